Source: an optimization exercise on an open RTL-to-GDS flow (aim: small area, a short achievable clock period and few clock cycles). Production flows keep margins and buffers that such runs may drop. RTL that was checked went through simulation tests only; none was proved equivalent to the original. Order is by start time. A run may have started before the one above it ended, and the first run may already hold edits. Not every run is shown, and edits may drop behaviour that the tests do not exercise. No functional check of the RTL was part of runs 3, 4, 7, 12 and 14.

[design.v]
module ALU(Ain,Bin,ALUop,out,Z,N,V);
  input [15:0] Ain, Bin;
  input [1:0] ALUop;
  output reg [15:0] out;
  output reg Z,N,V;
  always @(*) begin
    Z = 1'b0;
    N = 1'b0;
    V = 1'b0;
    case(ALUop)
      2'b00: begin  
        out = Ain + Bin;
        V = (~Ain[15] & ~Bin[15] & out[15]) | (Ain[15] & Bin[15] & ~out[15]);
      end
      2'b01: begin  
        out = Ain - Bin;
        V = (~Ain[15] & Bin[15] & out[15]) | (Ain[15] & ~Bin[15] & ~out[15]);
      end
      2'b10: out = Bin & Ain;
      2'b11: out = ~Bin;
      default: out = out;
    endcase
    if (out == 16'b0) Z = 1'b1;
    else Z = 1'b0;
    if (out[15] == 1'b1) N = 1'b1;
    else N = 1'b0;
  end
endmodule
module shifter(in,shift,sout);
    input [15:0] in;
    input [1:0] shift;
    output reg [15:0] sout;
    always @(*) begin
        case (shift) 
            2'b00: sout <= in;  
            2'b01: sout <= in << 1'b1;  
            2'b10: sout <= in >> 1'b1;  
            2'b11: sout <= $signed(in) >>> 1'b1;  
        endcase
    end
endmodule
module regfile(data_in,writenum,write,readnum,clk,data_out);
    input [15:0] data_in;
    input [2:0] writenum, readnum;
    input write, clk;
    output reg [15:0] data_out;
    reg [15:0] R0, R1, R2, R3, R4, R5, R6, R7;
    wire [7:0] tmpWrite;
    assign tmpWrite = (write) ? (1 << writenum) : 8'b0;  
    always @(posedge clk) begin
        if (tmpWrite[0]) R0 <= data_in;
        else R0 <= R0;
        if (tmpWrite[1]) R1 <= data_in;
        else R1 <= R1;
        if (tmpWrite[2]) R2 <= data_in;
        else R2 <= R2;
        if (tmpWrite[3]) R3 <= data_in;
        else R3 <= R3;
        if (tmpWrite[4]) R4 <= data_in;
        else R4 <= R4;
        if (tmpWrite[5]) R5 <= data_in;
        else R5 <= R5;
        if (tmpWrite[6]) R6 <= data_in;
        else R6 <= R6;
        if (tmpWrite[7]) R7 <= data_in;
        else R7 <= R7;
    end
    always @(*) begin
        case(readnum)
            3'b000: data_out = R0;
            3'b001: data_out = R1;
            3'b010: data_out = R2;
            3'b011: data_out = R3;
            3'b100: data_out = R4;
            3'b101: data_out = R5;
            3'b110: data_out = R6;
            3'b111: data_out = R7;
            default: data_out = 16'b0;
        endcase
    end
endmodule
module inDecoder(in, nsel, opcode, ALUop, sximm5, sximm8, shift, writenum, readnum);
    input [15:0] in;
    input [2:0] nsel;
    output reg [1:0] ALUop, shift;
    output reg [15:0] sximm5, sximm8;
    output reg [2:0] opcode, readnum, writenum;
    wire [2:0] Rn, Rd, Rm;
    wire [4:0] imm5;
    wire [7:0] imm8;
    assign imm5 = in[4:0];
    assign imm8 = in[7:0];
    assign ALUop = in[12:11];
    assign shift = (opcode == 3'b110 | opcode == 3'b101) ? in[4:3] : 2'b00;  
    assign Rn = in[10:8];
    assign Rd = in[7:5];
    assign Rm = in[2:0];
    assign op = in[12:11];
    assign opcode = in[15:13];
    assign sximm5 = {{11{imm5[4]}},imm5};
    assign sximm8 = {{8{imm8[7]}},imm8};
    always @(*) begin
        case(nsel) 
            3'b001 : begin 
                writenum <= Rm; 
                readnum <= Rm; 
            end
            3'b010 : begin 
                writenum <= Rd; 
                readnum <= Rd; 
            end
            3'b100 : begin 
                writenum <= Rn; 
                readnum <= Rn; 
            end
            default: begin
                writenum = 3'b000;
                readnum = 3'b000;
            end 
        endcase
    end
endmodule
module stateMachine(clk, s, reset, opcode, ALUop, shift, nsel, vsel, write, loada, loadb, loadc, loads, asel, bsel, load_addr, load_ir, load_pc, addr_sel, mem_cmd, reset_pc);
    input clk, s, reset;
    input [1:0] ALUop, shift;
    input [2:0] opcode;
    output wire load_addr, load_ir, addr_sel, reset_pc, load_pc;
    output wire [1:0] mem_cmd;
    output wire [1:0] vsel;
    output wire [2:0] nsel;
    output wire loada, loadb, loadc, loads, write, asel, bsel;
    enum reg [5:0] {mov_1, mov1, mov2, mov3, 
                    mvn1, mvn2, mvn3, 
                    add1, add2, add3, add4, 
                    cmp1, cmp2, cmp3, 
                    and1, and2, and3, and4,
                    ldr1, ldr2, ldr3, ldr4, ldr5, ldr6,
                    str1, str2, str3, str4, str5,
                    RST, IF1, IF2, UpdatePC, HALT, Decode} state;
    always @(posedge clk) begin
        if (reset) 
            state <= RST;
        else begin
            case (state)
                RST: state <= IF1;
                IF1: state <= IF2;
                IF2: state <= UpdatePC;
                UpdatePC: state <= Decode;
                HALT: state <= HALT;
                Decode: begin
                    if (opcode == 3'b111) state <= HALT;
                    else if (opcode == 3'b110) begin
                        if (ALUop == 2'b10) state <= mov_1;
                        else if (ALUop == 2'b00) state <= mov1;
                    end
                    else if (opcode == 3'b101) begin
                        if (ALUop == 2'b00) state <= add1;
                        else if (ALUop == 2'b01) state <= cmp1;
                        else if (ALUop == 2'b10) state <= and1;
                        else if (ALUop == 2'b11) state <= mvn1;
                    end
                    else if (opcode == 3'b011 && ALUop == 2'b00) state <= ldr1;
                    else if (opcode == 3'b100 && ALUop == 2'b00) state <= str1;
                end
                mov_1: state <= IF1;
                mov1: state <= mov2;
                mov2: state <= mov3;
                mov3: state <= IF1;
                add1: state <= add2;
                add2: state <= add3;
                add3: state <= add4;
                add4: state <= IF1;
                and1: state <= and2;
                and2: state <= and3;
                and3: state <= and4;
                and4: state <= IF1;
                cmp1: state <= cmp2;
                cmp2: state <= cmp3;
                cmp3: state <= IF1;
                mvn1: state <= mvn2;
                mvn2: state <= mvn3;
                mvn3: state <= IF1;
                ldr1: state <= ldr2;
                ldr2: state <= ldr3;
                ldr3: state <= ldr4;
                ldr4: state <= ldr5;
                ldr5: state <= IF1;
                str1: state <= str2;
                str2: state <= str3;
                str3: state <= str4;
                str4: state <= str5;
                str5: state <= IF1;
            endcase
        end
    end
    assign W = (state == IF1) ? 1'b1 : 1'b0 ;
    assign loada = (state == add1) ? 1'b1 :
                    (state == cmp1) ? 1'b1 :
                    (state == and1) ? 1'b1 : 
                    (state == ldr1) ? 1'b1 :   
                    (state == str1) ? 1'b1 : 
                    1'b0 ;
    assign loadb = (state == add2) ? 1'b1 :
                    (state == cmp2) ? 1'b1 :
                    (state == and2) ? 1'b1 :
                    (state == mvn1) ? 1'b1 :
                    (state == mov1) ? 1'b1 : 
                    (state == str3) ? 1'b1 : 1'b0 ;
    assign loadc = (state == add3) ? 1'b1 :
                    (state == and3) ? 1'b1 :
                    (state == mvn2) ? 1'b1 :
                    (state == mov2) ? 1'b1 : 
                    (state == cmp3) ? 1'b1 : 
                    (state == ldr2) ? 1'b1 : 
                    (state == str2) ? 1'b1 : 
                    (state == str4) ? 1'b1 : 
                    1'b0;
    assign loads = (state == cmp3) ? 1'b1 : 1'b0 ;
    assign vsel = (state == mov_1) ? 2'b01 : 
                  (state == ldr5) ? 2'b00 : 
                  2'b11 ;
    assign asel = (state == mvn2) ? 1'b1 :
                    (state == mov2) ? 1'b1 : 
                    (state == str2) ? 1'b0 : 
                    (state == str4) ? 1'b1 :
                    1'b0 ;
    assign bsel = (state == ldr2) ? 1'b1 :
                  (state == str2) ? 1'b1 : 
                   1'b0;
    assign nsel = (state == add1) ? 3'b100 :
                    (state == cmp1) ? 3'b100 :
                    (state == and1) ? 3'b100 :
                    (state == mov_1) ? 3'b100 :
                    (state == add4) ? 3'b010 :
                    (state == and4) ? 3'b010 :
                    (state == mvn3) ? 3'b010 :
                    (state == mov3) ? 3'b010 : 
                    (state == ldr1) ? 3'b100 :    
                    (state == ldr5) ? 3'b010 : 
                    (state == ldr6) ? 3'b010 : 
                    (state == str1) ? 3'b100 : 
                    (state == str3) ? 3'b010 : 
                    3'b001 ;
    assign write = (state == add4) ? 1'b1 :
                    (state == mvn3) ? 1'b1 :
                    (state == and4) ? 1'b1 :
                    (state == mov_1) ? 1'b1 :
                    (state == mov3) ? 1'b1 : 
                    (state == ldr5) ? 1'b1 :
                    (state == ldr6) ? 1'b1 :
                    1'b0 ;
    assign load_pc = (state == RST) ? 1'b1 :
                     (state == UpdatePC) ? 1'b1 : 1'b0;
    assign reset_pc = (state == RST) ? 1'b1 : 1'b0;
    assign load_ir = (state == IF2) ? 1'b1 : 1'b0;
    assign addr_sel = (state == IF1) ? 1'b1 :
                      (state == IF2) ? 1'b1 : 
                      (state == str4) ? 1'b0 :
                      (state == str5) ? 1'b0 : 
                      1'b0;
    assign mem_cmd = (state == IF1) ? 2'b10 :
                      (state == IF2) ? 2'b10 : 
                      (state == ldr4) ? 2'b10 : 
                      (state == ldr5) ? 2'b10 : 
                      (state == str5) ? 2'b01 :
                      2'b00;
    assign load_addr = (state == ldr3) ? 1'b1 : 
                        (state == str3) ? 1'b1 : 1'b0;
endmodule
module datapath(
    input [2:0] writenum, readnum,
    input [1:0] shift, ALUop,
    input write, loada, loadb, loadc, loads, asel, bsel, clk,
    input [1:0] vsel,
    input [15:0] mdata, sximm8, sximm5,
    input [7:0] PC,
    output reg [15:0] datapath_out, 
    output reg Z_out, V_out, N_out
  );
    reg [15:0] data_in;
    wire [15:0] data_out;
    regfile REGFILE (.data_in(data_in), .writenum(writenum), .write(write), .readnum(readnum), .clk(clk), .data_out(data_out));
    reg [15:0] Ain, Bin;
    wire [15:0] out;
    wire Z,N,V;
    ALU ALU (.Ain(Ain), .Bin(Bin), .out(out), .Z(Z), .N(N), .V(V), .ALUop(ALUop));
    reg [15:0] in;
    wire [15:0] sout;
    shifter SHIFT (.in(in), .sout(sout), .shift(shift));
    reg [15:0] A, C;
    assign Ain = asel ? 16'b0 : A;
    assign Bin = bsel ? sximm5 : sout;
    always @(*) begin
        case(vsel) 
            2'b00 : data_in <= mdata;
            2'b01 : data_in <= sximm8;
            2'b10 : data_in <= {8'b0,PC};
            2'b11 : data_in <= C;
        endcase
    end
    always_ff @(posedge clk) begin
        if (loada) A <= data_out;   
        if (loadb) in <= data_out;
        if (loadc) begin
            C <= out;
            datapath_out <= out;
        end
        if (loads) begin
            Z_out <= Z;
            N_out <= N;
            V_out <= V;
        end
    end
endmodule
module cpu(clk,reset,N,V,Z, mem_cmd, mem_addr, read_data, write_data);
    input clk, reset;
    input [15:0] read_data;
    output [15:0] write_data;
    output Z, V, N;
    output [8:0] mem_addr;
    output [1:0] mem_cmd;
    reg [15:0] instruction; 
    wire [2:0] nsel;
    wire [1:0] ALUop, shift;
    wire [2:0] opcode, readnum, writenum;
    wire [15:0] sximm5, sximm8;
    wire write;
    wire [1:0] vsel;
    wire loada, loadb, loadc, loads, asel, bsel; 
    reg [7:0] PC;
    wire [15:0] mdata;
    assign mdata = read_data;  
    wire load_pc, reset_pc, load_addr, addr_sel, load_ir;
    inDecoder dec(.in(instruction), .nsel(nsel), .opcode(opcode), 
              .ALUop(ALUop), .sximm5(sximm5), .sximm8(sximm8), 
              .shift(shift), .readnum(readnum), .writenum(writenum));
    stateMachine sm(.clk(clk), .s(s), .reset(reset), .opcode(opcode), .ALUop(ALUop), .shift(shift),
                    .nsel(nsel), .vsel(vsel), .write(write), 
                    .loada(loada), .loadb(loadb), .loadc(loadc), .loads(loads), .asel(asel), .bsel(bsel), 
                    .load_addr(load_addr), .load_ir(load_ir), .load_pc(load_pc),.addr_sel(addr_sel), .mem_cmd(mem_cmd), .reset_pc(reset_pc));
    datapath DP(.ALUop(ALUop), .sximm5(sximm5), .sximm8(sximm8),  
                .shift(shift), .readnum(readnum), .writenum(writenum), 
                .mdata(mdata), .clk(clk), .PC(PC), 
                .write(write), .loada(loada), .loadb(loadb), .loadc(loadc), .loads(loads), .asel(asel), .bsel(bsel), .vsel(vsel),
                .datapath_out(write_data), .Z_out(Z), .V_out(V), .N_out(N));
    reg [8:0] next_pc;
    assign next_pc = (reset_pc) ? 9'b0 : (PC + 1'b1);
    reg [8:0] address;
    assign mem_addr = (addr_sel) ? PC : address;
    always_ff @(posedge clk) begin
        if (load_pc) PC <= next_pc;
        if (load_addr) address <= write_data[8:0];
        if (load_ir) instruction <= read_data; 
    end
endmodule
[constraint.sdc]
create_clock -name core_clock -period 7.0 [get_ports {clk}]
set_input_delay 1.4000 -clock core_clock [delete_from_list [all_inputs] [get_ports {clk}]]
set_output_delay 1.4000 -clock core_clock [all_outputs]
set_load 0.01 [all_outputs]
[config.mk]
export PLATFORM = sky130hd
export DESIGN_NAME = cpu
export DESIGN_NICKNAME = cpu
export VERILOG_FILES = /design/flow/design.v
export SDC_FILE = /design/flow/constraint.sdc
export NUM_CORES = 4
export LEC_CHECK = 0
export CAP_MARGIN = 20
export CORE_MARGIN = 2
export CORE_UTILIZATION = 40
export SLEW_MARGIN = 20
[run.sh]
#!/bin/bash
# synth_recipe.tcl (not shown) runs the flow's synth.tcl, then flattens the netlist and writes it again
# the make line also repeats each setting of config.mk as NAME=value (left out here)
make -C /OpenROAD-flow-scripts/flow DESIGN_CONFIG=/design/flow/config.mk WORK_HOME=/design/flow/orfs CLKGATE_MAP_FILE= SYNTH_SCRIPT=/design/flow/synth_recipe.tcl finish
==> impl_metrics.json, run 1 <==
{
  "antenna_found_initial": 0,
  "tns_ns": 0,
  "diodes": 0,
  "max_freq_ghz": 0.188,
  "path_max_fanout": 30,
  "yosysTopAreaCell": "edfxtp_1",
  "grt_pass1_wl_um": 52600,
  "r2r_end": "DP.Z_out",
  "syn_area_um2": 12500,
  "yosysTopAreaCellShare_pct": 50.9,
  "path_clk_slew_ns": 0.07,
  "cp.required_ns": 7.37,
  "vias_per_cell": 5.82,
  "cts_tree": "yes",
  "yosysWarnings": 18,
  "syn_nets": 1261,
  "ios": 48,
  "async_flop_share_pct": 0,
  "vias": 9497,
  "top_layer_used": "met4",
  "postCtsResizedCells": 0,
  "netlist_instances": 1199,
  "multi_input_area_um2": 5510,
  "synth_edf_count": 212,
  "avgSynthCellArea_um2": 10.4,
  "cp-start-kind": "flop",
  "num_rows": 64,
  "hp-class": "flop to flop",
  "dr_wl_met3_um": 2000,
  "cts_root_buffer": "clkbuf_16",
  "start_util_pct": 40.8,
  "wl_um": 33900,
  "final.min_clock_period_ns": 5.31,
  "slew_violations": 0,
  "yosysUniqueCellTypes": 92,
  "cap_violations": 0,
  "cts-buffers-inserted": 24,
  "grt_pass1_vias": 8868,
  "ctsLongestPathBuffers": 3,
  "wl_met2_um": 16000,
  "nNetsFinal": 1281,
  "syn_to_final_growth_pct": 12.9,
  "max_slew_margin_pct": 35.8,
  "cp.arrival_ns": 5.68,
  "seq_area_um2": 6490,
  "dr.first_iter.drc_count": 1017,
  "rsz0062_at_grt": "false",
  "status": "finished clean",
  "wl_per_cell_um": 20.8,
  "ys_ff_latch": 218,
  "critPathCapture": "DP.Z_out",
  "io_buffers": 47,
  "grt_use_total_pct": 20.5,
  "layout_common_cells": "edfxtp_1, nand2_1, nor2_1",
  "worstHoldStart": "DP.C[6]",
  "clkLatencyLatePin_ns": 0.54,
  "fillers": 2874,
  "mostFrequentLayoutCell": "edfxtp_1",
  "antenna_left": 0,
  "place_congestion": 0.908,
  "drcViolationCount": 0,
  "reg2reg_depth": 21,
  "dp_hpwl_um": 24200,
  "path_class": "flop to flop",
  "cts_setup_buffers": 0,
  "dieArea_um2": 32700,
  "setup_viol_count_final": 0,
  "overflow": 0,
  "ys.flop_type": "edfxtp_1",
  "skew_ns": 0.0125,
  "core_um2": 30700,
  "cts.sinks": 218,
  "synth-seq-area-share_pct": 51.9,
  "drt-met1-wl_um": 15200,
  "cts_max_level": 1,
  "fp.dieW_um": 181,
  "cp-end-kind": "flop",
  "tightest_slew_ns": 0.963,
  "layout-drive-gt1-share_pct": 9.88,
  "reg2reg_slack_ns": 1.69,
  "fin_crit_sh_pct": 75.9,
  "hold_viol": 0,
  "startpoint": "sm.state[1]",
  "reg2reg_from": "sm.state[1]",
  "hold_buffers": 0,
  "first_pass_iters": 5,
  "grt_max_degree": 46,
  "synth_area_leaders": "edfxtp_1, ha_1, nand2_1",
  "dieHeight_um": 181
}
-- state kept, by name (all words and copies together), names as in the netlist, 6 cells and up --
| name | count |
|---|---|
| DP.A | 16 |
| DP.C | 16 |
| DP.REGFILE.R0 | 16 |
| DP.REGFILE.R1 | 16 |
| DP.REGFILE.R2 | 16 |
| DP.REGFILE.R3 | 16 |
| DP.REGFILE.R4 | 16 |
| DP.REGFILE.R5 | 16 |
| DP.REGFILE.R6 | 16 |
| DP.REGFILE.R7 | 16 |
| DP.in | 16 |
| PC | 8 |
| address | 9 |
| instruction | 16 |
| sm.state | 6 |
-- metrics by stage --
step / area, um2 / instances / setup slack (ns) / hold slack [ns] / util, %
after floorplan: 12500 / 1199 / 2.27 / 0.520 / -
after global placement: 13300 / 1589 / 1.86 / 0.591 / 43.4
after detailed placement: 13300 / 1589 / 1.72 / 0.596 / 43.4
after CTS: 14100 / 1631 / 1.68 / 0.612 / 46.0
after global routing: 14100 / 1631 / 1.29 / 0.633 / 46.0
final: 14100 / 1631 / 1.69 / 0.614 / 46.0
-- cell usage after synthesis (10+ instances only) --
master and n:
a21oi_1 90, nand2_1 134, clkbuf_1 38, mux2_2 11
o22ai_1 19, nor2_1 97, nand2b_1 14, a31oi_1 22
a21o_1 10, and3_1 16, inv_1 45, edfxtp_1 212
or2_2 15, o21ai_0 55, o21ai_1 11, mux2i_1 16
ha_1 42, and2_1 10, buf_2 23, xor2_1 10
nor2b_1 28, o21a_1 10, nor3_1 46, nand3_1 37
-- routing by layer --
metal	track usage (%)	vias to the layer above
met4	4.55	0
met1	29.0	4633
met5	0	-
li1	-	4507
met2	33.1	310
met3	3.33	47
-- worst min path at each step --
| stage | to | slack (ns) | depth (start not counted) |
|---|---|---|---|
| 5_1_grt | address[4] | 0.63 | 0 |
| 3_3_place_gp | DP.A[13] | 0.59 | 1 |
| 6_report | address[6] | 0.61 | 0 |
| 4_1_cts | address[4] | 0.61 | 0 |
| 3_5_place_dp | DP.A[11] | 0.60 | 1 |
| 2_1_floorplan | address[0] | 0.52 | 0 |
-- final cells by class --
type | count | share of cell area, %
Sequential cell | 218 | 45.9
Multi-Input combinational cell | 857 | 39.0
Timing Repair Buffer | 72 | 4.66
Clock buffer | 26 | 4.31
Tap cell | 396 | 3.51
Clock inverter | 16 | 1.36
Inverter | 46 | 1.22
-- worst max-delay path: stages (launching register included) --
cell and delay [ns]:
dfxtp_1 0.31, buf_4 0.32, clkinv_1 0.31, nor2_1 0.32, a22oi_1 0.12, nor3_1 0.15, a41oi_1 0.06, nor2_1 0.12
buf_4 0.22, nand2b_1 0.18, inv_1 0.05, ha_1 0.22, fa_1 0.47, a21o_1 0.23, a2111oi_4 0.41, o21ai_2 0.09
mux2_4 0.31, nand4_2 0.10, o31ai_1 0.07, or4_1 0.52, or4_1 0.42, nor4_2 0.14
-- cells by family (layout without fill, tap and decap cells) --
kind of cell / after synthesis / after routing / synth area share, %
xor+xnor: 22 / 22 / 1.87
fa+ha+maj: 44 / 44 / 4.52
mux: 28 / 28 / 2.39
flops: 218 / 218 / 51.9
buf+inv: 124 / 160 / 4.61
simple gates: 445 / 445 / 17.7
compound gates: 318 / 318 / 17.1
Testbench counts, summed over its fixed seeds: cycles 94,424.
Power of run 1 is not shown: the default activity estimate is doubtful for this run.
==> run 2, diff against run 1 <==
==> design.v (replaced) <==
module cpu(clk,reset,N,V,Z, mem_cmd, mem_addr, read_data, write_data);
    input clk, reset;
    input [15:0] read_data;
    output [15:0] write_data;
    output Z, V, N;
    output [8:0] mem_addr;
    output [1:0] mem_cmd;
    localparam [1:0] C_NONE = 2'b00, C_WRITE = 2'b01, C_READ = 2'b10;
    reg [127:0] R;               
    reg [15:0] IR;               
    reg        irv;              
    reg        halted;
    reg [1:0]  cmd;              
    reg [8:0]  maddr;            
    reg [15:0] wdata;            
    reg [7:0]  fpc;              
    reg        isf;              
    reg        fv;               
    reg        ldm_v, ldw_v;     
    reg [2:0]  ldm_rd, ldw_rd;
    reg        ldw_kill;         
    reg        fN, fV, fZ;
    assign mem_cmd = cmd;
    assign mem_addr = maddr;
    assign write_data = wdata;
    assign N = fN;
    assign V = fV;
    assign Z = fZ;
    wire [2:0] op = IR[15:13];
    wire [1:0] alu = IR[12:11];
    wire [2:0] rn = IR[10:8];
    wire [2:0] rd = IR[7:5];
    wire [1:0] sh = IR[4:3];
    wire [2:0] rm = IR[2:0];
    wire i_ldr  = ~op[2];
    wire i_str  = op[2] & ~op[1] & ~op[0];
    wire i_alu  = op[2] & ~op[1] & op[0];
    wire i_mov  = op[2] & op[1] & ~op[0];
    wire i_halt = op[2] & op[1] & op[0];
    wire i_movi = i_mov & alu[1];
    wire i_cmp  = i_alu & (alu == 2'b01);
    wire i_wr   = i_mov | (i_alu & (alu != 2'b01));
    wire [2:0] dst = i_movi ? rn : rd;
    wire use_rn = i_ldr | i_str | (i_alu & (alu != 2'b11));
    wire use_rm = i_alu | (i_mov & ~alu[1]);
    wire use_rd = i_str;
    wire hazard = ldm_v & ((use_rn & (rn == ldm_rd)) | (use_rm & (rm == ldm_rd)) |
                           (use_rd & (rd == ldm_rd)));
    wire ex = irv & ~halted & ~ldw_v & ~hazard;
    wire [2:0] bidx = i_str ? rd : rm;
    reg [15:0] a, bq;
    integer i;
    always @(*) begin
        a = 16'b0;
        bq = 16'b0;
        for (i = 0; i < 8; i = i + 1) begin
            a  = a  | ({16{rn == i}} & R[16*i +: 16]);
            bq = bq | ({16{bidx == i}} & R[16*i +: 16]);
        end
    end
    reg [15:0] b;
    always @(*) begin
        case (sh)
            2'b00: b = bq;
            2'b01: b = {bq[14:0], 1'b0};
            2'b10: b = {1'b0, bq[15:1]};
            default: b = {bq[15], bq[15:1]};
        endcase
    end
    wire [15:0] sum = a + b;
    wire [16:0] dif = {1'b0, a} + {1'b0, ~b} + 17'd1;
    wire cN = dif[15];
    wire cV = (~a[15] & b[15] & dif[15]) | (a[15] & ~b[15] & ~dif[15]);
    wire cZ = (a == b);
    reg [15:0] res;
    always @(*) begin
        if (i_movi) res = {{8{IR[7]}}, IR[7:0]};
        else if (i_mov) res = b;
        else case (alu)
            2'b00: res = sum;
            2'b10: res = a & b;
            default: res = ~b;
        endcase
    end
    wire [8:0] daddr = a[8:0] + {{4{IR[4]}}, IR[4:0]};
    integer j;
    wire        we = (ldw_v & ~ldw_kill) | (ex & i_wr);
    wire [2:0]  widx = ldw_v ? ldw_rd : dst;
    wire [15:0] wd = ldw_v ? read_data : res;
    always_ff @(posedge clk) begin
        for (j = 0; j < 8; j = j + 1)
            if (we && widx == j) R[16*j +: 16] <= wd;
    end
    wire accept = fv & (~irv | ex);
    wire reject = fv & irv & ~ex;
    always_ff @(posedge clk) begin
        if (accept) IR <= read_data;
        wdata <= bq;
        if (ex & i_cmp) begin
            fN <= cN;
            fV <= cV;
            fZ <= cZ;
        end
    end
    wire mem_ex = ex & (i_ldr | i_str);
    wire stop = halted | (ex & i_halt);
    always_ff @(posedge clk) begin
        if (reset) begin
            irv <= 1'b0;
            halted <= 1'b0;
            cmd <= C_READ;
            maddr <= 9'd0;
            fpc <= 8'd1;
            isf <= 1'b1;
            fv <= 1'b0;
            ldm_v <= 1'b0;
            ldw_v <= 1'b0;
        end else begin
            irv <= accept | (irv & ~ex);
            halted <= stop;
            ldm_v <= ex & i_ldr;
            ldw_v <= ldm_v;
            fv <= isf;
            isf <= 1'b0;
            if (mem_ex) begin
                cmd <= i_ldr ? C_READ : C_WRITE;
                maddr <= daddr;
            end else if (stop) begin
                cmd <= C_NONE;
            end else begin
                cmd <= C_READ;
                isf <= 1'b1;
                if (reject) maddr <= {1'b0, fpc - 8'd1};
                else begin
                    maddr <= {1'b0, fpc};
                    fpc <= fpc + 8'd1;
                end
            end
        end
        ldm_rd <= rd;
        ldw_rd <= ldm_rd;
        ldw_kill <= ex & i_wr & (dst == ldm_rd);
    end
endmodule
==> impl_metrics.json, run 2 <==
{
  "start_util_pct": 40.5,
  "avgSynthCellArea_um2": 10.6,
  "rsz0062_at_grt": "false",
  "cts_max_level": 4,
  "diodes": 0,
  "fillers": 2588,
  "ctsLongestPathBuffers": 2,
  "hold_buffers": 0,
  "antenna_left": 0,
  "grt_max_degree": 47,
  "syn_area_um2": 11600,
  "cp-end-kind": "flop",
  "nNetsFinal": 1193,
  "cts_root_buffer": "clkbuf_16",
  "max_freq_ghz": 0.166,
  "dieHeight_um": 174,
  "tightest_slew_ns": 0.939,
  "clkLatencyLatePin_ns": 0.46,
  "path_clk_slew_ns": 0.08,
  "hold_viol": 0,
  "path_max_fanout": 16,
  "async_flop_share_pct": 0,
  "final.min_clock_period_ns": 6.01,
  "synth-seq-area-share_pct": 46.4,
  "top_regs": "R x128, IR x16, wdata x16",
  "dieArea_um2": 30300,
  "vias_per_cell": 6.14,
  "ys.flop_type": "edfxtp_1",
  "grt_pass1_wl_um": 55900,
  "cap_violations": 0,
  "path_class": "flop to flop",
  "synth_area_leaders": "edfxtp_1, dfxtp_1, ha_1",
  "vias": 9382,
  "grt_use_total_pct": 24.6,
  "synth_edf_count": 147,
  "setup_viol_count_final": 0,
  "ys_ff_latch": 195,
  "cts-buffers-inserted": 17,
  "overflow": 0,
  "mostFrequentLayoutCell": "edfxtp_1",
  "tns_ns": 0,
  "cts_tree": "yes",
  "cts.sinks": 195,
  "io_buffers": 47,
  "cts_setup_buffers": 0,
  "yosysTopAreaCellShare_pct": 38.1,
  "fp.dieW_um": 174,
  "first_pass_iters": 6,
  "largest_register_ffs": 128,
  "max_slew_margin_pct": 35.6,
  "slew_violations": 0,
  "cp-start-kind": "flop",
  "cp.arrival_ns": 6.26,
  "postCtsResizedCells": 0,
  "wl_per_cell_um": 24.4,
  "num_rows": 62,
  "synth_top_cells_by_count": "edfxtp_1, nor2_1, nand2_1, a21oi_1, a22oi_1",
  "antenna_found_initial": 1,
  "ios": 48,
  "layout-drive-gt1-share_pct": 11.8,
  "drcViolationCount": 0,
  "skew_ns": 0.0136,
  "netlist_instances": 1097,
  "post-synth-top-count-cell": "edfxtp_1",
  "syn_nets": 1160,
  "hp-class": "flop to flop",
  "dr.first_iter.drc_count": 1092,
  "dp_hpwl_um": 26700,
  "layout_common_cells": "edfxtp_1, nor2_1, nand2_1",
  "largest-register": "R",
  "yosysTopAreaCell": "edfxtp_1",
  "syn_to_final_growth_pct": 13.4,
  "core_um2": 28600,
  "yosysUniqueCellTypes": 83,
  "status": "finished clean",
  "wl_um": 37300,
  "place_congestion": 0.924,
  "fin_crit_sh_pct": 85.9,
  "grt_pass1_vias": 8747,
  "cp.required_ns": 7.25,
  "yosysWarnings": 1
}
==> run 2: cell types whose count changed in the layout (fill, tap and decap cells not counted), moves of 22 or more <==
cell	before	now
mux2_2	11	33
o21ai_0	55	23
a21oi_1	90	60
edfxtp_1	212	147
mux2i_1	16	46
dfxtp_1	6	48
nand2_1	134	69
xnor2_1	8	30
a22oi_1	9	55
==> run 2: critical path: stages (launching register included) <==
cell and delay [ns]:
edfxtp_1 0.52, nor3b_4 0.37, buf_4 0.32, mux2i_1 0.64
mux2_2 0.40, a21oi_1 0.37, a21o_1 0.23, nor2_1 0.06
or2_2 0.31, ha_1 0.39, o21ai_0 0.18, o21a_1 0.22
o21ai_0 0.29, nand4_1 0.14, a31oi_1 0.39, a211oi_1 0.14
or4_1 0.52, nand3_1 0.29
==> run 2: final cells by class <==
class	instances	area, um2	area share (%)
clock buffers	17	425	3.24
clock inverters	15	204	1.55
inverters	52	195	1.49
multi-input cells	780	5710	43.4
flip-flops and latches	195	5380	40.9
well taps	384	480	3.66
repair buffers	84	748	5.70
==> run 2: cell families after synthesis <==
group                      Yosys count  synth area share [%]
adders and majority gates           45                  4.99
and+or+nand+nor                    314                  13.7
AOI/OAI and AO/OA                  285                  18.1
DFF                                195                  46.4
xor gates and xnor gates            46                  3.48
muxes                               90                  8.93
buffers and inverters              122                  4.44
==> run 2: path summary, 6_finish.rpt <==
| path | from | endpoint | slack, ns | depth (start not counted) |
|---|---|---|---|---|
| max reg2reg | IR[15] | R[15] | 0.99 | 17 |
| min | isf | fv | 0.45 | 1 |
| max | IR[15] | R[15] | 0.99 | 17 |
| min reg2reg | isf | fv | 0.45 | 1 |
==> run 2: metal layers <==
layer / up-vias / wire, um / GRT usage [%]
met3: 79 / 3070 / 4.55
met4: 0 / 1400 / 9.94
met1: 4566 / 15600 / 33.1
met2: 504 / 17200 / 39.2
li1: 4233 / - / -
met5: - / 0 / 0
==> run 2: metrics by stage <==
stage | worst slack, ns | cell area [um2] | hold WS (ns) | instances | utilization [%]
detailed placement | 1.23 | 12500 | 0.436 | 1495 | 43.7
global route | 0.641 | 13100 | 0.462 | 1527 | 45.9
floorplan | 2.36 | 11600 | 0.329 | 1097 | -
CTS | 1.17 | 13100 | 0.456 | 1527 | 45.9
global placement | 1.26 | 12500 | 0.430 | 1495 | 43.6
finish | 0.989 | 13100 | 0.454 | 1527 | 45.9
Testbench counts for the RTL of run 2, summed over its fixed seeds: cycles 17,575.
Power of run 2 is not shown: the default activity estimate is doubtful for this run.
==> run 3, diff against run 2 <==
--- a/design.v
+++ b/design.v
@@ -69,7 +69,9 @@
     end
-    wire [15:0] sum = a + b;
-    wire [16:0] dif = {1'b0, a} + {1'b0, ~b} + 17'd1;
-    wire cN = dif[15];
-    wire cV = (~a[15] & b[15] & dif[15]) | (a[15] & ~b[15] & ~dif[15]);
-    wire cZ = (a == b);
+    wire i_ldst = i_ldr | i_str;
+    wire [15:0] bb = i_ldst ? {{11{IR[4]}}, IR[4:0]} : b;
+    wire sub = ~i_ldst & alu[0];
+    wire [15:0] sum = a + (bb ^ {16{sub}}) + {15'b0, sub};
+    wire cN = sum[15];
+    wire cV = (a[15] ^ sum[15]) & (a[15] ^ b[15]);
+    wire cZ = (sum == 16'b0);
     reg [15:0] res;
@@ -84,3 +86,3 @@
     end
-    wire [8:0] daddr = a[8:0] + {{4{IR[4]}}, IR[4:0]};
+    wire [8:0] daddr = sum[8:0];
     integer j;
--- a/config.mk
+++ b/config.mk
@@ -10,2 +10,3 @@
 export CORE_UTILIZATION = 40
+export SETUP_SLACK_MARGIN = 3.5
 export SLEW_MARGIN = 20
==> impl_metrics.json, run 3 <==
{
  "crit_chain": "or3b_4, mux2_8, buf_12, buf_6, mux2i_1, o211ai_1, a21oi_2, inv_1, o21ai_2, xnor2_1, a21oi_1, ha_2, a21o_4, nor3_4, a221oi_2, buf_4, nand4_1, a41oi_2, nand3_1, nand2_2, xnor2_2, o21ai_2, o22a_2",
  "path_clk_slew_ns": 0.09,
  "synth_top_cells_by_count": "edfxtp_1, nand2_1, nor2_1, a21oi_1, mux2i_1",
  "dieHeight_um": 171,
  "fin_crit_sh_pct": 73.6,
  "largest_register_ffs": 128,
  "dr.first_iter.drc_count": 986,
  "reg2reg_from": "IR[14]",
  "cts_max_level": 4,
  "synth-seq-area-share_pct": 48.3,
  "core_um2": 27600,
  "netlist_instances": 1023,
  "ios": 48,
  "io_buffers": 47,
  "first_pass_iters": 8,
  "dp_hpwl_um": 23800,
  "ctsLongestPathBuffers": 2,
  "vias_per_cell": 6.09,
  "reg2reg_slack_ns": 1.85,
  "cap_violations": 0,
  "drcViolationCount": 0,
  "largest-register": "R",
  "skew_ns": 0.0219,
  "status": "finished clean",
  "dieArea_um2": 29200,
  "syn_area_um2": 11100,
  "tightest_slew_ns": 1.39,
  "cts_tree": "yes",
  "layout-drive-gt1-share_pct": 29.4,
  "grt_use_total_pct": 25.4,
  "ys.flop_type": "edfxtp_1",
  "wl_per_cell_um": 23.8,
  "wl_um": 36800,
  "cp.required_ns": 7.18,
  "setup_viol_count_final": 0,
  "yosysTopAreaCell": "edfxtp_1",
  "path_class": "flop to flop",
  "cp-start-kind": "flop",
  "yosysTopAreaCellShare_pct": 39.6,
  "whs_path_depth": 0,
  "grt_pass1_vias": 9040,
  "syn_nets": 1059,
  "grt_max_degree": 40,
  "diodes": 0,
  "overflow": 0,
  "top_regs": "R x128, IR x16, wdata x16",
  "avgSynthCellArea_um2": 10.9,
  "num_rows": 61,
  "antenna_found_initial": 0,
  "start_util_pct": 40.3,
  "cp.arrival_ns": 5.33,
  "fin_hold_ws_ns": 0.464,
  "yosysWarnings": 1,
  "max_slew_margin_pct": 6.05,
  "final_util_pct": 52.5,
  "fp.dieW_um": 171,
  "r2r_end": "R[126]",
  "vias": 9399,
  "synth_area_leaders": "edfxtp_1, dfxtp_1, mux4_2",
  "cpPeakStageDelay_ns": 0.49,
  "cpMostUsedCell": "o21ai_2",
  "ys_ff_latch": 195,
  "yosysUniqueCellTypes": 88,
  "fillers": 2395,
  "hold_end": "ldw_rd[2]",
  "async_flop_share_pct": 0,
  "antenna_left": 0,
  "hold_buffers": 0,
  "tns_ns": 0,
  "grt_pass1_wl_um": 54900,
  "final.min_clock_period_ns": 5.15,
  "path_max_fanout": 8,
  "cts-buffers-inserted": 17,
  "hold_viol": 0,
  "worstHoldStart": "ldm_rd[2]",
  "cts.sinks": 195,
  "rsz0062_at_grt": "true",
  "clkLatencyLatePin_ns": 0.46,
  "post-synth-top-count-cell": "edfxtp_1",
  "nNetsFinal": 1189,
  "mostFrequentLayoutCell": "edfxtp_1",
  "slew_violations": 0,
  "cts_root_buffer": "clkbuf_16",
  "hp-class": "flop to flop",
  "synth_edf_count": 147,
  "reg2reg_depth": 23,
  "cp-end-kind": "flop",
  "layout_common_cells": "edfxtp_1, buf_4, nand2_1",
  "max_freq_ghz": 0.194,
  "place_congestion": 0.909,
  "syn_to_final_growth_pct": 30.2,
  "slowest_stage": "or3b_4"
}
==> run 3: cell types whose count changed after synthesis, sizes merged, moves of 18 or more <==
cell,delta
a22oi,-49
ha,-26
nand2,+24
mux2,-18
mux4,+23
o21ai,+32
==> run 3: repair_timing <==
action	CTS	global route
buffers inserted	71	29
cloned	3	0
setup endpoints to repair	191	267
pin swaps	52	55
gates resized for setup	102	56
==> run 3: area by class of cell <==
class                           instances  area, um2  area share [%]
Timing Repair Buffer                  170       1520            10.5
Clock inverter                         15        239            1.65
Sequential cell                       195       5380            37.1
Tap cell                              378        473            3.26
Inverter                               36        135           0.932
Multi-Input combinational cell        733       6330            43.7
Clock buffer                           17        425            2.93
==> run 3: cells by family (layout without fill, tap and decap cells) <==
| group | Yosys count | count (layout) | synth area share, % |
|---|---|---|---|
| and+or+nand+nor | 301 | 301 | 12.9 |
| AOI/OAI and AO/OA | 260 | 260 | 16.5 |
| DFF | 195 | 195 | 48.3 |
| buffers and inverters | 98 | 238 | 3.78 |
| muxes | 95 | 98 | 12.1 |
| xor gates and xnor gates | 56 | 56 | 4.40 |
| adders and majority gates | 18 | 18 | 2.09 |
==> run 3: worst max-delay path: cells and delay by family (launching register included) <==
kind	cells	cell delay [ns]
multiplexers	2	0.52
XOR/XNOR	2	0.28
adder cells (fa/ha/maj)	1	0.39
AO/OA/AOI/OAI	9	1.79
buffers and inverters	4	0.61
AND/OR/NAND/NOR	5	0.86
flip-flops	1	0.40
==> run 3: metrics by stage <==
stage / cell area, um2 / cells / setup WS (ns)
after CTS: 13900 / 1515 / 2.04
final: 14500 / 1544 / 1.85
after global placement: 12100 / 1409 / 1.05
after floorplan: 11300 / 1023 / 2.24
after detailed placement: 12100 / 1409 / 0.957
after global routing: 14500 / 1544 / 1.70
==> run 3: worst max-delay path by stage <==
stage | startpoint | to | slack (ns) | depth (start not counted)
global placement | IR[14] | R[26] | 1.05 | 18
CTS | IR[13] | fZ | 2.04 | 22
detailed placement | IR[14] | R[106] | 0.96 | 18
floorplan | IR[14] | R[110] | 2.24 | 23
global route | IR[14] | R[126] | 1.70 | 22
finish | IR[14] | R[126] | 1.85 | 23
==> run 3: layer usage <==
layer	global-route usage [%]	routed length [um]	vias up	part of all wire, %
li1	-	-	4152	-
met1	33.5	14300	4604	39
met2	40.9	17400	528	47
met3	4.21	3240	115	8.8
met4	12.6	1870	0	5.1
met5	0	0	-	0
Power of run 3 is not shown: the default activity estimate is doubtful for this run.
==> run 4, diff against run 3 <==
--- a/config.mk
+++ b/config.mk
@@ -10,3 +10,3 @@
 export CORE_UTILIZATION = 40
-export SETUP_SLACK_MARGIN = 3.5
+export SETUP_SLACK_MARGIN = 2.5
 export SLEW_MARGIN = 20
==> impl_metrics.json, run 4 <==
{
  "status": "finished clean",
  "fp.dieW_um": 171,
  "fin_hold_ws_ns": 0.440,
  "cts-buffers-inserted": 17,
  "vias": 9397,
  "grt_max_degree": 40,
  "first_pass_iters": 6,
  "grt_pass1_wl_um": 54800,
  "r2r_end": "R[94]",
  "cpPeakStageDelay_ns": 0.47,
  "path_class": "flop to flop",
  "yosysTopAreaCellShare_pct": 39.6,
  "slew_violations": 0,
  "reg2reg_depth": 21,
  "dp_hpwl_um": 23600,
  "crit_chain": "or3b_4, mux2_8, mux2_4, a221oi_4, a2bb2oi_4, a21oi_2, xnor2_1, o21ai_1, inv_1, fa_2, nor2b_4, o31ai_4, a221oi_2, buf_4, nand4_1, a41oi_2, nand3_1, nand2_2, xnor2_2, o21ai_1, o22a_2",
  "setup_slack_ns": 1.83,
  "hold_viol": 0,
  "yosysTopAreaCell": "edfxtp_1",
  "max_freq_ghz": 0.194,
  "skew_ns": 0.0134,
  "wl_per_cell_um": 23.9,
  "post-place-ws_ns": 1.06,
  "wl_um": 37200,
  "synth-seq-area-share_pct": 48.3,
  "path_clk_slew_ns": 0.09,
  "synthXorXnorAreaFrac_pct": 4.40,
  "slowest_stage": "or3b_4",
  "fin_crit_sh_pct": 73.8,
  "synth_fa_ha_area_share_pct": 2.09,
  "post-synth-top-count-cell": "edfxtp_1",
  "largest-register": "R",
  "reg2reg_from": "IR[14]",
  "core_um2": 27600,
  "dieHeight_um": 171,
  "cts_tree": "yes",
  "ys.flop_type": "edfxtp_1",
  "largest_register_ffs": 128,
  "antenna_left": 0,
  "antenna_found_initial": 0,
  "synth_edf_count": 147,
  "syn_to_final_growth_pct": 29.7,
  "diodes": 0,
  "cts_root_buffer": "clkbuf_16",
  "final.min_clock_period_ns": 5.17,
  "async_flop_share_pct": 0,
  "rsz0062_at_grt": "true",
  "overflow": 0,
  "tns_ns": 0,
  "cp-end-kind": "flop",
  "yosys.area_share.simple_pct": 12.9,
  "mostFrequentLayoutCell": "edfxtp_1",
  "hold_end": "fv",
  "start_util_pct": 40.3,
  "clkLatencyLatePin_ns": 0.45,
  "reg2reg_slack_ns": 1.83,
  "synth.area.mux_share_pct": 12.1,
  "syn_area_um2": 11100,
  "cp-start-kind": "flop",
  "worstHoldStart": "isf",
  "synth_area_leaders": "edfxtp_1, dfxtp_1, mux4_2",
  "grt_use_total_pct": 25.3,
  "layout_common_cells": "edfxtp_1, buf_4, nand2_1",
  "syn_nets": 1059,
  "grt_pass1_vias": 8929,
  "avgSynthCellArea_um2": 10.9,
  "startpoint": "IR[14]",
  "vias_per_cell": 6.04,
  "place_congestion": 0.878,
  "ys_ff_latch": 195,
  "dieArea_um2": 29200,
  "max_slew_margin_pct": 20.6,
  "path_max_fanout": 8,
  "whs_path_depth": 1,
  "top_regs": "R x128, IR x16, wdata x16",
  "synth_compound_area_share_pct": 16.5,
  "nNetsFinal": 1200,
  "ctsLongestPathBuffers": 2,
  "netlist_instances": 1023,
  "cts_max_level": 4,
  "cts.sinks": 195,
  "cp.arrival_ns": 5.33,
  "cpMostUsedCell": "o21ai_1",
  "synth_top_family_by_area": "compound AO/OA/AOI/OAI gates",
  "hp-class": "flop to flop",
  "num_rows": 61,
  "layout-drive-gt1-share_pct": 29.8,
  "io_buffers": 47,
  "dr.first_iter.drc_count": 1101,
  "tightest_slew_ns": 1.18,
  "yosysWarnings": 1,
  "setup_viol_count_final": 0,
  "drcViolationCount": 0,
  "cap_violations": 0,
  "cp.required_ns": 7.16,
  "synth_top_cells_by_count": "edfxtp_1, nand2_1, nor2_1, a21oi_1, mux2i_1",
  "ios": 48,
  "yosysUniqueCellTypes": 88
}
-- run 4: stage by stage --
| step | std cells | utilization, % | instance area (um2) |
|---|---|---|---|
| 2_1_floorplan | 1023 | - | 11300 |
| 3_3_place_gp | 1412 | 43.8 | 12100 |
| 3_5_place_dp | 1412 | 43.8 | 12100 |
| 4_1_cts | 1509 | 49.9 | 13800 |
| 5_1_grt | 1555 | 52.3 | 14400 |
| 6_report | 1555 | 52.3 | 14400 |
-- run 4: worst max-delay path, delay by kind of cell, from the launching register on --
family | cells | cell delay (ns)
AOI/OAI and AO/OA | 9 | 1.87
xor gates and xnor gates | 2 | 0.29
adders and majority gates | 1 | 0.38
buffers and inverters | 2 | 0.26
DFF | 1 | 0.42
muxes | 2 | 0.72
and+or+nand+nor | 5 | 0.95
-- run 4: kinds of logic (layout without fill, tap and decap cells) --
kind of cell	Yosys count	in the layout
compound gates	260	260
xor+xnor	56	56
buf+inv	98	247
flops	195	195
simple gates	301	302
fa+ha+maj	18	18
mux	95	99
-- run 4: per-layer routing --
layer  share of wire, %  wire length, um  GRT usage (%)
met1                 40            15000           33.6
met2                 47            17600           41.2
met3                7.8             2900           3.28
met4                4.6             1720           11.7
met5                  0                0              0
-- run 4: layout make-up --
type | count | area (um2)
clock buffer | 17 | 425
clock inverter | 15 | 189
tap | 378 | 473
timing repair buffer | 179 | 1560
sequential | 195 | 5380
inverter | 36 | 135
fill | 2388 | 13200
multi-input combinational | 735 | 6280
-- run 4: how the worst max path moves through the flow --
stage,endpoint,slack (ns),depth (start not counted)
after floorplan,R[110],2.24,23
after global placement,R[37],1.16,18
after detailed placement,R[125],1.06,18
final,R[94],1.83,21
after CTS,fZ,1.99,19
after global routing,R[14],1.69,23
-- run 4: timing repair --
| item | 4_1_cts | 5_1_grt |
|---|---|---|
| resized for setup | 98 | 62 |
| pin swaps | 65 | 53 |
| endpoints found under the setup margin | 129 | 128 |
| gates cloned | 5 | 1 |
| buffers inserted | 60 | 45 |
| hold buffers | 0 | 0 |
Power of run 4 is not shown: the default activity estimate is doubtful for this run.
==> run 5, diff against run 4 <==
==> design.v (replaced) <==
module cpu(clk,reset,N,V,Z, mem_cmd, mem_addr, read_data, write_data);
    input clk, reset;
    input [15:0] read_data;
    output [15:0] write_data;
    output Z, V, N;
    output [8:0] mem_addr;
    output [1:0] mem_cmd;
    localparam [1:0] C_NONE = 2'b00, C_WRITE = 2'b01, C_READ = 2'b10;
    reg [127:0] R;               
    reg        halted;
    reg [1:0]  cmd;              
    reg [8:0]  maddr;            
    reg [15:0] wdata;            
    reg        isf;              
    reg [7:0]  fpc;              
    reg [7:0]  apc;              
    reg        fv;               
    reg        ldm_v, ldw_v;     
    reg [2:0]  ldm_rd, ldw_rd;
    reg        ldw_kill;         
    reg        fN, fV, fZ;
    assign mem_cmd = cmd;
    assign mem_addr = maddr;
    assign write_data = wdata;
    assign N = fN;
    assign V = fV;
    assign Z = fZ;
    reg [15:0] IR;
    reg        irv;
    reg [2:0]  bidx;             
    wire [2:0] op = IR[15:13];
    wire [1:0] alu = IR[12:11];
    wire [2:0] rn = IR[10:8];
    wire [2:0] rd = IR[7:5];
    wire [1:0] sh = IR[4:3];
    wire [2:0] rm = IR[2:0];
    wire i_ldr  = ~op[2];
    wire i_str  = op[2] & ~op[1] & ~op[0];
    wire i_alu  = op[2] & ~op[1] & op[0];
    wire i_mov  = op[2] & op[1] & ~op[0];
    wire i_halt = op[2] & op[1] & op[0];
    wire i_movi = i_mov & alu[1];
    wire i_cmp  = i_alu & (alu == 2'b01);
    wire i_add  = i_alu & (alu == 2'b00);
    wire i_and  = i_alu & (alu == 2'b10);
    wire i_mvn  = i_alu & (alu == 2'b11);
    wire i_wr   = i_mov | (i_alu & (alu != 2'b01));
    wire [2:0] dst = i_movi ? rn : rd;
    wire use_rn = i_ldr | i_str | (i_alu & (alu != 2'b11));
    wire use_rm = i_alu | (i_mov & ~alu[1]);
    wire use_rd = i_str;
    reg [15:0] A, B;
    reg        xv, x_wr, x_add, x_and, x_mvn, x_cmp, x_ldr, x_str, x_halt;
    reg [2:0]  x_dst;
    reg [4:0]  x_imm5;
    wire [15:0] xres;
    wire rd_x = (use_rn & (rn == x_dst)) | (use_rm & (rm == x_dst)) | (use_rd & (rd == x_dst));
    wire rd_m = (use_rn & (rn == ldm_rd)) | (use_rm & (rm == ldm_rd)) | (use_rd & (rd == ldm_rd));
    wire r_hazard = (xv & x_ldr & rd_x) | (ldm_v & rd_m);
    wire x_fire = xv & ~halted & ~(ldw_v & x_wr);
    wire r_go = irv & ~halted & (~xv | x_fire) & ~r_hazard;
    reg [15:0] rfa, rfb;
    integer i;
    always @(*) begin
        rfa = 16'b0;
        rfb = 16'b0;
        for (i = 0; i < 8; i = i + 1) begin
            rfa = rfa | ({16{rn == i}} & R[16*i +: 16]);
            rfb = rfb | ({16{bidx == i}} & R[16*i +: 16]);
        end
    end
    wire ldw_ok = ldw_v & ~ldw_kill;
    wire fa_x = xv & x_wr & (x_dst == rn);
    wire fa_l = ldw_ok & (ldw_rd == rn);
    wire fb_x = xv & x_wr & (x_dst == bidx);
    wire fb_l = ldw_ok & (ldw_rd == bidx);
    wire [15:0] ra = fa_x ? xres : (fa_l ? read_data : rfa);
    wire [15:0] rb = fb_x ? xres : (fb_l ? read_data : rfb);
    reg [15:0] B_n;
    always @(*) begin
        if (i_movi) B_n = {{8{IR[7]}}, IR[7:0]};
        else if (i_str) B_n = rb;
        else case (sh)
            2'b00: B_n = rb;
            2'b01: B_n = {rb[14:0], 1'b0};
            2'b10: B_n = {1'b0, rb[15:1]};
            default: B_n = {rb[15], rb[15:1]};
        endcase
    end
    wire [15:0] A_n = ra ^ {16{i_cmp}};    
    wire [15:0] sum = A + B;
    assign xres = x_add ? sum : (x_and ? (A & B) : (x_mvn ? ~B : B));
    wire cN = ~sum[15];
    wire cZ = &sum;
    wire cV = (A[15] == B[15]) & (sum[15] != A[15]);
    wire [8:0] xaddr = A[8:0] + {{4{x_imm5[4]}}, x_imm5};
    integer j;
    wire        we = ldw_ok | (x_fire & x_wr);
    wire [2:0]  widx = ldw_v ? ldw_rd : x_dst;
    wire [15:0] wd = ldw_v ? read_data : xres;
    always @(posedge clk) begin
        for (j = 0; j < 8; j = j + 1)
            if (we && widx == j) R[16*j +: 16] <= wd;
    end
    wire accept = fv & (~irv | r_go);
    wire reject = fv & irv & ~r_go;
    wire [7:0] nf = reject ? apc : fpc;
    wire mem_go = x_fire & (x_ldr | x_str);
    wire stop = halted | (x_fire & x_halt);
    always @(posedge clk) begin
        if (accept) begin
            IR <= read_data;
            bidx <= (read_data[15:13] == 3'b100) ? read_data[7:5] : read_data[2:0];
        end
        if (r_go) begin
            A <= A_n;
            B <= B_n;
            x_wr <= i_wr;
            x_add <= i_add;
            x_and <= i_and;
            x_mvn <= i_mvn;
            x_cmp <= i_cmp;
            x_ldr <= i_ldr;
            x_str <= i_str;
            x_halt <= i_halt;
            x_dst <= dst;
            x_imm5 <= IR[4:0];
        end
        wdata <= B;
        apc <= maddr[7:0];
        if (x_fire & x_cmp) begin
            fN <= cN;
            fV <= cV;
            fZ <= cZ;
        end
        ldm_rd <= x_dst;
        ldw_rd <= ldm_rd;
        ldw_kill <= x_fire & x_wr & ldm_v & (x_dst == ldm_rd);
    end
    always @(posedge clk) begin
        if (reset) begin
            irv <= 1'b0;
            xv <= 1'b0;
            halted <= 1'b0;
            cmd <= C_READ;
            maddr <= 9'd0;
            isf <= 1'b1;
            fpc <= 8'd1;
            fv <= 1'b0;
            ldm_v <= 1'b0;
            ldw_v <= 1'b0;
        end else begin
            irv <= accept | (irv & ~r_go);
            xv <= r_go | (xv & ~x_fire);
            halted <= stop;
            ldm_v <= x_fire & x_ldr;
            ldw_v <= ldm_v;
            fv <= isf & ~reject;
            if (mem_go) begin
                cmd <= x_ldr ? C_READ : C_WRITE;
                maddr <= xaddr;
                isf <= 1'b0;
                fpc <= nf;
            end else if (stop) begin
                cmd <= C_NONE;
                isf <= 1'b0;
            end else begin
                cmd <= C_READ;
                maddr <= {1'b0, nf};
                isf <= 1'b1;
                fpc <= nf + 8'd1;
            end
        end
    end
endmodule
--- a/config.mk
+++ b/config.mk
@@ -10,3 +10,3 @@
 export CORE_UTILIZATION = 40
-export SETUP_SLACK_MARGIN = 2.5
+export SETUP_SLACK_MARGIN = 3.5
 export SLEW_MARGIN = 20
==> impl_metrics.json, run 5 <==
{
  "yosys.area_share.simple_pct": 11.0,
  "critical-path-top-delay-family": "compound AO/OA/AOI/OAI gates",
  "synth_top_cells_by_count": "edfxtp_1, nor2_1, a21oi_1, nand2_1, xnor2_1",
  "grt_pass1_vias": 9997,
  "post-synth-top-count-cell": "edfxtp_1",
  "synth_fa_ha_area_share_pct": 2.57,
  "tightest_slew_ns": 1.10,
  "synth_compound_area_share_pct": 17.2,
  "reg2reg_depth": 9,
  "synthXorXnorAreaFrac_pct": 5.61,
  "ys.flop_type": "edfxtp_1",
  "cts_root_buffer": "clkbuf_16",
  "reg2reg_slack_ns": 3.67,
  "synth_top_family_by_area": "compound AO/OA/AOI/OAI gates",
  "startpoint": "B[0]",
  "core_um2": 33700,
  "avgSynthCellArea_um2": 11.1,
  "nNetsFinal": 1307,
  "antenna_left": 0,
  "skew_ns": 0.0340,
  "path_clk_slew_ns": 0.06,
  "hold_viol": 0,
  "status": "finished clean",
  "yosysWarnings": 1,
  "syn_area_um2": 13700,
  "r2r_end": "R[94]",
  "slew_violations": 0,
  "dr.first_iter.drc_count": 1132,
  "ys_ff_latch": 255,
  "place_congestion": 0.921,
  "grt_max_degree": 49,
  "cts_max_level": 1,
  "layout-drive-gt1-share_pct": 11.0,
  "cp.required_ns": 7.29,
  "drcViolationCount": 0,
  "fin_crit_sh_pct": 47.5,
  "largest_register_ffs": 128,
  "hold_end": "apc[7]",
  "cts.sinks": 255,
  "netlist_instances": 1235,
  "num_rows": 67,
  "synth_edf_count": 198,
  "synth-seq-area-share_pct": 51.6,
  "synth.area.mux_share_pct": 8.49,
  "cts_tree": "yes",
  "clkLatencyLatePin_ns": 0.57,
  "yosysTopAreaCellShare_pct": 43.3,
  "slowest_stage": "mux2i_2",
  "syn_to_final_growth_pct": 13.6,
  "path_max_fanout": 8,
  "vias_per_cell": 6.03,
  "fp.dieW_um": 189,
  "worstHoldStart": "maddr[7]",
  "hp-class": "flop to flop",
  "layout_common_cells": "edfxtp_1, nor2_1, a21oi_1",
  "ios": 48,
  "max_slew_margin_pct": 25.9,
  "cap_violations": 0,
  "mostFrequentLayoutCell": "edfxtp_1",
  "grt_pass1_wl_um": 60800,
  "dp_hpwl_um": 27800,
  "largest-register": "R",
  "syn_nets": 1280,
  "antenna_found_initial": 0,
  "critPathBufInv": 0,
  "yosysTopAreaCell": "edfxtp_1",
  "cpPeakStageDelay_ns": 0.52,
  "diodes": 0,
  "yosysUniqueCellTypes": 82,
  "fin_area_um2": 15600,
  "cts-buffers-inserted": 29,
  "first_pass_iters": 7,
  "crit_chain": "ha_1, fa_1, a21o_1, a221o_1, a22o_1, a21oi_1, xnor2_1, a21oi_1, mux2i_2",
  "rsz0062_at_grt": "false",
  "final.min_clock_period_ns": 3.33,
  "grt_use_total_pct": 22.0,
  "dieHeight_um": 189,
  "overflow": 0,
  "cpMostUsedCell": "a21oi_1",
  "dpl_cell_area_um2": 14600,
  "cp-end-kind": "flop",
  "cp-start-kind": "flop",
  "whs_path_depth": 0,
  "setup_viol_count_final": 0,
  "async_flop_share_pct": 0,
  "wl_per_cell_um": 23.1,
  "ctsLongestPathBuffers": 3,
  "tns_ns": 0,
  "start_util_pct": 40.8,
  "path_class": "flop to flop",
  "cp.arrival_ns": 3.62,
  "reg2reg_from": "B[0]",
  "wl_um": 40100,
  "dieArea_um2": 35800,
  "max_freq_ghz": 0.301,
  "vias": 10400,
  "io_buffers": 47,
  "synth_area_leaders": "edfxtp_1, dfxtp_1, xnor2_1"
}
[run 5: cell types whose count changed after synthesis, moves of 12 or more]
cell      previous run  this run
buf_2                9        26
o21ai_0             47        67
o22ai_1              2        15
mux4_2              29        17
a22oi_1              6        24
xnor2_1             30        71
mux2_2              15        37
edfxtp_1           147       198
nor2_1              84       109
mux2i_1             49        34
a21oi_1             61        85
nand2_1             93        81
[run 5: repair_timing]
action,CTS,global route
setup endpoints to repair,0,22
hold buffers,0,0
setup buffers,0,1
resized for setup,0,4
[run 5: final cells by class]
type / instances / area [um2]
repair buffers: 73 / 673
multi-input cells: 874 / 6190
flip-flops and latches: 255 / 7090
well taps: 448 / 561
clock buffers: 35 / 768
fillers: 3131 / 18100
inverters: 29 / 109
clock inverters: 18 / 220
[run 5: metal layers]
metal  GRT usage (%)  vias to the layer above  share of wire [%]
met4            6.23                        0                2.8
met5               0                        -                  0
li1                -                     4793                  -
met1            29.8                     5117                 42
met3            3.97                       81                7.5
met2            36.1                      451                 47
[run 5: worst max path at each step]
stage / to / slack (ns) / cells after the start
2_1_floorplan: IR[0] / 3.71 / 6
3_3_place_gp: bidx[1] / 3.48 / 3
3_5_place_dp: bidx[1] / 3.50 / 3
4_1_cts: R[14] / 3.55 / 9
5_1_grt: fpc[6] / 3.51 / 13
6_report: R[94] / 3.67 / 9
[run 5: cells by family after synthesis]
group,after synthesis
adder cells (fa/ha/maj),27
XOR/XNOR,88
multiplexers,89
AO/OA/AOI/OAI,349
buffers and inverters,106
AND/OR/NAND/NOR,321
flip-flops,255
[run 5: per-stage QoR]
stage	std cells	hold slack, ns	setup WS, ns	util [%]
2_1_floorplan	1235	0.326	3.71	-
3_3_place_gp	1678	0.356	3.48	43.3
3_5_place_dp	1678	0.363	3.50	43.3
4_1_cts	1731	0.372	3.55	46.3
5_1_grt	1732	0.375	3.51	46.3
6_report	1732	0.366	3.67	46.3
Testbench counts for the RTL of run 5, summed over its fixed seeds: cycles 17,817.
Power of run 5 is not shown: the default activity estimate is doubtful for this run.
==> run 6, diff against run 5 <==
--- a/config.mk
+++ b/config.mk
@@ -10,3 +10,3 @@
 export CORE_UTILIZATION = 40
-export SETUP_SLACK_MARGIN = 3.5
+export SETUP_SLACK_MARGIN = 4.5
 export SLEW_MARGIN = 20
==> impl_metrics.json, run 6 <==
{
  "status": "finished clean",
  "grt_max_degree": 39,
  "clkLatencyLatePin_ns": 0.57,
  "final.min_clock_period_ns": 2.97,
  "reg2reg_from": "B[0]",
  "yosys.area_share.simple_pct": 11.0,
  "fin_cells": 1829,
  "hp-class": "flop to flop",
  "final_util_pct": 51.2,
  "yosysUniqueCellTypes": 82,
  "synth_compound_area_share_pct": 17.2,
  "vias_per_cell": 6.04,
  "cp.required_ns": 7.30,
  "num_rows": 67,
  "largest_register_ffs": 128,
  "cp.arrival_ns": 3.26,
  "async_flop_share_pct": 0,
  "critPathBufInv": 4,
  "setup_viol_count_final": 0,
  "post-synth-top-count-cell": "edfxtp_1",
  "avgSynthCellArea_um2": 11.1,
  "antenna_found_initial": 0,
  "cts_max_level": 1,
  "yosysTopAreaCellShare_pct": 43.3,
  "cts-buffers-inserted": 28,
  "fin_crit_sh_pct": 42.4,
  "path_clk_slew_ns": 0.06,
  "nNetsFinal": 1405,
  "ios": 48,
  "synth_top_family_by_area": "compound AO/OA/AOI/OAI gates",
  "dieArea_um2": 35800,
  "cts_root_buffer": "clkbuf_16",
  "wl_um": 43600,
  "antenna_left": 0,
  "tns_ns": 0,
  "vias": 11000,
  "first_pass_iters": 6,
  "fin_hold_ws_ns": 0.360,
  "ys.flop_type": "edfxtp_1",
  "syn_to_final_growth_pct": 25.6,
  "dp_hpwl_um": 27600,
  "synth_edf_count": 198,
  "synth.area.mux_share_pct": 8.49,
  "max_slew_margin_pct": 47.8,
  "path_max_fanout": 8,
  "io_buffers": 47,
  "fp.dieW_um": 189,
  "diodes": 0,
  "slowest_stage": "edfxtp_1",
  "wl_per_cell_um": 23.8,
  "cpMostUsedCell": "buf_6",
  "yosysWarnings": 1,
  "synth_top_cells_by_count": "edfxtp_1, nor2_1, a21oi_1, nand2_1, xnor2_1",
  "synth_area_leaders": "edfxtp_1, dfxtp_1, xnor2_1",
  "skew_ns": 0.0236,
  "place_congestion": 0.917,
  "startpoint": "B[0]",
  "ys_ff_latch": 255,
  "start_util_pct": 40.8,
  "synth_fa_ha_area_share_pct": 2.57,
  "grt_use_total_pct": 23.6,
  "grt_pass1_wl_um": 65200,
  "cts.sinks": 255,
  "ctsLongestPathBuffers": 3,
  "dp.cells": 1680,
  "syn_nets": 1280,
  "hold_viol": 0,
  "rsz0062_at_grt": "true",
  "layout-drive-gt1-share_pct": 28.4,
  "overflow": 0,
  "layout_common_cells": "edfxtp_1, nor2_1, buf_4",
  "drcViolationCount": 0,
  "hold_buffers": 0,
  "worstHoldStart": "maddr[1]",
  "critical-path-top-delay-family": "compound AO/OA/AOI/OAI gates",
  "dieHeight_um": 189,
  "largest-register": "R",
  "grt_pass1_vias": 10600,
  "dr.first_iter.drc_count": 1273,
  "mostFrequentLayoutCell": "edfxtp_1",
  "netlist_instances": 1235,
  "max_freq_ghz": 0.337,
  "core_um2": 33700,
  "cts_tree": "yes",
  "yosysTopAreaCell": "edfxtp_1",
  "cp-end-kind": "flop",
  "crit_chain": "ha_4, fa_2, a21o_1, a221o_2, buf_4, buf_6, xnor2_4, mux2i_4, buf_6, buf_6, mux2_4",
  "cap_violations": 0,
  "tightest_slew_ns": 0.775,
  "path_class": "flop to flop",
  "synth-seq-area-share_pct": 51.6,
  "slew_violations": 0,
  "synthXorXnorAreaFrac_pct": 5.61,
  "cpPeakStageDelay_ns": 0.45,
  "syn_area_um2": 13700,
  "cp-start-kind": "flop"
}
run 6: cell count changes in the layout (fill, tap and decap cells not counted), sizes merged, moves of 4 or more:
cell	change
clkbuf	+12
clkinv	-6
buf	+116
bufinv	-4
clkdlybuf4s50	-32
clkinvlp	+5
run 6: path summary, 6_finish.rpt:
| check | to | slack [ns] | depth (start not counted) |
|---|---|---|---|
| max | R[118] | 4.03 | 11 |
| min | apc[1] | 0.36 | 0 |
| max reg2reg | R[118] | 4.03 | 11 |
| min reg2reg | apc[1] | 0.36 | 0 |
run 6: layout make-up:
cell class	count	area, um2
flip-flops and latches	255	7100
inverters	29	124
multi-input cells	875	7030
repair inverters	3	22.5
repair buffers	168	1530
clock inverters	9	82.6
fillers	2936	16400
well taps	448	561
clock buffers	42	806
run 6: metal layers:
layer	track usage [%]	wire, um	up-vias
li1	-	-	4991
met1	32.2	17500	5337
met2	38.9	20300	622
met3	3.47	4110	95
met4	7.51	1650	0
met5	0	0	-
run 6: cells by family after synthesis:
kind of cell	count (synthesis)
mux	89
compound gates	349
buf+inv	106
xor+xnor	88
simple gates	321
flops	255
fa+ha+maj	27
run 6: what timing repair did:
| item | 4_1_cts | 5_1_grt |
|---|---|---|
| pin swaps | 31 | 20 |
| setup endpoints to repair | 244 | 242 |
| cloned | 6 | 2 |
| gates resized for setup | 252 | 87 |
| buffers inserted | 61 | 29 |
run 6: metrics by stage:
step / area, um2 / setup slack (ns)
floorplan: 13800 / 4.18
global placement: 14700 / 3.41
detailed placement: 14700 / 3.43
CTS: 16700 / 4.07
global route: 17300 / 3.93
finish: 17300 / 4.03
Power of run 6 is not shown: the default activity estimate is doubtful for this run.
==> run 7, diff against run 6 <==
--- a/design.v
+++ b/design.v
@@ -15,3 +15,2 @@
     reg [7:0]  fpc;              
-    reg [7:0]  apc;              
     reg        fv;               
@@ -29,3 +28,2 @@
     reg        irv;
-    reg [2:0]  bidx;             
     wire [2:0] op = IR[15:13];
@@ -48,2 +46,3 @@
     wire [2:0] dst = i_movi ? rn : rd;
+    wire [2:0] bidx = i_str ? rd : rm;       
     wire use_rn = i_ldr | i_str | (i_alu & (alu != 2'b11));
@@ -78,13 +77,11 @@
     wire [15:0] rb = fb_x ? xres : (fb_l ? read_data : rfb);
-    reg [15:0] B_n;
-    always @(*) begin
-        if (i_movi) B_n = {{8{IR[7]}}, IR[7:0]};
-        else if (i_str) B_n = rb;
-        else case (sh)
-            2'b00: B_n = rb;
-            2'b01: B_n = {rb[14:0], 1'b0};
-            2'b10: B_n = {1'b0, rb[15:1]};
-            default: B_n = {rb[15], rb[15:1]};
-        endcase
-    end
+    wire s_imm = i_movi;
+    wire s_pas = ~i_movi & (i_str | (sh == 2'b00));
+    wire s_shl = ~i_movi & ~i_str & (sh == 2'b01);
+    wire s_shr = ~i_movi & ~i_str & sh[1];
+    wire s_msb = ~i_movi & ~i_str & (sh == 2'b11);
+    wire [15:0] imm8 = {{8{IR[7]}}, IR[7:0]};
+    wire [15:0] B_n = ({16{s_imm}} & imm8) | ({16{s_pas}} & rb) |
+                      ({16{s_shl}} & {rb[14:0], 1'b0}) |
+                      ({16{s_shr}} & {s_msb & rb[15], rb[15:1]});
     wire [15:0] A_n = ra ^ {16{i_cmp}};    
@@ -106,3 +103,3 @@
     wire reject = fv & irv & ~r_go;
-    wire [7:0] nf = reject ? apc : fpc;
+    wire [7:0] nf = reject ? fpc - {6'b0, isf, ~isf} : fpc;
     wire mem_go = x_fire & (x_ldr | x_str);
@@ -110,6 +107,3 @@
     always @(posedge clk) begin
-        if (accept) begin
-            IR <= read_data;
-            bidx <= (read_data[15:13] == 3'b100) ? read_data[7:5] : read_data[2:0];
-        end
+        if (accept) IR <= read_data;
         if (r_go) begin
@@ -129,3 +123,2 @@
         wdata <= B;
-        apc <= maddr[7:0];
         if (x_fire & x_cmp) begin
--- a/config.mk
+++ b/config.mk
@@ -10,3 +10,5 @@
 export CORE_UTILIZATION = 40
-export SETUP_SLACK_MARGIN = 4.5
+export CTS_BUF_LIST = sky130_fd_sc_hd__clkbuf_8
+export CTS_CLUSTER_SIZE = 30
+export SETUP_SLACK_MARGIN = 4.0
 export SLEW_MARGIN = 20
==> impl_metrics.json, run 7 <==
{
  "fin_crit_sh_pct": 47.0,
  "reg2reg_depth": 9,
  "whs_path_depth": 0,
  "path_clk_slew_ns": 0.06,
  "ys.flop_type": "edfxtp_1",
  "cap_violations": 0,
  "clkLatencyLatePin_ns": 0.61,
  "vias_per_cell": 6.08,
  "cts_root_buffer": "clkbuf_8",
  "post-synth-top-count-cell": "edfxtp_1",
  "synth_compound_area_share_pct": 17.8,
  "grt_pass1_wl_um": 67000,
  "final.min_clock_period_ns": 3.29,
  "grt_pass1_vias": 10900,
  "num_rows": 67,
  "grt_use_total_pct": 24.9,
  "syn_nets": 1310,
  "cts-buffers-inserted": 44,
  "synth.area.mux_share_pct": 7.59,
  "yosysWarnings": 1,
  "path_max_fanout": 17,
  "ys_ff_latch": 244,
  "nNetsFinal": 1432,
  "place_congestion": 0.887,
  "syn_area_um2": 13500,
  "tightest_slew_ns": 1.22,
  "core_um2": 33400,
  "yosys.area_share.simple_pct": 11.5,
  "synth_top_cells_by_count": "edfxtp_1, nor2_1, nand2_1, a21oi_1, xnor2_1",
  "cts_max_level": 2,
  "cp-end-kind": "flop",
  "first_pass_iters": 6,
  "wl_per_cell_um": 24.2,
  "ios": 48,
  "grt_max_degree": 49,
  "async_flop_share_pct": 0,
  "synth_fa_ha_area_share_pct": 2.94,
  "synth_top_family_by_area": "compound AO/OA/AOI/OAI gates",
  "slew_violations": 0,
  "dp_hpwl_um": 28000,
  "status": "finished clean",
  "yosysTopAreaCellShare_pct": 43.3,
  "layout-drive-gt1-share_pct": 23.9,
  "wl_um": 45100,
  "syn_to_final_growth_pct": 25.3,
  "synth_edf_count": 195,
  "vias": 11300,
  "avgSynthCellArea_um2": 10.7,
  "largest_register_ffs": 128,
  "io_buffers": 47,
  "dieHeight_um": 188,
  "rsz0062_at_grt": "true",
  "max_freq_ghz": 0.304,
  "mostFrequentLayoutCell": "edfxtp_1",
  "hold_viol": 0,
  "cp.required_ns": 7.31,
  "synth_area_leaders": "edfxtp_1, dfxtp_1, xnor2_1",
  "tns_ns": 0,
  "max_slew_margin_pct": 17.6,
  "netlist_instances": 1262,
  "layout_common_cells": "edfxtp_1, nor2_1, nand2_1",
  "cts_tree": "yes",
  "yosysTopAreaCell": "edfxtp_1",
  "setup_viol_count_final": 0,
  "skew_ns": 0.0597,
  "largest-register": "R",
  "drcViolationCount": 0,
  "ctsLongestPathBuffers": 3,
  "dr.first_iter.drc_count": 1204,
  "start_util_pct": 40.5,
  "yosysUniqueCellTypes": 76,
  "cp.arrival_ns": 3.60,
  "overflow": 0,
  "cp-start-kind": "flop",
  "antenna_found_initial": 0,
  "path_class": "flop to flop",
  "antenna_left": 0,
  "synth-seq-area-share_pct": 50.6,
  "cts.sinks": 244,
  "fp.dieW_um": 188,
  "dieArea_um2": 35300,
  "hp-class": "flop to flop",
  "synthXorXnorAreaFrac_pct": 6.22
}
run 7: cell count changes in the layout (fill, tap and decap cells not counted), moves of 11 or more:
cell	change
nand2_1	+19
mux2_2	+14
clkbuf_16	-30
clkdlybuf4s50_1	+32
buf_6	-12
o211ai_1	+11
clkbuf_8	+44
a21oi_1	+15
inv_1	+19
xnor2_1	+12
buf_2	-24
mux4_2	-14
run 7: critical path: stages (launching register included):
cell and delay [ns]:
edfxtp_1 0.41, or3b_4 0.44, buf_4 0.19, mux2_4 0.43, a222oi_1 0.70, o221a_2 0.31, o21ai_0 0.09, mux2i_1 0.20
buf_4 0.15, o221ai_1 0.11
run 7: path summary, 6_finish.rpt:
path                                  end  slack [ns]    from
worst min-delay path            wdata[12]        0.45   B[12]
worst min register to register  wdata[12]        0.45   B[12]
worst max-delay path                 B[7]        3.71  IR[13]
worst max register to register       B[7]        3.71  IR[13]
run 7: kinds of logic (layout without fill, tap and decap cells):
family          Yosys count  in the layout
mux                      90             91
other cells               0              1
simple gates            333            335
buf+inv                 113            265
xor+xnor                 96             96
flops                   244            244
compound gates          356            356
fa+ha+maj                30             30
run 7: routing by layer:
layer / share of wire, % / global-route usage, %
met2: 46 / 40.2
met3: 9.6 / 5.84
met1: 40 / 31.8
met5: 0 / 0
met4: 4.7 / 11.1
run 7: final cells by class:
cell class,count,area [um2]
clock buffer,49,674
clock inverter,30,169
sequential,244,6840
inverter,29,121
fill,2942,16400
multi-input combinational,908,7010
timing repair buffer,157,1560
tap,448,561
antenna,1,2.50
run 7: timing repair:
item | in CTS | in global routing
setup endpoints to repair | 123 | 58
setup buffers | 62 | 16
pin swaps | 28 | 51
hold buffers | 0 | 0
resized for setup | 90 | 85
gates cloned | 9 | 0
run 7: through the flow:
step | cell area (um2) | instances | hold slack (ns) | worst slack, ns | util [%]
floorplan | 13600 | 1262 | 0.329 | 3.73 | -
finish | 16900 | 1866 | 0.449 | 3.71 | 50.7
CTS | 16400 | 1849 | 0.452 | 3.77 | 49.1
detailed placement | 14500 | 1699 | 0.439 | 2.90 | 43.4
global placement | 14500 | 1699 | 0.441 | 2.97 | 43.4
global route | 16900 | 1865 | 0.462 | 3.67 | 50.7
Power of run 7 is not shown: the default activity estimate is doubtful for this run.
==> run 8, diff against run 7 <==
--- a/design.v
+++ b/design.v
@@ -51,3 +51,9 @@
     reg [15:0] A, B;
-    reg        xv, x_wr, x_add, x_and, x_mvn, x_cmp, x_ldr, x_str, x_halt;
+    reg        xv;
+    reg [2:0]  xop;
+    wire x_wr   = ~xop[2];
+    wire x_cmp  = xop == 3'b100;
+    wire x_ldr  = xop == 3'b101;
+    wire x_str  = xop == 3'b110;
+    wire x_halt = xop == 3'b111;
     reg [2:0]  x_dst;
@@ -57,3 +63,4 @@
     wire rd_m = (use_rn & (rn == ldm_rd)) | (use_rm & (rm == ldm_rd)) | (use_rd & (rd == ldm_rd));
-    wire r_hazard = (xv & x_ldr & rd_x) | (ldm_v & rd_m);
+    wire rd_w = (use_rn & (rn == ldw_rd)) | (use_rm & (rm == ldw_rd)) | (use_rd & (rd == ldw_rd));
+    wire r_hazard = (xv & x_ldr & rd_x) | (ldm_v & rd_m) | (ldw_v & rd_w);
     wire x_fire = xv & ~halted & ~(ldw_v & x_wr);
@@ -72,7 +79,5 @@
     wire fa_x = xv & x_wr & (x_dst == rn);
-    wire fa_l = ldw_ok & (ldw_rd == rn);
     wire fb_x = xv & x_wr & (x_dst == bidx);
-    wire fb_l = ldw_ok & (ldw_rd == bidx);
-    wire [15:0] ra = fa_x ? xres : (fa_l ? read_data : rfa);
-    wire [15:0] rb = fb_x ? xres : (fb_l ? read_data : rfb);
+    wire [15:0] ra = fa_x ? xres : rfa;
+    wire [15:0] rb = fb_x ? xres : rfb;
     wire s_imm = i_movi;
@@ -88,3 +93,12 @@
     wire [15:0] sum = A + B;
-    assign xres = x_add ? sum : (x_and ? (A & B) : (x_mvn ? ~B : B));
+    reg [15:0] xres_r;
+    always @(*) begin
+        case (xop[1:0])
+            2'b00: xres_r = sum;
+            2'b01: xres_r = B;
+            2'b10: xres_r = A & B;
+            default: xres_r = ~B;
+        endcase
+    end
+    assign xres = xres_r;
     wire cN = ~sum[15];
@@ -111,10 +125,4 @@
             B <= B_n;
-            x_wr <= i_wr;
-            x_add <= i_add;
-            x_and <= i_and;
-            x_mvn <= i_mvn;
-            x_cmp <= i_cmp;
-            x_ldr <= i_ldr;
-            x_str <= i_str;
-            x_halt <= i_halt;
+            xop <= i_add ? 3'b000 : i_mov ? 3'b001 : i_and ? 3'b010 : i_mvn ? 3'b011 :
+                   i_cmp ? 3'b100 : i_ldr ? 3'b101 : i_str ? 3'b110 : 3'b111;
             x_dst <= dst;
--- a/config.mk
+++ b/config.mk
@@ -7,2 +7,3 @@
 export LEC_CHECK = 0
+export ABC_AREA = 1
 export CAP_MARGIN = 20
==> impl_metrics.json, run 8 <==
{
  "worstHoldStart": "B[12]",
  "hp-class": "flop to flop",
  "mostFrequentLayoutCell": "nand2_1",
  "vias": 11200,
  "path_clk_slew_ns": 0.06,
  "whs_path_depth": 0,
  "max_slew_margin_pct": 34.0,
  "yosysTopAreaCellShare_pct": 44.6,
  "ys.flop_type": "edfxtp_1",
  "overflow": 0,
  "path_max_fanout": 8,
  "grt_pass1_vias": 10200,
  "ctsLongestPathBuffers": 3,
  "largest_register_ffs": 128,
  "skew_ns": 0.0339,
  "hold_buffers": 0,
  "rsz0062_at_grt": "true",
  "diodes": 0,
  "cp.arrival_ns": 3.22,
  "gr-usage-met2_pct": 39.0,
  "synth-seq-area-share_pct": 52.2,
  "place_congestion": 0.971,
  "reg2reg_from": "B[3]",
  "cts-buffers-inserted": 43,
  "slew_violations": 0,
  "cts_root_buffer": "clkbuf_8",
  "nNetsFinal": 1589,
  "drcViolationCount": 0,
  "cpMostUsedCell": "nand2_1",
  "status": "finished clean",
  "first_pass_iters": 6,
  "tightest_slew_ns": 0.986,
  "cp-end-kind": "flop",
  "syn_nets": 1475,
  "fin_crit_sh_pct": 42.2,
  "met1_usage_pct": 30.8,
  "reg2reg_depth": 11,
  "setup_viol_count_final": 0,
  "cap_violations": 0,
  "fillers": 3005,
  "syn_to_final_growth_pct": 18.4,
  "final.min_clock_period_ns": 2.95,
  "synth_area_leaders": "edfxtp_1, nand2_1, dfxtp_1",
  "wl_per_cell_um": 20.4,
  "core_um2": 31600,
  "io_buffers": 47,
  "grt_use_total_pct": 23.6,
  "yosysTopAreaCell": "edfxtp_1",
  "path_class": "flop to flop",
  "tns_ns": 0,
  "cts.sinks": 239,
  "syn_area_um2": 12800,
  "dieArea_um2": 33400,
  "synth_top_cells_by_count": "nand2_1, edfxtp_1, inv_1, nor2_1, nand3_1",
  "synth_edf_count": 190,
  "dieHeight_um": 183,
  "max_freq_ghz": 0.339,
  "yosysUniqueCellTypes": 56,
  "antenna_left": 0,
  "netlist_instances": 1427,
  "wl_um": 40300,
  "yosysWarnings": 1,
  "cp.required_ns": 7.27,
  "slowest_stage": "o21ai_1",
  "start_util_pct": 40.6,
  "async_flop_share_pct": 0,
  "num_rows": 65,
  "grt.busiest_layer": "met2",
  "fp.dieW_um": 183,
  "post-synth-top-count-cell": "nand2_1",
  "dp_hpwl_um": 27700,
  "layout-drive-gt1-share_pct": 13.1,
  "startpoint": "B[3]",
  "cpPeakStageDelay_ns": 0.55,
  "dr.first_iter.drc_count": 1379,
  "avgSynthCellArea_um2": 8.97,
  "vias_per_cell": 5.66,
  "crit_chain": "ha_1, nand2_1, nor3_1, nor2_1, o21ai_1, nand3_1, nand3b_1, nand3_1, nand2_1, nand2_1, o21ai_1",
  "grt_max_degree": 47,
  "ios": 48,
  "cts_max_level": 2,
  "layout_common_cells": "nand2_1, edfxtp_1, inv_1",
  "cts_tree": "yes",
  "antenna_found_initial": 0,
  "grt_util_met3_pct": 4.27,
  "largest-register": "R",
  "grt_pass1_wl_um": 60300,
  "clkLatencyLatePin_ns": 0.57,
  "ys_ff_latch": 239,
  "hold_viol": 0,
  "cp-start-kind": "flop"
}
## run 8: changes by cell type in the layout (fill, tap and decap cells not counted), moves of 13 or more
cell,change
a21oi_1,-14
a21oi_2,-13
buf_4,-27
inv_1,+121
inv_2,+13
mux2_2,-40
mux2i_1,-34
nand2_1,+247
nand3_1,+73
nand4_1,+13
o21ai_0,+26
o22ai_1,+21
xnor2_1,-67
xor2_1,+20
## run 8: per-stage QoR
step	std cells	area [um2]	hold slack (ns)	utilization, %	setup slack (ns)
after floorplan	1427	12800	0.343	-	4.20
after global placement	1856	13800	0.379	43.6	3.70
after detailed placement	1856	13800	0.406	43.6	3.70
after CTS	1945	14800	0.422	46.8	4.01
after global routing	1978	15200	0.436	48.0	3.89
final	1978	15200	0.429	48.0	4.05
## run 8: worst paths after layout
| path | to | slack [ns] |
|---|---|---|
| worst max-delay path | R[15] | 4.05 |
| worst min-delay path | wdata[12] | 0.43 |
| worst min register to register | wdata[12] | 0.43 |
| worst max register to register | R[15] | 4.05 |
## run 8: timing repair
item                       4_1_cts  5_1_grt
setup buffers                    9       31
resized for setup               15       40
setup endpoints to repair      134      132
pin swaps                        0        9
gates cloned                     0        2
## run 8: final cells by class
type                    count  area (um2)  share of cell area, %
clock inverters            33         288                   1.90
inverters                 173         667                   4.40
well taps                 402         503                   3.32
repair buffers            109         973                   6.42
multi-input cells         975        5390                   35.6
clock buffers              47         647                   4.27
flip-flops and latches    239        6690                   44.1
## run 8: cell families (layout without fill, tap and decap cells)
| logic type | after synthesis | in the layout | synth area share (%) |
|---|---|---|---|
| DFF | 239 | 239 | 52.2 |
| xor gates and xnor gates | 42 | 42 | 2.87 |
| AOI/OAI and AO/OA | 278 | 278 | 13.8 |
| buffers and inverters | 214 | 362 | 6.59 |
| adders and majority gates | 30 | 30 | 3.11 |
| and+or+nand+nor | 624 | 625 | 21.4 |
## run 8: layer usage
layer / routed length [um] / vias to the layer above
met5: 0 / -
met4: 1500 / 0
met3: 3610 / 111
met2: 19000 / 625
met1: 16100 / 5254
li1: - / 5203
## run 8: worst max-delay path, delay by kind of cell, from the launching register on
kind / cells / cell delay, ns
simple gates: 8 / 1.04
compound gates: 2 / 0.76
flops: 1 / 0.46
fa+ha+maj: 1 / 0.41
Testbench counts for the RTL of run 8, summed over its fixed seeds: cycles 17,825.
Power of run 8 is not shown: the default activity estimate is doubtful for this run.
==> run 9, diff against run 8 <==
--- a/config.mk
+++ b/config.mk
@@ -11,5 +11,3 @@
 export CORE_UTILIZATION = 40
-export CTS_BUF_LIST = sky130_fd_sc_hd__clkbuf_8
-export CTS_CLUSTER_SIZE = 30
-export SETUP_SLACK_MARGIN = 4.0
+export SETUP_SLACK_MARGIN = 3.5
 export SLEW_MARGIN = 20
==> impl_metrics.json, run 9 <==
{
  "status": "finished clean",
  "grt_pass1_wl_um": 60900,
  "max_slew_margin_pct": 18.9,
  "mostFrequentLayoutCell": "nand2_1",
  "ios": 48,
  "path_clk_slew_ns": 0.06,
  "seq_area_um2": 6690,
  "layout-drive-gt1-share_pct": 8.38,
  "synth_area_leaders": "edfxtp_1, nand2_1, dfxtp_1",
  "fin_crit_sh_pct": 46.4,
  "cp-end-kind": "flop",
  "core_um2": 31600,
  "cts_setup_buffers": 0,
  "largest_register_ffs": 128,
  "wl_per_cell_um": 20.6,
  "ctsLongestPathBuffers": 3,
  "ys_ff_latch": 239,
  "largest-register": "R",
  "cts_tree": "yes",
  "synth_edf_count": 190,
  "skew_ns": 0.0128,
  "io_buffers": 47,
  "tightest_slew_ns": 1.20,
  "met1_usage_pct": 30.9,
  "dieArea_um2": 33400,
  "grt_max_degree": 46,
  "async_flop_share_pct": 0,
  "vias": 10900,
  "vias_per_cell": 5.71,
  "hold_end": "ldw_rd[0]",
  "cts.sinks": 239,
  "yosysUniqueCellTypes": 56,
  "post-synth-top-count-cell": "nand2_1",
  "num_rows": 65,
  "cp.arrival_ns": 3.46,
  "dp_hpwl_um": 27500,
  "grt_util_met3_pct": 4.23,
  "path_class": "flop to flop",
  "gr-usage-met2_pct": 38.8,
  "cp.required_ns": 7.21,
  "dr.first_iter.drc_count": 1357,
  "syn_nets": 1475,
  "setup_slack_ns": 3.75,
  "cp-start-kind": "flop",
  "drcViolationCount": 0,
  "overflow": 0,
  "antenna_left": 0,
  "cts-buffers-inserted": 28,
  "cap_violations": 0,
  "post-place-ws_ns": 3.72,
  "multi_input_area_um2": 5300,
  "grt.busiest_layer": "met2",
  "fin_hold_ws_ns": 0.417,
  "syn_to_final_growth_pct": 15.2,
  "rsz0062_at_grt": "false",
  "yosysTopAreaCell": "edfxtp_1",
  "synth_top_cells_by_count": "nand2_1, edfxtp_1, inv_1, nor2_1, nand3_1",
  "setup_viol_count_final": 0,
  "hp-class": "flop to flop",
  "fin_area_um2": 14700,
  "ys.flop_type": "edfxtp_1",
  "start_util_pct": 40.6,
  "nNetsFinal": 1531,
  "yosysTopAreaCellShare_pct": 44.6,
  "place_congestion": 0.957,
  "clkLatencyLatePin_ns": 0.54,
  "whs_path_depth": 0,
  "hold_viol": 0,
  "max_freq_ghz": 0.308,
  "dpl_cell_area_um2": 13800,
  "reg2reg_slack_ns": 3.75,
  "cts_max_level": 1,
  "fillers": 2979,
  "layout_common_cells": "nand2_1, edfxtp_1, inv_1",
  "syn_area_um2": 12800,
  "diodes": 0,
  "first_pass_iters": 5,
  "r2r_end": "R[88]",
  "netlist_instances": 1427,
  "fp.dieW_um": 183,
  "wl_um": 39300,
  "reg2reg_from": "B[0]",
  "final.min_clock_period_ns": 3.25,
  "antenna_found_initial": 0,
  "reg2reg_depth": 9,
  "synth-seq-area-share_pct": 52.2,
  "dieHeight_um": 183,
  "path_max_fanout": 8,
  "cts_root_buffer": "clkbuf_16",
  "grt_use_total_pct": 23.7,
  "yosysWarnings": 1,
  "avgSynthCellArea_um2": 8.97,
  "worstHoldStart": "ldm_rd[0]",
  "slew_violations": 0,
  "tns_ns": 0,
  "grt_pass1_vias": 10500
}
run 9: worst max path at each step:
stage	slack (ns)	end	from	depth (start not counted)
floorplan	3.97	IR[0]	IR[15]	11
global placement	3.79	R[7]	B[2]	10
detailed placement	3.72	R[55]	B[3]	10
CTS	3.70	R[119]	B[3]	10
global route	3.51	R[8]	B[0]	9
finish	3.75	R[88]	B[0]	9
run 9: cell families after synthesis:
logic type      Yosys count  synth area share (%)
flops                   239                  52.2
xor+xnor                 42                  2.87
compound gates          278                  13.8
fa+ha+maj                30                  3.11
buf+inv                 214                  6.59
simple gates            624                  21.4
run 9: metal layers:
metal  up-vias  wire length [um]
met3       126              3450
met4         0              1810
li1       5073                 -
met1      5120             16100
met5         -                 0
met2       568             18000
run 9: cell type report:
type,instances,area share (%)
flip-flops and latches,239,45.3
multi-input cells,974,35.9
clock buffers,31,4.97
inverters,173,4.40
repair buffers,67,4.21
well taps,402,3.41
clock inverters,20,1.75
run 9: what timing repair did:
action / 4_1_cts / 5_1_grt
hold buffers: 0 / 0
endpoints found under the setup margin: 0 / 48
resized for setup: 0 / 6
run 9: worst max-delay path, cell delays in order, from the launching register on:
cell	delay (ns)
edfxtp_1	0.42
ha_1	0.26
fa_1	0.44
a21oi_1	0.29
o21ai_0	0.21
xor2_1	0.23
nand2_1	0.07
o21ai_0	0.08
nand2_1	0.14
o21ai_0	0.77
run 9: per-stage QoR:
stage | utilization (%) | instances
5_1_grt | 46.7 | 1906
3_5_place_dp | 43.6 | 1855
3_3_place_gp | 43.6 | 1855
2_1_floorplan | - | 1427
6_report | 46.7 | 1906
4_1_cts | 46.7 | 1906
Power of run 9 is not shown: the default activity estimate is doubtful for this run.
==> run 10, diff against run 9 <==
--- a/config.mk
+++ b/config.mk
@@ -11,3 +11,3 @@
 export CORE_UTILIZATION = 40
-export SETUP_SLACK_MARGIN = 3.5
+export SETUP_SLACK_MARGIN = 4.5
 export SLEW_MARGIN = 20
==> impl_metrics.json, run 10 <==
{
  "largest-register": "R",
  "drcViolationCount": 0,
  "antenna_found_initial": 1,
  "cts.sinks": 239,
  "avgSynthCellArea_um2": 8.97,
  "fin_crit_sh_pct": 37.0,
  "wl_per_cell_um": 21.4,
  "io_buffers": 47,
  "cts-buffers-inserted": 27,
  "synth_top_cells_by_count": "nand2_1, edfxtp_1, inv_1, nor2_1, nand3_1",
  "wl_um": 43700,
  "core_um2": 31600,
  "yosysWarnings": 1,
  "netlist_instances": 1427,
  "path_clk_slew_ns": 0.06,
  "layout_common_cells": "nand2_1, edfxtp_1, inv_1",
  "path_max_fanout": 8,
  "yosysTopAreaCell": "edfxtp_1",
  "setup_viol_count_final": 0,
  "vias_per_cell": 5.76,
  "hold_viol": 0,
  "ctsLongestPathBuffers": 3,
  "start_util_pct": 40.6,
  "cp.required_ns": 7.28,
  "yosysTopAreaCellShare_pct": 44.6,
  "synth_edf_count": 190,
  "async_flop_share_pct": 0,
  "ios": 48,
  "slew_violations": 0,
  "syn_to_final_growth_pct": 33.1,
  "grt_pass1_vias": 10900,
  "dieArea_um2": 33400,
  "ys_ff_latch": 239,
  "cp.arrival_ns": 2.87,
  "tns_ns": 0,
  "seq_area_um2": 6690,
  "max_freq_ghz": 0.386,
  "grt_use_total_pct": 25.2,
  "fillers": 2760,
  "syn_area_um2": 12800,
  "hold_buffers": 0,
  "cts_max_level": 1,
  "max_slew_margin_pct": 43.2,
  "first_pass_iters": 6,
  "dp_hpwl_um": 27800,
  "tightest_slew_ns": 0.853,
  "syn_nets": 1475,
  "largest_register_ffs": 128,
  "dieHeight_um": 183,
  "post-synth-top-count-cell": "nand2_1",
  "synth-seq-area-share_pct": 52.2,
  "vias": 11800,
  "cap_violations": 0,
  "grt_pass1_wl_um": 64100,
  "dr.first_iter.drc_count": 1262,
  "layout-drive-gt1-share_pct": 29.6,
  "num_rows": 65,
  "place_congestion": 0.907,
  "nNetsFinal": 1671,
  "fp.dieW_um": 183,
  "path_class": "flop to flop",
  "synth_area_leaders": "edfxtp_1, nand2_1, dfxtp_1",
  "cts_tree": "yes",
  "diodes": 0,
  "yosysUniqueCellTypes": 56,
  "antenna_left": 0,
  "status": "finished clean",
  "cp-start-kind": "flop",
  "ys.flop_type": "edfxtp_1",
  "cp-end-kind": "flop",
  "clkLatencyLatePin_ns": 0.55,
  "grt_max_degree": 41,
  "hp-class": "flop to flop",
  "final.min_clock_period_ns": 2.59,
  "skew_ns": 0.0283,
  "rsz0062_at_grt": "true",
  "multi_input_area_um2": 6440,
  "overflow": 0,
  "mostFrequentLayoutCell": "nand2_1",
  "cts_root_buffer": "clkbuf_16"
}
run 10: area by class of cell:
| cell class | instances | area share, % |
|---|---|---|
| clock buffer | 39 | 4.35 |
| multi-input combinational | 975 | 37.8 |
| sequential | 239 | 39.3 |
| clock inverter | 9 | 0.852 |
| timing repair inverter | 1 | 0.0514 |
| timing repair buffer | 206 | 10.5 |
| tap | 402 | 2.95 |
| inverter | 173 | 4.22 |
run 10: worst max-delay path: stages, from the launching register on:
cell and delay [ns]:
edfxtp_1 0.46, inv_2 0.12, nand3_4 0.14, buf_12 0.18, o21ai_4 0.30, nor3_2 0.08
buf_6 0.18, nand2_2 0.07, nand2_1 0.05, nor2_1 0.08, nand4_1 0.26, nand3_1 0.18
nand2_1 0.06, nand2_1 0.09, o221ai_2 0.08
run 10: cell families (layout without fill, tap and decap cells):
| kind of cell | after synthesis | count (layout) | synth area share (%) |
|---|---|---|---|
| fa+ha+maj | 30 | 30 | 3.11 |
| simple gates | 624 | 625 | 21.4 |
| xor+xnor | 42 | 42 | 2.87 |
| compound gates | 278 | 278 | 13.8 |
| flops | 239 | 239 | 52.2 |
| buf+inv | 214 | 428 | 6.59 |
run 10: through the flow:
stage / util (%) / hold WS [ns] / worst slack, ns / area, um2 / cells
after CTS: 50.7 / 0.422 / 4.42 / 16000 / 1993
after global routing: 54.0 / 0.429 / 4.22 / 17000 / 2044
after global placement: 43.6 / 0.411 / 3.64 / 13800 / 1854
after detailed placement: 43.6 / 0.414 / 3.57 / 13800 / 1854
after floorplan: - / 0.343 / 4.27 / 12800 / 1427
final: 54.0 / 0.425 / 4.41 / 17000 / 2044
run 10: path summary, 6_finish.rpt:
check	slack, ns	start	cells past startpoint	to
max	4.41	IR[13]	14	B[4]
min	0.42	ldm_rd[0]	0	ldw_rd[0]
max reg2reg	4.41	IR[13]	14	B[4]
min reg2reg	0.42	ldm_rd[0]	0	ldw_rd[0]
run 10: layer usage:
layer / global-route usage [%] / up-vias / share of wire (%)
met1: 32.7 / 5582 / 39
li1: - / 5364 / -
met2: 42.1 / 638 / 46
met4: 11.4 / 2 / 5.5
met3: 3.49 / 181 / 8.8
met5: 0 / - / 0.030
run 10: timing repair:
action | CTS | global route
resized for setup | 258 | 185
cloned | 4 | 0
pin swaps | 61 | 89
setup endpoints to repair | 226 | 175
setup buffers | 87 | 51
Power of run 10 is not shown: the default activity estimate is doubtful for this run.
==> run 11, diff against run 10 <==
--- a/config.mk
+++ b/config.mk
@@ -11,3 +11,5 @@
 export CORE_UTILIZATION = 40
-export SETUP_SLACK_MARGIN = 4.5
+export CTS_CLUSTER_DIAMETER = 100
+export CTS_CLUSTER_SIZE = 24
+export SETUP_SLACK_MARGIN = 4.0
 export SLEW_MARGIN = 20
==> impl_metrics.json, run 11 <==
{
  "tightest_slew_ns": 0.979,
  "path_class": "flop to flop",
  "vias": 10900,
  "first_pass_iters": 5,
  "grt_pass1_wl_um": 59700,
  "dieHeight_um": 183,
  "crit_chain": "ha_1, nand2_1, nor3_1, nor2_1, xnor2_1, nand2_1, nand2_1, a22oi_1, nand2_1, nand3_1, nand2_1, nand2_1, o221ai_1",
  "hold_viol": 0,
  "clkLatencyLatePin_ns": 0.50,
  "synth_top_cells_by_count": "nand2_1, edfxtp_1, inv_1, nor2_1, nand3_1",
  "fin_crit_sh_pct": 42.9,
  "critical-path-top-delay-family": "simple AND/OR/NAND/NOR gates",
  "cp-start-kind": "flop",
  "vias_per_cell": 5.67,
  "yosysTopAreaCellShare_pct": 44.6,
  "synth_edf_count": 190,
  "netlist_instances": 1427,
  "layout_common_cells": "nand2_1, edfxtp_1, inv_1",
  "status": "finished clean",
  "dp_hpwl_um": 27700,
  "core_um2": 31600,
  "ys.flop_type": "edfxtp_1",
  "cts-buffers-inserted": 14,
  "max_slew_margin_pct": 34.5,
  "mostFrequentLayoutCell": "nand2_1",
  "setup_viol_count_final": 0,
  "rsz0062_at_grt": "true",
  "ys_ff_latch": 239,
  "antenna_left": 0,
  "syn_to_final_growth_pct": 15.1,
  "grt_max_degree": 47,
  "dr.first_iter.drc_count": 1373,
  "slowest_stage": "edfxtp_1",
  "wl_um": 39900,
  "max_freq_ghz": 0.333,
  "antenna_found_initial": 0,
  "path_max_fanout": 5,
  "yosysUniqueCellTypes": 56,
  "cp.required_ns": 7.20,
  "cp.arrival_ns": 3.20,
  "cp-end-kind": "flop",
  "cts.sinks": 239,
  "cts_root_buffer": "clkbuf_16",
  "yosysWarnings": 1,
  "num_rows": 65,
  "slew_violations": 0,
  "layout-drive-gt1-share_pct": 11.0,
  "diodes": 0,
  "largest_register_ffs": 128,
  "largest-register": "R",
  "synth_area_leaders": "edfxtp_1, nand2_1, dfxtp_1",
  "cpPeakStageDelay_ns": 0.48,
  "ios": 48,
  "critPathBufInv": 0,
  "hp-class": "flop to flop",
  "nNetsFinal": 1564,
  "cts_max_level": 1,
  "wl_per_cell_um": 20.7,
  "overflow": 0,
  "final.min_clock_period_ns": 3.00,
  "tns_ns": 0,
  "yosysTopAreaCell": "edfxtp_1",
  "grt_pass1_vias": 9932,
  "fp.dieW_um": 183,
  "cap_violations": 0,
  "cpMostUsedCell": "nand2_1",
  "avgSynthCellArea_um2": 8.97,
  "async_flop_share_pct": 0,
  "post-synth-top-count-cell": "nand2_1",
  "io_buffers": 47,
  "place_congestion": 0.971,
  "drcViolationCount": 0,
  "grt_use_total_pct": 23.3,
  "syn_area_um2": 12800,
  "path_clk_slew_ns": 0.09,
  "start_util_pct": 40.6,
  "ctsLongestPathBuffers": 3,
  "synth-seq-area-share_pct": 52.2,
  "dieArea_um2": 33400,
  "syn_nets": 1475,
  "skew_ns": 0.0243,
  "hold_buffers": 0,
  "cts_tree": "yes"
}
-- run 11: cell types whose count changed in the layout (fill, tap and decap cells not counted), sizes merged --
| cell | before | now |
|---|---|---|
| buf | 173 | 65 |
| clkdlybuf4s15 | 6 | 0 |
| clkinvlp | 6 | 3 |
| dlygate4sd2 | 1 | 0 |
| nand3 | 101 | 100 |
| inv | 167 | 172 |
| bufinv | 4 | 0 |
| clkinv | 6 | 1 |
| clkbuf | 47 | 23 |
| clkdlybuf4s50 | 16 | 47 |
| bufbuf | 2 | 0 |
-- run 11: area by class of cell --
| type | instances | area, um2 |
|---|---|---|
| Clock buffer | 21 | 419 |
| Sequential cell | 239 | 6690 |
| Inverter | 173 | 667 |
| Timing Repair Buffer | 114 | 1030 |
| Tap cell | 402 | 503 |
| Fill cell | 3012 | 16800 |
| Clock inverter | 3 | 25.0 |
| Multi-Input combinational cell | 974 | 5400 |
-- run 11: metrics by stage --
step | std cells | hold slack, ns | setup slack [ns] | utilization [%] | instance area (um2)
after floorplan | 1427 | 0.343 | 4.20 | - | 12800
after global placement | 1856 | 0.379 | 3.70 | 43.6 | 13800
after detailed placement | 1856 | 0.406 | 3.70 | 43.6 | 13800
after CTS | 1884 | 0.430 | 3.99 | 45.1 | 14200
after global routing | 1926 | 0.443 | 3.84 | 46.7 | 14700
final | 1926 | 0.434 | 4.00 | 46.7 | 14700
-- run 11: cell families (layout without fill, tap and decap cells) --
logic type | count (synthesis) | in the layout | share of synthesized area, %
flops | 239 | 239 | 52.2
buf+inv | 214 | 311 | 6.59
compound gates | 278 | 278 | 13.8
xor+xnor | 42 | 42 | 2.87
simple gates | 624 | 624 | 21.4
fa+ha+maj | 30 | 30 | 3.11
-- run 11: routing by layer --
layer / routed length (um) / share of wire (%) / vias up / GRT usage, %
met4: 1620 / 4.1 / 0 / 9.02
met2: 18900 / 47 / 573 / 38.7
met1: 16000 / 40 / 5118 / 30.8
met5: 0 / 0 / - / 0
li1: - / - / 5125 / -
met3: 3430 / 8.6 / 100 / 3.59
-- run 11: final timing paths --
kind         startpoint        to  slack, ns  cells past startpoint
max reg2reg        B[3]      B[4]       4.00                     13
max                B[3]      B[4]       4.00                     13
min reg2reg        B[0]  wdata[0]       0.43                      0
min                B[0]  wdata[0]       0.43                      0
-- run 11: timing repair --
action / 4_1_cts / 5_1_grt
resized for setup: 15 / 45
hold endpoints to repair: 0 / 0
buffers inserted: 4 / 40
cloned: 0 / 2
pin swaps: 0 / 10
endpoints found under the setup margin: 136 / 147
-- run 11: worst register-to-register path, stage by stage, from the launching register on --
cell      delay [ns]
edfxtp_1        0.48
ha_1            0.42
nand2_1         0.13
nor3_1          0.29
nor2_1          0.12
xnor2_1         0.16
nand2_1         0.07
nand2_1         0.06
a22oi_1         0.36
nand2_1         0.16
nand3_1         0.10
nand2_1         0.06
nand2_1         0.09
o221ai_1        0.20
Power of run 11 is not shown: the default activity estimate is doubtful for this run.
==> run 12, diff against run 11 <==
--- a/design.v
+++ b/design.v
@@ -12,3 +12,2 @@
     reg [8:0]  maddr;            
-    reg [15:0] wdata;            
     reg        isf;              
@@ -18,3 +17,2 @@
     reg [2:0]  ldm_rd, ldw_rd;
-    reg        ldw_kill;         
     reg        fN, fV, fZ;
@@ -22,3 +20,3 @@
     assign mem_addr = maddr;
-    assign write_data = wdata;
+    assign write_data = B;
     assign N = fN;
@@ -28,2 +26,3 @@
     reg        irv;
+    reg [2:0]  bidx;             
     wire [2:0] op = IR[15:13];
@@ -46,3 +45,2 @@
     wire [2:0] dst = i_movi ? rn : rd;
-    wire [2:0] bidx = i_str ? rd : rm;       
     wire use_rn = i_ldr | i_str | (i_alu & (alu != 2'b11));
@@ -59,3 +57,2 @@
     reg [2:0]  x_dst;
-    reg [4:0]  x_imm5;
     wire [15:0] xres;
@@ -64,5 +61,8 @@
     wire rd_w = (use_rn & (rn == ldw_rd)) | (use_rm & (rm == ldw_rd)) | (use_rd & (rd == ldw_rd));
-    wire r_hazard = (xv & x_ldr & rd_x) | (ldm_v & rd_m) | (ldw_v & rd_w);
+    wire i_ldst = i_ldr | i_str;
+    wire base_x = xv & x_wr & (x_dst == rn);
+    wire r_hazard = (ldm_v & rd_m) | (ldw_v & rd_w) |
+                    (i_ldst & base_x & (xop[1:0] != 2'b01));
     wire x_fire = xv & ~halted & ~(ldw_v & x_wr);
-    wire r_go = irv & ~halted & (~xv | x_fire) & ~r_hazard;
+    wire r_go = irv & ~halted & ~(xv & x_halt) & (~xv | x_fire) & ~r_hazard;
     reg [15:0] rfa, rfb;
@@ -77,3 +77,2 @@
     end
-    wire ldw_ok = ldw_v & ~ldw_kill;
     wire fa_x = xv & x_wr & (x_dst == rn);
@@ -92,2 +91,19 @@
     wire [15:0] A_n = ra ^ {16{i_cmp}};    
+    wire [8:0] base = base_x ? B[8:0] : rfa[8:0];
+    wire [4:0] ag = base[4:0] & IR[4:0];
+    wire [4:0] ap = base[4:0] ^ IR[4:0];
+    wire [5:0] ac;
+    assign ac[0] = 1'b0;
+    assign ac[1] = ag[0];
+    assign ac[2] = ag[1] | (ap[1] & ag[0]);
+    assign ac[3] = ag[2] | (ap[2] & ag[1]) | (ap[2] & ap[1] & ag[0]);
+    assign ac[4] = ag[3] | (ap[3] & ag[2]) | (ap[3] & ap[2] & ag[1]) | (ap[3] & ap[2] & ap[1] & ag[0]);
+    assign ac[5] = ag[4] | (ap[4] & ag[3]) | (ap[4] & ap[3] & ag[2]) | (ap[4] & ap[3] & ap[2] & ag[1]) |
+                   (ap[4] & ap[3] & ap[2] & ap[1] & ag[0]);
+    wire [5:0] alo = {ac[5], ap ^ ac[4:0]};
+    wire [3:0] bh = base[8:5];
+    wire [3:0] hinc = bh ^ {&bh[2:0], &bh[1:0], bh[0], 1'b1};
+    wire [3:0] hdec = bh ^ {~|bh[2:0], ~|bh[1:0], ~bh[0], 1'b1};
+    wire [3:0] ahi = (alo[5] == IR[4]) ? base[8:5] : (alo[5] ? hinc : hdec);
+    wire [8:0] raddr = {ahi, alo[4:0]};
     wire [15:0] sum = A + B;
@@ -106,5 +122,4 @@
     wire cV = (A[15] == B[15]) & (sum[15] != A[15]);
-    wire [8:0] xaddr = A[8:0] + {{4{x_imm5[4]}}, x_imm5};
     integer j;
-    wire        we = ldw_ok | (x_fire & x_wr);
+    wire        we = ldw_v | (x_fire & x_wr);
     wire [2:0]  widx = ldw_v ? ldw_rd : x_dst;
@@ -118,6 +133,9 @@
     wire [7:0] nf = reject ? fpc - {6'b0, isf, ~isf} : fpc;
-    wire mem_go = x_fire & (x_ldr | x_str);
+    wire mem_go = r_go & i_ldst;
     wire stop = halted | (x_fire & x_halt);
     always @(posedge clk) begin
-        if (accept) IR <= read_data;
+        if (accept) begin
+            IR <= read_data;
+            bidx <= (read_data[15:13] == 3'b100) ? read_data[7:5] : read_data[2:0];
+        end
         if (r_go) begin
@@ -128,5 +146,3 @@
             x_dst <= dst;
-            x_imm5 <= IR[4:0];
         end
-        wdata <= B;
         if (x_fire & x_cmp) begin
@@ -136,6 +152,8 @@
         end
-        ldm_rd <= x_dst;
+        ldm_rd <= rd;
         ldw_rd <= ldm_rd;
-        ldw_kill <= x_fire & x_wr & ldm_v & (x_dst == ldm_rd);
     end
+    wire mgo = mem_go & ~reset;
+    wire [8:0] fa_next = reset ? 9'd0 : {1'b0, nf};
+    always @(posedge clk) maddr <= mgo ? raddr : fa_next;
     always @(posedge clk) begin
@@ -146,3 +164,2 @@
             cmd <= C_READ;
-            maddr <= 9'd0;
             isf <= 1'b1;
@@ -156,3 +173,3 @@
             halted <= stop;
-            ldm_v <= x_fire & x_ldr;
+            ldm_v <= mem_go & i_ldr;
             ldw_v <= ldm_v;
@@ -160,4 +177,3 @@
             if (mem_go) begin
-                cmd <= x_ldr ? C_READ : C_WRITE;
-                maddr <= xaddr;
+                cmd <= i_ldr ? C_READ : C_WRITE;
                 isf <= 1'b0;
@@ -169,3 +185,2 @@
                 cmd <= C_READ;
-                maddr <= {1'b0, nf};
                 isf <= 1'b1;
--- a/config.mk
+++ b/config.mk
@@ -13,3 +13,3 @@
 export CTS_CLUSTER_SIZE = 24
-export SETUP_SLACK_MARGIN = 4.0
+export SETUP_SLACK_MARGIN = 4.5
 export SLEW_MARGIN = 20
==> impl_metrics.json, run 12 <==
{
  "start_util_pct": 40.6,
  "place_congestion": 0.937,
  "setup_viol_count_final": 0,
  "critical-path-top-delay-family": "simple AND/OR/NAND/NOR gates",
  "largest-register": "R",
  "antenna_found_initial": 0,
  "reg2reg_from": "IR[8]",
  "async_flop_share_pct": 0,
  "largest_register_ffs": 128,
  "syn_to_final_growth_pct": 32.1,
  "tightest_slew_ns": 0.780,
  "ys_ff_latch": 220,
  "hp-class": "flop to flop",
  "dp_hpwl_um": 26400,
  "hold_buffers": 0,
  "yosysTopAreaCellShare_pct": 46.9,
  "dr.first_iter.drc_count": 1404,
  "wl_per_cell_um": 21.3,
  "mostFrequentLayoutCell": "nand2_1",
  "crit_chain": "buf_6, nand3_4, clkinvlp_4, buf_4, a221oi_1, nand3_1, o21ai_1, inv_1, ha_4, a21oi_2, inv_1, nand2_1, inv_2, or2_4, nand2_4, nand2_4, nor2_4, buf_4, nor2_4, xor2_1, nand2_1, o21ai_0",
  "dieHeight_um": 177,
  "drcViolationCount": 0,
  "grt_pass1_wl_um": 59000,
  "grt_pass1_vias": 10100,
  "skew_ns": 0.0195,
  "vias_per_cell": 5.68,
  "cp.arrival_ns": 3.80,
  "path_class": "flop to flop",
  "core_um2": 29600,
  "yosysTopAreaCell": "edfxtp_1",
  "cts_max_level": 1,
  "slew_violations": 0,
  "startpoint": "IR[8]",
  "cp-end-kind": "flop",
  "syn_nets": 1376,
  "synth-seq-area-share_pct": 52.2,
  "cp.required_ns": 7.38,
  "hold_viol": 0,
  "syn_area_um2": 12000,
  "synth_edf_count": 188,
  "cpPeakStageDelay_ns": 0.56,
  "cts_root_buffer": "clkbuf_16",
  "yosysUniqueCellTypes": 57,
  "cts.sinks": 220,
  "yosysWarnings": 1,
  "synth_area_leaders": "edfxtp_1, nand2_1, dfxtp_1",
  "overflow": 0,
  "layout_common_cells": "nand2_1, edfxtp_1, inv_1",
  "cp-start-kind": "flop",
  "max_freq_ghz": 0.292,
  "path_max_fanout": 6,
  "fin_crit_sh_pct": 48.9,
  "critPathBufInv": 7,
  "clkLatencyLatePin_ns": 0.50,
  "netlist_instances": 1331,
  "cap_violations": 0,
  "num_rows": 63,
  "layout-drive-gt1-share_pct": 31.6,
  "post-synth-top-count-cell": "nand2_1",
  "slowest_stage": "edfxtp_1",
  "ios": 48,
  "reg2reg_slack_ns": 3.58,
  "tns_ns": 0,
  "vias": 10800,
  "antenna_left": 0,
  "grt_use_total_pct": 24.6,
  "nNetsFinal": 1558,
  "cts_tree": "yes",
  "worstHoldStart": "ldm_rd[2]",
  "final.min_clock_period_ns": 3.42,
  "status": "finished clean",
  "path_clk_slew_ns": 0.11,
  "avgSynthCellArea_um2": 9.04,
  "first_pass_iters": 9,
  "max_slew_margin_pct": 48.0,
  "cts-buffers-inserted": 13,
  "grt_max_degree": 41,
  "rsz0062_at_grt": "true",
  "ys.flop_type": "edfxtp_1",
  "synth_top_cells_by_count": "nand2_1, edfxtp_1, inv_1, nand3_1, nor2_1",
  "io_buffers": 47,
  "fp.dieW_um": 177,
  "ctsLongestPathBuffers": 3,
  "wl_um": 40600,
  "dieArea_um2": 31500,
  "diodes": 0
}
==> run 12: cell count changes after synthesis, moves of 10 or more <==
cell | previous run | this run
nand2_1 | 345 | 318
a221oi_1 | 27 | 51
nor2_1 | 105 | 83
o22ai_1 | 25 | 45
dfxtp_1 | 49 | 32
a22oi_1 | 19 | 3
nand4_1 | 25 | 15
o2111ai_1 | 13 | 3
==> run 12: cells by family (layout without fill, tap and decap cells) <==
family          count (synthesis)  in the layout  share of synthesized area, %
buf+inv                       205            392                          6.73
xor+xnor                       45             45                          3.27
mux                             3              3                         0.281
simple gates                  558            558                          20.1
flops                         220            220                          52.2
fa+ha+maj                      27             27                          2.99
compound gates                273            273                          14.4
==> run 12: timing repair <==
| action | CTS | global route |
|---|---|---|
| gates resized for setup | 271 | 219 |
| setup buffers | 94 | 45 |
| setup endpoints to repair | 263 | 282 |
| cloned | 1 | 1 |
| pin swaps | 46 | 99 |
==> run 12: cell type report <==
class | instances | area [um2]
fill | 2619 | 13700
sequential | 220 | 6290
multi-input combinational | 906 | 6280
timing repair buffer | 207 | 1790
inverter | 164 | 678
tap | 390 | 488
clock buffer | 14 | 329
clock inverter | 6 | 40.0
timing repair inverter | 1 | 8.76
==> run 12: path summary, 6_finish.rpt <==
kind | endpoint | cells after the start
worst max-delay path | maddr[5] | 22
worst min-delay path | ldw_rd[2] | 0
worst max register to register | maddr[5] | 22
worst min register to register | ldw_rd[2] | 0
==> run 12: per-stage QoR <==
stage / util, % / hold WS (ns) / worst slack, ns / instances / cell area (um2)
2_1_floorplan: - / 0.386 / 3.89 / 1331 / 12100
3_3_place_gp: 43.8 / 0.411 / 3.20 / 1747 / 13000
3_5_place_dp: 43.8 / 0.411 / 3.12 / 1747 / 13000
4_1_cts: 49.5 / 0.425 / 3.72 / 1862 / 14700
5_1_grt: 53.7 / 0.438 / 3.35 / 1908 / 15900
6_report: 53.7 / 0.424 / 3.58 / 1908 / 15900
==> run 12: per-layer routing <==
metal / vias up / track usage, % / part of all wire (%)
li1: 5013 / - / -
met2: 586 / 40.3 / 47
met4: 0 / 10.4 / 5.0
met5: - / 0 / 0
met3: 133 / 3.38 / 7.8
met1: 5113 / 32.6 / 40
Power of run 12 is not shown: the default activity estimate is doubtful for this run.
==> run 13, diff against run 12 <==
==> design.v: back to that of run 8 <==
==> impl_metrics.json, run 13 <==
{
  "status": "finished clean",
  "path_clk_slew_ns": 0.09,
  "cts_root_buffer": "clkbuf_16",
  "post-place-ws_ns": 3.57,
  "skew_ns": 0.0239,
  "dr.first_iter.drc_count": 1421,
  "synth_edf_count": 190,
  "syn_nets": 1475,
  "yosysTopAreaCellShare_pct": 44.6,
  "path_class": "flop to flop",
  "grt_pass1_wl_um": 63900,
  "ctsLongestPathBuffers": 3,
  "grt_max_degree": 41,
  "place_congestion": 0.907,
  "cpPeakStageDelay_ns": 0.48,
  "dp_hpwl_um": 27800,
  "slew_violations": 0,
  "path_max_fanout": 7,
  "post-synth-top-count-cell": "nand2_1",
  "clkLatencyLatePin_ns": 0.50,
  "ys_ff_latch": 239,
  "netlist_instances": 1427,
  "fin_crit_sh_pct": 37.7,
  "setup_viol_count_final": 0,
  "cts-buffers-inserted": 14,
  "fp.dieW_um": 183,
  "max_slew_margin_pct": 43.4,
  "yosysTopAreaCell": "edfxtp_1",
  "setup_slack_ns": 4.36,
  "grt_pass1_vias": 11000,
  "start_util_pct": 40.6,
  "largest_register_ffs": 128,
  "vias_per_cell": 5.80,
  "yosysWarnings": 1,
  "cpMostUsedCell": "buf_6",
  "synth-seq-area-share_pct": 52.2,
  "cp.required_ns": 7.26,
  "nNetsFinal": 1659,
  "cp.arrival_ns": 2.90,
  "first_pass_iters": 5,
  "synth_top_cells_by_count": "nand2_1, edfxtp_1, inv_1, nor2_1, nand3_1",
  "antenna_found_initial": 0,
  "wl_um": 43300,
  "hold_buffers": 0,
  "critPathBufInv": 5,
  "syn_area_um2": 12800,
  "critical-path-top-delay-family": "buffers and inverters",
  "cts_max_level": 1,
  "cap_violations": 0,
  "final_util_pct": 52.7,
  "fillers": 2795,
  "wl_per_cell_um": 21.5,
  "num_rows": 65,
  "max_freq_ghz": 0.379,
  "layout-drive-gt1-share_pct": 28.3,
  "avgSynthCellArea_um2": 8.97,
  "yosysUniqueCellTypes": 56,
  "crit_chain": "inv_2, buf_6, nand3_4, buf_6, o21ai_4, buf_12, nor3_4, buf_6, a22oi_2, nand4_1, nand2_2, o22ai_1, a21oi_1, nand2_1",
  "dieArea_um2": 33400,
  "cp-end-kind": "flop",
  "hold_viol": 0,
  "ys.flop_type": "edfxtp_1",
  "slowest_stage": "edfxtp_1",
  "drcViolationCount": 0,
  "tightest_slew_ns": 0.850,
  "antenna_left": 0,
  "layout_common_cells": "nand2_1, edfxtp_1, inv_1",
  "mostFrequentLayoutCell": "nand2_1",
  "final.min_clock_period_ns": 2.64,
  "grt_use_total_pct": 25.2,
  "io_buffers": 47,
  "largest-register": "R",
  "tns_ns": 0,
  "diodes": 0,
  "cts.sinks": 239,
  "rsz0062_at_grt": "true",
  "synth_area_leaders": "edfxtp_1, nand2_1, dfxtp_1",
  "syn_to_final_growth_pct": 30.0,
  "core_um2": 31600,
  "hp-class": "flop to flop",
  "overflow": 0,
  "vias": 11700,
  "dieHeight_um": 183,
  "cp-start-kind": "flop",
  "async_flop_share_pct": 0,
  "ios": 48,
  "cts_tree": "yes"
}
## run 13: cell families (layout without fill, tap and decap cells)
kind of cell	after synthesis	after routing	synth area share, %
xor+xnor	42	42	2.87
flops	239	239	52.2
buf+inv	214	401	6.59
compound gates	278	278	13.8
simple gates	624	625	21.4
fa+ha+maj	30	30	3.11
## run 13: stage by stage
stage | instances | hold slack [ns] | area, um2
3_5_place_dp | 1854 | 0.414 | 13800
3_3_place_gp | 1854 | 0.411 | 13800
5_1_grt | 2017 | 0.422 | 16600
2_1_floorplan | 1427 | 0.343 | 12800
6_report | 2017 | 0.417 | 16600
4_1_cts | 1980 | 0.419 | 15800
## run 13: cell type report
class	count	area (um2)	share of cell area (%)
clock buffer	18	408	2.45
inverter	173	727	4.37
clock inverter	2	22.5	0.135
timing repair inverter	1	11.3	0.0677
tap	402	503	3.02
multi-input combinational	975	6390	38.4
sequential	239	6690	40.2
timing repair buffer	207	1890	11.4
## run 13: what timing repair did
action | in CTS | in global routing
setup endpoints to repair | 226 | 191
setup buffers | 102 | 36
gates resized for setup | 241 | 176
pin swaps | 68 | 82
gates cloned | 4 | 1
## run 13: path summary, 6_finish.rpt
path,startpoint,end,slack [ns],cells after the start
worst max-delay path,IR[13],B[2],4.36,14
worst min register to register,ldm_rd[0],ldw_rd[0],0.42,0
worst min-delay path,ldm_rd[0],ldw_rd[0],0.42,0
worst max register to register,IR[13],B[2],4.36,14
## run 13: routing by layer
| layer | up-vias | GRT usage [%] | part of all wire (%) | wire length [um] |
|---|---|---|---|---|
| met4 | 0 | 13.2 | 6.0 | 2600 |
| met5 | - | 0 | 0 | 0 |
| met2 | 654 | 41.7 | 46 | 20100 |
| met3 | 158 | 4.79 | 9.4 | 4050 |
| met1 | 5562 | 31.4 | 38 | 16600 |
| li1 | 5334 | - | - | - |
Testbench counts for the RTL of run 13, summed over its fixed seeds: cycles 17,825.
Power of run 13 is not shown: the default activity estimate is doubtful for this run.
==> run 14, diff against run 13 <==
==> design.v: back to that of run 12 <==
--- a/config.mk
+++ b/config.mk
@@ -7,3 +7,3 @@
 export LEC_CHECK = 0
-export ABC_AREA = 1
+export ABC_AREA = 0
 export CAP_MARGIN = 20
==> impl_metrics.json, run 14 <==
{
  "hp-class": "flop to flop",
  "syn_to_final_growth_pct": 31.9,
  "startpoint": "IR[10]",
  "grt_pass1_vias": 9825,
  "reg2reg_depth": 15,
  "yosysWarnings": 1,
  "syn_area_um2": 12500,
  "cts-buffers-inserted": 13,
  "synth_area_leaders": "edfxtp_1, dfxtp_1, mux2i_1",
  "path_clk_slew_ns": 0.11,
  "place_congestion": 0.876,
  "num_rows": 64,
  "path_max_fanout": 8,
  "path_class": "flop to flop",
  "first_pass_iters": 5,
  "seq_area_um2": 6290,
  "post-synth-top-count-cell": "edfxtp_1",
  "fp.dieW_um": 181,
  "tns_ns": 0,
  "cts_root_buffer": "clkbuf_16",
  "io_buffers": 47,
  "multi_input_area_um2": 7150,
  "status": "finished clean",
  "reg2reg_slack_ns": 3.49,
  "syn_nets": 1166,
  "antenna_left": 0,
  "vias": 10400,
  "wl_per_cell_um": 24.6,
  "final_util_pct": 53.9,
  "drcViolationCount": 0,
  "tightest_slew_ns": 0.875,
  "start_util_pct": 40.8,
  "final.min_clock_period_ns": 3.51,
  "synth_top_cells_by_count": "edfxtp_1, nor2_1, nand2_1, a21oi_1, clkbuf_1",
  "mostFrequentLayoutCell": "edfxtp_1",
  "dp_hpwl_um": 26000,
  "async_flop_share_pct": 0,
  "cp-start-kind": "flop",
  "grt.busiest_layer": "met2",
  "skew_ns": 0.0245,
  "critPathCapture": "fpc[2]",
  "yosysTopAreaCellShare_pct": 45.1,
  "overflow": 0,
  "grt_pass1_wl_um": 61000,
  "fin_crit_sh_pct": 50.2,
  "clkLatencyLatePin_ns": 0.50,
  "largest-register": "R",
  "layout_common_cells": "edfxtp_1, buf_4, nor2_1",
  "rsz0062_at_grt": "true",
  "grt_use_total_pct": 24.2,
  "core_um2": 30700,
  "nNetsFinal": 1326,
  "cp.arrival_ns": 3.88,
  "fillers": 2518,
  "reg2reg_from": "IR[10]",
  "dieHeight_um": 181,
  "cap_violations": 0,
  "gr-usage-met2_pct": 39.3,
  "ys_ff_latch": 220,
  "yosysTopAreaCell": "edfxtp_1",
  "slew_violations": 0,
  "wl_um": 41400,
  "synth_edf_count": 188,
  "vias_per_cell": 6.18,
  "r2r_end": "fpc[2]",
  "ctsLongestPathBuffers": 3,
  "grt_max_degree": 43,
  "met1_usage_pct": 33.8,
  "ys.flop_type": "edfxtp_1",
  "dieArea_um2": 32700,
  "ios": 48,
  "max_freq_ghz": 0.285,
  "avgSynthCellArea_um2": 11.2,
  "max_slew_margin_pct": 41.1,
  "cp-end-kind": "flop",
  "worstHoldStart": "ldm_rd[2]",
  "hold_viol": 0,
  "grt_util_met3_pct": 3.39,
  "antenna_found_initial": 1,
  "yosysUniqueCellTypes": 73,
  "cp.required_ns": 7.37,
  "diodes": 0,
  "layout-drive-gt1-share_pct": 33.9,
  "cts_tree": "yes",
  "cts_max_level": 1,
  "setup_viol_count_final": 0,
  "largest_register_ffs": 128,
  "dr.first_iter.drc_count": 1082,
  "cts.sinks": 220,
  "netlist_instances": 1121,
  "synth-seq-area-share_pct": 50.2
}
run 14: logic make-up (layout without fill, tap and decap cells):
kind of cell	Yosys count	after routing	share of synthesized area [%]
xor+xnor	83	83	5.81
fa+ha+maj	27	27	2.88
mux	102	102	10.5
compound gates	292	292	16.1
buf+inv	91	253	2.91
flops	220	220	50.2
simple gates	306	308	11.6
run 14: worst min-delay path by stage:
stage / to / cells after the start
floorplan: ldw_rd[0] / 0
global placement: ldw_rd[2] / 0
detailed placement: ldw_rd[2] / 0
CTS: ldw_rd[2] / 0
global route: ldw_rd[2] / 0
finish: ldw_rd[2] / 0
run 14: timing repair:
item,in CTS,in global routing
gates cloned,9,2
endpoints found under the setup margin,302,240
setup buffers,96,43
gates resized for setup,268,127
pin swaps,47,46
hold buffers,0,0
run 14: through the flow:
step	cell area [um2]	hold WS, ns	setup slack, ns	cells
after floorplan	12800	0.397	3.60	1121
after global placement	13600	0.430	2.79	1512
after detailed placement	13600	0.418	2.69	1512
after CTS	15600	0.426	3.59	1636
after global routing	16500	0.440	3.42	1681
final	16500	0.430	3.49	1681
run 14: layout make-up:
| class | instances | area share, % |
|---|---|---|
| multi-input cells | 812 | 43.3 |
| flip-flops and latches | 220 | 38.1 |
| repair buffers | 209 | 12.0 |
| well taps | 396 | 3.00 |
| clock buffers | 16 | 2.17 |
| repair inverters | 6 | 0.614 |
| inverters | 19 | 0.598 |
| clock inverters | 3 | 0.197 |
run 14: worst max-delay path: stages, from the launching register on:
cell and delay [ns]:
edfxtp_1 0.42, buf_6 0.15, buf_12 0.13, xor2_4 0.19
or4_4 0.48, buf_12 0.17, o2111ai_4 0.19, o41a_1 0.33
buf_6 0.15, o21ai_4 0.06, ha_4 0.17, buf_6 0.11
or4_4 0.47, a21oi_2 0.16, xnor2_1 0.13, nor2_1 0.06
run 14: metal layers:
metal | wire length, um | part of all wire (%)
met1 | 17300 | 42
met4 | 1200 | 2.9
met3 | 3260 | 7.9
met2 | 19600 | 47
met5 | 0 | 0
Power of run 14 is not shown: the default activity estimate is doubtful for this run.
==> run 15, diff against run 14 <==
--- a/design.v
+++ b/design.v
@@ -12,2 +12,3 @@
     reg [8:0]  maddr;            
+    reg [15:0] wdata;            
     reg        isf;              
@@ -17,2 +18,3 @@
     reg [2:0]  ldm_rd, ldw_rd;
+    reg        ldw_kill;         
     reg        fN, fV, fZ;
@@ -20,3 +22,3 @@
     assign mem_addr = maddr;
-    assign write_data = B;
+    assign write_data = wdata;
     assign N = fN;
@@ -57,2 +59,3 @@
     reg [2:0]  x_dst;
+    reg [4:0]  x_imm5;
     wire [15:0] xres;
@@ -61,8 +64,5 @@
     wire rd_w = (use_rn & (rn == ldw_rd)) | (use_rm & (rm == ldw_rd)) | (use_rd & (rd == ldw_rd));
-    wire i_ldst = i_ldr | i_str;
-    wire base_x = xv & x_wr & (x_dst == rn);
-    wire r_hazard = (ldm_v & rd_m) | (ldw_v & rd_w) |
-                    (i_ldst & base_x & (xop[1:0] != 2'b01));
+    wire r_hazard = (xv & x_ldr & rd_x) | (ldm_v & rd_m) | (ldw_v & rd_w);
     wire x_fire = xv & ~halted & ~(ldw_v & x_wr);
-    wire r_go = irv & ~halted & ~(xv & x_halt) & (~xv | x_fire) & ~r_hazard;
+    wire r_go = irv & ~halted & (~xv | x_fire) & ~r_hazard;
     reg [15:0] rfa, rfb;
@@ -77,2 +77,3 @@
     end
+    wire ldw_ok = ldw_v & ~ldw_kill;
     wire fa_x = xv & x_wr & (x_dst == rn);
@@ -91,19 +92,2 @@
     wire [15:0] A_n = ra ^ {16{i_cmp}};    
-    wire [8:0] base = base_x ? B[8:0] : rfa[8:0];
-    wire [4:0] ag = base[4:0] & IR[4:0];
-    wire [4:0] ap = base[4:0] ^ IR[4:0];
-    wire [5:0] ac;
-    assign ac[0] = 1'b0;
-    assign ac[1] = ag[0];
-    assign ac[2] = ag[1] | (ap[1] & ag[0]);
-    assign ac[3] = ag[2] | (ap[2] & ag[1]) | (ap[2] & ap[1] & ag[0]);
-    assign ac[4] = ag[3] | (ap[3] & ag[2]) | (ap[3] & ap[2] & ag[1]) | (ap[3] & ap[2] & ap[1] & ag[0]);
-    assign ac[5] = ag[4] | (ap[4] & ag[3]) | (ap[4] & ap[3] & ag[2]) | (ap[4] & ap[3] & ap[2] & ag[1]) |
-                   (ap[4] & ap[3] & ap[2] & ap[1] & ag[0]);
-    wire [5:0] alo = {ac[5], ap ^ ac[4:0]};
-    wire [3:0] bh = base[8:5];
-    wire [3:0] hinc = bh ^ {&bh[2:0], &bh[1:0], bh[0], 1'b1};
-    wire [3:0] hdec = bh ^ {~|bh[2:0], ~|bh[1:0], ~bh[0], 1'b1};
-    wire [3:0] ahi = (alo[5] == IR[4]) ? base[8:5] : (alo[5] ? hinc : hdec);
-    wire [8:0] raddr = {ahi, alo[4:0]};
     wire [15:0] sum = A + B;
@@ -122,4 +106,5 @@
     wire cV = (A[15] == B[15]) & (sum[15] != A[15]);
+    wire [8:0] xaddr = A[8:0] + {{4{x_imm5[4]}}, x_imm5};
     integer j;
-    wire        we = ldw_v | (x_fire & x_wr);
+    wire        we = ldw_ok | (x_fire & x_wr);
     wire [2:0]  widx = ldw_v ? ldw_rd : x_dst;
@@ -133,3 +118,3 @@
     wire [7:0] nf = reject ? fpc - {6'b0, isf, ~isf} : fpc;
-    wire mem_go = r_go & i_ldst;
+    wire mem_go = x_fire & (x_ldr | x_str);
     wire stop = halted | (x_fire & x_halt);
@@ -146,3 +131,5 @@
             x_dst <= dst;
+            x_imm5 <= IR[4:0];
         end
+        wdata <= B;
         if (x_fire & x_cmp) begin
@@ -152,8 +139,6 @@
         end
-        ldm_rd <= rd;
+        ldm_rd <= x_dst;
         ldw_rd <= ldm_rd;
+        ldw_kill <= x_fire & x_wr & ldm_v & (x_dst == ldm_rd);
     end
-    wire mgo = mem_go & ~reset;
-    wire [8:0] fa_next = reset ? 9'd0 : {1'b0, nf};
-    always @(posedge clk) maddr <= mgo ? raddr : fa_next;
     always @(posedge clk) begin
@@ -164,2 +149,3 @@
             cmd <= C_READ;
+            maddr <= 9'd0;
             isf <= 1'b1;
@@ -173,3 +159,3 @@
             halted <= stop;
-            ldm_v <= mem_go & i_ldr;
+            ldm_v <= x_fire & x_ldr;
             ldw_v <= ldm_v;
@@ -177,3 +163,4 @@
             if (mem_go) begin
-                cmd <= i_ldr ? C_READ : C_WRITE;
+                cmd <= x_ldr ? C_READ : C_WRITE;
+                maddr <= xaddr;
                 isf <= 1'b0;
@@ -185,2 +172,3 @@
                 cmd <= C_READ;
+                maddr <= {1'b0, nf};
                 isf <= 1'b1;
--- a/config.mk
+++ b/config.mk
@@ -7,3 +7,3 @@
 export LEC_CHECK = 0
-export ABC_AREA = 0
+export ABC_AREA = 1
 export CAP_MARGIN = 20
==> impl_metrics.json, run 15 <==
{
  "async_flop_share_pct": 0,
  "cap_violations": 0,
  "antenna_left": 0,
  "drcViolationCount": 0,
  "synth_area_leaders": "edfxtp_1, nand2_1, dfxtp_1",
  "slowest_stage": "edfxtp_1",
  "status": "finished clean",
  "hold_viol": 0,
  "wl_per_cell_um": 21.1,
  "max_slew_margin_pct": 33.5,
  "wl_um": 41300,
  "place_congestion": 0.969,
  "cts_max_level": 1,
  "slew_violations": 0,
  "layout-drive-gt1-share_pct": 27.6,
  "critPathBufInv": 3,
  "clkLatencyLatePin_ns": 0.51,
  "largest_register_ffs": 128,
  "setup_viol_count_final": 0,
  "grt_max_degree": 38,
  "synth-seq-area-share_pct": 52.7,
  "post-place-ws_ns": 3.72,
  "hp-class": "flop to flop",
  "dr.first_iter.drc_count": 1124,
  "dpl_cell_area_um2": 13800,
  "synth_edf_count": 193,
  "ctsLongestPathBuffers": 3,
  "io_buffers": 47,
  "fp.dieW_um": 183,
  "vias_per_cell": 5.68,
  "yosysTopAreaCellShare_pct": 45.1,
  "path_class": "flop to flop",
  "max_freq_ghz": 0.386,
  "synth_top_cells_by_count": "nand2_1, edfxtp_1, inv_1, nor2_1, o21ai_0",
  "fin_crit_sh_pct": 37.0,
  "grt_pass1_wl_um": 61100,
  "path_clk_slew_ns": 0.10,
  "yosysWarnings": 1,
  "start_util_pct": 40.6,
  "dp_hpwl_um": 27100,
  "met1_usage_pct": 30.5,
  "ys_ff_latch": 242,
  "grt_util_met3_pct": 3.40,
  "yosysTopAreaCell": "edfxtp_1",
  "grt_pass1_vias": 10700,
  "dieArea_um2": 33600,
  "skew_ns": 0.0227,
  "syn_nets": 1442,
  "ys.flop_type": "edfxtp_1",
  "cts.sinks": 242,
  "ios": 48,
  "antenna_found_initial": 0,
  "cp.required_ns": 7.36,
  "setup_slack_ns": 4.41,
  "syn_area_um2": 12900,
  "cts_root_buffer": "clkbuf_16",
  "cts_tree": "yes",
  "diodes": 0,
  "crit_chain": "ha_4, nand2_4, nor3_4, buf_4, buf_6, buf_6, o211ai_1, nand2_1, nand2_1, nand2_2, o21ai_4, nand3_2, nand2_4, nand2_1, nand3_2",
  "core_um2": 31600,
  "mostFrequentLayoutCell": "nand2_1",
  "num_rows": 65,
  "cpMostUsedCell": "nand2_1",
  "cpPeakStageDelay_ns": 0.50,
  "layout_common_cells": "nand2_1, edfxtp_1, inv_1",
  "tightest_slew_ns": 0.993,
  "grt_use_total_pct": 23.9,
  "fin_area_um2": 16400,
  "gr-usage-met2_pct": 39.8,
  "avgSynthCellArea_um2": 9.22,
  "tns_ns": 0,
  "vias": 11100,
  "cp.arrival_ns": 2.95,
  "grt.busiest_layer": "met2",
  "path_max_fanout": 3,
  "dieHeight_um": 183,
  "cp-end-kind": "flop",
  "syn_to_final_growth_pct": 27.2,
  "netlist_instances": 1394,
  "first_pass_iters": 5,
  "cts-buffers-inserted": 14,
  "cp-start-kind": "flop",
  "post-synth-top-count-cell": "nand2_1",
  "nNetsFinal": 1599,
  "largest-register": "R",
  "yosysUniqueCellTypes": 57,
  "overflow": 0,
  "rsz0062_at_grt": "true",
  "final.min_clock_period_ns": 2.59,
  "critical-path-top-delay-family": "simple AND/OR/NAND/NOR gates"
}
-- run 15: changes by cell type in the layout (fill, tap and decap cells not counted), sizes merged, moves of 20 or more --
cell,delta
xnor2,-40
o22ai,+34
inv,+154
nand3,+67
mux2i,-48
nand2,+247
o21ai,+41
nor2b,-20
mux2,-31
a221oi,+22
mux4,-20
buf,-41
-- run 15: timing repair --
item,CTS,global route
pin swaps,26,68
endpoints found under the setup margin,233,208
hold buffers,0,0
gates resized for setup,170,192
gates cloned,2,1
setup buffers,67,52
-- run 15: layer usage --
layer	share of wire (%)	vias to the layer above
met1	40	5236
li1	-	5167
met5	0	-
met3	7.6	137
met4	5.5	0
met2	47	569
-- run 15: metrics by stage --
step	cells	util, %	hold WS (ns)
CTS	1903	48.0	0.437
floorplan	1394	-	0.343
global route	1956	51.7	0.459
detailed placement	1815	43.6	0.415
finish	1956	51.7	0.446
global placement	1815	43.6	0.402
-- run 15: kinds of logic (layout without fill, tap and decap cells) --
| family | count (synthesis) | count (layout) | synth area share [%] |
|---|---|---|---|
| XOR/XNOR | 46 | 46 | 3.13 |
| flip-flops | 242 | 242 | 52.7 |
| multiplexers | 3 | 3 | 0.263 |
| buffers and inverters | 221 | 378 | 6.76 |
| AND/OR/NAND/NOR | 565 | 568 | 20.0 |
| adder cells (fa/ha/maj) | 30 | 30 | 3.09 |
| AO/OA/AOI/OAI | 287 | 287 | 14.0 |
-- run 15: final timing paths --
kind	start	end	slack, ns	cells after the start
worst min register to register	B[10]	wdata[10]	0.45	0
worst min-delay path	B[10]	wdata[10]	0.45	0
worst max-delay path	A[2]	B[12]	4.41	15
worst max register to register	A[2]	B[12]	4.41	15
-- run 15: layout make-up --
type,instances,area (um2)
Multi-Input combinational cell,934,6390
Clock buffer,16,379
Tap cell,402,503
Sequential cell,242,6780
Timing Repair Buffer,183,1570
Clock inverter,3,28.8
Inverter,176,693
Fill cell,2753,15300
Testbench counts for the RTL of run 15, summed over its fixed seeds: cycles 17,825.
Power of run 15 is not shown: the default activity estimate is doubtful for this run.
==> run 16, diff against run 15 <==
--- a/config.mk
+++ b/config.mk
@@ -13,3 +13,3 @@
 export CTS_CLUSTER_SIZE = 24
-export SETUP_SLACK_MARGIN = 4.5
+export SETUP_SLACK_MARGIN = 5.0
 export SLEW_MARGIN = 20
==> impl_metrics.json, run 16 <==
{
  "status": "finished clean",
  "diodes": 0,
  "cts_root_buffer": "clkbuf_16",
  "grt_pass1_vias": 11100,
  "cts-buffers-inserted": 15,
  "netlist_instances": 1394,
  "core_um2": 31600,
  "cts_max_level": 1,
  "dieArea_um2": 33600,
  "fin_crit_sh_pct": 37.7,
  "whs_path_depth": 0,
  "rsz0062_at_grt": "true",
  "slowest_stage": "edfxtp_1",
  "synth-seq-area-share_pct": 52.7,
  "cpPeakStageDelay_ns": 0.46,
  "cp.arrival_ns": 2.90,
  "grt_use_total_pct": 25.8,
  "async_flop_share_pct": 0,
  "clkLatencyLatePin_ns": 0.52,
  "ys_ff_latch": 242,
  "yosysUniqueCellTypes": 57,
  "cp-end-kind": "flop",
  "hold_buffers": 0,
  "path_class": "flop to flop",
  "dpl_cell_area_um2": 14100,
  "yosysTopAreaCellShare_pct": 45.1,
  "syn_to_final_growth_pct": 39.5,
  "synth_area_leaders": "edfxtp_1, nand2_1, dfxtp_1",
  "skew_ns": 0.0294,
  "syn_nets": 1442,
  "drcViolationCount": 0,
  "yosysTopAreaCell": "edfxtp_1",
  "critPathBufInv": 2,
  "start_util_pct": 40.6,
  "dp_hpwl_um": 27300,
  "hold_viol": 0,
  "first_pass_iters": 6,
  "reg2reg_depth": 10,
  "slew_violations": 0,
  "vias_per_cell": 5.82,
  "grt_pass1_wl_um": 65500,
  "synth_edf_count": 193,
  "fin_area_um2": 17900,
  "path_clk_slew_ns": 0.10,
  "cp.required_ns": 7.26,
  "syn_area_um2": 12900,
  "place_congestion": 0.914,
  "cp-start-kind": "flop",
  "dieHeight_um": 183,
  "ys.flop_type": "edfxtp_1",
  "max_slew_margin_pct": 30.2,
  "largest-register": "R",
  "fin_hold_ws_ns": 0.457,
  "ios": 48,
  "tightest_slew_ns": 1.04,
  "antenna_left": 0,
  "fillers": 2576,
  "layout_common_cells": "nand2_1, edfxtp_1, inv_1",
  "ctsLongestPathBuffers": 3,
  "critical-path-top-delay-family": "compound AO/OA/AOI/OAI gates",
  "cts_tree": "yes",
  "tns_ns": 0,
  "vias": 11800,
  "setup_viol_count_final": 0,
  "avgSynthCellArea_um2": 9.22,
  "nNetsFinal": 1663,
  "hp-class": "flop to flop",
  "layout-drive-gt1-share_pct": 38.1,
  "mostFrequentLayoutCell": "nand2_1",
  "overflow": 0,
  "antenna_found_initial": 0,
  "post-synth-top-count-cell": "nand2_1",
  "path_max_fanout": 3,
  "num_rows": 65,
  "max_freq_ghz": 0.379,
  "largest_register_ffs": 128,
  "cts.sinks": 242,
  "cp_num_cells": 10,
  "wl_per_cell_um": 22.4,
  "dr.first_iter.drc_count": 1247,
  "wl_um": 45400,
  "final_util_pct": 56.7,
  "grt_max_degree": 26,
  "io_buffers": 47,
  "yosysWarnings": 1,
  "final.min_clock_period_ns": 2.64,
  "crit_chain": "ha_2, fa_2, buf_4, xor2_2, nand2_1, a32o_2, nand2_2, o41ai_4, inv_1, a211o_1",
  "fp.dieW_um": 183,
  "synth_top_cells_by_count": "nand2_1, edfxtp_1, inv_1, nor2_1, o21ai_0",
  "cap_violations": 0
}
run 16: cell types whose count changed in the layout (fill, tap and decap cells not counted), moves of 13 or more:
cell     previous run  this run
buf_6              10        51
nand2_1           268       240
nand2_2            50        69
o21ai_4            18        37
buf_4             118       134
nor2_1             74        58
buf_12              7        22
inv_1             156       143
run 16: worst reg2reg max path, cell delays in order (launching register included):
cell	delay, ns
edfxtp_1	0.46
ha_2	0.24
fa_2	0.39
buf_4	0.16
xor2_2	0.15
nand2_1	0.06
a32o_2	0.25
nand2_2	0.10
o41ai_4	0.10
inv_1	0.17
a211o_1	0.30
run 16: cell families after synthesis:
logic type	after synthesis	share of synthesized area [%]
xor gates and xnor gates	46	3.13
AOI/OAI and AO/OA	287	14.0
adders and majority gates	30	3.09
buffers and inverters	221	6.76
muxes	3	0.263
DFF	242	52.7
and+or+nand+nor	565	20.0
run 16: per-stage QoR:
step                setup slack [ns]  std cells
floorplan                       4.54       1394
global placement                3.64       1809
detailed placement              3.80       1810
CTS                             4.53       1977
global route                    4.34       2022
finish                          4.36       2022
run 16: cell type report:
cell class / instances / area [um2] / area share (%)
well taps: 402 / 503 / 2.80
clock inverters: 6 / 65.1 / 0.363
inverters: 176 / 724 / 4.04
multi-input cells: 934 / 7050 / 39.3
clock buffers: 16 / 379 / 2.11
flip-flops and latches: 242 / 6800 / 37.9
repair buffers: 246 / 2410 / 13.4
run 16: path summary, 6_finish.rpt:
| path | end | start | slack, ns |
|---|---|---|---|
| worst max-delay path | B[1] | A[0] | 4.36 |
| worst min-delay path | wdata[14] | B[14] | 0.46 |
| worst max register to register | B[1] | A[0] | 4.36 |
| worst min register to register | wdata[14] | B[14] | 0.46 |
run 16: routing by layer:
metal	part of all wire [%]	global-route usage (%)
met1	39	32.9
met2	48	42.7
met3	8.4	4.33
met4	5.5	12.3
met5	0	0
run 16: repair_timing:
| action | in CTS | in global routing |
|---|---|---|
| cloned | 6 | 1 |
| pin swaps | 85 | 98 |
| endpoints found under the setup margin | 415 | 357 |
| buffers inserted | 139 | 44 |
| resized for setup | 386 | 156 |
Power of run 16 is not shown: the default activity estimate is doubtful for this run.
==> run 17, diff against run 16 <==
--- a/config.mk
+++ b/config.mk
@@ -13,3 +13,3 @@
 export CTS_CLUSTER_SIZE = 24
-export SETUP_SLACK_MARGIN = 5.0
+export SETUP_SLACK_MARGIN = 4.25
 export SLEW_MARGIN = 20
==> impl_metrics.json, run 17 <==
{
  "ctsLongestPathBuffers": 3,
  "grt_pass1_wl_um": 59700,
  "fillers": 2999,
  "syn_area_um2": 12900,
  "drcViolationCount": 0,
  "synth_top_cells_by_count": "nand2_1, edfxtp_1, inv_1, nor2_1, o21ai_0",
  "cp_num_cells": 1,
  "wl_um": 39800,
  "synth_edf_count": 193,
  "mostFrequentLayoutCell": "nand2_1",
  "path_max_fanout": 1,
  "grt_pass1_vias": 10200,
  "whs_path_depth": 0,
  "seq_area_um2": 6780,
  "cts.sinks": 242,
  "cp.required_ns": 5.60,
  "multi_input_area_um2": 5590,
  "ys_ff_latch": 242,
  "diodes": 0,
  "io_buffers": 47,
  "fp.dieW_um": 183,
  "netlist_instances": 1394,
  "fin_crit_sh_pct": 38.6,
  "dieHeight_um": 183,
  "start_util_pct": 40.6,
  "syn_nets": 1442,
  "antenna_found_initial": 0,
  "dr.first_iter.drc_count": 896,
  "final.min_clock_period_ns": 2.71,
  "vias_per_cell": 5.61,
  "wl_per_cell_um": 21.1,
  "cp.arrival_ns": 1.31,
  "avgSynthCellArea_um2": 9.22,
  "synth_area_leaders": "edfxtp_1, nand2_1, dfxtp_1",
  "cap_violations": 0,
  "max_freq_ghz": 0.370,
  "critical-path-top-delay-family": "buffers and inverters",
  "critPathBufInv": 1,
  "num_rows": 65,
  "skew_ns": 0.0238,
  "path_class": "flop to output pin",
  "max_slew_margin_pct": 27.8,
  "cp-end-kind": "output pin",
  "cts_tree": "yes",
  "tns_ns": 0,
  "slew_violations": 0,
  "rsz0062_at_grt": "true",
  "dp_hpwl_um": 27400,
  "overflow": 0,
  "layout-drive-gt1-share_pct": 14.3,
  "antenna_left": 0,
  "post-synth-top-count-cell": "nand2_1",
  "nNetsFinal": 1529,
  "largest-register": "R",
  "status": "finished clean",
  "setup_viol_count_final": 0,
  "dieArea_um2": 33600,
  "tightest_slew_ns": 1.08,
  "path_clk_slew_ns": 0.11,
  "cts_root_buffer": "clkbuf_16",
  "place_congestion": 0.925,
  "async_flop_share_pct": 0,
  "core_um2": 31600,
  "layout_common_cells": "nand2_1, edfxtp_1, inv_1",
  "vias": 10600,
  "first_pass_iters": 5,
  "largest_register_ffs": 128,
  "cts-buffers-inserted": 14,
  "yosysWarnings": 1,
  "cp-start-kind": "flop",
  "cpPeakStageDelay_ns": 0.52,
  "synth-seq-area-share_pct": 52.7,
  "ys.flop_type": "edfxtp_1",
  "grt_max_degree": 38,
  "hp-class": "flop to flop",
  "syn_to_final_growth_pct": 16.5,
  "grt_use_total_pct": 23.2,
  "slowest_stage": "clkdlybuf4s50_1",
  "yosysUniqueCellTypes": 57,
  "ios": 48,
  "hold_viol": 0,
  "yosysTopAreaCellShare_pct": 45.1,
  "fin_hold_ws_ns": 0.447,
  "cts_max_level": 1,
  "reg2reg_depth": 12,
  "clkLatencyLatePin_ns": 0.50,
  "yosysTopAreaCell": "edfxtp_1",
  "crit_chain": "clkdlybuf4s50_1"
}
## run 17: cell count changes in the layout (fill, tap and decap cells not counted), moves of 20 or more
cell,delta
nand2_1,+73
buf_4,-71
nand2_4,-20
buf_6,-50
nor2_1,+24
nand3_1,+26
nand2_2,-51
o21ai_4,-35
## run 17: logic make-up after synthesis
family,share of synthesized area (%)
simple gates,20.0
compound gates,14.0
flops,52.7
buf+inv,6.76
xor+xnor,3.13
fa+ha+maj,3.09
mux,0.263
## run 17: final timing paths
check,from,end,slack (ns)
worst max-delay path,wdata[7],write_data[7],4.29
worst min-delay path,B[0],wdata[0],0.45
worst max register to register,B[2],B[8],4.33
worst min register to register,B[0],wdata[0],0.45
## run 17: routing by layer
layer	up-vias	track usage, %	share of wire [%]
met5	-	0	0
met4	0	9.76	4.1
met3	92	2.22	6.7
met2	451	38.0	47
met1	5020	31.7	43
li1	5020	-	-
## run 17: final cells by class
type	count	share of cell area, %
tap	402	3.36
multi-input combinational	933	37.3
sequential	242	45.2
clock buffer	17	2.56
clock inverter	3	0.284
inverter	176	4.51
timing repair buffer	114	6.73
## run 17: repair_timing
item	in CTS	in global routing
endpoints found under the hold margin	0	0
pin swaps	5	14
gates cloned	2	0
hold buffers	0	0
resized for setup	57	59
endpoints found under the setup margin	200	145
buffers inserted	13	36
## run 17: metrics by stage
stage / worst slack, ns / cells / util [%] / area, um2
finish: 4.29 / 1887 / 47.4 / 15000
CTS: 4.25 / 1851 / 45.6 / 14400
global placement: 3.70 / 1816 / 43.6 / 13800
global route: 4.17 / 1887 / 47.4 / 15000
floorplan: 4.38 / 1394 / - / 12900
detailed placement: 3.62 / 1816 / 43.6 / 13800
Power of run 17 is not shown: the default activity estimate is doubtful for this run.
==> run 18, diff against run 17 <==
--- a/config.mk
+++ b/config.mk
@@ -10,6 +10,7 @@
 export CORE_MARGIN = 2
-export CORE_UTILIZATION = 40
+export CORE_UTILIZATION = 55
 export CTS_CLUSTER_DIAMETER = 100
 export CTS_CLUSTER_SIZE = 24
-export SETUP_SLACK_MARGIN = 4.25
+export PLACE_DENSITY = 0.75
+export SETUP_SLACK_MARGIN = 4.5
 export SLEW_MARGIN = 20
==> impl_metrics.json, run 18 <==
{
  "place_congestion": 0.963,
  "fp.dieW_um": 157,
  "core_um2": 22800,
  "hold_buffers": 0,
  "nNetsFinal": 1560,
  "largest-register": "R",
  "mostFrequentLayoutCell": "nand2_1",
  "hold_viol": 0,
  "dieHeight_um": 157,
  "yosysTopAreaCellShare_pct": 45.1,
  "grt_pass1_wl_um": 59100,
  "cts.sinks": 242,
  "wl_per_cell_um": 22.3,
  "final.min_clock_period_ns": 2.56,
  "whs_path_depth": 0,
  "synth-seq-area-share_pct": 52.7,
  "grt.busiest_layer": "met2",
  "io_buffers": 47,
  "layout_common_cells": "nand2_1, edfxtp_1, inv_1",
  "critPathBufInv": 1,
  "cpPeakStageDelay_ns": 0.52,
  "met1_usage_pct": 41.6,
  "synth_area_leaders": "edfxtp_1, nand2_1, dfxtp_1",
  "yosysWarnings": 1,
  "cts-buffers-inserted": 14,
  "cp.required_ns": 7.24,
  "drcViolationCount": 0,
  "layout-drive-gt1-share_pct": 23.7,
  "grt_util_met3_pct": 4.98,
  "critical-path-top-delay-family": "flip-flops",
  "cts_root_buffer": "clkbuf_16",
  "cp-start-kind": "flop",
  "slowest_stage": "edfxtp_1",
  "yosysTopAreaCell": "edfxtp_1",
  "synth_edf_count": 193,
  "vias": 11200,
  "yosysUniqueCellTypes": 57,
  "path_max_fanout": 5,
  "fin_crit_sh_pct": 36.5,
  "path_clk_slew_ns": 0.10,
  "wl_um": 40800,
  "skew_ns": 0.0299,
  "first_pass_iters": 7,
  "synth_top_cells_by_count": "nand2_1, edfxtp_1, inv_1, nor2_1, o21ai_0",
  "grt_pass1_vias": 10400,
  "tightest_slew_ns": 0.949,
  "grt_max_degree": 38,
  "setup_viol_count_final": 0,
  "syn_area_um2": 12900,
  "cp.arrival_ns": 2.79,
  "cp_num_cells": 11,
  "async_flop_share_pct": 0,
  "largest_register_ffs": 128,
  "ys_ff_latch": 242,
  "max_slew_margin_pct": 36.5,
  "dieArea_um2": 24600,
  "post-synth-top-count-cell": "nand2_1",
  "diodes": 0,
  "dr.first_iter.drc_count": 1539,
  "ys.flop_type": "edfxtp_1",
  "tns_ns": 0,
  "netlist_instances": 1394,
  "path_class": "flop to flop",
  "hp-class": "flop to flop",
  "status": "finished clean",
  "syn_to_final_growth_pct": 21.5,
  "ctsLongestPathBuffers": 3,
  "num_rows": 55,
  "antenna_found_initial": 0,
  "fillers": 1738,
  "avgSynthCellArea_um2": 9.22,
  "max_freq_ghz": 0.391,
  "start_util_pct": 56.4,
  "cap_violations": 0,
  "antenna_left": 0,
  "vias_per_cell": 6.15,
  "syn_nets": 1442,
  "rsz0062_at_grt": "true",
  "dp_hpwl_um": 25900,
  "grt_use_total_pct": 32.0,
  "cts_tree": "yes",
  "gr-usage-met2_pct": 52.6,
  "crit_chain": "buf_6, fa_2, a21oi_4, o21ai_4, xor2_2, nand2_1, o21ai_1, nand2_2, nand2_1, nand2_2, xor2_2",
  "reg2reg_depth": 11,
  "cts_max_level": 1,
  "overflow": 0,
  "cp-end-kind": "flop",
  "clkLatencyLatePin_ns": 0.51,
  "ios": 48,
  "slew_violations": 0
}
-- run 18: cell counts after synthesis --
No cell type changed its count.
-- run 18: final cells by class --
type / count / area [um2] / share of cell area [%]
clock buffer: 18 / 387 / 2.48
tap: 313 / 392 / 2.51
timing repair buffer: 145 / 1190 / 7.62
sequential: 242 / 6780 / 43.4
multi-input combinational: 933 / 6160 / 39.4
inverter: 176 / 684 / 4.38
clock inverter: 2 / 27.5 / 0.176
-- run 18: kinds of logic (layout without fill, tap and decap cells) --
| kind of cell | Yosys count | after routing | synth area share [%] |
|---|---|---|---|
| AOI/OAI and AO/OA | 287 | 287 | 14.0 |
| xor gates and xnor gates | 46 | 46 | 3.13 |
| adders and majority gates | 30 | 30 | 3.09 |
| buffers and inverters | 221 | 341 | 6.76 |
| DFF | 242 | 242 | 52.7 |
| muxes | 3 | 3 | 0.263 |
| and+or+nand+nor | 565 | 567 | 20.0 |
-- run 18: stage by stage --
step	setup WS [ns]	hold slack [ns]	instances	utilization (%)	cell area (um2)
global route	4.38	0.441	1829	68.6	15600
finish	4.44	0.422	1829	68.6	15600
detailed placement	3.70	0.425	1729	60.2	13700
global placement	3.77	0.414	1729	60.2	13700
CTS	4.49	0.428	1796	65.1	14800
floorplan	4.50	0.343	1394	-	12900
-- run 18: final timing paths --
path         slack [ns]   endpoint       from
max                4.44       A[8]       B[1]
min                0.42  ldw_rd[0]  ldm_rd[0]
max reg2reg        4.44       A[8]       B[1]
min reg2reg        0.42  ldw_rd[0]  ldm_rd[0]
-- run 18: layer usage --
layer | wire length [um] | vias to the layer above
li1 | - | 5069
met4 | 2500 | 0
met1 | 14900 | 5251
met3 | 4220 | 183
met5 | 0 | -
met2 | 19200 | 741
-- run 18: worst reg2reg max path, delay by kind of cell (launching register included) --
family	cells	cell delay (ns)
buffers and inverters	1	0.17
AND/OR/NAND/NOR	4	0.38
XOR/XNOR	2	0.39
adder cells (fa/ha/maj)	1	0.42
flip-flops	1	0.52
AO/OA/AOI/OAI	3	0.41
-- run 18: what timing repair did --
action / CTS / global route
hold endpoints to repair: 0 / 0
pin swaps: 20 / 43
resized for setup: 142 / 163
setup endpoints to repair: 231 / 192
gates cloned: 2 / 0
buffers inserted: 45 / 33
Power of run 18 is not shown: the default activity estimate is doubtful for this run.
==> run 19, diff against run 18 <==
--- a/config.mk
+++ b/config.mk
@@ -10,7 +10,7 @@
 export CORE_MARGIN = 2
-export CORE_UTILIZATION = 55
+export CORE_UTILIZATION = 65
 export CTS_CLUSTER_DIAMETER = 100
 export CTS_CLUSTER_SIZE = 24
-export PLACE_DENSITY = 0.75
-export SETUP_SLACK_MARGIN = 4.5
+export PLACE_DENSITY = 0.85
+export SETUP_SLACK_MARGIN = 4.25
 export SLEW_MARGIN = 20
==> impl_metrics.json, run 19 <==
{
  "status": "finished clean",
  "cts_root_buffer": "clkbuf_16",
  "setup_viol_count_final": 0,
  "largest_register_ffs": 128,
  "critPathBufInv": 0,
  "synth_area_leaders": "edfxtp_1, nand2_1, dfxtp_1",
  "grt_pass1_vias": 10500,
  "max_slew_margin_pct": 27.1,
  "ios": 48,
  "worstHoldStart": "B[14]",
  "rsz0062_at_grt": "true",
  "hold_viol": 0,
  "place_congestion": 0.961,
  "fp.dieW_um": 145,
  "fin_area_um2": 14900,
  "avgSynthCellArea_um2": 9.22,
  "reg2reg_from": "A[8]",
  "wl_per_cell_um": 21.8,
  "nNetsFinal": 1531,
  "tightest_slew_ns": 1.09,
  "grt_max_degree": 38,
  "antenna_found_initial": 0,
  "dp_hpwl_um": 25700,
  "reg2reg_depth": 10,
  "layout-drive-gt1-share_pct": 14.5,
  "dieArea_um2": 20900,
  "overflow": 0,
  "dieHeight_um": 145,
  "reg2reg_slack_ns": 4.25,
  "fillers": 1325,
  "syn_area_um2": 12900,
  "path_class": "flop to flop",
  "vias": 11200,
  "yosysTopAreaCell": "edfxtp_1",
  "max_freq_ghz": 0.364,
  "yosysUniqueCellTypes": 57,
  "cts.sinks": 242,
  "path_max_fanout": 8,
  "vias_per_cell": 6.37,
  "ctsLongestPathBuffers": 3,
  "startpoint": "A[8]",
  "critical-path-top-delay-family": "compound AO/OA/AOI/OAI gates",
  "first_pass_iters": 8,
  "ys.flop_type": "edfxtp_1",
  "final.min_clock_period_ns": 2.75,
  "skew_ns": 0.0358,
  "cp-end-kind": "flop",
  "grt_pass1_wl_um": 56500,
  "dr.first_iter.drc_count": 1449,
  "hp-class": "flop to flop",
  "cap_violations": 0,
  "mostFrequentLayoutCell": "nand2_1",
  "synth_edf_count": 193,
  "clkLatencyLatePin_ns": 0.50,
  "cts-buffers-inserted": 14,
  "diodes": 0,
  "cp.arrival_ns": 2.96,
  "netlist_instances": 1394,
  "yosysTopAreaCellShare_pct": 45.1,
  "num_rows": 51,
  "yosysWarnings": 1,
  "cpPeakStageDelay_ns": 0.51,
  "grt_use_total_pct": 36.0,
  "drcViolationCount": 0,
  "slew_violations": 0,
  "io_buffers": 47,
  "core_um2": 19500,
  "cp-start-kind": "flop",
  "start_util_pct": 66.1,
  "hold_buffers": 0,
  "post-synth-top-count-cell": "nand2_1",
  "cts_tree": "yes",
  "slowest_stage": "edfxtp_1",
  "whs_path_depth": 0,
  "path_clk_slew_ns": 0.10,
  "syn_to_final_growth_pct": 15.5,
  "async_flop_share_pct": 0,
  "tns_ns": 0,
  "antenna_left": 0,
  "cp.required_ns": 7.22,
  "cts_max_level": 1,
  "r2r_end": "R[9]",
  "cp_num_cells": 10,
  "syn_nets": 1442,
  "fin_crit_sh_pct": 39.2,
  "layout_common_cells": "nand2_1, edfxtp_1, inv_1",
  "synth_top_cells_by_count": "nand2_1, edfxtp_1, inv_1, nor2_1, o21ai_0",
  "synth-seq-area-share_pct": 52.7,
  "cpMostUsedCell": "nand2_1",
  "largest-register": "R",
  "dpl_cell_area_um2": 13600,
  "crit_chain": "ha_4, a21oi_1, o21ai_2, a21oi_1, nand2_1, xor2_1, nand2_1, nand2_1, nand2_1, o21ai_1",
  "wl_um": 38400,
  "ys_ff_latch": 242,
  "hold_end": "wdata[14]"
}
[run 19: metrics by stage]
step / hold WS, ns / instances / utilization (%) / setup slack, ns
after floorplan: 0.343 / 1394 / - / 4.38
after global placement: 0.409 / 1679 / 69.9 / 3.80
after detailed placement: 0.427 / 1679 / 69.9 / 3.74
after CTS: 0.448 / 1720 / 73.1 / 4.25
after global routing: 0.452 / 1756 / 76.3 / 4.17
final: 0.441 / 1756 / 76.3 / 4.25
[run 19: layout make-up]
cell class | count | area (um2) | area share (%)
inverters | 176 | 679 | 4.57
multi-input cells | 933 | 5600 | 37.7
well taps | 265 | 332 | 2.23
repair buffers | 116 | 1030 | 6.93
flip-flops and latches | 242 | 6780 | 45.6
clock buffers | 23 | 405 | 2.73
clock inverters | 1 | 30.0 | 0.202
[run 19: worst reg2reg max path, cell delays in order (launching register included)]
cell and delay (ns):
edfxtp_1 0.51, ha_4 0.31, a21oi_1 0.24, o21ai_2 0.12, a21oi_1 0.14, nand2_1 0.11, xor2_1 0.23, nand2_1 0.10
nand2_1 0.13, nand2_1 0.13, o21ai_1 0.46
[run 19: timing repair]
item                                   in CTS  in global routing
gates resized for setup                    50                 76
setup endpoints to repair                 187                164
setup buffers                              15                 36
gates cloned                                2                  0
endpoints found under the hold margin       0                  0
pin swaps                                   5                 11
[run 19: cells by family (layout without fill, tap and decap cells)]
logic type / count (synthesis) / after routing / share of synthesized area, %
AO/OA/AOI/OAI: 287 / 287 / 14.0
XOR/XNOR: 46 / 46 / 3.13
multiplexers: 3 / 3 / 0.263
adder cells (fa/ha/maj): 30 / 30 / 3.09
flip-flops: 242 / 242 / 52.7
buffers and inverters: 221 / 316 / 6.76
AND/OR/NAND/NOR: 565 / 567 / 20.0
[run 19: per-layer routing]
metal | global-route usage, % | share of wire (%)
met4 | 19.5 | 6.1
met5 | 0 | 0
met2 | 58.9 | 46
met3 | 6.42 | 13
met1 | 45.7 | 35
[run 19: worst max path at each step]
stage                         to  slack, ns
after floorplan            IR[0]       4.38
after CTS                 fpc[4]       4.25
after global routing       A[15]       4.17
after detailed placement  IR[10]       3.74
after global placement     IR[9]       3.80
final                       R[9]       4.25
Power of run 19 is not shown: the default activity estimate is doubtful for this run.
==> run 20, diff against run 19 <==
--- a/config.mk
+++ b/config.mk
@@ -7,10 +7,10 @@
 export LEC_CHECK = 0
-export ABC_AREA = 1
+export ABC_AREA = 0
 export CAP_MARGIN = 20
 export CORE_MARGIN = 2
-export CORE_UTILIZATION = 65
+export CORE_UTILIZATION = 55
 export CTS_CLUSTER_DIAMETER = 100
 export CTS_CLUSTER_SIZE = 24
-export PLACE_DENSITY = 0.85
-export SETUP_SLACK_MARGIN = 4.25
+export PLACE_DENSITY = 0.75
+export SETUP_SLACK_MARGIN = 4.5
 export SLEW_MARGIN = 20
==> impl_metrics.json, run 20 <==
{
  "status": "finished clean",
  "layout-drive-gt1-share_pct": 30.7,
  "cts_tree": "yes",
  "r2r_end": "fpc[4]",
  "grt_pass1_vias": 10100,
  "hold_end": "wdata[15]",
  "num_rows": 56,
  "ys.flop_type": "edfxtp_1",
  "cp-start-kind": "flop",
  "crit_chain": "xnor2_1, nand4_1, o21ai_2, nor4_4, a21oi_4, mux2_4, ha_4, nand2b_4, mux2_4, nor3b_2, o21ai_1, xor2_1, nor2_1",
  "grt_use_total_pct": 31.4,
  "slew_violations": 0,
  "largest_register_ffs": 128,
  "grt_pass1_wl_um": 59200,
  "final_util_pct": 71.4,
  "fin_hold_ws_ns": 0.440,
  "wl_um": 43000,
  "layout_common_cells": "edfxtp_1, buf_4, nand2_1",
  "grt_max_degree": 47,
  "antenna_left": 0,
  "first_pass_iters": 7,
  "cts.sinks": 242,
  "vias_per_cell": 6.82,
  "grt_util_met3_pct": 5.55,
  "mostFrequentLayoutCell": "edfxtp_1",
  "async_flop_share_pct": 0,
  "syn_to_final_growth_pct": 27.5,
  "dieHeight_um": 159,
  "drcViolationCount": 0,
  "hold_viol": 0,
  "io_buffers": 47,
  "synth_edf_count": 193,
  "synth-seq-area-share_pct": 51.5,
  "dieArea_um2": 25200,
  "synth_top_cells_by_count": "edfxtp_1, nand2_1, a21oi_1, nor2_1",
  "fp.dieW_um": 159,
  "reg2reg_slack_ns": 3.88,
  "slowest_stage": "edfxtp_1",
  "post-synth-top-count-cell": "edfxtp_1",
  "syn_area_um2": 13200,
  "syn_nets": 1225,
  "overflow": 0,
  "reg2reg_depth": 13,
  "dr.first_iter.drc_count": 1681,
  "cpPeakStageDelay_ns": 0.56,
  "yosysWarnings": 1,
  "synth_area_leaders": "edfxtp_1, dfxtp_1, mux4_2",
  "netlist_instances": 1177,
  "met1_usage_pct": 40.7,
  "cp.arrival_ns": 3.47,
  "grt.busiest_layer": "met2",
  "skew_ns": 0.0241,
  "avgSynthCellArea_um2": 11.2,
  "start_util_pct": 56.0,
  "path_clk_slew_ns": 0.10,
  "tightest_slew_ns": 1.04,
  "core_um2": 23500,
  "antenna_found_initial": 0,
  "ios": 48,
  "ys_ff_latch": 242,
  "whs_path_depth": 0,
  "path_max_fanout": 5,
  "dpl_cell_area_um2": 14000,
  "worstHoldStart": "B[15]",
  "clkLatencyLatePin_ns": 0.50,
  "fin_area_um2": 16800,
  "path_class": "flop to flop",
  "rsz0062_at_grt": "true",
  "place_congestion": 0.942,
  "cts_root_buffer": "clkbuf_16",
  "ctsLongestPathBuffers": 3,
  "yosysUniqueCellTypes": 76,
  "max_slew_margin_pct": 30.9,
  "reg2reg_from": "IR[1]",
  "hp-class": "flop to flop",
  "cp.required_ns": 7.35,
  "max_freq_ghz": 0.320,
  "gr-usage-met2_pct": 51.6,
  "cp-end-kind": "flop",
  "cts-buffers-inserted": 14,
  "nNetsFinal": 1356,
  "yosysTopAreaCell": "edfxtp_1",
  "vias": 11100,
  "tns_ns": 0,
  "yosysTopAreaCellShare_pct": 44.1,
  "largest-register": "R",
  "cpMostUsedCell": "mux2_4",
  "dp_hpwl_um": 23700,
  "wl_per_cell_um": 26.3,
  "cap_violations": 0,
  "diodes": 0,
  "setup_viol_count_final": 0,
  "final.min_clock_period_ns": 3.12,
  "fin_crit_sh_pct": 44.6,
  "cts_max_level": 1
}
run 20: changes by cell type after synthesis, sizes merged, moves of 33 or more:
cell | before | now
o22ai | 39 | 6
mux2 | 3 | 36
xnor2 | 11 | 48
nand3 | 85 | 26
nand2 | 338 | 94
clkbuf | 22 | 65
inv | 175 | 26
run 20: worst max path at each step:
stage           start  endpoint  slack [ns]
3_5_place_dp    ldw_v    fpc[4]        3.11
2_1_floorplan  IR[13]    fpc[4]        4.01
3_3_place_gp    ldw_v    fpc[4]        3.25
5_1_grt         IR[6]    fpc[4]        3.76
4_1_cts        IR[14]    fpc[4]        3.97
6_report        IR[1]    fpc[4]        3.88
run 20: final cells by class:
type	count	area, um2
multi-input cells	832	7080
flip-flops and latches	242	6780
fillers	1482	6710
repair buffers	188	1920
clock buffers	23	427
well taps	319	399
inverters	26	109
repair inverters	4	30.0
clock inverters	1	20.0
run 20: worst max-delay path, delay by kind of cell (launching register included):
family                     cells  cell delay (ns)
AOI/OAI and AO/OA              3             0.54
xor gates and xnor gates       2             0.46
adders and majority gates      1             0.17
DFF                            1             0.56
muxes                          2             0.64
and+or+nand+nor                5             0.59
run 20: routing by layer:
layer,vias to the layer above,wire length (um)
met2,915,20000
li1,4720,-
met4,0,2870
met1,5302,15000
met5,-,0
met3,210,5220
run 20: cells by family after synthesis:
family	synth area share, %
compound gates	16.1
xor+xnor	5.26
fa+ha+maj	3.03
buf+inv	2.96
flops	51.5
mux	9.29
simple gates	11.8
run 20: timing repair:
action	CTS	global route
endpoints found under the setup margin	348	272
hold buffers	0	0
gates resized for setup	210	136
pin swaps	55	65
buffers inserted	69	41
gates cloned	8	7
run 20: stage by stage:
step	worst slack, ns	std cells
2_1_floorplan	4.01	1177
3_3_place_gp	3.25	1486
3_5_place_dp	3.11	1486
4_1_cts	3.97	1587
5_1_grt	3.76	1635
6_report	3.88	1635
Power of run 20 is not shown: the default activity estimate is doubtful for this run.
==> run 21, diff against run 20 <==
--- a/config.mk
+++ b/config.mk
@@ -7,3 +7,3 @@
 export LEC_CHECK = 0
-export ABC_AREA = 0
+export ABC_AREA = 1
 export CAP_MARGIN = 20
@@ -14,3 +14,3 @@
 export PLACE_DENSITY = 0.75
-export SETUP_SLACK_MARGIN = 4.5
+export SETUP_SLACK_MARGIN = 4.0
 export SLEW_MARGIN = 20
==> impl_metrics.json, run 21 <==
{
  "vias": 10600,
  "grt_pass1_vias": 9990,
  "wl_per_cell_um": 20.8,
  "hold_buffers": 0,
  "reg2reg_depth": 6,
  "largest-register": "R",
  "fin_crit_sh_pct": 42.3,
  "syn_area_um2": 12900,
  "diodes": 0,
  "dp_hpwl_um": 25600,
  "post-synth-top-count-cell": "nand2_1",
  "yosysTopAreaCell": "edfxtp_1",
  "rsz0062_at_grt": "false",
  "worstHoldStart": "B[14]",
  "whs_path_depth": 0,
  "grt_use_total_pct": 30.2,
  "cts.sinks": 242,
  "cp-end-kind": "flop",
  "post-place-ws_ns": 3.66,
  "setup_viol_count_final": 0,
  "slew_violations": 0,
  "yosysTopAreaCellShare_pct": 45.1,
  "synth-seq-area-share_pct": 52.7,
  "antenna_left": 0,
  "ys.flop_type": "edfxtp_1",
  "max_slew_margin_pct": 27.2,
  "avgSynthCellArea_um2": 9.22,
  "path_clk_slew_ns": 0.10,
  "fin_hold_ws_ns": 0.450,
  "mostFrequentLayoutCell": "nand2_1",
  "cp.arrival_ns": 3.21,
  "skew_ns": 0.0195,
  "status": "finished clean",
  "ctsLongestPathBuffers": 3,
  "ys_ff_latch": 242,
  "num_rows": 55,
  "nNetsFinal": 1498,
  "cts_tree": "yes",
  "place_congestion": 0.947,
  "grt_pass1_wl_um": 55900,
  "hold_end": "wdata[14]",
  "ios": 48,
  "start_util_pct": 56.4,
  "dr.first_iter.drc_count": 1208,
  "first_pass_iters": 6,
  "cts-buffers-inserted": 14,
  "r2r_end": "B[1]",
  "fp.dieW_um": 157,
  "reg2reg_from": "bidx[2]",
  "dieHeight_um": 157,
  "drcViolationCount": 0,
  "hold_viol": 0,
  "cp.required_ns": 7.25,
  "yosysWarnings": 1,
  "overflow": 0,
  "dieArea_um2": 24600,
  "tightest_slew_ns": 1.09,
  "cap_violations": 0,
  "io_buffers": 47,
  "cts_root_buffer": "clkbuf_16",
  "cp-start-kind": "flop",
  "netlist_instances": 1394,
  "setup_slack_ns": 4.04,
  "vias_per_cell": 6.00,
  "synth_top_cells_by_count": "nand2_1, edfxtp_1, inv_1, nor2_1, o21ai_0",
  "antenna_found_initial": 0,
  "path_class": "flop to flop",
  "max_freq_ghz": 0.338,
  "clkLatencyLatePin_ns": 0.50,
  "reg2reg_slack_ns": 4.04,
  "cts_max_level": 1,
  "tns_ns": 0,
  "yosysUniqueCellTypes": 57,
  "synth_area_leaders": "edfxtp_1, nand2_1, dfxtp_1",
  "largest_register_ffs": 128,
  "layout_common_cells": "nand2_1, edfxtp_1, inv_1",
  "core_um2": 22800,
  "grt_max_degree": 38,
  "synth_edf_count": 193,
  "async_flop_share_pct": 0,
  "layout-drive-gt1-share_pct": 9.63,
  "path_max_fanout": 16,
  "final.min_clock_period_ns": 2.96,
  "syn_to_final_growth_pct": 11.3,
  "hp-class": "flop to flop",
  "wl_um": 36700,
  "syn_nets": 1442
}
-- run 21: cell types whose count changed in the layout (fill, tap and decap cells not counted), moves of 24 or more --
| cell | before | now |
|---|---|---|
| buf_4 | 96 | 36 |
| mux2i_1 | 30 | 0 |
| o22ai_1 | 5 | 39 |
| nand2_1 | 90 | 319 |
| xnor2_1 | 40 | 11 |
| nand3_1 | 21 | 75 |
| inv_1 | 22 | 159 |
| nor2_1 | 62 | 86 |
| mux2_2 | 28 | 3 |
| clkdlybuf4s50_1 | 14 | 47 |
| a221oi_1 | 16 | 46 |
-- run 21: per-stage QoR --
stage          instance area [um2]  instances  util, %
2_1_floorplan                12900       1394        -
3_3_place_gp                 13700       1730     60.1
3_5_place_dp                 13700       1730     60.1
4_1_cts                      14100       1751     62.0
5_1_grt                      14300       1767     62.8
6_report                     14300       1767     62.8
-- run 21: cells by family after synthesis --
group                    share of synthesized area, %
AO/OA/AOI/OAI                                    14.0
AND/OR/NAND/NOR                                  20.0
buffers and inverters                            6.76
multiplexers                                    0.263
XOR/XNOR                                         3.13
adder cells (fa/ha/maj)                          3.09
flip-flops                                       52.7
-- run 21: worst max-delay path, stage by stage (launching register included) --
cell and delay (ns):
edfxtp_1 0.50, inv_2 0.12, nand3_1 0.83, o2111ai_1 0.23
o41ai_1 0.62, inv_1 0.14, a211o_1 0.29
-- run 21: per-layer routing --
| metal | vias up | GRT usage [%] | wire (um) |
|---|---|---|---|
| met5 | - | 0 | 0 |
| met4 | 0 | 15.0 | 1950 |
| met3 | 129 | 5.12 | 3640 |
| met2 | 591 | 48.3 | 16700 |
| met1 | 4928 | 39.9 | 14500 |
| li1 | 4958 | - | - |
-- run 21: cell type report --
cell class	count	area (um2)
Clock buffer	18	387
Tap cell	313	392
Inverter	176	669
Sequential cell	242	6780
Timing Repair Buffer	83	741
Multi-Input combinational cell	933	5320
Clock inverter	2	27.5
Fill cell	1923	8470
-- run 21: repair_timing --
item / 4_1_cts / 5_1_grt
resized for setup: 11 / 23
setup endpoints to repair: 85 / 169
buffers inserted: 0 / 15
gates cloned: 1 / 1
pin swaps: 1 / 2
-- run 21: worst max path at each step --
stage	cells past startpoint	end	start
after detailed placement	9	IR[1]	xop[0]
final	6	B[1]	bidx[2]
after floorplan	11	IR[0]	IR[15]
after global placement	9	IR[1]	xop[0]
after CTS	11	R[108]	B[0]
after global routing	9	maddr[6]	xop[1]
Power of run 21 is not shown: the default activity estimate is doubtful for this run.
==> run 22, diff against run 21 <==
--- a/config.mk
+++ b/config.mk
@@ -10,7 +10,7 @@
 export CORE_MARGIN = 2
-export CORE_UTILIZATION = 55
+export CORE_UTILIZATION = 50
 export CTS_CLUSTER_DIAMETER = 100
-export CTS_CLUSTER_SIZE = 24
-export PLACE_DENSITY = 0.75
-export SETUP_SLACK_MARGIN = 4.0
+export CTS_CLUSTER_SIZE = 22
+export PLACE_DENSITY = 0.7
+export SETUP_SLACK_MARGIN = 4.35
 export SLEW_MARGIN = 20
==> impl_metrics.json, run 22 <==
{
  "first_pass_iters": 5,
  "ios": 48,
  "core_um2": 25200,
  "clkLatencyLatePin_ns": 0.51,
  "wl_um": 38300,
  "reg2reg_depth": 12,
  "fillers": 2132,
  "synth.area.mux_share_pct": 0.263,
  "synth_edf_count": 193,
  "syn_to_final_growth_pct": 17.9,
  "yosysWarnings": 1,
  "async_flop_share_pct": 0,
  "cpMostUsedCell": "a21oi_1",
  "yosysUniqueCellTypes": 57,
  "layout-drive-gt1-share_pct": 17.4,
  "antenna_left": 0,
  "reg2reg_from": "B[4]",
  "skew_ns": 0.0316,
  "avgSynthCellArea_um2": 9.22,
  "place_congestion": 0.949,
  "netlist_instances": 1394,
  "io_buffers": 47,
  "ys.flop_type": "edfxtp_1",
  "cpPeakStageDelay_ns": 0.49,
  "worstHoldStart": "B[10]",
  "max_slew_margin_pct": 34.3,
  "synth_compound_area_share_pct": 14.0,
  "grt_pass1_vias": 9981,
  "syn_area_um2": 12900,
  "path_clk_slew_ns": 0.10,
  "fp.dieW_um": 164,
  "synth_fa_ha_area_share_pct": 3.09,
  "hold_end": "wdata[10]",
  "num_rows": 58,
  "tightest_slew_ns": 0.982,
  "critPathBufInv": 1,
  "post-synth-top-count-cell": "nand2_1",
  "cp_num_cells": 12,
  "path_max_fanout": 4,
  "whs_path_depth": 0,
  "critical-path-top-delay-family": "compound AO/OA/AOI/OAI gates",
  "antenna_found_initial": 0,
  "largest-register": "R",
  "yosysTopAreaCell": "edfxtp_1",
  "final_util_pct": 60.2,
  "setup_viol_count_final": 0,
  "cp.arrival_ns": 2.87,
  "slew_violations": 0,
  "status": "finished clean",
  "nNetsFinal": 1551,
  "cts_tree": "yes",
  "hp-class": "flop to flop",
  "ys_ff_latch": 242,
  "yosys.area_share.simple_pct": 20.0,
  "fin_crit_sh_pct": 37.8,
  "dieHeight_um": 164,
  "hold_buffers": 0,
  "dp_hpwl_um": 25900,
  "synth_top_cells_by_count": "nand2_1, edfxtp_1, inv_1, nor2_1, o21ai_0",
  "synth_top_family_by_area": "simple AND/OR/NAND/NOR gates",
  "grt_max_degree": 38,
  "cts_root_buffer": "clkbuf_16",
  "vias_per_cell": 5.90,
  "dieArea_um2": 27000,
  "diodes": 0,
  "cp.required_ns": 7.22,
  "ctsLongestPathBuffers": 3,
  "fin_hold_ws_ns": 0.454,
  "largest_register_ffs": 128,
  "max_freq_ghz": 0.378,
  "drcViolationCount": 0,
  "r2r_end": "A[9]",
  "hold_viol": 0,
  "start_util_pct": 51.1,
  "grt_pass1_wl_um": 57300,
  "tns_ns": 0,
  "slowest_stage": "edfxtp_1",
  "reg2reg_slack_ns": 4.35,
  "final.min_clock_period_ns": 2.65,
  "cp-end-kind": "flop",
  "path_class": "flop to flop",
  "overflow": 0,
  "cap_violations": 0,
  "vias": 10800,
  "crit_chain": "ha_4, a21oi_1, o21ai_2, a21oi_1, nand2_2, buf_4, xor2_4, nand2_1, nand2_2, a21oi_1, a31oi_1, xor2_1",
  "rsz0062_at_grt": "true",
  "synth-seq-area-share_pct": 52.7,
  "cts-buffers-inserted": 15,
  "grt_use_total_pct": 28.1,
  "cts_max_level": 1,
  "syn_nets": 1442,
  "cp-start-kind": "flop",
  "mostFrequentLayoutCell": "nand2_1",
  "synthXorXnorAreaFrac_pct": 3.13,
  "dr.first_iter.drc_count": 1396,
  "cts.sinks": 242,
  "yosysTopAreaCellShare_pct": 45.1,
  "layout_common_cells": "nand2_1, edfxtp_1, inv_1",
  "wl_per_cell_um": 20.8,
  "synth_area_leaders": "edfxtp_1, nand2_1, dfxtp_1"
}
## run 22: changes by cell type in the layout (fill, tap and decap cells not counted), sizes merged
cell           change
buf               +52
dlymetal6s2s       +1
dlygate4sd2       +30
clkinvlp           +2
clkdlybuf4s50     -31
## run 22: layer usage
layer / global-route usage, % / wire length [um]
met1: 37.6 / 15300
met2: 46.2 / 17800
met3: 3.38 / 3390
met4: 11.8 / 1840
met5: 0 / 0
## run 22: kinds of logic (layout without fill, tap and decap cells)
logic type | after synthesis | count (layout)
AOI/OAI and AO/OA | 287 | 287
xor gates and xnor gates | 46 | 46
adders and majority gates | 30 | 30
buffers and inverters | 221 | 333
DFF | 242 | 242
muxes | 3 | 3
and+or+nand+nor | 565 | 567
## run 22: layout make-up
| cell class | count | area, um2 | area share (%) |
|---|---|---|---|
| multi-input cells | 933 | 5730 | 37.8 |
| clock buffers | 18 | 387 | 2.55 |
| clock inverters | 4 | 37.5 | 0.248 |
| flip-flops and latches | 242 | 6780 | 44.7 |
| well taps | 330 | 413 | 2.72 |
| repair buffers | 135 | 1130 | 7.47 |
| inverters | 176 | 682 | 4.50 |
## run 22: stage by stage
stage | cells | worst slack, ns | instance area (um2)
global route | 1838 | 4.21 | 15200
detailed placement | 1746 | 3.63 | 13700
global placement | 1746 | 3.67 | 13700
finish | 1838 | 4.35 | 15200
CTS | 1797 | 4.32 | 14500
floorplan | 1394 | 4.38 | 12900
## run 22: how the worst max path moves through the flow
stage / start / endpoint / slack (ns)
6_report: B[4] / A[9] / 4.35
5_1_grt: B[2] / A[9] / 4.21
4_1_cts: B[0] / A[1] / 4.32
3_5_place_dp: xop[1] / IR[8] / 3.63
3_3_place_gp: xop[1] / IR[8] / 3.67
2_1_floorplan: IR[15] / IR[0] / 4.38
## run 22: what timing repair did
| item | 4_1_cts | 5_1_grt |
|---|---|---|
| pin swaps | 5 | 26 |
| gates cloned | 2 | 0 |
| buffers inserted | 27 | 41 |
| resized for setup | 82 | 82 |
| endpoints found under the setup margin | 216 | 235 |
Power of run 22 is not shown: the default activity estimate is doubtful for this run.
==> run 23, diff against run 22 <==
--- a/config.mk
+++ b/config.mk
@@ -10,7 +10,7 @@
 export CORE_MARGIN = 2
-export CORE_UTILIZATION = 50
+export CORE_UTILIZATION = 55
 export CTS_CLUSTER_DIAMETER = 100
-export CTS_CLUSTER_SIZE = 22
-export PLACE_DENSITY = 0.7
-export SETUP_SLACK_MARGIN = 4.35
+export CTS_CLUSTER_SIZE = 24
+export PLACE_DENSITY = 0.75
+export SETUP_SLACK_MARGIN = 4.25
 export SLEW_MARGIN = 20
==> impl_metrics.json, run 23 <==
{
  "yosysWarnings": 1,
  "cts_max_level": 1,
  "tns_ns": 0,
  "seq_area_um2": 6780,
  "worstHoldStart": "B[0]",
  "critical-path-top-delay-family": "buffers and inverters",
  "tightest_slew_ns": 1.08,
  "reg2reg_slack_ns": 4.32,
  "grt_pass1_vias": 10200,
  "crit_chain": "clkdlybuf4s50_1",
  "ys.flop_type": "edfxtp_1",
  "layout-drive-gt1-share_pct": 14.3,
  "dp_hpwl_um": 26000,
  "grt_use_total_pct": 30.8,
  "hold_viol": 0,
  "start_util_pct": 56.4,
  "dieHeight_um": 157,
  "cts-buffers-inserted": 14,
  "diodes": 0,
  "fp.dieW_um": 157,
  "synth-seq-area-share_pct": 52.7,
  "fillers": 1840,
  "cap_violations": 0,
  "cpPeakStageDelay_ns": 0.52,
  "wl_per_cell_um": 21.3,
  "cp-end-kind": "output pin",
  "path_max_fanout": 1,
  "final.min_clock_period_ns": 2.72,
  "rsz0062_at_grt": "true",
  "cts_tree": "yes",
  "mostFrequentLayoutCell": "nand2_1",
  "nNetsFinal": 1523,
  "r2r_end": "B[12]",
  "wl_um": 38300,
  "post-synth-top-count-cell": "nand2_1",
  "cts_root_buffer": "clkbuf_16",
  "yosysTopAreaCellShare_pct": 45.1,
  "yosysTopAreaCell": "edfxtp_1",
  "path_clk_slew_ns": 0.10,
  "avgSynthCellArea_um2": 9.22,
  "ctsLongestPathBuffers": 3,
  "ios": 48,
  "vias": 10800,
  "status": "finished clean",
  "dpl_cell_area_um2": 13700,
  "hp-class": "flop to flop",
  "whs_path_depth": 0,
  "cp.required_ns": 5.60,
  "antenna_left": 0,
  "synth_top_cells_by_count": "nand2_1, edfxtp_1, inv_1, nor2_1, o21ai_0",
  "largest-register": "R",
  "syn_area_um2": 12900,
  "multi_input_area_um2": 5570,
  "grt_pass1_wl_um": 57100,
  "slew_violations": 0,
  "overflow": 0,
  "synth_area_leaders": "edfxtp_1, nand2_1, dfxtp_1",
  "syn_nets": 1442,
  "place_congestion": 0.927,
  "dieArea_um2": 24600,
  "drcViolationCount": 0,
  "skew_ns": 0.0183,
  "vias_per_cell": 6.04,
  "io_buffers": 47,
  "yosysUniqueCellTypes": 57,
  "critPathBufInv": 1,
  "async_flop_share_pct": 0,
  "netlist_instances": 1394,
  "max_slew_margin_pct": 28.0,
  "first_pass_iters": 6,
  "num_rows": 55,
  "syn_to_final_growth_pct": 15.1,
  "cp.arrival_ns": 1.32,
  "path_class": "flop to output pin",
  "max_freq_ghz": 0.368,
  "ys_ff_latch": 242,
  "core_um2": 22800,
  "layout_common_cells": "nand2_1, edfxtp_1, inv_1",
  "cp-start-kind": "flop",
  "reg2reg_depth": 13,
  "reg2reg_from": "B[8]",
  "fin_area_um2": 14800,
  "hold_buffers": 0,
  "slowest_stage": "clkdlybuf4s50_1",
  "cts.sinks": 242,
  "antenna_found_initial": 0,
  "dr.first_iter.drc_count": 1279,
  "largest_register_ffs": 128,
  "clkLatencyLatePin_ns": 0.51,
  "fin_crit_sh_pct": 38.8,
  "setup_viol_count_final": 0,
  "grt_max_degree": 38,
  "synth_edf_count": 193,
  "hold_end": "wdata[0]"
}
==> run 23: cell counts after synthesis <==
Identical to the previous run, type by type.
==> run 23: final cells by class <==
cell class                 instances  area share (%)
clock buffer                      18            2.61
multi-input combinational        933            37.7
clock inverter                     2           0.169
tap                              313            2.65
sequential                       242            45.8
timing repair buffer             108            6.55
inverter                         176            4.52
==> run 23: what timing repair did <==
action	in CTS	in global routing
gates resized for setup	61	60
setup buffers	17	25
setup endpoints to repair	217	163
cloned	2	0
pin swaps	5	9
==> run 23: cell families after synthesis <==
group,count (synthesis),synth area share (%)
fa+ha+maj,30,3.09
compound gates,287,14.0
buf+inv,221,6.76
mux,3,0.263
flops,242,52.7
xor+xnor,46,3.13
simple gates,565,20.0
==> run 23: routing by layer <==
metal  wire length, um  global-route usage [%]  up-vias
met5                 0                       0        -
met3              3570                    4.35      134
li1                  -                       -     5010
met2             17600                    48.9      633
met4              2140                    16.3        0
met1             15000                    41.1     5041
==> run 23: worst max-delay path by stage <==
stage	from	to	cells after the start
2_1_floorplan	IR[15]	IR[0]	11
4_1_cts	ldw_v	R[44]	6
3_5_place_dp	xop[1]	IR[15]	8
5_1_grt	IR[8]	fpc[4]	17
3_3_place_gp	xop[1]	IR[11]	8
6_report	wdata[6]	write_data[6]	1
==> run 23: through the flow <==
step / hold slack, ns / utilization [%] / setup WS (ns) / instances
2_1_floorplan: 0.343 / - / 4.38 / 1394
3_3_place_gp: 0.400 / 60.1 / 3.70 / 1728
3_5_place_dp: 0.416 / 60.1 / 3.62 / 1728
4_1_cts: 0.438 / 62.9 / 4.19 / 1767
5_1_grt: 0.451 / 64.9 / 4.14 / 1792
6_report: 0.435 / 64.9 / 4.28 / 1792
Power of run 23 is not shown: the default activity estimate is doubtful for this run.

## afterwards: timing with drivers on the ports
The flow's constraints put no driver on any port. The routed layouts listed below were extracted and timed again, unchanged, in two steps. Step 1, drivers: a clkbuf_16 drives clk and a buf_2 each remaining input, both assumed. Step 2 moves the port delays by t, midway between the first and last clock arrival at a register: inputs arrive t later, outputs are due t later. That takes back most of the time a late clock gives input paths. Three values: ideal ports, drivers, drivers and shift; two values: the first two.
run | shift t [ns] | setup slack, ns | worst hold slack (ns) | worst setup path at the end
run 1 | 0.585 | 1.689 / 1.689 / 1.689 | 0.614 / 0.614 / 0.614 | register to register
run 2 | 0.507 | 0.989 / 0.989 / 0.989 | 0.454 / 0.454 / 0.454 | register to register
run 3 | 0.502 | 1.848 / 1.848 / 1.848 | 0.464 / 0.464 / 0.464 | register to register
run 4 | 0.493 | 1.833 / 1.833 / 1.833 | 0.440 / 0.440 / 0.440 | register to register
run 5 | 0.606 | 3.674 / 3.674 / 3.451 | 0.366 / 0.366 / 0.366 | input to register
run 6 | 0.609 | 4.032 / 4.032 / 3.672 | 0.360 / 0.360 / 0.360 | input to register
run 7 | 0.626 | 3.712 / 3.712 / 3.648 | 0.449 / 0.449 / 0.449 | input to register
run 8 | 0.603 | 4.046 / 4.046 / 3.878 | 0.429 / 0.429 / 0.429 | input to register
run 9 | 0.589 | 3.749 / 3.749 / 3.749 | 0.417 / 0.417 / 0.417 | register to register
run 10 | 0.592 | 4.410 / 4.410 / 4.137 | 0.425 / 0.425 / 0.425 | input to register
run 11 | 0.541 | 3.998 / 3.998 / 3.873 | 0.434 / 0.434 / 0.434 | input to register
run 12 | 0.534 | 3.580 / 3.580 / 3.580 | 0.424 / 0.424 / 0.424 | register to register
run 13 | 0.542 | 4.359 / 4.359 / 4.148 | 0.417 / 0.417 / 0.417 | input to register
run 14 | 0.540 | 3.486 / 3.486 / 3.486 | 0.430 / 0.430 / 0.430 | register to register
run 15 | 0.546 | 4.411 / 4.411 / 4.123 | 0.446 / 0.446 / 0.446 | input to register
run 16 | 0.551 | 4.363 / 4.363 / 4.363 | 0.457 / 0.457 / 0.457 | register to register
run 17 | 0.533 | 4.295 / 4.246 / 3.920 | 0.447 / 0.447 / 0.447 | input to register
run 18 | 0.544 | 4.444 / 4.444 / 4.078 | 0.422 / 0.422 / 0.422 | input to register
run 19 | 0.532 | 4.254 / 4.254 / 3.914 | 0.441 / 0.441 / 0.441 | input to register
run 20 | 0.542 | 3.879 / 3.879 / 3.879 | 0.440 / 0.440 / 0.440 | register to register
run 21 | 0.536 | 4.042 / 4.042 / 3.915 | 0.450 / 0.450 / 0.450 | input to register
run 22 | 0.542 | 4.353 / 4.353 / 4.115 | 0.454 / 0.454 / 0.454 | input to register
run 23 | 0.546 | 4.282 / 4.232 / 3.942 | 0.435 / 0.435 / 0.435 | input to register
After both steps every run listed still meets setup and hold. The setup slack of run 17, which loses most, moves by -0.049 ns with the drivers and by -0.375 ns with both steps.
